Source: an optimization exercise on an open RTL-to-GDS flow (aim: small area, a short achievable clock period and few clock cycles). Production flows keep margins and buffers that such runs may drop.
Where RTL was checked, it was by simulation tests only, not by an equivalence proof against the original.
The runs stand in the order in which they began. Some may have run side by side, so a run need not build on the results above it, and the first need not be the original design.
Some runs may be left out. An edit can pass the tests and still lose a function that they never use.
For runs 5 to 7, 11 to 13 and 16 to 21, only the layout was checked, not whether the RTL still works.
Power figures rest on the tool's default switching activity, not on a simulated workload.

[design/flow/config.mk]
export PLATFORM = sky130hd
export DESIGN_NAME = MIPS
export DESIGN_NICKNAME = MIPS
export VERILOG_FILES = /design/flow/design.v
export SDC_FILE = /design/flow/constraint.sdc
export NUM_CORES = 4
export LEC_CHECK = 0
export CAP_MARGIN = 20
export CORE_MARGIN = 2
export CORE_UTILIZATION = 40
export PLACE_DENSITY = 0.6
export SLEW_MARGIN = 20
[design/flow/constraint.sdc]
create_clock -name core_clock -period 8.0 [get_ports {clk}]
set_input_delay 1.6000 -clock core_clock [delete_from_list [all_inputs] [get_ports {clk}]]
set_output_delay 1.6000 -clock core_clock [all_outputs]
set_load 0.01 [all_outputs]
[design/flow/design.v]
module PCALU ( in1 , in2  , out );
	input 	[7:0] in1 , in2 ;
	output 	[7:0]	out;
	assign out = in1 + in2 ;
endmodule
module PC (enable, inPC , adr_PC , reset ,clk );
  input 		enable;
  input 		[7:0] inPC;
  output	reg[7:0] adr_PC;
  input 		reset ,clk ;
always @(posedge clk)
begin
	if (reset==1)
    adr_PC <= 8'd0;
	else
	begin 
	if(!enable)	
		adr_PC <= inPC;
	end
 end 
 endmodule
module IF_stage
(  input 					clk,
	input						rst,
	input						instr_fetch_enable,
	input			[5:0]		imm_branch_offset,
	input						branch_enable,
	output 		[7:0]		pc,
	output 		[15:0]	instr,
	input			[15:0]	instr_int
);
wire [7:0] pc_plus; 
wire [7:0] pc_add , imm_branch_offset_extend;
assign imm_branch_offset_extend = { imm_branch_offset[5], imm_branch_offset[5], imm_branch_offset };
assign pc_add = ( branch_enable ) ? imm_branch_offset_extend : 8'd1;
PCALU pcalu (pc , pc_add , pc_plus);
PC m_pc ( instr_fetch_enable , pc_plus , pc , rst ,clk);
assign instr = ( branch_enable ) ? 16'b0 : instr_int;
endmodule
module controller 
(
input [3:0] opcode,
output	reg	write_back_en,  
output	reg	write_back_result_mux,  
output	reg	mem_write_en,	 
output	reg	branch_en,	 
output	reg	mux_imm_or_reg	, 
output 		[2:0]alu_opcode  
);
reg [3:0] alu_opcode_tmp;
always@(*)begin
	write_back_en= 0;
	write_back_result_mux = 0;
	mem_write_en =0 ;
	branch_en =0;
	mux_imm_or_reg =0;
	alu_opcode_tmp = 4'b0;
	if(opcode > 0 && opcode < 4'd9)
		begin
			alu_opcode_tmp = opcode-4'd1;
			write_back_en =1;
		end
	else if(opcode == 4'b 1001)  
		begin
			alu_opcode_tmp=4'b0;
			mux_imm_or_reg = 1;
			write_back_en = 1;
		end
	else if(opcode == 4'b1100)  
		begin
			branch_en=1;
		end
	else if(opcode == 4'b 1010)  
		begin
			alu_opcode_tmp = 4'b 0;
			mux_imm_or_reg =1;
			write_back_en =1;
			write_back_result_mux =1 ; 
		end
	else if(opcode == 4'b 1011)  
		begin
			alu_opcode_tmp = 4'b 0;
			mux_imm_or_reg =1;
			mem_write_en =1;
		end
	end
assign alu_opcode = alu_opcode_tmp[2:0];
endmodule
module ID_stage
(
input							clk,
input							rst,
input							instruction_decode_en,
input 						enable,
output	reg	[62:0]	pipeline_reg_out,
input				[15:0]	instruction_in,
output			[5:0]		branch_offset_imm,
output						branch_taken,
output			[2:0]		reg_read_addr_1,
output			[2:0]		reg_read_addr_2,
input				[15:0]	reg_read_data_1,
input				[15:0]	reg_read_data_2,
output			[2:0]		decoding_op_src1,
output			[2:0]		decoding_op_src2,
output branch_en_stall,
input				[15:0]	instruction_fetched,
output						branch_in_decode
);
reg 				[15:0]		instruction;
wire 				[3:0]			op; 
always @(posedge clk)
begin 
	if(rst)
		instruction <= 16'b0;
	else if ( ~instruction_decode_en )
		instruction <= instruction_in; 
end
assign op = (instruction_decode_en)? 4'b0 : instruction[15:12];
assign branch_en_stall = ( instruction_fetched[15:12] == 4'b1100 ) ? 1 : 0;
assign branch_in_decode = ( instruction[15:12] == 4'b1100 ) ? 1 : 0;
assign reg_read_addr_1 =  instruction[8:6]; 
assign reg_read_addr_2 = ( instruction[15:12] == 4'b1011 )  ?  instruction[11:9] : instruction[5:3];  
assign branch_offset_imm = instruction [5:0];
wire write_back_en,write_back_result_mux, mem_write_en,mux_imm_or_reg;
wire branch_en;
wire [15:0] offset , reg_read_data_2_mux;
wire [2:0]alu_opcode;
controller Ctrlr( op ,write_back_en,write_back_result_mux, mem_write_en, branch_en,mux_imm_or_reg ,alu_opcode);
assign offset = { instruction[5], instruction[5], instruction[5], instruction[5], instruction[5], instruction[5], instruction[5], instruction[5], instruction[5], instruction[5], instruction[5:0] };
assign reg_read_data_2_mux = (mux_imm_or_reg) ? offset : reg_read_data_2;
always@(posedge clk)
	begin
	if(rst) begin pipeline_reg_out <= 63'b0; end
	else if ( !enable )
		begin 	
			pipeline_reg_out[62:60] <= decoding_op_src1;				 
			pipeline_reg_out[59:57] <= decoding_op_src2;				 
			pipeline_reg_out[56:22] <= {alu_opcode, reg_read_data_1 , reg_read_data_2_mux };
			pipeline_reg_out[21:5] <= {mem_write_en , reg_read_data_2 };  
			pipeline_reg_out[4:0] <= {write_back_en , instruction[11:9], write_back_result_mux};
		end
	end
wire condition ;
assign	condition = (reg_read_data_1 == 16'b0 ) ? 1:0;
assign	branch_taken = branch_en & condition;
assign decoding_op_src1 = ( (instruction[15:12] == 4'b0) )      
									 ? 3'b0 : reg_read_addr_1;
assign decoding_op_src2 = ( (instruction[15:12] == 4'b1010) ||  
									 (instruction[15:12] == 4'b1001) ||  
									 (instruction[15:12] == 4'b1100) ||  
									 (instruction[15:12] == 4'b0) )      
									 ? 3'b0 : reg_read_addr_2;	
endmodule
module reg_file
(
	input	clk,
	input	rst,
	input				rg_wrt_enable,
	input		[2:0]	rg_wrt_dest,
	input		[15:0]rg_wrt_data,
	input		[2:0]	rg_rd_addr1,
	output	[15:0]rg_rd_data1,
	input 	[2:0]	rg_rd_addr2,
	output	[15:0]rg_rd_data2
);
  reg		[15:0]	R	[0:7];
  integer i;
  always @(posedge clk)
  begin
   if(rst)
     begin
       for (i = 0; i < 8; i = i + 1)
         R[i] <= 16'd0;
    end
  else if(rg_wrt_enable && (rg_wrt_dest != 0 ))
      R[rg_wrt_dest]<= rg_wrt_data;
  end
  wire wr_valid = rg_wrt_enable && (rg_wrt_dest != 0);
  assign rg_rd_data1	=	(wr_valid && rg_rd_addr1 == rg_wrt_dest) ? rg_wrt_data : R[rg_rd_addr1];
  assign rg_rd_data2	=	(wr_valid && rg_rd_addr2 == rg_wrt_dest) ? rg_wrt_data : R[rg_rd_addr2];
  endmodule
module alu(a , b , cmd , r);
  input signed [15:0] 	a , b ;
  input signed	[2:0] cmd ;
  output reg [15:0] r ; 
  always @(*)
  begin
  r = 16'd0;
  if			(cmd==3'b000)
    begin
    r	=	a	+	b;
    end 
  else if	(cmd==3'b001)
    begin
    r	=	a	-	b;
    end
  else if	(cmd==3'b010)
    begin
    r	=	a	&	b;
    end  
  else if	(cmd==3'b011)
    begin
    r =	a	| b;
    end  
  else if	(cmd==3'b100)
    begin
    r =	a	^ b;
    end  
  else if	(cmd==3'b101)
    begin
    r = a <<< b;    
    end
  else if	(cmd==3'b110)
    begin
    r = a >>> b; 
	 end
  else if	(cmd==3'b111)
    begin
    r = a >> b; 
    end 
  end
endmodule
module EX_stage
(
input							clk,
input							rst,
input							enable,
input			   [62:0]	pipline_reg_in,
output	reg 	[37:0]	pipline_reg_out,
output			[2:0]		ex_op_dest,
input 			[1:0]		forwarding_sel_1,
input 			[1:0]		forwarding_sel_2,
input 			[15:0]	Mem_data,
input 			[15:0]	WB_data,
output			mem_or_reg
);
reg [15:0] alu_input_1;
reg [15:0] alu_input_2;
wire [15:0] a , b ;
wire [2:0]  cmd ;
wire [15:0] r ;
wire mem_write;
wire [15:0] mem_data_ex;
wire [15:0] temp;
assign cmd	 = pipline_reg_in[56:54];
assign a 	 = pipline_reg_in[53:38];
assign b		 = pipline_reg_in[37:22];
always @(*)
begin
	case(forwarding_sel_1) 
		2'd0: alu_input_1 = a;
		2'd1:	alu_input_1 = Mem_data;
		2'd2:	alu_input_1 = WB_data;
		default: alu_input_1 = a;
	endcase
	case(forwarding_sel_2) 
		2'd0: alu_input_2 = b;
		2'd1:	alu_input_2 = Mem_data;
		2'd2:	alu_input_2 = WB_data;
		default: alu_input_2 = b;
	endcase
	if ( mem_write )
	alu_input_2 =b;
end
alu	alu_unit(alu_input_1 , alu_input_2 , cmd , r);
assign ex_op_dest = (pipline_reg_in[4]) ? pipline_reg_in[3:1] : 3'b0 ;
assign mem_or_reg = pipline_reg_in[0];
assign mem_write = pipline_reg_in[21];
assign mem_data_ex  = pipline_reg_in[20:5];
assign temp = (forwarding_sel_2 == 2'd1) ? Mem_data : ( (forwarding_sel_2 == 2'd2) ? WB_data : mem_data_ex ) ;
always@(posedge clk)
	begin
	if(rst) pipline_reg_out <= 38'b0;
	else if (!enable)
		begin
			pipline_reg_out[37:22] <= r;
			pipline_reg_out[21:5]  <= {mem_write , temp };
			pipline_reg_out[4:0]   <= pipline_reg_in[4:0];
		end
	end
endmodule
module MEM_stage
(
input				clk,
input				rst,
input				enable,
input				[37:0]	pipeline_reg_in,
output	reg	[36:0]	pipeline_reg_out,
output			[2:0]		mem_op_dest,
output			[15:0]	mem_addr,
output			[15:0]	mem_wdata,
output						mem_we,
input				[15:0]	mem_rdata
);
wire mem_write_en;
wire [15:0] data, q , addr;
assign mem_write_en = pipeline_reg_in [21];	
assign data = pipeline_reg_in [20:5];
assign addr = pipeline_reg_in [37:22];
assign mem_addr  = addr;
assign mem_wdata = data;
assign mem_we    = mem_write_en;
assign q         = mem_rdata;
always@(posedge clk)
	begin
	if(rst) begin pipeline_reg_out <= 37'b0; end
	else if (!enable)
			pipeline_reg_out <= {pipeline_reg_in[37:22], q , pipeline_reg_in[4:0]};
	else 
			pipeline_reg_out <= 37'd0;
	end
assign mem_op_dest = (pipeline_reg_in[4])  ? pipeline_reg_in[3:1] : 3'b0 ;
endmodule
module WB_stage
(
input			[36:0]		pipeline_reg_in,
output						reg_write_en,
output		[2:0]			reg_write_dest,
output		[15:0]		reg_write_data,
output		[2:0]			wb_op_dest
);
assign reg_write_data = (pipeline_reg_in[0]) ? pipeline_reg_in[20:5] : pipeline_reg_in[36:21];
assign reg_write_dest = pipeline_reg_in [3:1];
assign reg_write_en = pipeline_reg_in [4];
assign wb_op_dest = (reg_write_en) ? reg_write_dest  : 3'b0;
endmodule
module Forwarding (src1 , src2 , dest_Mem , dest_WB , reg_write_en_Mem , reg_write_en_WB, sel_a , sel_b , forwarding_en);
input 			[2:0] src1 , src2 , dest_Mem , dest_WB;							
input				reg_write_en_Mem , reg_write_en_WB;   
output	reg	[1:0] sel_a , sel_b;
input forwarding_en;
always@(*)
begin
	sel_a = 2'd0;
	sel_b = 2'd0;
	if(forwarding_en)
	begin 
		if ((src1 == dest_Mem) && (reg_write_en_Mem) && (src1 != 3'b0))
			sel_a = 2'd1;
		else if ( (src1 == dest_WB) && (reg_write_en_WB) && (src1 != 3'b0) )
			sel_a = 2'd2;
		else 
			sel_a = 2'd0;
		if ((src2 == dest_Mem) && (reg_write_en_Mem) && (src2 != 3'b0) )
			sel_b = 2'd1;
		else if ( (src2 == dest_WB) && (reg_write_en_WB) && (src2 != 3'b0) )
			sel_b = 2'd2;
		else 
			sel_b = 2'd0;
	end
end                   
endmodule
module hazard_detection_unit 
(
input [2:0]		decode_op_src1,
input [2:0]		decode_op_src2,
input [2:0]		ex_op_dest,
input [2:0]		mem_op_dest,
input [2:0]		wb_op_dest,
output	 reg	 pipline_stall_n,
input forwarding_en,
input mem_or_reg,
input branch_en,
input branch_in_decode,
input [2:0]		branch_src
);
always@(*)
begin
	if ((!forwarding_en) | branch_en)
		begin
			if( ( ( decode_op_src1 == ex_op_dest) && (ex_op_dest != 3'b0) ) || ( (decode_op_src1 == mem_op_dest) && (mem_op_dest != 3'b0) ) || ((decode_op_src1== wb_op_dest) && (wb_op_dest != 3'b0) ) ||
				( ( decode_op_src2 == ex_op_dest) && (ex_op_dest != 3'b0) ) || ( (decode_op_src2 == mem_op_dest) && (mem_op_dest != 3'b0) ) || ((decode_op_src2== wb_op_dest) && (wb_op_dest != 3'b0) ) )
					pipline_stall_n=1'b1;
			else
					pipline_stall_n=1'b0;
		end
	else if ( branch_in_decode && ( ((branch_src == ex_op_dest) && (ex_op_dest != 3'b0)) ||
											  ((branch_src == mem_op_dest) && (mem_op_dest != 3'b0)) ) )
		pipline_stall_n=1'b1;
	else  
		begin
			if (   
					( (decode_op_src1== ex_op_dest) && (ex_op_dest != 3'b0) && mem_or_reg ) ||
					( (decode_op_src2== ex_op_dest) && (ex_op_dest != 3'b0) && mem_or_reg ) )				
					pipline_stall_n=1'b1;
			else
					pipline_stall_n=1'b0;
		end
end 
endmodule
module datapath 
(
input			clk ,
input			rst ,
output 		[15:0] IF_reg,
output 	 	[62:0] ID_reg ,
output 		[37:0] EX_reg ,
output 		[36:0] MEM_reg ,
output		[7:0]		imem_addr,
input			[15:0]	imem_rdata,
output		[15:0]	dmem_addr,
output		[15:0]	dmem_wdata,
output					dmem_we,
input			[15:0]	dmem_rdata
);
wire 			[7:0]		pc;
wire			[2:0]		reg_read_addr_1;
wire			[2:0]		reg_read_addr_2;
wire			[15:0]	reg_read_data1;
wire			[15:0]	reg_read_data2;
wire						branch_taken;
wire 			[5:0]		branch_offset_imm;
wire 						reg_write_en;
wire 			[2:0]		reg_write_dest;
wire 			[15:0]	reg_write_data;
wire			[2:0]		decoding_op_src1;
wire			[2:0]		decoding_op_src2;
wire			[2:0]		ex_op_dest;
wire 			[2:0]		mem_op_dest;
wire 			[2:0]		wb_op_dest;
wire						pipline_stall_n;
wire 			[2:0]		src1 , src2;
wire			[2:0]		dest_Mem;
wire 						reg_write_en_Mem;
wire 			[1:0]		sel_a;
wire 			[1:0]		sel_b;
wire						forwarding_en; 
wire 						mem_or_reg;
wire 			[15:0]	Mem_reg_data;
wire 						branch_en;
wire 						branch_in_id;
assign forwarding_en = 1'b1;
wire		fetch_en;
assign	fetch_en =  pipline_stall_n;
IF_stage ifstage (clk, rst, fetch_en , branch_offset_imm ,branch_taken, pc, IF_reg, imem_rdata);
assign imem_addr = pc;
wire ID_stall;
assign ID_stall = pipline_stall_n; 
ID_stage idstage (clk, rst, ID_stall , 1'b0 ,ID_reg, IF_reg , branch_offset_imm ,branch_taken,  reg_read_addr_1, reg_read_addr_2 ,
						reg_read_data1  , reg_read_data2 , decoding_op_src1 , decoding_op_src2 , branch_en, imem_rdata, branch_in_id); 
reg_file REGFILE(clk,rst,reg_write_en ,reg_write_dest, reg_write_data, 
					reg_read_addr_1, reg_read_data1 , reg_read_addr_2 , reg_read_data2);
EX_stage exstage ( clk, rst, 1'b0 , ID_reg, EX_reg, ex_op_dest, sel_a, sel_b, Mem_reg_data, reg_write_data, mem_or_reg );
MEM_stage memstage(clk, rst, 1'b0 , EX_reg, MEM_reg, mem_op_dest,
 dmem_addr, dmem_wdata, dmem_we, dmem_rdata );
WB_stage wbstage(MEM_reg, reg_write_en, reg_write_dest, reg_write_data, wb_op_dest);
hazard_detection_unit HD ( decoding_op_src1, decoding_op_src2 , ex_op_dest, mem_op_dest, wb_op_dest, pipline_stall_n , forwarding_en , mem_or_reg, branch_en,
 branch_in_id, reg_read_addr_1);
assign src1 = ID_reg[62:60];
assign src2 = ID_reg[59:57];
assign reg_write_en_Mem = EX_reg[4];
assign dest_Mem = (EX_reg[0])  ?  3'd0 : EX_reg[3:1];
assign Mem_reg_data = EX_reg[37:22];
Forwarding fw (src1 , src2 , dest_Mem , reg_write_dest , reg_write_en_Mem , reg_write_en, sel_a, sel_b, forwarding_en);
endmodule
module MIPS (
	input				clk,
	input				rst,
	output	[7:0]		imem_addr,
	input		[15:0]	imem_rdata,
	output	[15:0]	dmem_addr,
	output	[15:0]	dmem_wdata,
	output				dmem_we,
	input		[15:0]	dmem_rdata
);
wire	[15:0] IF_reg ;
wire 	[62:0] ID_reg ;
wire	[37:0] EX_reg ;
wire	[36:0] MEM_reg ;
datapath dp ( clk , rst , IF_reg , ID_reg , EX_reg , MEM_reg ,
imem_addr, imem_rdata, dmem_addr, dmem_wdata, dmem_we, dmem_rdata
 );
endmodule
[design/flow/run.sh]
#!/bin/bash
# synth_recipe.tcl (not shown) runs the flow's synth.tcl, then flattens the netlist and writes it again
# the make line also repeats each setting of config.mk as NAME=value (left out here)
make -C /OpenROAD-flow-scripts/flow DESIGN_CONFIG=/design/flow/config.mk WORK_HOME=/design/flow/orfs CLKGATE_MAP_FILE= SYNTH_SCRIPT=/design/flow/synth_recipe.tcl finish
==> results of run 1 <==
cells in the final DEF, fill, tap and decap left out, types with 12 or more instances in the layout:
| cell | instances |
|---|---|
| nor2_1 | 264 |
| dfxtp_1 | 164 |
| a211oi_1 | 22 |
| o31ai_1 | 20 |
| nor2b_1 | 68 |
| mux2_2 | 62 |
| clkdlybuf4s50_1 | 73 |
| clkbuf_16 | 36 |
| edfxtp_1 | 128 |
| mux4_2 | 33 |
| a311oi_1 | 18 |
| nand2_1 | 260 |
| nand2b_1 | 19 |
| inv_1 | 56 |
| and3_1 | 25 |
| ha_1 | 59 |
| conb_1 | 16 |
| a31oi_1 | 37 |
| o21a_1 | 12 |
| nor3_1 | 38 |
| nor4_1 | 15 |
| nand3_1 | 64 |
| o21ai_0 | 75 |
| or3_1 | 14 |
| mux2i_1 | 105 |
| a21oi_1 | 101 |
| and2_1 | 22 |
| xnor2_1 | 38 |
| o211ai_1 | 24 |
| buf_4 | 50 |
stage by stage:
step	std cells	instance area [µm²]	power, µW
2_1_floorplan	2151	19000	2490
3_3_place_gp	2684	20000	2870
3_5_place_dp	2685	20000	2880
4_1_cts	2749	21200	4530
5_1_grt	2749	21200	4700
6_report	2751	21200	4540
power by group:
group | switching (µW) | total (µW) | leakage, µW | internal [µW]
logic | 677 | 1100 | 0.00448 | 419
registers | 129 | 1790 | 0.00267 | 1660
clock network | 684 | 1660 | 0.000589 | 971
final cells by class:
class / count / area, µm² / share of cell area (%)
Sequential cell: 293 / 7150 / 33.7
Tap cell: 607 / 759 / 3.58
Multi-Input combinational cell: 1599 / 10700 / 50.7
Clock buffer: 45 / 975 / 4.60
Timing Repair Buffer: 124 / 1110 / 5.24
Inverter: 62 / 235 / 1.11
Antenna cell: 2 / 5.00 / 0.0236
Clock inverter: 19 / 218 / 1.03
worst max-delay path, stage by stage (launching register included):
cell and delay, ns:
dfxtp_1 0.66, nand4b_2 0.44, mux2_2 0.51, buf_4 0.57, nand4b_1 0.16, a221oi_1 0.29, o31ai_1 0.10, o21ai_1 0.18
a22o_2 0.45, nor2b_1 0.18, inv_1 0.15, ha_1 0.22, nand3_1 0.15, nor4_4 0.32, nor2b_4 0.28, nand2_1 0.10
inv_1 0.06, ha_1 0.21, a21o_1 0.17, a21oi_1 0.21, o21bai_1 0.09, a21oi_1 0.22, o21bai_1 0.09, a21oi_1 0.18
xnor2_1 0.10, or3_1 0.31, a21oi_1 0.13
logic make-up (layout without fill, tap and decap cells):
| logic type | Yosys count | after routing |
|---|---|---|
| adders and majority gates | 62 | 62 |
| AOI/OAI and AO/OA | 441 | 441 |
| other | 1 | 18 |
| and+or+nand+nor | 827 | 827 |
| xor gates and xnor gates | 47 | 47 |
| muxes | 206 | 206 |
| DFF | 293 | 293 |
| buffers and inverters | 259 | 250 |
routing by layer:
metal  vias up  track usage, %  wire (µm)
met3       155            5.34       6360
met1      8272            38.6      30000
met4         2            9.63       2420
met5         -               0         12
met2       889            41.0      29800
li1       7576               -          -
state kept, by name, indices dropped and copies added (netlist names), named ones only:
name / cells
dp.memstage.pipeline_reg_out: 37
dp.idstage.pipeline_reg_out: 63
dp.idstage.instruction: 16
dp.exstage.pipline_reg_out: 38
dp.ifstage.m_pc.adr_PC: 8
dp.REGFILE.R: 128
worst max path at each step:
stage	to	slack (ns)	cells after the start
2_1_floorplan	dp.ifstage.m_pc.adr_PC[7]	2.55	26
3_3_place_gp	dp.ifstage.m_pc.adr_PC[7]	1.55	26
3_5_place_dp	dp.ifstage.m_pc.adr_PC[7]	1.38	26
4_1_cts	dp.ifstage.m_pc.adr_PC[7]	1.36	26
5_1_grt	dp.ifstage.m_pc.adr_PC[7]	0.78	26
6_report	dp.ifstage.m_pc.adr_PC[7]	1.40	26
==> summary.txt, run 1 <==
* Worst-path clk slew at 0.06 ns
* R2R Path End: dp.ifstage.m_pc.adr_PC[7]
* PortBufs at 74
* RSZ-0062 raised after global routing: no
* Hpwl dp at 48500 µm
* Area Overhead vs Synth at 11.7%
* Most common cell in the netlist: nor2_1
* Setup crit start: dp.idstage.instruction[15]
* Total global routing overflow at 0
* Root buf cell: clkbuf_16
* Worst hold path class: reg2reg
* CP Data Required Time at 8.49 ns
* Reg2reg start: dp.idstage.instruction[15]
* Vias at about 17000
* CP arrival at 7.09 ns
* GR Util All Layers at a little over a quarter
* CTS tree: built
* Worst Hold Endpoint: dp.exstage.pipline_reg_out[0]
* Ys Warns at 9
* Synth area leaders: edfxtp_1, dfxtp_1, mux2i_1
* Share of cells above drive strength 1 at ~11%
* Initial Util at approximately 41%
* Max Cap Viol at 0
* Pre-CTS setup slack at approximately 1.4 ns
* #FFs+latches synth at 293
* Worst rel slew slack at 25.9%
* Fmax at 151 MHz
* Yosys top cell by area: edfxtp_1
* Final setup margin at between 1 and 1.5 ns
* TNS Setup at 0 ns
* Cts bufs inserted at 35
* Synth Area in Adders at 4.21%
* Final Hold Slack at 0.494 ns
* Post-synth ARST share at 0%
* Drt wl/cell at 24.9 µm
* Reg2reg setup slack at 1.40 ns
* Reg2reg path depth at 26
* Max-slew violations at 0
* Die H at ~220 µm
* Vias in the first global route at 15700
* Hold Vio Cnt, Final at 0
* Initial antenna violation count at 4
* Later-pin clock latency in the skew report at 0.56 ns
* Drt pass-1 iters at 17
* Power per cell area at 214 nW/µm²
* Pin count of the biggest net entering global routing at 66
* Post-DRT Antenna Nets at 0
* Post-CTS Setup Inserts at 0
* Post-Syn Area at 19000 µm²
* Fin util at 45.4%
* Mapped Cells at ~2100
* Leak at 0.00774 µW
* Skew final at 0.0173 ns
* Yosys cell types at 98
* Hold Crit Start: dp.idstage.pipeline_reg_out[0]
* Critical-path maximum fanout at 60
* Cts hold-fix bufs at 0
* Syn avg cell area at 8.88 µm²
* Largest family of logic cells by synthesized area: simple AND/OR/NAND/NOR gates
* Critical Path Start Type: register
* Synth top area share at between 20% and 30%
* Peak supply drop at 0.123 mV
* Synth Area in Simple Gates at 20.1%
* Post-synth top cells: nor2_1, nand2_1, dfxtp_1
* Fin nets at between 2000 and 2500
* Final WL at 68600 µm
* Finish-stage setup viols at 0
* Xor and xnor fraction of the mapped netlist area at 2.17%
* Core footprint at 46700 µm²
* Crit path time final at about 6.6 ns
* Predominant post-synthesis flop cell: dfxtp_1
* I/O Pins at 75
* Global placer's final weighted congestion at around 0.96
* Post-synthesis mux area share at 13.5%
* Status: no timing/DRC/antenna violations
* H-tree depth at 2
* Num rows at 79
* Fillers at 4453
* Die area at 49200 µm²
* Critical path type: reg2reg
* Worst Max-Slew Pin Slew at 1.10 ns
* First-pass GRT wire length at slightly above 100000 µm
* Synth Area in Compound Gates at 16.0%
* Post-synth EDFFs at around 130
* Share of synthesized area occupied by flip-flops and latches at between 30% and 40%
* Final worst-path cycle share at 82.5%
* # clock sinks at 293
* WHS Path Cells at 1
* PostCTS Resize Cnt at 0
* Iteration-0 DRC Markers at ~2000
* Clock buffer depth at 3
* Crit. End Element: register
* Die W at 222 µm
* Drt drc at 0
* Vias per cell at 6.14
Testbench counts, summed over its fixed seeds: cycles 74,148.
==> inputs of run 2 (changes only) <==
==> design/flow/design.v (replaced) <==
module reg_file (
	input			clk,
	input			rst,
	input			we,
	input	[2:0]	wa,
	input	[15:0]	wd,
	input	[7:1]	s1,
	output	[15:0]	rd1,
	input	[7:1]	s2,
	output	[15:0]	rd2
);
reg [15:0] R [1:7];
wire [15:0] wdz = rst ? 16'd0 : wd;
genvar i;
generate for (i = 1; i < 8; i = i + 1) begin : g
	always @(posedge clk)
		if (rst || (we && wa == i)) R[i] <= wdz;
end endgenerate
assign rd1 = ({16{s1[1]}} & R[1]) | ({16{s1[2]}} & R[2]) | ({16{s1[3]}} & R[3])
           | ({16{s1[4]}} & R[4]) | ({16{s1[5]}} & R[5]) | ({16{s1[6]}} & R[6])
           | ({16{s1[7]}} & R[7]);
assign rd2 = ({16{s2[1]}} & R[1]) | ({16{s2[2]}} & R[2]) | ({16{s2[3]}} & R[3])
           | ({16{s2[4]}} & R[4]) | ({16{s2[5]}} & R[5]) | ({16{s2[6]}} & R[6])
           | ({16{s2[7]}} & R[7]);
endmodule
module alu (
	input	[15:0]	a,
	input	[15:0]	b,
	input			sub,
	input			s_add,		 
	input			s_and,
	input			s_or,
	input			s_xor,
	input			s_sll,
	input			s_sra,
	input			s_srl,
	output	[15:0]	r,
	output	[15:0]	sum
);
wire [15:0] bx = b ^ {16{sub}};
wire [15:0] g0 = a & bx;
wire [15:0] p0 = a ^ bx;
wire [15:0] g [0:4];
wire [15:0] p [0:4];
assign g[0] = {g0[15:1], g0[0] | (p0[0] & sub)};
assign p[0] = p0;
genvar l, i;
generate for (l = 0; l < 4; l = l + 1) begin : lv
	for (i = 0; i < 16; i = i + 1) begin : bt
		if ((i >> l) & 1) begin : c
			localparam integer j = ((i >> l) << l) - 1;
			assign g[l+1][i] = g[l][i] | (p[l][i] & g[l][j]);
			assign p[l+1][i] = p[l][i] & p[l][j];
		end else begin : n
			assign g[l+1][i] = g[l][i];
			assign p[l+1][i] = p[l][i];
		end
	end
end endgenerate
wire [15:0] cin = {g[4][14:0], sub};
assign sum = p0 ^ cin;
wire big = |b[15:4];
wire [15:0] ar;
generate for (i = 0; i < 16; i = i + 1) begin : rv
	assign ar[i] = a[15-i];
end endgenerate
wire fill = s_sra & a[15];
wire [15:0] sin = s_sll ? ar : a;
wire signed [16:0] sx = {fill, sin};
wire [16:0] sr = sx >>> b[3:0];
wire [15:0] sh = big ? {16{fill}} : sr[15:0];
wire [15:0] shl;
generate for (i = 0; i < 16; i = i + 1) begin : rv2
	assign shl[i] = sh[15-i];
end endgenerate
assign r = ({16{s_add}} & sum)
         | ({16{s_and}} & (a & b))
         | ({16{s_or}}  & (a | b))
         | ({16{s_xor}} & (a ^ b))
         | ({16{s_sll}} & shl)
         | ({16{s_sra | s_srl}} & sh);
endmodule
module MIPS (
	input				clk,
	input				rst,
	output	[7:0]		imem_addr,
	input		[15:0]	imem_rdata,
	output	[15:0]	dmem_addr,
	output	[15:0]	dmem_wdata,
	output				dmem_we,
	input		[15:0]	dmem_rdata
);
reg  [7:1]	s1, s2;		 
reg			f1, f2;		 
reg			e_imm;		 
reg  [5:0]	e_i6;		 
reg			e_sub, e_add, e_and, e_or, e_xor, e_sll, e_sra, e_srl;
reg			e_st, e_ld, e_wr, e_br;	 
reg  [2:0]	e_rd;
reg  [7:0]	e_tgt;		 
reg			e_stl;		 
reg  [15:0]	res;
reg  [15:0]	sd;
reg			mwe, wbe, mld;
reg  [2:0]	mrd;
reg  [7:0]	pc;
wire [7:0]	pc1 = pc + 8'd1;
assign imem_addr = pc;
wire [15:0]	ins = imem_rdata;
wire [3:0]	op  = ins[15:12];
wire [2:0]	rd  = ins[11:9];
wire [2:0]	rs1 = ins[8:6];
wire [2:0]	rs2 = ins[5:3];
wire [7:0]	tgt = pc1 + {{2{ins[5]}}, ins[5:0]};
wire d_alu  = (op >= 4'd1) && (op <= 4'd8);
wire d_addi = op == 4'd9;
wire d_ld   = op == 4'd10;
wire d_st   = op == 4'd11;
wire d_br   = op == 4'd12;
wire d_use1 = d_alu | d_addi | d_ld | d_st | d_br;
wire d_use2 = d_alu | d_st;
wire rd_nz  = rd != 3'd0;
wire d_wr   = (d_alu | d_addi | d_ld) & rd_nz;
wire br0    = d_br & (rs1 == 3'd0);
wire [2:0]	ra2 = d_st ? rd : rs2;
wire e_fw   = e_wr & !e_ld;
wire m1     = d_use1 && (rs1 == e_rd);
wire m2     = d_use2 && (ra2 == e_rd);
wire [7:0]	oh1 = d_use1 ? (8'd1 << rs1) : 8'd0;
wire [7:0]	oh2 = d_use2 ? (8'd1 << ra2) : 8'd0;
wire [15:0]	r1, r2;
wire [15:0]	wd = mld ? dmem_rdata : res;
reg_file rf (.clk(clk), .rst(rst), .we(wbe), .wa(mrd), .wd(wd),
	.s1(s1), .rd1(r1), .s2(s2), .rd2(r2));
wire [15:0]	a  = r1 | ({16{f1}} & res);
wire [15:0]	b2 = r2 | ({16{f2}} & res);
wire [15:0]	b  = e_imm ? {{10{e_i6[5]}}, e_i6} : b2;
wire [15:0]	r, sum;
alu alu_u (.a(a), .b(b), .sub(e_sub), .s_add(e_add), .s_and(e_and), .s_or(e_or),
	.s_xor(e_xor), .s_sll(e_sll), .s_sra(e_sra), .s_srl(e_srl), .r(r), .sum(sum));
wire stall = e_stl;
wire taken = e_br && (a == 16'd0) && !stall;
wire kill  = rst || taken;		 
always @(posedge clk) begin
	if (rst)
		pc <= 8'd0;
	else if (!stall)
		pc <= taken ? e_tgt : (br0 ? tgt : pc1);
end
always @(posedge clk) begin
	if (kill) begin
		s1 <= 7'd0; s2 <= 7'd0; f1 <= 1'b0; f2 <= 1'b0;
		e_sub <= 1'b0; e_add <= 1'b0; e_and <= 1'b0; e_or <= 1'b0; e_xor <= 1'b0;
		e_sll <= 1'b0; e_sra <= 1'b0; e_srl <= 1'b0;
		e_st <= 1'b0; e_ld <= 1'b0; e_wr <= 1'b0; e_br <= 1'b0; e_stl <= 1'b0;
	end else if (stall) begin
		e_stl <= 1'b0;
	end else begin
		f1 <= m1 && e_fw;
		f2 <= m2 && e_fw;
		s1 <= (m1 && e_fw) ? 7'd0 : oh1[7:1];
		s2 <= (m2 && e_fw) ? 7'd0 : oh2[7:1];
		e_stl <= ((m1 || m2) && e_wr && e_ld);
		e_sub <= op == 4'd2;
		e_add <= op == 4'd1 || op == 4'd2 || d_addi || d_ld || d_st;
		e_and <= op == 4'd3;
		e_or  <= op == 4'd4;
		e_xor <= op == 4'd5;
		e_sll <= op == 4'd6;
		e_sra <= op == 4'd7;
		e_srl <= op == 4'd8;
		e_st  <= d_st;
		e_ld  <= d_ld && rd_nz;
		e_wr  <= d_wr;
		e_br  <= d_br && !br0;
	end
	if (!stall) begin
		e_imm <= d_addi | d_ld | d_st;
		e_i6  <= ins[5:0];
		e_rd  <= rd;
		e_tgt <= tgt;
	end
end
always @(posedge clk) begin
	if (rst) begin
		mwe <= 1'b0;
		wbe <= 1'b0;
		mld <= 1'b0;
	end else begin
		mwe <= e_st && !stall;
		wbe <= e_wr && !stall;
		mld <= e_ld && !stall;
	end
	res <= r;
	sd  <= b2;
	mrd <= e_rd;
end
assign dmem_addr  = res;
assign dmem_wdata = sd;
assign dmem_we    = mwe;
endmodule
--- a/design/flow/config.mk
+++ b/design/flow/config.mk
@@ -11,2 +11,3 @@
 export PLACE_DENSITY = 0.6
+export SETUP_SLACK_MARGIN = 4
 export SLEW_MARGIN = 20
==> summary.txt, run 2 <==
* Largest regs: rf.R: 112 flops, res: 16 flops, sd: 16 flops
* Leak at 0.00504 µW
* Critical-path maximum fanout at 9
* Die area at 31100 µm²
* Predominant post-synthesis flop cell: edfxtp_1
* Setup crit start: s1[5]
* Crit path time final at 3.89 ns
* Hpwl dp at 26300 µm
* Pint at between 1500 and 2000 µW
* Antenna diodes at 0
* Skew final at 0.0177 ns
* Pin count of the biggest net entering global routing at 55
* Fin nets at 1253
* Worst Path Buf+Inv at 1
* Crit-path cells: buf_4, a22oi_1, nand4_1, ha_1, o21a_1, o31ai_2, a21oi_1, o31ai_1, a21oi_2, a211oi_1, xnor2_1, o221ai_1
* Iteration-0 DRC Markers at 1472
* CTS tree: built
* Clock buffer depth at 3
* Final worst-path cycle share at between 40% and 50%
* Global placer's final weighted congestion at 0.993
* CP Data Required Time at 8.37 ns
* Core footprint at 29500 µm²
* Initial Util at about two fifths
* Power per cell area at between 200 and 250 nW/µm²
* Total global routing overflow at 0
* Yosys top cell by area: edfxtp_1
* Post-synth EDFFs at 130
* Most common cell after layout, fill and taps aside: a22oi_1
* Drt pass-1 iters at 6
* Critical Path Start Type: register
* Psw at between 700 and 800 µW
* Worst Max-Slew Pin Slew at 1.08 ns
* Syn avg cell area at 10.7 µm²
* Power share of the sequential group at 45.8%
* Initial antenna violation count at 1
* H-tree depth at 1
* Final Instance Area at 13700 µm²
* Drt drc at 0
* TNS Setup at 0 ns
* Max Cap Viol at 0
* First-pass GRT wire length at around 58000 µm
* Critical path type: reg2reg
* Finish-stage setup viols at 0
* Yosys cell types at 79
* Max reg flops at ~110
* Drt wl/cell at 24.7 µm
* GR Util All Layers at 24.7%
* Crit. End Element: register
* #FFs+latches synth at ~210
* # clock sinks at around 210
* Reg2reg path depth at 12
* Mapped Cells at 1108
* Num rows at 63
* Die H at 176 µm
* Logic pwr share at 17.8%
* Later-pin clock latency in the skew report at roughly 0.52 ns
* Ys Warns at 4
* Fmax at roughly 260 MHz
* Final WL at 38700 µm
* Sw Ratio at roughly 29%
* Post-synth top cells: a22oi_1, edfxtp_1, nor2_1
* Delay of the slowest cell on the worst path at 0.60 ns
* Fin util at 46.5%
* Worst hold path class: reg2reg
* WP depth at 12
* Synth top area share at 32.8%
* Worst rel slew slack at 27.9%
* R2R Path End: res[15]
* Synth area leaders: edfxtp_1, dfxtp_1, a22oi_1
* Share of cells above drive strength 1 at between 10% and 20%
* Critical path's slowest cell: nand4_1
* Share of synthesized area occupied by flip-flops and latches at 45.4%
* Die W at 176 µm
* DP Area at 12900 µm²
* Hold Vio Cnt, Final at 0
* Post-DRT Antenna Nets at 0
* Vias at 9886
* Peak supply drop at 0.154 mV
* RSZ-0062 raised after global routing: yes
* Final Hold Slack at 0.455 ns
* Reg2reg start: s1[5]
* Post-synth ARST share at 0%
* CP arrival at 4.26 ns
* Area Overhead vs Synth at 15.3%
* Worst path top cell family by delay: compound AO/OA/AOI/OAI gates
* Vias per cell at 6.30
* Root buf cell: clkbuf_16
* Top reg by flops: rf.R
* Most frequent cells in the layout: a22oi_1, edfxtp_1, nor2_1
* Status: no timing/DRC/antenna violations
* Post-Syn Area at between 10000 and 15000 µm²
* Reg2reg setup slack at approximately 4.1 ns
* Max-slew violations at 0
* Cts hold-fix bufs at 0
* Worst-path clk slew at 0.07 ns
* PortBufs at 74
* Most common cell in the netlist: a22oi_1
* Worst Setup EP: res[15]
* Vias in the first global route at 9463
* Clock network power share at 36.4%
* Cts bufs inserted at 23
* I/O Pins at 75
[run 2: metal layers]
metal / GRT usage [%] / routed length, µm / up-vias
met5: 0 / 0 / -
met4: 9.44 / 1590 / 0
met3: 3.57 / 3720 / 97
met2: 38.0 / 17000 / 634
met1: 35.2 / 16400 / 4761
li1: - / - / 4394
[run 2: area by class of cell]
class | instances | area (µm²)
clock buffer | 24 | 579
clock inverter | 18 | 130
fill | 2786 | 15800
inverter | 46 | 185
multi-input combinational | 778 | 5930
sequential | 205 | 5410
tap | 390 | 488
timing repair buffer | 107 | 995
[run 2: worst min-delay path by stage]
stage | depth (start not counted) | to | slack (ns) | startpoint
after global placement | 0 | mrd[1] | 0.44 | e_rd[1]
after detailed placement | 0 | mrd[0] | 0.44 | e_rd[0]
after CTS | 0 | mrd[0] | 0.45 | e_rd[0]
final | 0 | mrd[0] | 0.46 | e_rd[0]
after global routing | 0 | mrd[0] | 0.46 | e_rd[0]
after floorplan | 0 | mrd[0] | 0.41 | e_rd[0]
[run 2: cells by family (layout without fill, tap and decap cells)]
| family | count (synthesis) | in the layout | synth area share, % |
|---|---|---|---|
| AOI/OAI and AO/OA | 336 | 337 | 20.2 |
| and+or+nand+nor | 260 | 260 | 11.2 |
| DFF | 205 | 205 | 45.4 |
| buffers and inverters | 126 | 195 | 5.16 |
| muxes | 80 | 80 | 8.40 |
| adders and majority gates | 58 | 58 | 6.42 |
| xor gates and xnor gates | 43 | 43 | 3.17 |
[run 2: metrics by stage]
step	worst slack, ns	total power [µW]	cells
5_1_grt	3.98	2860	1568
3_5_place_dp	3.03	1750	1515
6_report	4.11	2750	1568
4_1_cts	4.00	2750	1561
3_3_place_gp	3.13	1750	1515
2_1_floorplan	4.38	1570	1108
[run 2: timing repair]
| item | CTS | global route |
|---|---|---|
| pin swaps | 2 | 3 |
| endpoints found under the setup margin | 16 | 16 |
| endpoints found under the hold margin | 0 | 0 |
| setup buffers | 3 | 7 |
| resized for setup | 6 | 10 |
| gates cloned | 1 | 0 |
[run 2: worst reg2reg max path, cell delays in order (launching register included)]
cell and delay, ns:
dfxtp_1 0.48, buf_4 0.29, a22oi_1 0.20, nand4_1 0.60
ha_1 0.60, o21a_1 0.20, o31ai_2 0.09, a21oi_1 0.14
o31ai_1 0.37, a21oi_2 0.19, a211oi_1 0.30, xnor2_1 0.16
o221ai_1 0.13
[run 2: power by group through the flow]
stage	logic [µW]	clock network (µW)	registers, µW
6_report	490	1000	1260
5_1_grt	529	1060	1270
4_1_cts	476	1010	1260
3_5_place_dp	469	0	1280
3_3_place_gp	465	0	1280
2_1_floorplan	310	0	1260
Testbench counts for the RTL of run 2, summed over its fixed seeds: cycles 58,788.
==> inputs of run 3 (changes only) <==
--- a/design/flow/config.mk
+++ b/design/flow/config.mk
@@ -11,3 +11,3 @@
 export PLACE_DENSITY = 0.6
-export SETUP_SLACK_MARGIN = 4
+export SETUP_SLACK_MARGIN = 5
 export SLEW_MARGIN = 20
==> summary.txt, run 3 <==
* Iteration-0 DRC Markers at 1391
* Post-synth ARST share at 0%
* Worst Max-Slew Pin Slew at between 0.9 and 1 ns
* Critical Path Start Type: register
* I/O Pins at 75
* Max-slew violations at 0
* Drt drc at 0
* Skew final at roughly 0.017 ns
* Clock buffer depth at 3
* Fin nets at 1363
* Total power at 3060 µW
* Worst-path clk slew at 0.06 ns
* Share of synthesized area occupied by flip-flops and latches at 45.4%
* Largest regs: rf.R: 112 flops, res: 16 flops, sd: 16 flops
* Max reg flops at 112
* Root buf cell: clkbuf_16
* # clock sinks at 205
* Crit path time final at 3.44 ns
* Vias at 10600
* Post-synth top cells: a22oi_1, edfxtp_1, nor2_1
* Hold Crit Start: e_wr
* Fillers at approximately 2600
* Fin util at 52.9%
* Fmax at about 290 MHz
* Yosys cell types at 79
* Status: no timing/DRC/antenna violations
* Worst hold path class: reg2reg
* H-tree depth at 1
* Finish-stage setup viols at 0
* Cts bufs inserted at 23
* Initial Util at 40.4%
* Antenna diodes at 0
* Top reg by flops: rf.R
* Core footprint at 29500 µm²
* Initial antenna violation count at 0
* Ys Warns at 4
* Synth area leaders: edfxtp_1, dfxtp_1, a22oi_1
* GR Util All Layers at a little over a quarter
* Synth top area share at about a third
* Critical-path maximum fanout at 9
* Most frequent cells in the layout: a22oi_1, edfxtp_1, buf_4
* CTS tree: built
* Mapped Cells at 1108
* Setup crit start: s2[6]
* Vias per cell at 6.29
* Hold Vio Cnt, Final at 0
* Hpwl dp at roughly 26000 µm
* Reg2reg start: s2[6]
* Later-pin clock latency in the skew report at 0.52 ns
* PortBufs at 74
* Yosys top cell by area: edfxtp_1
* Max Cap Viol at 0
* TNS Setup at 0 ns
* Most common cell in the netlist: a22oi_1
* Num rows at 63
* CP arrival at 3.84 ns
* Pin count of the biggest net entering global routing at 55
* Drt wl/cell at 24.7 µm
* Post-Syn Area at 11900 µm²
* Post-DRT Antenna Nets at 0
* Vias in the first global route at 10000
* Die W at 176 µm
* Area Overhead vs Synth at 31.1%
* Die area at 31100 µm²
* Final setup margin at 4.56 ns
* Critical path type: reg2reg
* Share of cells above drive strength 1 at ~29%
* Power per cell area at between 150 and 200 nW/µm²
* Leak at 0.00613 µW
* Die H at around 180 µm
* Drt pass-1 iters at 6
* Global placer's final weighted congestion at ~0.91
* Total global routing overflow at 0
* CP Data Required Time at 8.40 ns
* Final worst-path cycle share at 43.1%
* Pre-CTS setup slack at 3.68 ns
* Worst rel slew slack at 39.1%
* #FFs+latches synth at approximately 210
* Peak supply drop at 0.155 mV
* RSZ-0062 raised after global routing: yes
* First-pass GRT wire length at 61600 µm
* Post-synth EDFFs at 130
* Syn avg cell area at 10.7 µm²
* Final WL at roughly 42000 µm
* Predominant post-synthesis flop cell: edfxtp_1
* Most common cell after layout, fill and taps aside: a22oi_1
* Crit. End Element: register
## run 3: cell families after synthesis
group	synth area share, %
AND/OR/NAND/NOR	11.2
buffers and inverters	5.16
AO/OA/AOI/OAI	20.2
multiplexers	8.40
XOR/XNOR	3.17
adder cells (fa/ha/maj)	6.42
flip-flops	45.4
## run 3: final cells by class
cell class	instances	area [µm²]	area share (%)
multi-input cells	778	6680	42.8
flip-flops and latches	205	5480	35.1
repair buffers	217	1940	12.4
clock buffers	26	587	3.76
well taps	390	488	3.13
clock inverters	16	235	1.51
inverters	46	198	1.27
## run 3: repair_timing
item | 4_1_cts | 5_1_grt
setup buffers | 106 | 25
cloned | 1 | 1
endpoints found under the hold margin | 0 | 0
setup endpoints to repair | 146 | 89
pin swaps | 56 | 40
hold buffers | 0 | 0
resized for setup | 185 | 83
## run 3: through the flow
| stage | hold WS (ns) | cells | area (µm²) |
|---|---|---|---|
| 2_1_floorplan | 0.409 | 1108 | 12100 |
| 3_3_place_gp | 0.462 | 1503 | 12900 |
| 3_5_place_dp | 0.448 | 1503 | 12900 |
| 4_1_cts | 0.473 | 1652 | 15100 |
| 5_1_grt | 0.497 | 1678 | 15600 |
| 6_report | 0.473 | 1678 | 15600 |
## run 3: path summary, 6_finish.rpt
kind,cells after the start,slack (ns),end
setup reg to reg,15,4.56,res[4]
hold / removal,2,0.47,e_stl
hold reg to reg,2,0.47,e_stl
setup / recovery,15,4.56,res[4]
## run 3: critical path, stage by stage (launching register included)
cell and delay, ns:
dfxtp_4 0.40, a22oi_1 0.19, nand4_1 0.24, o21ai_2 0.25, buf_12 0.15, inv_12 0.03
xnor2_4 0.11, fa_2 0.43, nor2b_4 0.17, buf_6 0.11, o21a_1 0.12, nor2_2 0.05
fa_2 0.54, o22ai_1 0.07, nand3b_1 0.20, a211o_1 0.25
## run 3: per-layer routing
| layer | share of wire, % | global-route usage (%) | wire length (µm) |
|---|---|---|---|
| met1 | 42 | 36.1 | 17400 |
| met2 | 46 | 40.8 | 19000 |
| met3 | 8.1 | 4.01 | 3370 |
| met4 | 4.1 | 10.5 | 1720 |
| met5 | 0 | 0 | 0 |
## run 3: where the power goes
| part | total (µW) | internal, µW | switching, µW |
|---|---|---|---|
| Combinational | 637 | 282 | 355 |
| Sequential | 1270 | 1200 | 66.3 |
| Clock | 1150 | 721 | 432 |
==> inputs of run 4 (changes only) <==
==> design/flow/flow/run.sh (new file) <==
#!/bin/bash
# The standard layout, with plain buffers (not delay cells) on the ports.
set -euo pipefail
bash standard.sh BUFFER_PORTS_ARGS="-buffer_cell sky130_fd_sc_hd__buf_2" finish > standard.log 2>&1
==> design/flow/standard.sh (new file) <==
#!/bin/bash
# synth_recipe.tcl (not shown) runs the flow's synth.tcl, then flattens the netlist and writes it again
# the make line also repeats each setting of config.mk as NAME=value (left out here)
make -C /OpenROAD-flow-scripts/flow DESIGN_CONFIG=/design/flow/config.mk WORK_HOME=/design/flow/orfs CLKGATE_MAP_FILE= SYNTH_SCRIPT=/design/flow/synth_recipe.tcl "${@:-finish}"
removed: design/flow/run.sh
==> summary.txt, run 4 <==
* Drt drc at 0
* Power per cell area at 200 nW/µm²
* Synth area leaders: edfxtp_1, dfxtp_1, a22oi_1
* R2R Path End: res[12]
* Hpwl dp at 26600 µm
* Die W at ~180 µm
* Predominant post-synthesis flop cell: edfxtp_1
* Largest regs: rf.R: 112 flops, res: 16 flops, sd: 16 flops
* Ys Warns at 4
* Later-pin clock latency in the skew report at ~0.52 ns
* Yosys cell types at between 70 and 80
* Fmax at around 300 MHz
* Skew final at roughly 0.015 ns
* Setup crit start: rf.R[1][1]
* Total global routing overflow at 0
* Area Overhead vs Synth at 23.5%
* Peak supply drop at 0.182 mV
* Vias in the first global route at 9781
* Reg2reg setup slack at approximately 4.6 ns
* Initial antenna violation count at 1
* CP arrival at 3.83 ns
* Most common cell in the netlist: a22oi_1
* Share of synthesized area occupied by flip-flops and latches at 45.4%
* Global placer's final weighted congestion at 0.941
* TNS Setup at 0 ns
* Fin nets at 1339
* Syn avg cell area at roughly 11 µm²
* Top reg by flops: rf.R
* Iteration-0 DRC Markers at 1342
* Global routing usage on met1 at 36.3%
* Die H at 176 µm
* Worst path top cell family by delay: compound AO/OA/AOI/OAI gates
* Fillers at about 2600
* Worst Hold Endpoint: e_stl
* Post-synth EDFFs at 130
* GR Util All Layers at approximately a quarter
* RSZ-0062 raised after global routing: yes
* CTS tree: built
* Yosys top cell by area: edfxtp_1
* Final WL at slightly above 40000 µm
* Reg2reg path depth at 16
* Max-slew violations at 0
* Final Instance Area at 14700 µm²
* Delay of the slowest cell on the worst path at 0.42 ns
* Post-synth ARST share at 0%
* Critical-path maximum fanout at 5
* WHS Path Cells at 2
* Die area at 31100 µm²
* Crit path time final at between 3 and 4 ns
* GRT Max-Usage Layer: met2
* WP depth at 16
* Max Cap Viol at 0
* Post-DRT Antenna Nets at 0
* Status: no timing/DRC/antenna violations
* Reg2reg start: rf.R[1][1]
* Initial Util at 40.4%
* CP Data Required Time at roughly 8.4 ns
* Post-Syn Area at ~12000 µm²
* Num rows at 63
* Finish-stage setup viols at 0
* Share of cells above drive strength 1 at 29.0%
* Most frequent cells in the layout: a22oi_1, edfxtp_1, buf_4
* Critical path's slowest cell: edfxtp_1
* Placed Cells at 1503
* H-tree depth at 1
* Most common cell after layout, fill and taps aside: a22oi_1
* Post-synth top cells: a22oi_1, edfxtp_1, nor2_1
* First-pass GRT wire length at 60700 µm
* Leak at between 0.005 and 0.006 µW
* GR Layer Usage met3 at 3.66%
* Vias at 10400
* Crit-path most repeated cell: o31ai_4
* Worst Max-Slew Pin Slew at 0.872 ns
* Crit. End Element: register
* Worst hold path class: reg2reg
* Antenna diodes at 0
* Root buf cell: clkbuf_16
* Drt wl/cell at between 20 and 25 µm
* Final worst-path cycle share at 42.9%
* Hold Crit Start: e_wr
* Core footprint at 29500 µm²
* Worst-path clk slew at 0.06 ns
* Layout Cells excl Fill at 1654
* Worst Path Buf+Inv at 3
* Worst rel slew slack at 41.3%
* Mapped Cells at 1108
* Critical Path Start Type: register
* PortBufs at 74
* Vias per cell at 6.28
* Critical path type: reg2reg
* Crit-path cells: a22oi_2, nand4_1, o21ai_2, buf_12, inv_12, xnor2_4, fa_2, nor2b_4, o31ai_4, a21oi_2, buf_4, o31ai_4, a21oi_4, xor2_1, a221oi_1, o21ai_1
* DP Area at 12600 µm²
* Hold Vio Cnt, Final at 0
* Pin count of the biggest net entering global routing at 55
* Cts bufs inserted at 23
* # clock sinks at 205
* Drt pass-1 iters at 8
* Clock buffer depth at 3
* #FFs+latches synth at 205
* Synth top area share at 32.8%
* Max reg flops at 112
* I/O Pins at 75
* Routing usage on met2 at 40.2%
-- run 4: worst register-to-register path: cells and delay by family, from the launching register on --
family                     cells  cell delay, ns
AOI/OAI and AO/OA              8            1.64
adders and majority gates      1            0.29
DFF                            1            0.42
xor gates and xnor gates       2            0.31
and+or+nand+nor                2            0.32
buffers and inverters          3            0.34
-- run 4: metal layers --
metal  routed length, µm  vias up
li1                    -     4559
met1               17000     5060
met2               18300      632
met3                4000      131
met4                1620        2
met5                  11        -
-- run 4: worst max path at each step --
stage | to | slack, ns
global placement | res[15] | 4.02
finish | res[12] | 4.57
global route | res[13] | 4.41
floorplan | pc[6] | 4.65
CTS | res[13] | 4.64
detailed placement | res[13] | 3.89
-- run 4: layout make-up --
cell class	instances	area (µm²)	area share, %
well taps	390	488	3.32
multi-input cells	778	6400	43.6
clock inverters	15	185	1.26
inverters	46	198	1.35
repair buffers	193	1380	9.39
flip-flops and latches	205	5450	37.1
clock buffers	27	591	4.02
-- run 4: where the power goes --
| group | leakage (µW) | switching [µW] | internal, µW |
|---|---|---|---|
| Sequential | 0.00197 | 71.4 | 1200 |
| Combinational | 0.00338 | 334 | 243 |
| Clock | 0.000378 | 434 | 660 |
-- run 4: logic make-up (layout without fill, tap and decap cells) --
family	after synthesis	after routing	share of synthesized area, %
adder cells (fa/ha/maj)	58	58	6.42
AND/OR/NAND/NOR	260	261	11.2
buffers and inverters	126	281	5.16
AO/OA/AOI/OAI	336	336	20.2
flip-flops	205	205	45.4
multiplexers	80	80	8.40
XOR/XNOR	43	43	3.17
-- run 4: stage by stage --
step                      power, µW  hold WS, ns  worst slack [ns]  util (%)
after CTS                      2910        0.463              4.64      48.9
after global routing           3040        0.486              4.41      49.8
after detailed placement       1740        0.452              3.89      42.6
after floorplan                1590        0.409              4.65         -
after global placement         1740        0.453              4.02      42.6
final                          2940        0.463              4.57      49.8
-- run 4: timing repair --
| action | 4_1_cts | 5_1_grt |
|---|---|---|
| setup buffers | 85 | 21 |
| hold buffers | 0 | 0 |
| pin swaps | 59 | 37 |
| resized for setup | 90 | 31 |
| cloned | 2 | 1 |
| endpoints found under the setup margin | 78 | 84 |
==> inputs of run 5 (changes only) <==
--- a/design/flow/design.v
+++ b/design/flow/design.v
@@ -27,3 +27,7 @@
 	input	[15:0]	a,
-	input	[15:0]	b,
+	input	[15:0]	b2,		 
+	input	[15:0]	imm,
+	input			bp,
+	input			bn,
+	input			bi,
 	input			sub,
@@ -36,6 +40,5 @@
 	input			s_srl,
-	output	[15:0]	r,
-	output	[15:0]	sum
+	output	[15:0]	r
 );
-wire [15:0] bx = b ^ {16{sub}};
+wire [15:0] bx = ({16{bp}} & b2) | ({16{bn}} & ~b2) | ({16{bi}} & imm);
 wire [15:0] g0 = a & bx;
@@ -49,6 +52,5 @@
 	for (i = 0; i < 16; i = i + 1) begin : bt
-		if ((i >> l) & 1) begin : c
-			localparam integer j = ((i >> l) << l) - 1;
-			assign g[l+1][i] = g[l][i] | (p[l][i] & g[l][j]);
-			assign p[l+1][i] = p[l][i] & p[l][j];
+		if (i >= (1 << l)) begin : c
+			assign g[l+1][i] = g[l][i] | (p[l][i] & g[l][i - (1 << l)]);
+			assign p[l+1][i] = p[l][i] & p[l][i - (1 << l)];
 		end else begin : n
@@ -60,4 +62,3 @@
 wire [15:0] cin = {g[4][14:0], sub};
-assign sum = p0 ^ cin;
-wire big = |b[15:4];
+wire big = |b2[15:4];
 wire [15:0] ar;
@@ -69,3 +70,3 @@
 wire signed [16:0] sx = {fill, sin};
-wire [16:0] sr = sx >>> b[3:0];
+wire [16:0] sr = sx >>> b2[3:0];
 wire [15:0] sh = big ? {16{fill}} : sr[15:0];
@@ -75,8 +76,10 @@
 end endgenerate
-assign r = ({16{s_add}} & sum)
-         | ({16{s_and}} & (a & b))
-         | ({16{s_or}}  & (a | b))
-         | ({16{s_xor}} & (a ^ b))
-         | ({16{s_sll}} & shl)
-         | ({16{s_sra | s_srl}} & sh);
+wire [15:0] other = ({16{s_and}} & (a & b2))
+                  | ({16{s_or}}  & (a | b2))
+                  | ({16{s_xor}} & (a ^ b2))
+                  | ({16{s_sll}} & shl)
+                  | ({16{s_sra | s_srl}} & sh);
+wire [15:0] r0 = s_add ? p0 : other;
+wire [15:0] r1 = s_add ? ~p0 : other;
+assign r = (cin & r1) | (~cin & r0);
 endmodule
@@ -95,2 +98,3 @@
 reg			e_imm;		 
+reg			e_bp;		 
 reg  [5:0]	e_i6;		 
@@ -136,6 +140,6 @@
 wire [15:0]	b2 = r2 | ({16{f2}} & res);
-wire [15:0]	b  = e_imm ? {{10{e_i6[5]}}, e_i6} : b2;
-wire [15:0]	r, sum;
-alu alu_u (.a(a), .b(b), .sub(e_sub), .s_add(e_add), .s_and(e_and), .s_or(e_or),
-	.s_xor(e_xor), .s_sll(e_sll), .s_sra(e_sra), .s_srl(e_srl), .r(r), .sum(sum));
+wire [15:0]	r;
+alu alu_u (.a(a), .b2(b2), .imm({{10{e_i6[5]}}, e_i6}), .bp(e_bp), .bn(e_sub), .bi(e_imm),
+	.sub(e_sub), .s_add(e_add), .s_and(e_and), .s_or(e_or),
+	.s_xor(e_xor), .s_sll(e_sll), .s_sra(e_sra), .s_srl(e_srl), .r(r));
 wire stall = e_stl;
@@ -152,3 +156,3 @@
 		s1 <= 7'd0; s2 <= 7'd0; f1 <= 1'b0; f2 <= 1'b0;
-		e_sub <= 1'b0; e_add <= 1'b0; e_and <= 1'b0; e_or <= 1'b0; e_xor <= 1'b0;
+		e_sub <= 1'b0; e_bp <= 1'b0; e_add <= 1'b0; e_and <= 1'b0; e_or <= 1'b0; e_xor <= 1'b0;
 		e_sll <= 1'b0; e_sra <= 1'b0; e_srl <= 1'b0;
@@ -164,2 +168,3 @@
 		e_sub <= op == 4'd2;
+		e_bp  <= op == 4'd1;
 		e_add <= op == 4'd1 || op == 4'd2 || d_addi || d_ld || d_st;
==> summary.txt, run 5 <==
* Status: no timing/DRC/antenna violations
* Fmax at a little under 300 MHz
* Share of cells above drive strength 1 at 31.7%
* Syn avg cell area at slightly above 10 µm²
* Ys Warns at 4
* Drt wl/cell at 24.6 µm
* Fin nets at 1422
* First-pass GRT wire length at between 60000 and 70000 µm
* Pin count of the biggest net entering global routing at 60
* Worst Max-Slew Pin Slew at between 0.8 and 0.9 ns
* Cts bufs inserted at 23
* H-tree depth at 1
* Post-synth top cells: a22oi_1, edfxtp_1, nor2_1
* Clock buffer depth at 3
* Drt drc at 0
* CTS tree: built
* I/O Pins at between 70 and 80
* Most frequent cells in the layout: a22oi_1, edfxtp_1, buf_4
* # clock sinks at between 200 and 250
* Mapped Cells at 1176
* Iteration-0 DRC Markers at 1407
* Initial antenna violation count at 0
* Synth area leaders: edfxtp_1, dfxtp_1, a22oi_1
* Post-Syn Area at 12000 µm²
* Predominant post-synthesis flop cell: edfxtp_1
* Top reg by flops: rf.R
* #FFs+latches synth at between 200 and 250
* Later-pin clock latency in the skew report at 0.52 ns
* Share of synthesized area occupied by flip-flops and latches at 45.2%
* Die H at 177 µm
* GR Util All Layers at 26.7%
* Final WL at 42800 µm
* Yosys cell types at 76
* Pre-CTS setup slack at around 3.4 ns
* TNS Setup at 0 ns
* Worst hold path class: reg2reg
* Hpwl dp at 26700 µm
* Vias at approximately 11000
* Core footprint at 29600 µm²
* RSZ-0062 raised after global routing: yes
* Vias in the first global route at 10400
* Layout Cells excl Fill at 1741
* Post-synth EDFFs at 130
* Skew final at between 0.02 and 0.025 ns
* Root buf cell: clkbuf_16
* Final setup margin at 4.54 ns
* Power per cell area at slightly below 200 nW/µm²
* Crit. End Element: register
* Post-synth ARST share at 0%
* CP Data Required Time at 8.38 ns
* Worst rel slew slack at 43.1%
* Cts hold-fix bufs at 0
* Drt pass-1 iters at 5
* Worst-path clk slew at 0.06 ns
* Finish-stage setup viols at 0
* Num rows at 63
* Die W at approximately 180 µm
* Crit path time final at 3.46 ns
* Most common cell in the netlist: a22oi_1
* Post-DRT Antenna Nets at 0
* Leak at 0.00589 µW
* Critical-path maximum fanout at 12
* Area Overhead vs Synth at 28.1%
* Yosys top cell by area: edfxtp_1
* Synth top area share at 32.6%
* Global placer's final weighted congestion at 0.967
* Max Cap Viol at 0
* Hold Vio Cnt, Final at 0
* Reg2reg setup slack at approximately 4.5 ns
* CP arrival at 3.85 ns
* Initial Util at approximately two fifths
* Total global routing overflow at 0
* PortBufs at 74
* Max reg flops at roughly 110
* Vias per cell at 6.32
* Critical Path Start Type: register
* Peak supply drop at 0.141 mV
* Final worst-path cycle share at 43.3%
* Largest regs: rf.R: 112 flops, res: 16 flops, sd: 16 flops
* Placed Cells at around 1600
* Max-slew violations at 0
* Die area at 31400 µm²
* Critical path type: reg2reg
[run 5: cell count changes after synthesis, moves of 7 or more]
cell / change
a211oi_1: +7
a21oi_1: +11
buf_2: -20
buf_4: -8
buf_6: +9
clkbuf_1: +23
nand2_1: +37
nand3_1: +24
nor2_1: +13
nor3_1: +7
o21ai_0: -21
xnor2_1: -15
[run 5: power by group]
group          internal [µW]  total (µW)  switching, µW
Sequential              1210        1280           69.2
Combinational            259         619            360
Clock                    672        1110            436
[run 5: critical path, cell delays in order (launching register included)]
cell	delay, ns
dfxtp_4	0.42
a22oi_1	0.20
nand4_1	0.21
buf_4	0.20
buf_6	0.10
buf_6	0.10
buf_6	0.10
buf_6	0.10
buf_6	0.10
buf_6	0.10
buf_6	0.10
buf_6	0.10
buf_6	0.10
buf_6	0.10
buf_8	0.13
buf_16	0.15
nor2_4	0.08
a22oi_2	0.08
a311oi_2	0.36
a211oi_4	0.12
a221oi_4	0.30
a21oi_1	0.07
[run 5: metrics by stage]
| stage | power (µW) | cell area, µm² | hold WS [ns] | utilization, % |
|---|---|---|---|---|
| 2_1_floorplan | 1580 | 12200 | 0.409 | - |
| 3_3_place_gp | 1730 | 12700 | 0.439 | 42.9 |
| 3_5_place_dp | 1730 | 12700 | 0.439 | 42.9 |
| 4_1_cts | 2950 | 14800 | 0.449 | 50.1 |
| 5_1_grt | 3100 | 15400 | 0.487 | 52.0 |
| 6_report | 3000 | 15400 | 0.450 | 52.0 |
[run 5: final timing paths]
| path | cells after the start | to | start |
|---|---|---|---|
| setup / recovery | 21 | res[11] | s2[3] |
| hold / removal | 2 | e_stl | e_wr |
| setup reg to reg | 21 | res[11] | s2[3] |
| hold reg to reg | 2 | e_stl | e_wr |
[run 5: kinds of logic (layout without fill, tap and decap cells)]
group	count (synthesis)	in the layout	share of synthesized area [%]
other	0	1	0
muxes	73	73	7.09
adders and majority gates	55	55	5.80
DFF	206	206	45.2
AOI/OAI and AO/OA	337	337	20.2
xor gates and xnor gates	34	34	2.48
and+or+nand+nor	342	344	14.0
buffers and inverters	129	301	5.22
[run 5: final cells by class]
class                      count  area, µm²
fill                        2627      14200
timing repair buffer         214       1660
clock inverter                14        190
inverter                      44        218
antenna                        1       2.50
clock buffer                  28        604
timing repair inverter         1       16.3
sequential                   206       5470
tap                          390        488
multi-input combinational    843       6720
[run 5: repair_timing]
item,4_1_cts,5_1_grt
gates resized for setup,123,72
gates cloned,5,1
buffers inserted,98,23
pin swaps,67,42
endpoints found under the setup margin,64,95
[run 5: routing by layer]
metal	GRT usage (%)	routed length, µm
met5	0	0
met4	12.2	2350
met3	4.17	3930
met2	43.0	19700
met1	35.4	16800
==> inputs of run 6 (changes only) <==
--- a/design/flow/design.v
+++ b/design/flow/design.v
@@ -104,3 +104,2 @@
 reg  [7:0]	e_tgt;		 
-reg			e_stl;		 
 reg  [15:0]	res;
@@ -144,5 +143,5 @@
 	.s_xor(e_xor), .s_sll(e_sll), .s_sra(e_sra), .s_srl(e_srl), .r(r));
-wire stall = e_stl;
-wire taken = e_br && (a == 16'd0) && !stall;
-wire kill  = rst || taken;		 
+wire stall = (m1 || m2) && e_ld;
+wire taken = e_br && (a == 16'd0);
+wire kill  = rst || taken || stall;	 
 always @(posedge clk) begin
@@ -150,4 +149,6 @@
 		pc <= 8'd0;
+	else if (taken)
+		pc <= e_tgt;
 	else if (!stall)
-		pc <= taken ? e_tgt : (br0 ? tgt : pc1);
+		pc <= br0 ? tgt : pc1;
 end
@@ -158,5 +159,3 @@
 		e_sll <= 1'b0; e_sra <= 1'b0; e_srl <= 1'b0;
-		e_st <= 1'b0; e_ld <= 1'b0; e_wr <= 1'b0; e_br <= 1'b0; e_stl <= 1'b0;
-	end else if (stall) begin
-		e_stl <= 1'b0;
+		e_st <= 1'b0; e_ld <= 1'b0; e_wr <= 1'b0; e_br <= 1'b0;
 	end else begin
@@ -166,3 +165,2 @@
 		s2 <= (m2 && e_fw) ? 7'd0 : oh2[7:1];
-		e_stl <= ((m1 || m2) && e_wr && e_ld);
 		e_sub <= op == 4'd2;
@@ -181,3 +179,3 @@
 	end
-	if (!stall) begin
+	begin
 		e_imm <= d_addi | d_ld | d_st;
@@ -194,5 +192,5 @@
 	end else begin
-		mwe <= e_st && !stall;
-		wbe <= e_wr && !stall;
-		mld <= e_ld && !stall;
+		mwe <= e_st;
+		wbe <= e_wr;
+		mld <= e_ld;
 	end
==> summary.txt, run 6 <==
* H-tree depth at 1
* TNS Setup at 0 ns
* Critical path type: reg2reg
* Final WL at 40500 µm
* Vias per cell at a little over 6
* Most common cell in the netlist: a22oi_1
* Max Cap Viol at 0
* Synth top area share at between 20% and 30%
* Die W at 172 µm
* Placed Cells at 1471
* Post-synth top cells: a22oi_1, edfxtp_1, dfxtp_1
* Ys Warns at 4
* Fin util at 52.2%
* Most common cell after layout, fill and taps aside: buf_4
* First-pass GRT wire length at 58800 µm
* Global placer's final weighted congestion at 0.928
* Post-DRT Antenna Nets at 0
* Post-synth EDFFs at 112
* Total global routing overflow at 0
* Initial antenna violation count at 0
* Status: no timing/DRC/antenna violations
* Worst hold path class: reg2reg
* Final worst-path cycle share at around 46%
* # clock sinks at 205
* Post-Syn Area at approximately 11000 µm²
* Mapped Cells at approximately 1100
* Drt wl/cell at 24.7 µm
* Largest regs: rf.R: 112 flops, res: 16 flops, sd: 16 flops
* Critical Path Start Type: register
* Yosys top cell by area: edfxtp_1
* CP Data Required Time at 8.37 ns
* Worst Max-Slew Pin Slew at between 0.8 and 0.9 ns
* Area Overhead vs Synth at 28.9%
* Cts bufs inserted at 23
* Reg2reg setup slack at 4.32 ns
* Die H at roughly 170 µm
* Critical-path maximum fanout at 5
* Leak at around 0.0057 µW
* Finish-stage setup viols at 0
* PortBufs at between 70 and 80
* Top reg by flops: rf.R
* Layout Cells excl Fill at 1644
* Vias in the first global route at roughly 9500
* Later-pin clock latency in the skew report at between 0.5 and 0.6 ns
* Yosys cell types at just under 80
* Crit path time final at 3.68 ns
* Peak supply drop at around 0.13 mV
* Core footprint at ~28000 µm²
* Worst rel slew slack at 40.9%
* Vias at 10200
* Drt drc at 0
* Fin nets at 1313
* Post-synth ARST share at 0%
* Crit. End Element: register
* Antenna diodes at 0
* Fmax at 272 MHz
* Synth area leaders: edfxtp_1, dfxtp_1, a22oi_1
* GR Util All Layers at 26.7%
* Clock buffer depth at 3
* Hpwl dp at around 24000 µm
* Total power at 2810 µW
* Power per cell area at roughly 190 nW/µm²
* Initial Util at around two fifths
* Worst-path clk slew at 0.06 ns
* Skew final at 0.0196 ns
* Iteration-0 DRC Markers at 1381
* Max reg flops at 112
* Root buf cell: clkbuf_16
* Num rows at between 60 and 70
* Max-slew violations at 0
* Most frequent cells in the layout: buf_4, edfxtp_1, a22oi_1
* Share of cells above drive strength 1 at 34.1%
* CP arrival at 4.05 ns
* Die area at 29500 µm²
* I/O Pins at 75
* Predominant post-synthesis flop cell: edfxtp_1
* RSZ-0062 raised after global routing: yes
* Syn avg cell area at 10.4 µm²
* #FFs+latches synth at 205
* CTS tree: built
* Share of synthesized area occupied by flip-flops and latches at a little under half
* Pin count of the biggest net entering global routing at 36
* Drt pass-1 iters at 6
* Hold Vio Cnt, Final at 0
==> run 6: worst paths after layout <==
kind	from	to	cells after the start
hold / removal	e_rd[2]	mrd[2]	0
hold reg to reg	e_rd[2]	mrd[2]	0
setup reg to reg	s2[4]	res[14]	16
setup / recovery	s2[4]	res[14]	16
==> run 6: per-layer routing <==
metal	global-route usage, %	up-vias	wire [µm]
met1	37.1	4928	16500
met4	10.4	0	1610
met2	40.1	674	17700
met5	0	-	0
met3	6.58	137	4760
li1	-	4496	-
==> run 6: timing repair <==
item                       4_1_cts  5_1_grt
hold buffers                     0        0
setup endpoints to repair       88       66
gates resized for setup        120       65
gates cloned                     5        0
pin swaps                       61       56
buffers inserted                98       29
==> run 6: layout make-up <==
type | instances | area (µm²)
sequential | 205 | 5280
clock buffer | 35 | 661
multi-input combinational | 749 | 6200
fill | 2432 | 13300
timing repair buffer | 209 | 1610
clock inverter | 6 | 33.8
inverter | 62 | 244
tap | 378 | 473
==> run 6: logic make-up after synthesis <==
logic type / synth area share [%]
AO/OA/AOI/OAI: 21.6
buffers and inverters: 5.34
flip-flops: 46.4
adder cells (fa/ha/maj): 3.66
multiplexers: 6.50
XOR/XNOR: 3.27
AND/OR/NAND/NOR: 13.2
==> run 6: per-stage QoR <==
| step | worst slack, ns | cell area, µm² | hold WS [ns] |
|---|---|---|---|
| finish | 4.32 | 14500 | 0.407 |
| global route | 4.19 | 14500 | 0.417 |
| CTS | 4.32 | 14000 | 0.409 |
| detailed placement | 3.41 | 12000 | 0.398 |
| global placement | 3.48 | 12000 | 0.403 |
| floorplan | 4.15 | 11600 | 0.374 |
==> run 6: report_power, final <==
group          leakage (µW)  switching, µW  internal, µW
registers           0.00193           67.9          1190
logic               0.00343            329           233
clock network      0.000346            422           568
==> run 6: worst max-delay path, cell delays in order (launching register included) <==
cell       delay (ns)
dfxtp_2          0.33
buf_12           0.13
a22oi_2          0.25
nand4_4          0.16
a221o_1          0.36
ha_4             0.24
a21oi_4          0.19
o211ai_2         0.16
a41oi_2          0.30
o21bai_4         0.11
a2111oi_4        0.36
a21oi_2          0.10
buf_4            0.17
o31ai_4          0.19
o21ai_2          0.12
a2111oi_4        0.31
a211oi_2         0.07
==> inputs of run 7 (changes only) <==
--- a/design/flow/design.v
+++ b/design/flow/design.v
@@ -6,6 +6,8 @@
 	input	[15:0]	wd,
-	input	[7:1]	s1,
+	input	[2:0]	ra1,
 	output	[15:0]	rd1,
-	input	[7:1]	s2,
-	output	[15:0]	rd2
+	input	[2:0]	ra2,
+	output	[15:0]	rd2,
+	input	[7:1]	s3,
+	output	[15:0]	rd3
 );
@@ -18,2 +20,4 @@
 end endgenerate
+wire [7:0] s1 = 8'd1 << ra1;
+wire [7:0] s2 = 8'd1 << ra2;
 assign rd1 = ({16{s1[1]}} & R[1]) | ({16{s1[2]}} & R[2]) | ({16{s1[3]}} & R[3])
@@ -24,2 +28,5 @@
            | ({16{s2[7]}} & R[7]);
+assign rd3 = ({16{s3[1]}} & R[1]) | ({16{s3[2]}} & R[2]) | ({16{s3[3]}} & R[3])
+           | ({16{s3[4]}} & R[4]) | ({16{s3[5]}} & R[5]) | ({16{s3[6]}} & R[6])
+           | ({16{s3[7]}} & R[7]);
 endmodule
@@ -27,7 +34,3 @@
 	input	[15:0]	a,
-	input	[15:0]	b2,		 
-	input	[15:0]	imm,
-	input			bp,
-	input			bn,
-	input			bi,
+	input	[15:0]	b,
 	input			sub,
@@ -42,3 +45,3 @@
 );
-wire [15:0] bx = ({16{bp}} & b2) | ({16{bn}} & ~b2) | ({16{bi}} & imm);
+wire [15:0] bx = b;
 wire [15:0] g0 = a & bx;
@@ -62,3 +65,4 @@
 wire [15:0] cin = {g[4][14:0], sub};
-wire big = |b2[15:4];
+wire [15:0] sum = p0 ^ cin;
+wire big = |b[15:4];
 wire [15:0] ar;
@@ -70,3 +74,3 @@
 wire signed [16:0] sx = {fill, sin};
-wire [16:0] sr = sx >>> b2[3:0];
+wire [16:0] sr = sx >>> b[3:0];
 wire [15:0] sh = big ? {16{fill}} : sr[15:0];
@@ -76,10 +80,8 @@
 end endgenerate
-wire [15:0] other = ({16{s_and}} & (a & b2))
-                  | ({16{s_or}}  & (a | b2))
-                  | ({16{s_xor}} & (a ^ b2))
-                  | ({16{s_sll}} & shl)
-                  | ({16{s_sra | s_srl}} & sh);
-wire [15:0] r0 = s_add ? p0 : other;
-wire [15:0] r1 = s_add ? ~p0 : other;
-assign r = (cin & r1) | (~cin & r0);
+assign r = ({16{s_add}} & sum)
+         | ({16{s_and}} & (a & b))
+         | ({16{s_or}}  & (a | b))
+         | ({16{s_xor}} & (a ^ b))
+         | ({16{s_sll}} & shl)
+         | ({16{s_sra | s_srl}} & sh);
 endmodule
@@ -95,7 +97,7 @@
 );
-reg  [7:1]	s1, s2;		 
-reg			f1, f2;		 
-reg			e_imm;		 
-reg			e_bp;		 
-reg  [5:0]	e_i6;		 
+reg  [15:0]	ea;			 
+reg  [15:0]	eb;			 
+reg			f1, fb;		 
+reg  [7:1]	s3;			 
+reg			f3, f3l;	 
 reg			e_sub, e_add, e_and, e_or, e_xor, e_sll, e_sra, e_srl;
@@ -122,4 +124,5 @@
 wire d_br   = op == 4'd12;
+wire d_sub  = op == 4'd2;
+wire d_imm  = d_addi | d_ld | d_st;
 wire d_use1 = d_alu | d_addi | d_ld | d_st | d_br;
-wire d_use2 = d_alu | d_st;
 wire rd_nz  = rd != 3'd0;
@@ -127,17 +130,16 @@
 wire br0    = d_br & (rs1 == 3'd0);
-wire [2:0]	ra2 = d_st ? rd : rs2;
-wire e_fw   = e_wr & !e_ld;
-wire m1     = d_use1 && (rs1 == e_rd);
-wire m2     = d_use2 && (ra2 == e_rd);
-wire [7:0]	oh1 = d_use1 ? (8'd1 << rs1) : 8'd0;
-wire [7:0]	oh2 = d_use2 ? (8'd1 << ra2) : 8'd0;
-wire [15:0]	r1, r2;
+wire [15:0]	r1, r2, r3;
 wire [15:0]	wd = mld ? dmem_rdata : res;
 reg_file rf (.clk(clk), .rst(rst), .we(wbe), .wa(mrd), .wd(wd),
-	.s1(s1), .rd1(r1), .s2(s2), .rd2(r2));
-wire [15:0]	a  = r1 | ({16{f1}} & res);
-wire [15:0]	b2 = r2 | ({16{f2}} & res);
+	.ra1(rs1), .rd1(r1), .ra2(rs2), .rd2(r2), .s3(s3), .rd3(r3));
+wire [15:0]	v1 = (wbe && mrd == rs1) ? wd : r1;
+wire [15:0]	v2 = (wbe && mrd == rs2) ? wd : r2;
+wire e_fw   = e_wr & !e_ld;
+wire m1     = d_use1 && (rs1 == e_rd) && e_wr;
+wire m2     = d_alu  && (rs2 == e_rd) && e_wr;
+wire m3     = d_st   && (rd  == e_rd) && e_wr;
+wire [15:0]	a = f1 ? res : ea;
+wire [15:0]	b = fb ? (res ^ {16{e_sub}}) : eb;
 wire [15:0]	r;
-alu alu_u (.a(a), .b2(b2), .imm({{10{e_i6[5]}}, e_i6}), .bp(e_bp), .bn(e_sub), .bi(e_imm),
-	.sub(e_sub), .s_add(e_add), .s_and(e_and), .s_or(e_or),
+alu alu_u (.a(a), .b(b), .sub(e_sub), .s_add(e_add), .s_and(e_and), .s_or(e_or),
 	.s_xor(e_xor), .s_sll(e_sll), .s_sra(e_sra), .s_srl(e_srl), .r(r));
@@ -156,4 +158,3 @@
 	if (kill) begin
-		s1 <= 7'd0; s2 <= 7'd0; f1 <= 1'b0; f2 <= 1'b0;
-		e_sub <= 1'b0; e_bp <= 1'b0; e_add <= 1'b0; e_and <= 1'b0; e_or <= 1'b0; e_xor <= 1'b0;
+		e_sub <= 1'b0; e_add <= 1'b0; e_and <= 1'b0; e_or <= 1'b0; e_xor <= 1'b0;
 		e_sll <= 1'b0; e_sra <= 1'b0; e_srl <= 1'b0;
@@ -161,9 +162,4 @@
 	end else begin
-		f1 <= m1 && e_fw;
-		f2 <= m2 && e_fw;
-		s1 <= (m1 && e_fw) ? 7'd0 : oh1[7:1];
-		s2 <= (m2 && e_fw) ? 7'd0 : oh2[7:1];
-		e_sub <= op == 4'd2;
-		e_bp  <= op == 4'd1;
-		e_add <= op == 4'd1 || op == 4'd2 || d_addi || d_ld || d_st;
+		e_sub <= d_sub;
+		e_add <= op == 4'd1 || d_sub || d_imm;
 		e_and <= op == 4'd3;
@@ -179,8 +175,11 @@
 	end
-	begin
-		e_imm <= d_addi | d_ld | d_st;
-		e_i6  <= ins[5:0];
-		e_rd  <= rd;
-		e_tgt <= tgt;
-	end
+	f1  <= m1 && e_fw;
+	fb  <= m2 && e_fw;
+	f3  <= m3 && e_fw;
+	f3l <= m3 && e_ld;
+	s3  <= (d_st && !m3) ? (8'd1 << rd) >> 1 : 7'd0;
+	ea  <= v1;
+	eb  <= d_imm ? {{10{ins[5]}}, ins[5:0]} : (v2 ^ {16{d_sub}});
+	e_rd  <= rd;
+	e_tgt <= tgt;
 end
@@ -197,3 +196,3 @@
 	res <= r;
-	sd  <= b2;
+	sd  <= r3 | ({16{f3}} & res) | ({16{f3l}} & dmem_rdata);
 	mrd <= e_rd;
==> summary.txt, run 7 <==
* Most common cell after layout, fill and taps aside: edfxtp_1
* Pin count of the biggest net entering global routing at 48
* Final worst-path cycle share at between 30% and 40%
* Final WL at 52300 µm
* Critical Path Start Type: primary input
* Post-Syn Area at ~14000 µm²
* Hpwl dp at around 33000 µm
* Post-synthesis mux area share at between 10% and 20%
* Yosys cell types at roughly 80
* Die area at 36400 µm²
* Post-synth ARST share at 0%
* Yosys top cell by area: edfxtp_1
* Area Overhead vs Synth at 23.6%
* CP Data Required Time at 8.44 ns
* Root buf cell: clkbuf_16
* Leak at 0.00667 µW
* Placed Cells at roughly 1900
* Initial antenna violation count at 1
* Crit path time final at 3.08 ns
* Later-pin clock latency in the skew report at around 0.54 ns
* Power per cell area at 209 nW/µm²
* Drt drc at 0
* Synth Area in Compound Gates at 20.3%
* # clock sinks at 224
* Crit. End Element: register
* Layout Cells excl Fill at a little under 2000
* Status: no timing/DRC/antenna violations
* Post-synth top cells: dfxtp_1, edfxtp_1, nand2_1
* GR Util All Layers at 27.5%
* TNS Setup at 0 ns
* Largest family of logic cells by synthesized area: compound AO/OA/AOI/OAI gates
* Predominant post-synthesis flop cell: edfxtp_1
* Max Cap Viol at 0
* Fmax at 325 MHz
* Mapped Cells at around 1400
* Total global routing overflow at 0
* First-pass GRT wire length at 75600 µm
* Post-DRT Antenna Nets at 0
* Core footprint at 34500 µm²
* Iteration-0 DRC Markers at 1562
* Num rows at 68
* Drt pass-1 iters at 6
* CP arrival at 3.51 ns
* Critical path type: in2reg
* Worst Max-Slew Pin Slew at roughly 1.1 ns
* Clock buffer depth at 3
* Met1 Wirelength at 20700 µm
* Worst hold path class: reg2reg
* Cts bufs inserted at 25
* Ys Warns at 4
* PortBufs at 74
* Synth Area in Simple Gates at between 10% and 20%
* Vias at between 10000 and 15000
* Fin nets at around 1600
* Worst-path clk slew at 0.06 ns
* Drt wl/cell at around 27 µm
* Most frequent cells in the layout: edfxtp_1, nand2_1, nor2_1
* Peak supply drop at 0.160 mV
* Max reg flops at 112
* I/O Pins at 75
* Top Metal Used: met5
* Top reg by flops: rf.R
* Finish-stage setup viols at 0
* RSZ-0062 raised after global routing: yes
* Share of synthesized area occupied by flip-flops and latches at 40.2%
* Antenna diodes at 0
* Xor and xnor fraction of the mapped netlist area at 3.26%
* Max-slew violations at 0
* Met2 routed WL at 24800 µm
* Syn avg cell area at 9.91 µm²
* Synth area leaders: edfxtp_1, dfxtp_1, mux2i_1
* Vias per cell at between 6 and 7
* Share of cells above drive strength 1 at approximately 27%
* Synth top area share at 24.1%
* Die H at 191 µm
* Hold Vio Cnt, Final at 0
* Global placer's final weighted congestion at 0.923
* Fillers at 3096
* Cts hold-fix bufs at 0
* Total power at 3610 µW
* CTS tree: built
* Worst rel slew slack at 28.5%
* #FFs+latches synth at 224
* H-tree depth at 1
* Initial Util at 40.4%
* Critical-path maximum fanout at 3
* Vias in the first global route at 12100
* Synth Area in Adders at 4.11%
* Skew final at approximately 0.020 ns
* Die W at 191 µm
* Wire length on met3 at 4550 µm
* Post-synth EDFFs at 112
-- run 7: per-layer routing --
metal	global-route usage, %	vias up
met5	0	-
met4	11.1	2
met3	4.44	159
met2	45.7	786
met1	35.6	6272
li1	-	5568
-- run 7: worst max-delay path: stages --
cell       delay [ns]
buf_2            0.14
ha_1             0.33
a21oi_4          0.20
o2111ai_4        0.15
nand3_1          0.11
or3b_4           0.41
xnor2_4          0.14
a21bo_2          0.22
a311oi_1         0.22
-- run 7: area by class of cell --
class	instances	area [µm²]	area share, %
sequential	224	5640	32.7
inverter	57	216	1.26
clock buffer	26	629	3.65
multi-input combinational	1022	8410	48.8
timing repair buffer	168	1570	9.13
clock inverter	19	196	1.14
tap	455	569	3.30
-- run 7: timing repair --
action / in CTS / in global routing
endpoints found under the setup margin: 95 / 48
pin swaps: 27 / 26
buffers inserted: 30 / 27
gates cloned: 9 / 5
gates resized for setup: 85 / 75
-- run 7: per-stage QoR --
stage                     worst slack [ns]  hold slack [ns]  util, %  instance area, µm²
after global routing                  4.84            0.455     50.0               17200
after detailed placement              3.51            0.439     43.1               14800
after floorplan                       4.67            0.397        -               14300
final                                 4.92            0.448     50.0               17200
after global placement                3.61            0.438     43.0               14800
after CTS                             4.93            0.443     48.0               16600
-- run 7: path summary, 6_finish.rpt --
path                                    start      end  cells after the start  slack, ns
worst max register to register          e_sub  res[12]                     14       4.93
worst min-delay path                  e_rd[0]   mrd[0]                      0       0.45
worst max-delay path            imem_rdata[1]    pc[7]                      9       4.92
worst min register to register        e_rd[0]   mrd[0]                      0       0.45
-- run 7: cells by family after synthesis --
kind of cell             after synthesis
AO/OA/AOI/OAI                        402
AND/OR/NAND/NOR                      366
flip-flops                           224
buffers and inverters                161
multiplexers                         158
XOR/XNOR                              51
adder cells (fa/ha/maj)               44
-- run 7: report_power, final --
| part | total, µW | leakage [µW] | internal [µW] | switching [µW] |
|---|---|---|---|---|
| combinational | 960 | 0.00419 | 415 | 545 |
| clock | 1170 | 0.000395 | 674 | 496 |
| sequential | 1480 | 0.00209 | 1330 | 150 |
| total | 3610 | 0.00667 | 2420 | 1190 |
==> inputs of run 8 (changes only) <==
==> design/flow/design.v (replaced) <==
module reg_file (
	input			clk,
	input			rst,
	input			we,
	input	[2:0]	wa,
	input	[15:0]	wd,
	input	[7:1]	s1,
	output	[15:0]	rd1,
	input	[7:1]	s2,
	output	[15:0]	rd2
);
reg [15:0] R [1:7];
wire [15:0] wdz = rst ? 16'd0 : wd;
genvar i;
generate for (i = 1; i < 8; i = i + 1) begin : g
	always @(posedge clk)
		if (rst || (we && wa == i)) R[i] <= wdz;
end endgenerate
assign rd1 = ({16{s1[1]}} & R[1]) | ({16{s1[2]}} & R[2]) | ({16{s1[3]}} & R[3])
           | ({16{s1[4]}} & R[4]) | ({16{s1[5]}} & R[5]) | ({16{s1[6]}} & R[6])
           | ({16{s1[7]}} & R[7]);
assign rd2 = ({16{s2[1]}} & R[1]) | ({16{s2[2]}} & R[2]) | ({16{s2[3]}} & R[3])
           | ({16{s2[4]}} & R[4]) | ({16{s2[5]}} & R[5]) | ({16{s2[6]}} & R[6])
           | ({16{s2[7]}} & R[7]);
endmodule
module alu (
	input	[15:0]	a,
	input	[15:0]	b2,		 
	input	[15:0]	imm,
	input			bp,
	input			bn,
	input			bi,
	input			sub,
	input			s_and,
	input			s_or,
	input			s_xor,
	input			s_sll,
	input			s_sra,
	input			s_srl,
	output	[15:0]	sum,		 
	output	[15:0]	other		 
);
wire [15:0] bx = ({16{bp}} & b2) | ({16{bn}} & ~b2) | ({16{bi}} & imm);
wire [15:0] g0 = a & bx;
wire [15:0] p0 = a ^ bx;
wire [15:0] g [0:4];
wire [15:0] p [0:4];
assign g[0] = {g0[15:1], g0[0] | (p0[0] & sub)};
assign p[0] = p0;
genvar l, i;
generate for (l = 0; l < 4; l = l + 1) begin : lv
	for (i = 0; i < 16; i = i + 1) begin : bt
		if (i >= (1 << l)) begin : c
			assign g[l+1][i] = g[l][i] | (p[l][i] & g[l][i - (1 << l)]);
			assign p[l+1][i] = p[l][i] & p[l][i - (1 << l)];
		end else begin : n
			assign g[l+1][i] = g[l][i];
			assign p[l+1][i] = p[l][i];
		end
	end
end endgenerate
wire [15:0] cin = {g[4][14:0], sub};
wire big = |b2[15:4];
wire [15:0] ar;
generate for (i = 0; i < 16; i = i + 1) begin : rv
	assign ar[i] = a[15-i];
end endgenerate
wire fill = s_sra & a[15];
wire [15:0] sin = s_sll ? ar : a;
wire signed [16:0] sx = {fill, sin};
wire [16:0] sr = sx >>> b2[3:0];
wire [15:0] sh = big ? {16{fill}} : sr[15:0];
wire [15:0] shl;
generate for (i = 0; i < 16; i = i + 1) begin : rv2
	assign shl[i] = sh[15-i];
end endgenerate
assign other = ({16{s_and}} & (a & b2))
                  | ({16{s_or}}  & (a | b2))
                  | ({16{s_xor}} & (a ^ b2))
                  | ({16{s_sll}} & shl)
                  | ({16{s_sra | s_srl}} & sh);
assign sum = p0 ^ cin;
endmodule
module MIPS (
	input				clk,
	input				rst,
	output	[7:0]		imem_addr,
	input		[15:0]	imem_rdata,
	output	[15:0]	dmem_addr,
	output	[15:0]	dmem_wdata,
	output				dmem_we,
	input		[15:0]	dmem_rdata
);
reg  [7:1]	s1, s2;		 
reg			f1, f2;		 
reg			e_imm;		 
reg			e_bp;		 
reg  [5:0]	e_i6;		 
reg			e_sub, e_add, e_and, e_or, e_xor, e_sll, e_sra, e_srl;
reg			e_st, e_ld, e_wr, e_br;	 
reg  [2:0]	e_rd;
reg  [7:0]	e_tgt;		 
reg  [15:0]	res_s;		 
reg  [15:0]	res_o;		 
reg			m_add;		 
wire [15:0]	res = m_add ? res_s : res_o;
reg  [15:0]	sd;
reg			mwe, wbe, mld;
reg  [2:0]	mrd;
reg  [7:0]	pc;
wire [7:0]	pc1 = pc + 8'd1;
assign imem_addr = pc;
wire [15:0]	ins = imem_rdata;
wire [3:0]	op  = ins[15:12];
wire [2:0]	rd  = ins[11:9];
wire [2:0]	rs1 = ins[8:6];
wire [2:0]	rs2 = ins[5:3];
wire [7:0]	tgt = pc1 + {{2{ins[5]}}, ins[5:0]};
wire d_alu  = (op >= 4'd1) && (op <= 4'd8);
wire d_addi = op == 4'd9;
wire d_ld   = op == 4'd10;
wire d_st   = op == 4'd11;
wire d_br   = op == 4'd12;
wire d_use1 = d_alu | d_addi | d_ld | d_st | d_br;
wire d_use2 = d_alu | d_st;
wire rd_nz  = rd != 3'd0;
wire d_wr   = (d_alu | d_addi | d_ld) & rd_nz;
wire br0    = d_br & (rs1 == 3'd0);
wire [2:0]	ra2 = d_st ? rd : rs2;
wire e_fw   = e_wr & !e_ld;
wire m1     = d_use1 && (rs1 == e_rd);
wire m2     = d_use2 && (ra2 == e_rd);
wire [7:0]	oh1 = d_use1 ? (8'd1 << rs1) : 8'd0;
wire [7:0]	oh2 = d_use2 ? (8'd1 << ra2) : 8'd0;
wire [15:0]	r1, r2;
wire [15:0]	wd = mld ? dmem_rdata : res;
reg_file rf (.clk(clk), .rst(rst), .we(wbe), .wa(mrd), .wd(wd),
	.s1(s1), .rd1(r1), .s2(s2), .rd2(r2));
wire [15:0]	a  = r1 | ({16{f1}} & res);
wire [15:0]	b2 = r2 | ({16{f2}} & res);
wire [15:0]	sum, other;
alu alu_u (.a(a), .b2(b2), .imm({{10{e_i6[5]}}, e_i6}), .bp(e_bp), .bn(e_sub), .bi(e_imm),
	.sub(e_sub), .s_and(e_and), .s_or(e_or),
	.s_xor(e_xor), .s_sll(e_sll), .s_sra(e_sra), .s_srl(e_srl), .sum(sum), .other(other));
wire stall = (m1 || m2) && e_ld;
wire taken = e_br && (a == 16'd0);
wire kill  = rst || taken || stall;	 
always @(posedge clk) begin
	if (rst)
		pc <= 8'd0;
	else if (taken)
		pc <= e_tgt;
	else if (!stall)
		pc <= br0 ? tgt : pc1;
end
always @(posedge clk) begin
	if (kill) begin
		e_st <= 1'b0; e_ld <= 1'b0; e_wr <= 1'b0; e_br <= 1'b0;
	end else begin
		e_st  <= d_st;
		e_ld  <= d_ld && rd_nz;
		e_wr  <= d_wr;
		e_br  <= d_br && !br0;
	end
	f1 <= m1 && e_fw;
	f2 <= m2 && e_fw;
	s1 <= (m1 && e_fw) ? 7'd0 : oh1[7:1];
	s2 <= (m2 && e_fw) ? 7'd0 : oh2[7:1];
	e_sub <= op == 4'd2;
	e_bp  <= op == 4'd1;
	e_add <= op == 4'd1 || op == 4'd2 || d_addi || d_ld || d_st;
	e_and <= op == 4'd3;
	e_or  <= op == 4'd4;
	e_xor <= op == 4'd5;
	e_sll <= op == 4'd6;
	e_sra <= op == 4'd7;
	e_srl <= op == 4'd8;
	begin
		e_imm <= d_addi | d_ld | d_st;
		e_i6  <= ins[5:0];
		e_rd  <= rd;
		e_tgt <= tgt;
	end
end
always @(posedge clk) begin
	if (rst) begin
		mwe <= 1'b0;
		wbe <= 1'b0;
		mld <= 1'b0;
	end else begin
		mwe <= e_st;
		wbe <= e_wr;
		mld <= e_ld;
	end
	res_s <= sum;
	res_o <= other;
	m_add <= e_add;
	sd  <= b2;
	mrd <= e_rd;
end
assign dmem_addr  = res_s;
assign dmem_wdata = sd;
assign dmem_we    = mwe;
endmodule
==> summary.txt, run 8 <==
* GR Util All Layers at between 20% and 30%
* Worst-path clk slew at 0.06 ns
* WP depth at 15
* Hold Vio Cnt, Final at 0
* Yosys cell types at 62
* Worst Setup EP: res_s[15]
* Reg2reg start: s2[3]
* CTS tree: built
* Max Cap Viol at 0
* Max-slew violations at 0
* Share of synthesized area occupied by flip-flops and latches at 48.5%
* Worst path top cell family by delay: compound AO/OA/AOI/OAI gates
* Drt drc at 0
* Area Overhead vs Synth at 30.0%
* Most common cell in the netlist: edfxtp_1
* Power per cell area at 231 nW/µm²
* Initial Util at 40.3%
* Drt pass-1 iters at 8
* PortBufs at 74
* Post-DRT Antenna Nets at 0
* Later-pin clock latency in the skew report at about 0.55 ns
* Worst Path Buf+Inv at 3
* Core footprint at around 28000 µm²
* Crit-path cells: buf_4, buf_4, a222oi_1, o2111ai_1, buf_4, nand2_1, nand3_2, ha_4, a21o_1, a21o_1, a21oi_2, o21ai_2, o21bai_4, o41ai_4, xnor2_1
* Predominant post-synthesis flop cell: edfxtp_1
* Antenna diodes at 0
* Share of cells above drive strength 1 at a little under a third
* First-pass GRT wire length at 62000 µm
* Most frequent cells in the layout: edfxtp_1, buf_4, dfxtp_1
* CP Data Required Time at 8.47 ns
* Yosys top cell by area: edfxtp_1
* Pre-CTS setup slack at about 3.6 ns
* CP arrival at 3.92 ns
* Die area at 30100 µm²
* Final worst-path cycle share at 43.2%
* Final setup margin at 4.55 ns
* RSZ-0062 raised after global routing: yes
* Most common cell after layout, fill and taps aside: edfxtp_1
* Hpwl dp at 26800 µm
* Worst rel slew slack at 31.5%
* Fmax at a little under 300 MHz
* TNS Setup at 0 ns
* Die H at 173 µm
* Crit path time final at 3.45 ns
* #FFs+latches synth at 222
* Critical Path Start Type: register
* Worst Max-Slew Pin Slew at 1.03 ns
* Mapped Cells at 1110
* Critical-path maximum fanout at 5
* Crit-path most repeated cell: buf_4
* Drt wl/cell at 25.2 µm
* WHS Path Cells at 0
* Post-synth EDFFs at around 110
* Reg2reg setup slack at 4.55 ns
* # clock sinks at 222
* Post-Syn Area at between 10000 and 15000 µm²
* H-tree depth at 1
* Vias in the first global route at approximately 10000
* Ys Warns at 4
* Leak at ~0.006 µW
* Root buf cell: clkbuf_16
* Critical path's slowest cell: a222oi_1
* Post-synth ARST share at 0%
* Post-synth top cells: edfxtp_1, dfxtp_1, nand2_1, nor2_1, a22oi_1
* Global placer's final weighted congestion at 1.01
* Top reg by flops: rf.R
* Skew final at between 0.01 and 0.015 ns
* Fillers at 2516
* Finish-stage setup viols at 0
* Die W at 173 µm
* Final WL at 42400 µm
* Total global routing overflow at 0
* Vias at 10500
* Delay of the slowest cell on the worst path at 0.57 ns
* Synth top area share at 29.3%
* Cts bufs inserted at 26
* Status: no timing/DRC/antenna violations
* Initial antenna violation count at 0
* Critical path type: reg2reg
* Iteration-0 DRC Markers at 1377
* Peak supply drop at 0.138 mV
* Pin count of the biggest net entering global routing at 38
* Syn avg cell area at 10.3 µm²
* Num rows at 62
* Max reg flops at about 110
* Fin nets at 1368
* R2R Path End: res_s[15]
* Reg2reg path depth at 15
* Worst hold path class: reg2reg
* Vias per cell at 6.27
* Clock buffer depth at 3
* Synth area leaders: edfxtp_1, dfxtp_1, ha_1
* Crit. End Element: register
* Setup crit start: s2[3]
* I/O Pins at 75
-- run 8: cell types whose count changed after synthesis, sizes merged, moves of 16 or more --
| cell | before | now |
|---|---|---|
| mux2i | 88 | 46 |
| a221oi | 38 | 4 |
| o21ai | 77 | 45 |
| clkbuf | 76 | 49 |
| o211ai | 31 | 6 |
| a22oi | 45 | 69 |
| a22o | 23 | 0 |
| mux4 | 31 | 8 |
| a21oi | 71 | 50 |
| mux2 | 39 | 18 |
| a222oi | 16 | 32 |
| xnor2 | 39 | 23 |
-- run 8: layout make-up --
type / count / area (µm²) / area share [%]
multi-input cells: 768 / 6220 / 41.6
flip-flops and latches: 222 / 5600 / 37.5
repair buffers: 204 / 1500 / 10.0
clock buffers: 37 / 742 / 4.97
well taps: 384 / 480 / 3.22
inverters: 54 / 234 / 1.57
clock inverters: 11 / 149 / 0.998
repair inverters: 1 / 8.76 / 0.0587
-- run 8: how the worst min path moves through the flow --
stage / end / from
final: m_add / e_add
after detailed placement: m_add / e_add
after CTS: m_add / e_add
after global routing: m_add / e_add
after global placement: m_add / e_add
after floorplan: m_add / e_add
-- run 8: power breakdown --
group | switching (µW) | total (µW) | internal [µW] | leakage [µW]
combinational | 474 | 806 | 331 | 0.00351
sequential | 99.5 | 1420 | 1320 | 0.00207
clock | 487 | 1230 | 743 | 0.000436
total | 1060 | 3450 | 2390 | 0.00602
-- run 8: stage by stage --
| step | hold slack [ns] | cells | total power (µW) | area, µm² | utilization, % |
|---|---|---|---|---|---|
| 2_1_floorplan | 0.310 | 1110 | 1790 | 11700 | - |
| 3_3_place_gp | 0.337 | 1525 | 2030 | 12300 | 43.2 |
| 3_5_place_dp | 0.339 | 1525 | 2030 | 12300 | 43.2 |
| 4_1_cts | 0.341 | 1636 | 3350 | 14200 | 49.8 |
| 5_1_grt | 0.344 | 1681 | 3570 | 14900 | 52.4 |
| 6_report | 0.341 | 1681 | 3450 | 14900 | 52.4 |
-- run 8: logic make-up after synthesis --
kind of cell               synth area share [%]
buffers and inverters                      4.37
muxes                                      7.35
xor gates and xnor gates                   2.44
AOI/OAI and AO/OA                          18.9
DFF                                        48.5
and+or+nand+nor                            12.1
adders and majority gates                  6.41
-- run 8: routing by layer --
layer | track usage (%) | part of all wire (%) | vias up | wire length (µm)
li1 | - | - | 4569 | -
met1 | 36.5 | 40 | 5103 | 16800
met2 | 41.6 | 44 | 701 | 18600
met3 | 4.10 | 10 | 170 | 4250
met4 | 15.1 | 6.7 | 0 | 2830
met5 | 0 | 0 | - | 0
-- run 8: what timing repair did --
item	4_1_cts	5_1_grt
resized for setup	126	96
gates cloned	2	1
hold buffers	0	0
pin swaps	47	58
endpoints found under the setup margin	82	55
buffers inserted	61	44
-- run 8: worst register-to-register path, delay by kind of cell, from the launching register on --
family / cells / cell delay (ns)
compound gates: 8 / 1.95
xor+xnor: 1 / 0.16
fa+ha+maj: 1 / 0.21
buf+inv: 3 / 0.47
flops: 1 / 0.38
simple gates: 2 / 0.19
Testbench counts for the RTL of run 8, summed over its fixed seeds: cycles 58,788.
==> inputs of run 9 (changes only) <==
--- a/design/flow/config.mk
+++ b/design/flow/config.mk
@@ -9,4 +9,4 @@
 export CORE_MARGIN = 2
-export CORE_UTILIZATION = 40
-export PLACE_DENSITY = 0.6
+export CORE_UTILIZATION = 60
+export PLACE_DENSITY = 0.75
 export SETUP_SLACK_MARGIN = 5
==> summary.txt, run 9 <==
* Status: no timing/DRC/antenna violations
* Clock buffer depth at 3
* # clock sinks at 222
* Die W at roughly 140 µm
* Area occupied by multi-input gates at around 6300 µm²
* Critical path type: reg2reg
* Die area at 20300 µm²
* CTS tree: built
* Most frequent cells in the layout: edfxtp_1, buf_4, dfxtp_1
* CP Data Required Time at 8.47 ns
* Core footprint at 18800 µm²
* Mapped Cells at 1110
* Reg2reg path depth at 13
* Power per cell area at 228 nW/µm²
* Total global routing overflow at 0
* Reg2reg setup slack at between 4 and 5 ns
* Num rows at 50
* Die H at approximately 140 µm
* Hold Crit Start: e_add
* Post-synth EDFFs at between 100 and 150
* Register Area at 5600 µm²
* Fillers at 1124
* PortBufs at between 70 and 80
* Clock network power share at 33.9%
* Syn avg cell area at between 10 and 15 µm²
* Vias in the first global route at 9902
* Post-synth top cells: edfxtp_1, dfxtp_1, nand2_1, nor2_1, a22oi_1
* Pint at 2320 µW
* Ys Warns at 4
* Share of cells above drive strength 1 at ~33%
* Final WL at 42300 µm
* Root buf cell: clkbuf_16
* Skew final at 0.0141 ns
* I/O Pins at 75
* Vias per cell at 7.08
* RSZ-0062 raised after global routing: yes
* Initial antenna violation count at 1
* Post-synth ARST share at 0%
* Most common cell in the netlist: edfxtp_1
* Max-slew violations at 0
* Antenna diodes at 0
* Worst hold path class: reg2reg
* Peak supply drop at 0.216 mV
* Top reg by flops: rf.R
* Synth area leaders: edfxtp_1, dfxtp_1, ha_1
* Cts bufs inserted at 25
* Psw at between 1000 and 1500 µW
* Critical-path maximum fanout at 9
* Max Cap Viol at 0
* Drt pass-1 iters at 9
* Worst Hold Endpoint: m_add
* Crit path time final at 3.43 ns
* Global placer's final weighted congestion at 1.01
* Power share of the sequential group at 41.9%
* Post-Syn Area at 11500 µm²
* Logic pwr share at 24.2%
* Worst-path clk slew at ~0.060 ns
* Fmax at approximately 290 MHz
* R2R Path End: res_s[15]
* Max reg flops at 112
* #FFs+latches synth at 222
* Reg2reg start: m_add
* Iteration-0 DRC Markers at between 1500 and 2000
* GR Util All Layers at 38.3%
* Crit. End Element: register
* Worst Max-Slew Pin Slew at 0.976 ns
* Sw Ratio at 31.8%
* Later-pin clock latency in the skew report at about 0.54 ns
* Initial Util at 61.2%
* Fin util at 79.4%
* Predominant post-synthesis flop cell: edfxtp_1
* Synth top area share at just under 30%
* Most common cell after layout, fill and taps aside: edfxtp_1
* Area Overhead vs Synth at 29.9%
* Drt drc at 0
* CP arrival at 3.90 ns
* Pin count of the biggest net entering global routing at 38
* Critical Path Start Type: register
* H-tree depth at 1
* Fin nets at 1369
* Worst rel slew slack at 34.9%
* Hpwl dp at approximately 25000 µm
* Yosys top cell by area: edfxtp_1
* Hold Vio Cnt, Final at 0
* WHS Path Cells at 0
* Yosys cell types at 62
* Final worst-path cycle share at 42.8%
* First-pass GRT wire length at 58200 µm
* Post-DRT Antenna Nets at 0
* Finish-stage setup viols at 0
* Share of synthesized area occupied by flip-flops and latches at 48.5%
* Drt wl/cell at 27.6 µm
* Vias at 10800
* Leak at 0.00607 µW
* TNS Setup at 0 ns
==> run 9: through the flow <==
stage                     instances  worst slack (ns)  hold WS (ns)  instance area [µm²]  power [µW]
after detailed placement       1363              3.63         0.350                12000        2010
after global placement         1363              3.66         0.357                12000        2000
after CTS                      1472              4.66         0.354                13900        3220
after global routing           1531              4.46         0.338                14900        3490
final                          1531              4.57         0.341                14900        3400
after floorplan                1110              4.49         0.310                11700        1790
==> run 9: final cells by class <==
cell class                      count  share of cell area [%]
Sequential cell                   222                    37.6
Timing Repair inverter              1                  0.0587
Timing Repair Buffer              207                    10.7
Clock buffer                       31                    4.76
Tap cell                          234                    1.96
Multi-Input combinational cell    767                    42.6
Inverter                           54                    1.59
Clock inverter                     15                   0.831
==> run 9: power by group through the flow <==
stage	sequential (µW)	clock (µW)	combinational, µW
global placement	1440	0	561
finish	1430	1150	825
CTS	1410	1150	662
global route	1430	1200	866
floorplan	1400	0	392
detailed placement	1440	0	569
==> run 9: per-layer routing <==
metal / up-vias / track usage, % / wire length (µm)
li1: 4560 / - / -
met1: 5077 / 51.2 / 15100
met2: 975 / 58.6 / 18700
met3: 225 / 8.08 / 5610
met4: 2 / 20.6 / 2940
met5: - / 0 / 13
==> run 9: timing repair <==
item,CTS,global route
endpoints found under the setup margin,47,83
hold buffers,0,0
cloned,1,0
setup buffers,62,59
pin swaps,42,64
gates resized for setup,127,121
==> run 9: how the worst max path moves through the flow <==
| stage | startpoint | to |
|---|---|---|
| final | m_add | res_s[15] |
| after global routing | m_add | res_s[15] |
| after CTS | rf.R[3][0] | res_s[12] |
| after detailed placement | imem_rdata[14] | e_ld |
| after global placement | imem_rdata[14] | e_ld |
| after floorplan | imem_rdata[14] | pc[1] |
==> run 9: critical path, cell delays in order (launching register included) <==
cell and delay [ns]:
dfxtp_4 0.43, buf_4 0.22, mux2i_1 0.46, nor2_1 0.18, nor2_2 0.41, inv_1 0.15
ha_2 0.23, a21o_1 0.15, a21o_1 0.20, a21oi_2 0.22, o21ai_2 0.12, o21bai_1 0.19
o41ai_2 0.24, xnor2_1 0.15
==> run 9: kinds of logic (layout without fill, tap and decap cells) <==
kind of cell / count (synthesis) / after routing / synth area share (%)
compound gates: 296 / 296 / 18.9
xor+xnor: 32 / 32 / 2.44
fa+ha+maj: 57 / 57 / 6.41
buf+inv: 121 / 308 / 4.37
flops: 222 / 222 / 48.5
mux: 72 / 72 / 7.35
simple gates: 310 / 310 / 12.1
==> inputs of run 10 (changes only) <==
--- a/design/flow/config.mk
+++ b/design/flow/config.mk
@@ -7,6 +7,7 @@
 export LEC_CHECK = 0
+export ABC_AREA = 1
 export CAP_MARGIN = 20
 export CORE_MARGIN = 2
-export CORE_UTILIZATION = 60
-export PLACE_DENSITY = 0.75
+export CORE_UTILIZATION = 40
+export PLACE_DENSITY = 0.6
 export SETUP_SLACK_MARGIN = 5
==> summary.txt, run 10 <==
* Largest family of logic cells by synthesized area: simple AND/OR/NAND/NOR gates
* Ys Warns at 4
* Yosys cell types at 55
* Synth Area in Compound Gates at 7.19%
* Clock buffer depth at 3
* Top reg by flops: rf.R
* First-pass GRT wire length at 60700 µm
* # clock sinks at around 220
* Synth Area in Simple Gates at 32.3%
* CP Data Required Time at 8.47 ns
* Antenna diodes at 0
* Fin nets at 1795
* Drt drc at 0
* Die area at 32700 µm²
* Global placer's final weighted congestion at 0.915
* Pin count of the biggest net entering global routing at 35
* Post-synth EDFFs at between 100 and 150
* GR Util All Layers at 23.8%
* Cts hold-fix bufs at 0
* Later-pin clock latency in the skew report at 0.55 ns
* Most frequent cells in the layout: nand2_1, nand3_1, inv_1
* Post-synth ARST share at 0%
* Leak at ~0.0071 µW
* Yosys top cell by area: edfxtp_1
* #FFs+latches synth at between 200 and 250
* Total global routing overflow at 0
* CP arrival at 3.53 ns
* Vias at around 11000
* Status: no timing/DRC/antenna violations
* Mapped Cells at 1591
* Skew final at 0.0215 ns
* Xor and xnor fraction of the mapped netlist area at under 10%
* Crit-path most repeated cell: nand2_1
* Iteration-0 DRC Markers at 1068
* Most common cell after layout, fill and taps aside: nand2_1
* PortBufs at 74
* Core footprint at 30700 µm²
* Critical path's slowest cell: fa_2
* Fmax at 326 MHz
* Final worst-path cycle share at 38.3%
* Critical-path maximum fanout at 7
* Root buf cell: clkbuf_16
* Crit-path cells: buf_4, nand2_1, and2_1, nand2_1, nand2_1, nor2_4, buf_6, o21ai_0, a21oi_2, fa_2, nand3b_1, nand2_1, inv_1, o21a_1, o21ai_2, nand2_1, nand2_1, nand2_1, nand2_1, nand3_1, nand2_1, xor2_1
* Final setup margin at 4.94 ns
* Drt pass-1 iters at 6
* Hold Vio Cnt, Final at 0
* Finish-stage setup viols at 0
* Final Hold Slack at 0.326 ns
* Initial Util at 40.7%
* H-tree depth at 1
* Fillers at 2980
* Area Overhead vs Synth at 17.9%
* Cts bufs inserted at 26
* Worst-path clk slew at 0.06 ns
* Num rows at 64
* Share of synthesized area occupied by flip-flops and latches at 44.5%
* Crit path time final at 3.07 ns
* Worst hold path class: reg2reg
* Post-synth top cells: nand2_1, nand3_1, inv_1
* Share of cells above drive strength 1 at 19.0%
* Power per cell area at 219 nW/µm²
* Critical Path Start Type: register
* Critical path type: reg2reg
* Pre-CTS setup slack at 4.15 ns
* Synth top area share at 26.9%
* Max reg flops at approximately 110
* Vias in the first global route at 10600
* Hpwl dp at 27300 µm
* Initial antenna violation count at 0
* Vias per cell at between 5 and 6
* Syn avg cell area at 7.85 µm²
* Post-Syn Area at roughly 12000 µm²
* Post-synthesis mux area share at 0%
* Synth Area in Adders at 5.89%
* Drt wl/cell at 18.7 µm
* Die H at 181 µm
* Predominant post-synthesis flop cell: edfxtp_1
* Worst Max-Slew Pin Slew at roughly 0.8 ns
* Crit. End Element: register
* Max-slew violations at 0
* RSZ-0062 raised after global routing: yes
* TNS Setup at 0 ns
* Max Cap Viol at 0
* Delay of the slowest cell on the worst path at approximately 0.42 ns
* Worst rel slew slack at 46.8%
* Post-DRT Antenna Nets at 0
* Peak supply drop at 0.163 mV
* Synth area leaders: edfxtp_1, dfxtp_1, nand2_1
* I/O Pins at 75
* Die W at around 180 µm
* Most common cell in the netlist: nand2_1
* Final WL at roughly 40000 µm
* CTS tree: built
## run 10: cell types whose count changed after synthesis, moves of 21 or more
cell,delta
a222oi_1,-32
o2111ai_1,-21
mux2i_1,-46
inv_1,+95
clkbuf_1,-28
nand2_2,+22
nand3_1,+136
a22oi_1,-69
nand2_1,+431
## run 10: kinds of logic after synthesis
group / Yosys count
adders and majority gates: 57
xor gates and xnor gates: 33
buffers and inverters: 225
and+or+nand+nor: 900
AOI/OAI and AO/OA: 154
DFF: 222
## run 10: cell type report
| class | instances | area (µm²) | area share [%] |
|---|---|---|---|
| flip-flops and latches | 222 | 5620 | 38.1 |
| well taps | 396 | 495 | 3.36 |
| clock inverters | 15 | 148 | 1.00 |
| inverters | 155 | 591 | 4.01 |
| multi-input cells | 1144 | 6140 | 41.7 |
| clock buffers | 33 | 721 | 4.89 |
| repair buffers | 155 | 1020 | 6.92 |
## run 10: timing repair
action | CTS | global route
resized for setup | 45 | 35
setup buffers | 41 | 24
endpoints found under the setup margin | 40 | 19
gates cloned | 3 | 0
pin swaps | 13 | 30
## run 10: path summary, 6_finish.rpt
kind / startpoint / endpoint / slack, ns / depth (start not counted)
max: m_add / res_s[12] / 4.94 / 22
min: e_add / m_add / 0.33 / 0
max reg2reg: m_add / res_s[12] / 4.94 / 22
min reg2reg: e_add / m_add / 0.33 / 0
## run 10: critical path: cells and delay by family, from the launching register on
family                     cells  cell delay, ns
AOI/OAI and AO/OA              4            0.63
xor gates and xnor gates       1            0.13
adders and majority gates      1            0.42
buffers and inverters          3            0.31
DFF                            1            0.38
and+or+nand+nor               13            1.10
## run 10: power by group
| part | switching, µW | internal, µW | total [µW] |
|---|---|---|---|
| Combinational | 429 | 224 | 653 |
| Sequential | 71.3 | 1310 | 1380 |
| Clock | 489 | 705 | 1190 |
## run 10: per-layer routing
layer / up-vias / GRT usage [%] / wire length [µm]
li1: 5465 / - / -
met1: 5361 / 33.1 / 17600
met2: 479 / 37.2 / 17400
met3: 92 / 4.21 / 3230
met4: 0 / 8.35 / 1480
met5: - / 0 / 0
## run 10: through the flow
step / area (µm²) / total power, µW / util [%] / std cells
after CTS: 14400 / 3200 / 46.9 / 2094
after detailed placement: 13100 / 1990 / 42.7 / 2002
after floorplan: 12500 / 1780 / - / 1591
final: 14700 / 3230 / 48.0 / 2120
after global routing: 14700 / 3370 / 48.0 / 2120
after global placement: 13100 / 1980 / 42.7 / 2002
==> inputs of run 11 (changes only) <==
==> design/flow/design.v: back to that of run 6 <==
==> summary.txt, run 11 <==
* Synth area leaders: edfxtp_1, nand2_1, dfxtp_1
* Vias per cell at 5.52
* Cts bufs inserted at 24
* Pint at 1950 µW
* Peak supply drop at 0.142 mV
* Later-pin clock latency in the skew report at 0.53 ns
* Sw Ratio at 29.6%
* Finish-stage setup viols at 0
* Die area at 32000 µm²
* Delay of the slowest cell on the worst path at 0.63 ns
* Max reg flops at between 100 and 150
* Max-slew violations at 0
* Setup crit start: rst
* RSZ-0062 raised after global routing: yes
* Global placer's final weighted congestion at 0.970
* GR Util All Layers at 26.8%
* Top reg by flops: rf.R
* Worst Setup EP: rf.R[7][12]
* Critical-path maximum fanout at 28
* Critical path type: in2reg
* CTS tree: built
* Ys Warns at 4
* R2R Path End: res[14]
* Worst rel slew slack at 34.2%
* DP Area at ~13000 µm²
* Crit path time final at 2.94 ns
* Largest regs: rf.R: 112 flops, res: 16 flops, sd: 16 flops
* Leak at 0.00664 µW
* Vias in the first global route at 11100
* CP arrival at 3.12 ns
* Power per cell area at 198 nW/µm²
* Core footprint at 30300 µm²
* Drt wl/cell at 20.0 µm
* Crit. End Element: register
* Die W at around 180 µm
* Reg2reg path depth at 14
* Fin nets at 1807
* CP Data Required Time at 8.18 ns
* Worst Max-Slew Pin Slew at between 0.9 and 1 ns
* Share of synthesized area occupied by flip-flops and latches at 42.7%
* Die H at 179 µm
* Total global routing overflow at 0
* Fmax at 340 MHz
* Post-Syn Area at 12200 µm²
* Syn avg cell area at 7.30 µm²
* Root buf cell: clkbuf_16
* First-pass GRT wire length at 64300 µm
* # clock sinks at around 210
* Iteration-0 DRC Markers at 1252
* Clock buffer depth at 3
* Initial Util at 40.3%
* Layout Cells excl Fill at 2158
* Predominant post-synthesis flop cell: edfxtp_1
* Post-synth EDFFs at 112
* Drt drc at 0
* Mapped Cells at 1676
* Hpwl dp at a little under 30000 µm
* Worst-path clk slew at 0.06 ns
* Drt pass-1 iters at 6
* Final Instance Area at 14000 µm²
* Critical path's slowest cell: clkinvlp_4
* Share of cells above drive strength 1 at 13.6%
* Initial antenna violation count at 0
* Antenna diodes at 0
* Max Cap Viol at 0
* #FFs+latches synth at ~210
* Most common cell in the netlist: nand2_1
* PortBufs at 74
* Power share of the sequential group at 45.0%
* Synth top area share at 27.5%
* Post-synth top cells: nand2_1, nand3_1, nor2_1
* H-tree depth at 1
* Num rows at 64
* Post-synth ARST share at 0%
* Status: no timing/DRC/antenna violations
* Critical Path Start Type: primary input
* I/O Pins at 75
* Final WL at 43200 µm
* Pin count of the biggest net entering global routing at 34
* Skew final at 0.0188 ns
* Post-DRT Antenna Nets at 0
* TNS Setup at 0 ns
* Yosys top cell by area: edfxtp_1
* Logic pwr share at 17.1%
* Reg2reg start: s1[1]
* Area Overhead vs Synth at 14.1%
* Psw at about 820 µW
* Vias at roughly 12000
* Reg2reg setup slack at 5.07 ns
* Placed Cells at 2094
* Hold Vio Cnt, Final at 0
* Final worst-path cycle share at 36.8%
* Most frequent cells in the layout: nand2_1, nand3_1, nor2_1
* Most common cell after layout, fill and taps aside: nand2_1
* Worst hold path class: reg2reg
* Yosys cell types at 49
* Clock network power share at around 38%
* Crit-path cells: buf_2, clkinvlp_4, o21ai_1, buf_4
[run 11: critical path, delay by kind of cell]
kind | cells | cell delay [ns]
compound gates | 1 | 0.27
buf+inv | 3 | 1.22
[run 11: logic make-up after synthesis]
kind of cell / share of synthesized area (%)
flops: 42.7
buf+inv: 7.75
fa+ha+maj: 3.03
xor+xnor: 1.43
simple gates: 38.8
compound gates: 6.32
[run 11: per-stage QoR]
| step | worst slack [ns] | utilization, % | hold slack, ns | power [µW] |
|---|---|---|---|---|
| CTS | 5.02 | 45.1 | 0.419 | 2750 |
| global route | 4.95 | 46.0 | 0.440 | 2870 |
| floorplan | 4.87 | - | 0.374 | 1550 |
| detailed placement | 4.25 | 42.2 | 0.400 | 1690 |
| global placement | 4.28 | 42.2 | 0.410 | 1690 |
| finish | 5.06 | 46.0 | 0.416 | 2770 |
[run 11: layout make-up]
cell class	instances	area (µm²)
clock buffer	31	648
fill	3058	16400
multi-input combinational	1278	6240
timing repair buffer	111	747
sequential	205	5240
clock inverter	13	101
tap	396	495
inverter	124	489
[run 11: worst min-delay path by stage]
stage                     startpoint     end  slack [ns]  cells after the start
after floorplan              e_rd[2]  mrd[2]        0.37                      0
after global placement          e_st     mwe        0.41                      2
after detailed placement        e_st     mwe        0.40                      2
after CTS                       e_st     mwe        0.42                      2
after global routing            e_st     mwe        0.44                      2
final                           e_st     mwe        0.42                      2
[run 11: power by group through the flow]
stage          Sequential (µW)  Clock [µW]  Combinational, µW
2_1_floorplan             1250           0                301
3_3_place_gp              1260           0                424
3_5_place_dp              1260           0                425
4_1_cts                   1240        1060                448
5_1_grt                   1250        1110                516
6_report                  1240        1050                475
[run 11: timing repair]
action / CTS / global route
hold buffers: 0 / 0
resized for setup: 27 / 43
endpoints found under the setup margin: 39 / 36
gates cloned: 1 / 1
pin swaps: 3 / 10
setup buffers: 5 / 13
[run 11: routing by layer]
layer	wire length (µm)	vias to the layer above	GRT usage, %	part of all wire, %
li1	-	5647	-	-
met1	18000	5519	36.2	42
met2	18800	622	41.7	44
met3	4090	132	4.50	9.5
met4	2280	0	13.1	5.3
met5	0	-	0	0
==> inputs of run 12 (changes only) <==
--- a/design/flow/design.v
+++ b/design/flow/design.v
@@ -2,3 +2,3 @@
 	input			clk,
-	input			rst,
+	input			clr,
 	input			we,
@@ -12,3 +12,3 @@
 reg [15:0] R [1:7];
-wire [15:0] wdz = rst ? 16'd0 : wd;
+wire [15:0] wdz = clr ? 16'd0 : wd;
 genvar i;
@@ -16,3 +16,3 @@
 	always @(posedge clk)
-		if (rst || (we && wa == i)) R[i] <= wdz;
+		if (clr || (we && wa == i)) R[i] <= wdz;
 end endgenerate
@@ -33,3 +33,2 @@
 	input			sub,
-	input			s_add,		 
 	input			s_and,
@@ -40,3 +39,4 @@
 	input			s_srl,
-	output	[15:0]	r
+	output	[15:0]	sum,		 
+	output	[15:0]	other		 
 );
@@ -76,3 +76,3 @@
 end endgenerate
-wire [15:0] other = ({16{s_and}} & (a & b2))
+assign other = ({16{s_and}} & (a & b2))
                   | ({16{s_or}}  & (a | b2))
@@ -81,5 +81,3 @@
                   | ({16{s_sra | s_srl}} & sh);
-wire [15:0] r0 = s_add ? p0 : other;
-wire [15:0] r1 = s_add ? ~p0 : other;
-assign r = (cin & r1) | (~cin & r0);
+assign sum = p0 ^ cin;
 endmodule
@@ -104,3 +102,6 @@
 reg  [7:0]	e_tgt;		 
-reg  [15:0]	res;
+reg  [15:0]	res_s;		 
+reg  [15:0]	res_o;		 
+reg			m_add;		 
+wire [15:0]	res = m_add ? res_s : res_o;
 reg  [15:0]	sd;
@@ -135,3 +136,5 @@
 wire [15:0]	wd = mld ? dmem_rdata : res;
-reg_file rf (.clk(clk), .rst(rst), .we(wbe), .wa(mrd), .wd(wd),
+reg			rf_clr;
+always @(posedge clk) rf_clr <= rst;
+reg_file rf (.clk(clk), .clr(rf_clr), .we(wbe), .wa(mrd), .wd(wd),
 	.s1(s1), .rd1(r1), .s2(s2), .rd2(r2));
@@ -139,6 +142,6 @@
 wire [15:0]	b2 = r2 | ({16{f2}} & res);
-wire [15:0]	r;
+wire [15:0]	sum, other;
 alu alu_u (.a(a), .b2(b2), .imm({{10{e_i6[5]}}, e_i6}), .bp(e_bp), .bn(e_sub), .bi(e_imm),
-	.sub(e_sub), .s_add(e_add), .s_and(e_and), .s_or(e_or),
-	.s_xor(e_xor), .s_sll(e_sll), .s_sra(e_sra), .s_srl(e_srl), .r(r));
+	.sub(e_sub), .s_and(e_and), .s_or(e_or),
+	.s_xor(e_xor), .s_sll(e_sll), .s_sra(e_sra), .s_srl(e_srl), .sum(sum), .other(other));
 wire stall = (m1 || m2) && e_ld;
@@ -156,20 +159,4 @@
 	if (kill) begin
-		s1 <= 7'd0; s2 <= 7'd0; f1 <= 1'b0; f2 <= 1'b0;
-		e_sub <= 1'b0; e_bp <= 1'b0; e_add <= 1'b0; e_and <= 1'b0; e_or <= 1'b0; e_xor <= 1'b0;
-		e_sll <= 1'b0; e_sra <= 1'b0; e_srl <= 1'b0;
 		e_st <= 1'b0; e_ld <= 1'b0; e_wr <= 1'b0; e_br <= 1'b0;
 	end else begin
-		f1 <= m1 && e_fw;
-		f2 <= m2 && e_fw;
-		s1 <= (m1 && e_fw) ? 7'd0 : oh1[7:1];
-		s2 <= (m2 && e_fw) ? 7'd0 : oh2[7:1];
-		e_sub <= op == 4'd2;
-		e_bp  <= op == 4'd1;
-		e_add <= op == 4'd1 || op == 4'd2 || d_addi || d_ld || d_st;
-		e_and <= op == 4'd3;
-		e_or  <= op == 4'd4;
-		e_xor <= op == 4'd5;
-		e_sll <= op == 4'd6;
-		e_sra <= op == 4'd7;
-		e_srl <= op == 4'd8;
 		e_st  <= d_st;
@@ -179,2 +166,15 @@
 	end
+	f1 <= m1 && e_fw;
+	f2 <= m2 && e_fw;
+	s1 <= (m1 && e_fw) ? 7'd0 : oh1[7:1];
+	s2 <= (m2 && e_fw) ? 7'd0 : oh2[7:1];
+	e_sub <= op == 4'd2;
+	e_bp  <= op == 4'd1;
+	e_add <= op == 4'd1 || op == 4'd2 || d_addi || d_ld || d_st;
+	e_and <= op == 4'd3;
+	e_or  <= op == 4'd4;
+	e_xor <= op == 4'd5;
+	e_sll <= op == 4'd6;
+	e_sra <= op == 4'd7;
+	e_srl <= op == 4'd8;
 	begin
@@ -196,3 +196,5 @@
 	end
-	res <= r;
+	res_s <= sum;
+	res_o <= other;
+	m_add <= e_add;
 	sd  <= b2;
@@ -200,3 +202,3 @@
 end
-assign dmem_addr  = res;
+assign dmem_addr  = res_s;
 assign dmem_wdata = sd;
==> summary.txt, run 12 <==
* Vias in the first global route at 10900
* Root buf cell: clkbuf_16
* GRT Max-Usage Layer: met2
* Synth Area in Compound Gates at 7.04%
* Post-Syn Area at 12600 µm²
* Routing usage on met2 at 37.7%
* Sw Ratio at a little under a third
* Global routing usage on met1 at around 34%
* Clock buffer depth at 3
* Share of cells above drive strength 1 at between 15 and 20%
* Max reg flops at around 110
* Fin nets at 1850
* H-tree depth at 1
* GR Util All Layers at 24.5%
* # clock sinks at between 200 and 250
* Yosys top cell by area: edfxtp_1
* Hpwl dp at slightly below 30000 µm
* Die W at around 180 µm
* GR Layer Usage met3 at 3.29%
* Skew final at a little under 0.01 ns
* Critical-path maximum fanout at 6
* Delay of the slowest cell on the worst path at about 0.36 ns
* Worst Path Buf+Inv at 4
* Critical path type: reg2reg
* Largest family of logic cells by synthesized area: simple AND/OR/NAND/NOR gates
* Post-synth EDFFs at 112
* Synth area leaders: edfxtp_1, dfxtp_1, nand2_1
* Core footprint at 31300 µm²
* Ys Warns at 4
* CP Data Required Time at between 8 and 9 ns
* Post-synth top cells: nand2_1, inv_1, nand3_1
* Final WL at 41300 µm
* Global placer's final weighted congestion at 0.929
* Worst hold path class: reg2reg
* Finish-stage setup viols at 0
* Final worst-path cycle share at 40.6%
* Cts bufs inserted at 26
* Vias per cell at roughly 5.4
* Cts hold-fix bufs at 0
* Fillers at 3002
* CP arrival at 3.66 ns
* Crit path time final at around 3.2 ns
* Antenna diodes at 0
* Worst Max-Slew Pin Slew at 0.755 ns
* Power per cell area at between 200 and 250 nW/µm²
* Peak supply drop at 0.146 mV
* Drt drc at 0
* Yosys cell types at between 40 and 50
* I/O Pins at 75
* Area Overhead vs Synth at 19.3%
* Crit. End Element: register
* Post-synth ARST share at 0%
* Syn avg cell area at 7.65 µm²
* PortBufs at 74
* Synth Area in Adders at 5.82%
* Power share of the sequential group at 42.4%
* Most frequent cells in the layout: nand2_1, nand3_1, inv_1
* Top reg by flops: rf.R
* Worst path top cell family by delay: compound AO/OA/AOI/OAI gates
* Pint at around 2300 µW
* Initial antenna violation count at 0
* Pin count of the biggest net entering global routing at 37
* Post-DRT Antenna Nets at 0
* Initial Util at 40.4%
* Most common cell in the netlist: nand2_1
* Leak at 0.00735 µW
* Critical Path Start Type: register
* Worst-path clk slew at ~0.060 ns
* Clock network power share at 36.0%
* Total global routing overflow at 0
* Share of synthesized area occupied by flip-flops and latches at 44.2%
* Hold Vio Cnt, Final at 0
* Num rows at 65
* First-pass GRT wire length at just over 60000 µm
* Max Cap Viol at 0
* #FFs+latches synth at 223
* Most common cell after layout, fill and taps aside: nand2_1
* Crit-path most repeated cell: a21oi_2
* Psw at 1020 µW
* TNS Setup at 0 ns
* Area occupied by multi-input gates at 6340 µm²
* Fin util at 48.1%
* Fmax at just over 300 MHz
* Register Area at between 5000 and 6000 µm²
* Vias at ~12000
* Mapped Cells at 1652
* CTS tree: built
* Drt pass-1 iters at 5
* Predominant post-synthesis flop cell: edfxtp_1
* Logic pwr share at 21.6%
* Max-slew violations at 0
* Die H at 182 µm
* Synth top area share at 26.6%
* Critical path's slowest cell: dfxtp_4
* Iteration-0 DRC Markers at 1079
* Crit-path cells: buf_12, clkinv_8, nand2_4, nand2_4, nor2_4, nor4_4, buf_6, inv_12, o211ai_1, ha_1, a21oi_2, nand2_2, a21o_1, a21oi_2, o21ai_2, a21oi_2, o21ai_1, xor2_1
* Die area at 33000 µm²
* Status: no timing/DRC/antenna violations
* Drt wl/cell at around 19 µm
* Later-pin clock latency in the skew report at about 0.53 ns
* Post-synthesis mux area share at 0%
* RSZ-0062 raised after global routing: yes
* Worst rel slew slack at between 40 and 50%
* Total power at 3310 µW
* Synth Area in Simple Gates at 31.8%
* Xor and xnor fraction of the mapped netlist area at 2.36%
## run 12: cell count changes in the layout (fill, tap and decap cells not counted), moves of 11 or more
cell,previous run,this run
xor2_1,12,23
nand3_1,206,162
dfxtp_1,84,101
inv_1,112,160
nand3b_1,18,4
a21oi_1,25,40
buf_4,27,58
nand2_1,649,569
nor2_1,133,94
ha_1,28,51
o2111ai_1,11,0
a21oi_2,0,11
## run 12: timing repair
item / 4_1_cts / 5_1_grt
setup buffers: 24 / 26
pin swaps: 21 / 44
setup endpoints to repair: 46 / 14
cloned: 1 / 2
resized for setup: 53 / 81
endpoints found under the hold margin: 0 / 0
## run 12: power groups by stage
stage | Clock, µW | Sequential (µW) | Combinational (µW)
3_5_place_dp | 0 | 1420 | 603
2_1_floorplan | 0 | 1400 | 399
3_3_place_gp | 0 | 1420 | 599
6_report | 1190 | 1400 | 714
5_1_grt | 1250 | 1410 | 781
4_1_cts | 1210 | 1400 | 639
## run 12: area by class of cell
type / instances / share of cell area, %
Tap cell: 402 / 3.34
Timing Repair Buffer: 147 / 7.00
Clock inverter: 11 / 0.739
Sequential cell: 223 / 37.2
Clock buffer: 35 / 5.03
Multi-Input combinational cell: 1187 / 42.1
Inverter: 174 / 4.56
## run 12: final timing paths
kind	cells after the start	startpoint	to	slack (ns)
hold / removal	0	e_add	m_add	0.33
setup reg to reg	18	m_add	res_s[9]	4.75
hold reg to reg	0	e_add	m_add	0.33
setup / recovery	18	m_add	res_s[9]	4.75
## run 12: cell families after synthesis
| logic type | Yosys count |
|---|---|
| compound gates | 154 |
| flops | 223 |
| fa+ha+maj | 57 |
| simple gates | 941 |
| xor+xnor | 34 |
| buf+inv | 243 |
## run 12: metrics by stage
stage | worst slack, ns | hold slack, ns | instances | area (µm²)
CTS | 4.86 | 0.335 | 2151 | 14500
finish | 4.75 | 0.331 | 2179 | 15100
floorplan | 4.97 | 0.310 | 1652 | 12700
global route | 4.62 | 0.337 | 2179 | 15100
detailed placement | 3.86 | 0.317 | 2080 | 13300
global placement | 4.03 | 0.318 | 2080 | 13300
## run 12: per-layer routing
metal | vias up | wire length (µm)
met5 | - | 0
met1 | 5395 | 17900
li1 | 5594 | -
met4 | 0 | 2350
met3 | 127 | 3320
met2 | 557 | 17700
==> inputs of run 13 (changes only) <==
==> design/flow/design.v: back to that of run 7 <==
==> summary.txt, run 13 <==
* Crit. End Element: register
* Pre-CTS setup slack at 4.01 ns
* Cts hold-fix bufs at 0
* Crit path time final at 2.97 ns
* Hold Vio Cnt, Final at 0
* Peak supply drop at 0.142 mV
* Vias in the first global route at ~13000
* Critical-path maximum fanout at 11
* Initial Util at 40.8%
* Post-synth ARST share at 0%
* Delay of the slowest cell on the worst path at about 0.50 ns
* Fin nets at roughly 2000
* Later-pin clock latency in the skew report at 0.57 ns
* PortBufs at 74
* RSZ-0062 raised after global routing: yes
* Power per cell area at 214 nW/µm²
* Most common cell in the netlist: nand2_1
* Drt wl/cell at roughly 22 µm
* Finish-stage setup viols at 0
* Max-slew violations at 0
* Core footprint at approximately 34000 µm²
* Antenna diodes at 0
* # clock sinks at 224
* Share of synthesized area occupied by flip-flops and latches at about two fifths
* Yosys top cell by area: edfxtp_1
* Crit-path most repeated cell: inv_1
* Power share of the sequential group at 40.9%
* Post-Syn Area at between 10000 and 15000 µm²
* Clock buffer depth at 3
* Worst hold path class: reg2reg
* Die H at 189 µm
* Die W at about 190 µm
* First-pass GRT wire length at 77200 µm
* CP Data Required Time at between 8 and 9 ns
* Sw Ratio at 32.2%
* Fmax at 337 MHz
* Max reg flops at 112
* Worst Max-Slew Pin Slew at 1.07 ns
* H-tree depth at 1
* CP arrival at 3.36 ns
* Skew final at approximately 0.038 ns
* Crit-path cells: buf_2, inv_1, nand3_2, inv_1, nand2_1, nand3_1, nor4_1, a21oi_1
* Leak at between 0.007 and 0.008 µW
* Global placer's final weighted congestion at between 0.9 and 1
* Pin count of the biggest net entering global routing at 38
* Cts bufs inserted at 26
* Post-synth top cells: nand2_1, inv_1, nand3_1
* Final WL at between 50000 and 60000 µm
* Most frequent cells in the layout: nand2_1, inv_1, nor2_1, nand3_1, edfxtp_1
* Status: no timing/DRC/antenna violations
* Yosys cell types at 61
* Predominant post-synthesis flop cell: edfxtp_1
* Top reg by flops: rf.R
* Placed Cells at 2295
* Worst Path Buf+Inv at 3
* Mapped Cells at 1836
* Die area at 35800 µm²
* Vias per cell at 5.72
* Root buf cell: clkbuf_16
* Drt drc at 0
* CTS tree: built
* Critical path type: in2reg
* Iteration-0 DRC Markers at 1464
* Critical path's slowest cell: nor4_1
* Share of cells above drive strength 1 at 14.0%
* Vias at 13600
* Post-synth EDFFs at 112
* Worst rel slew slack at just under 30%
* Final worst-path cycle share at 37.1%
* TNS Setup at 0 ns
* Syn avg cell area at 7.47 µm²
* Ys Warns at 4
* Drt pass-1 iters at 6
* GR Util All Layers at 28.2%
* Worst path top cell family by delay: simple AND/OR/NAND/NOR gates
* Initial antenna violation count at 0
* Final Hold Slack at 0.369 ns
* Num rows at 67
* Hpwl dp at 37200 µm
* #FFs+latches synth at 224
* Critical Path Start Type: primary input
* Max Cap Viol at 0
* Final setup margin at 5.03 ns
* Psw at approximately 1100 µW
* Pint at 2300 µW
* Post-DRT Antenna Nets at 0
* Layout Cells excl Fill at 2373
* Synth top area share at 24.5%
* Clock network power share at 37.8%
* I/O Pins at 75
* Area Overhead vs Synth at 15.7%
* Worst-path clk slew at approximately 0.060 ns
* Logic pwr share at 21.2%
* Total power at around 3400 µW
* Total global routing overflow at 0
* Synth area leaders: edfxtp_1, dfxtp_1, nand2_1
* Most common cell after layout, fill and taps aside: nand2_1
-- run 13: cell types whose count changed in the layout (fill, tap and decap cells not counted), sizes merged, moves of 28 or more --
cell / before / now
a21oi: 52 / 88
inv: 170 / 226
buf: 145 / 117
o22ai: 1 / 36
nand2: 590 / 531
a221oi: 6 / 38
-- run 13: cell type report --
type	instances	area, µm²
clock buffers	37	838
clock inverters	11	125
fillers	3309	17700
inverters	231	907
multi-input cells	1303	7040
flip-flops and latches	224	5630
well taps	448	561
repair buffers	119	767
-- run 13: per-stage QoR --
stage	util (%)	area (µm²)
4_1_cts	46.2	15500
3_5_place_dp	42.8	14400
6_report	47.2	15900
2_1_floorplan	-	13700
5_1_grt	47.2	15900
3_3_place_gp	42.8	14400
-- run 13: layer usage --
metal	global-route usage (%)	wire [µm]	vias to the layer above
met3	4.58	4360	148
met4	13.1	2190	0
li1	-	-	6353
met1	36.2	20900	6407
met2	46.4	24400	663
met5	0	0	-
-- run 13: kinds of logic after synthesis --
group                      count (synthesis)  share of synthesized area, %
adders and majority gates                 44                          4.18
xor gates and xnor gates                  23                          1.47
muxes                                      3                         0.219
and+or+nand+nor                          905                          28.5
DFF                                      224                          40.9
buffers and inverters                    309                          9.22
AOI/OAI and AO/OA                        328                          15.6
-- run 13: worst paths after layout --
path / startpoint / end / slack, ns / cells past startpoint
worst max register to register: fb / res[7] / 5.12 / 14
worst min register to register: e_rd[1] / mrd[1] / 0.37 / 0
worst min-delay path: e_rd[1] / mrd[1] / 0.37 / 0
worst max-delay path: imem_rdata[6] / ea[5] / 5.03 / 8
-- run 13: power by group through the flow --
| stage | Clock, µW | Sequential, µW | Combinational, µW |
|---|---|---|---|
| 2_1_floorplan | 0 | 1380 | 465 |
| 3_3_place_gp | 0 | 1410 | 671 |
| 3_5_place_dp | 0 | 1410 | 670 |
| 4_1_cts | 1300 | 1390 | 685 |
| 5_1_grt | 1350 | 1400 | 796 |
| 6_report | 1290 | 1390 | 721 |
-- run 13: timing repair --
item / 4_1_cts / 5_1_grt
gates resized for setup: 29 / 49
setup endpoints to repair: 61 / 58
endpoints found under the hold margin: 0 / 0
buffers inserted: 11 / 18
pin swaps: 3 / 4
cloned: 0 / 1
==> inputs of run 14 (changes only) <==
--- a/design/flow/design.v
+++ b/design/flow/design.v
@@ -2,3 +2,3 @@
 	input			clk,
-	input			rst,
+	input			clr,
 	input			we,
@@ -6,11 +6,9 @@
 	input	[15:0]	wd,
-	input	[2:0]	ra1,
+	input	[7:1]	s1,
 	output	[15:0]	rd1,
-	input	[2:0]	ra2,
-	output	[15:0]	rd2,
-	input	[7:1]	s3,
-	output	[15:0]	rd3
+	input	[7:1]	s2,
+	output	[15:0]	rd2
 );
 reg [15:0] R [1:7];
-wire [15:0] wdz = rst ? 16'd0 : wd;
+wire [15:0] wdz = clr ? 16'd0 : wd;
 genvar i;
@@ -18,6 +16,4 @@
 	always @(posedge clk)
-		if (rst || (we && wa == i)) R[i] <= wdz;
-end endgenerate
-wire [7:0] s1 = 8'd1 << ra1;
-wire [7:0] s2 = 8'd1 << ra2;
+		if (clr || (we && wa == i)) R[i] <= wdz;
+end endgenerate
 assign rd1 = ({16{s1[1]}} & R[1]) | ({16{s1[2]}} & R[2]) | ({16{s1[3]}} & R[3])
@@ -28,5 +24,2 @@
            | ({16{s2[7]}} & R[7]);
-assign rd3 = ({16{s3[1]}} & R[1]) | ({16{s3[2]}} & R[2]) | ({16{s3[3]}} & R[3])
-           | ({16{s3[4]}} & R[4]) | ({16{s3[5]}} & R[5]) | ({16{s3[6]}} & R[6])
-           | ({16{s3[7]}} & R[7]);
 endmodule
@@ -34,3 +27,7 @@
 	input	[15:0]	a,
-	input	[15:0]	b,
+	input	[15:0]	b2,		 
+	input	[15:0]	imm,
+	input			bp,
+	input			bn,
+	input			bi,
 	input			sub,
@@ -45,3 +42,3 @@
 );
-wire [15:0] bx = b;
+wire [15:0] bx = ({16{bp}} & b2) | ({16{bn}} & ~b2) | ({16{bi}} & imm);
 wire [15:0] g0 = a & bx;
@@ -65,4 +62,3 @@
 wire [15:0] cin = {g[4][14:0], sub};
-wire [15:0] sum = p0 ^ cin;
-wire big = |b[15:4];
+wire big = |b2[15:4];
 wire [15:0] ar;
@@ -74,3 +70,3 @@
 wire signed [16:0] sx = {fill, sin};
-wire [16:0] sr = sx >>> b[3:0];
+wire [16:0] sr = sx >>> b2[3:0];
 wire [15:0] sh = big ? {16{fill}} : sr[15:0];
@@ -80,8 +76,10 @@
 end endgenerate
-assign r = ({16{s_add}} & sum)
-         | ({16{s_and}} & (a & b))
-         | ({16{s_or}}  & (a | b))
-         | ({16{s_xor}} & (a ^ b))
-         | ({16{s_sll}} & shl)
-         | ({16{s_sra | s_srl}} & sh);
+wire [15:0] other = ({16{s_and}} & (a & b2))
+                  | ({16{s_or}}  & (a | b2))
+                  | ({16{s_xor}} & (a ^ b2))
+                  | ({16{s_sll}} & shl)
+                  | ({16{s_sra | s_srl}} & sh);
+wire [15:0] r0 = s_add ? p0 : other;
+wire [15:0] r1 = s_add ? ~p0 : other;
+assign r = (cin & r1) | (~cin & r0);
 endmodule
@@ -97,7 +95,7 @@
 );
-reg  [15:0]	ea;			 
-reg  [15:0]	eb;			 
-reg			f1, fb;		 
-reg  [7:1]	s3;			 
-reg			f3, f3l;	 
+reg  [7:1]	s1, s2;		 
+reg			f1, f2;		 
+reg			e_imm;		 
+reg			e_bp;		 
+reg  [5:0]	e_i6;		 
 reg			e_sub, e_add, e_and, e_or, e_xor, e_sll, e_sra, e_srl;
@@ -124,5 +122,4 @@
 wire d_br   = op == 4'd12;
-wire d_sub  = op == 4'd2;
-wire d_imm  = d_addi | d_ld | d_st;
 wire d_use1 = d_alu | d_addi | d_ld | d_st | d_br;
+wire d_use2 = d_alu | d_st;
 wire rd_nz  = rd != 3'd0;
@@ -130,16 +127,19 @@
 wire br0    = d_br & (rs1 == 3'd0);
-wire [15:0]	r1, r2, r3;
+wire [2:0]	ra2 = d_st ? rd : rs2;
+wire e_fw   = e_wr & !e_ld;
+wire m1     = d_use1 && (rs1 == e_rd);
+wire m2     = d_use2 && (ra2 == e_rd);
+wire [7:0]	oh1 = d_use1 ? (8'd1 << rs1) : 8'd0;
+wire [7:0]	oh2 = d_use2 ? (8'd1 << ra2) : 8'd0;
+wire [15:0]	r1, r2;
 wire [15:0]	wd = mld ? dmem_rdata : res;
-reg_file rf (.clk(clk), .rst(rst), .we(wbe), .wa(mrd), .wd(wd),
-	.ra1(rs1), .rd1(r1), .ra2(rs2), .rd2(r2), .s3(s3), .rd3(r3));
-wire [15:0]	v1 = (wbe && mrd == rs1) ? wd : r1;
-wire [15:0]	v2 = (wbe && mrd == rs2) ? wd : r2;
-wire e_fw   = e_wr & !e_ld;
-wire m1     = d_use1 && (rs1 == e_rd) && e_wr;
-wire m2     = d_alu  && (rs2 == e_rd) && e_wr;
-wire m3     = d_st   && (rd  == e_rd) && e_wr;
-wire [15:0]	a = f1 ? res : ea;
-wire [15:0]	b = fb ? (res ^ {16{e_sub}}) : eb;
+reg			rf_clr;
+always @(posedge clk) rf_clr <= rst;
+reg_file rf (.clk(clk), .clr(rf_clr), .we(wbe), .wa(mrd), .wd(wd),
+	.s1(s1), .rd1(r1), .s2(s2), .rd2(r2));
+wire [15:0]	a  = r1 | ({16{f1}} & res);
+wire [15:0]	b2 = r2 | ({16{f2}} & res);
 wire [15:0]	r;
-alu alu_u (.a(a), .b(b), .sub(e_sub), .s_add(e_add), .s_and(e_and), .s_or(e_or),
+alu alu_u (.a(a), .b2(b2), .imm({{10{e_i6[5]}}, e_i6}), .bp(e_bp), .bn(e_sub), .bi(e_imm),
+	.sub(e_sub), .s_add(e_add), .s_and(e_and), .s_or(e_or),
 	.s_xor(e_xor), .s_sll(e_sll), .s_sra(e_sra), .s_srl(e_srl), .r(r));
@@ -158,3 +158,4 @@
 	if (kill) begin
-		e_sub <= 1'b0; e_add <= 1'b0; e_and <= 1'b0; e_or <= 1'b0; e_xor <= 1'b0;
+		s1 <= 7'd0; s2 <= 7'd0; f1 <= 1'b0; f2 <= 1'b0;
+		e_sub <= 1'b0; e_bp <= 1'b0; e_add <= 1'b0; e_and <= 1'b0; e_or <= 1'b0; e_xor <= 1'b0;
 		e_sll <= 1'b0; e_sra <= 1'b0; e_srl <= 1'b0;
@@ -162,4 +163,9 @@
 	end else begin
-		e_sub <= d_sub;
-		e_add <= op == 4'd1 || d_sub || d_imm;
+		f1 <= m1 && e_fw;
+		f2 <= m2 && e_fw;
+		s1 <= (m1 && e_fw) ? 7'd0 : oh1[7:1];
+		s2 <= (m2 && e_fw) ? 7'd0 : oh2[7:1];
+		e_sub <= op == 4'd2;
+		e_bp  <= op == 4'd1;
+		e_add <= op == 4'd1 || op == 4'd2 || d_addi || d_ld || d_st;
 		e_and <= op == 4'd3;
@@ -175,11 +181,8 @@
 	end
-	f1  <= m1 && e_fw;
-	fb  <= m2 && e_fw;
-	f3  <= m3 && e_fw;
-	f3l <= m3 && e_ld;
-	s3  <= (d_st && !m3) ? (8'd1 << rd) >> 1 : 7'd0;
-	ea  <= v1;
-	eb  <= d_imm ? {{10{ins[5]}}, ins[5:0]} : (v2 ^ {16{d_sub}});
-	e_rd  <= rd;
-	e_tgt <= tgt;
+	begin
+		e_imm <= d_addi | d_ld | d_st;
+		e_i6  <= ins[5:0];
+		e_rd  <= rd;
+		e_tgt <= tgt;
+	end
 end
@@ -196,3 +199,3 @@
 	res <= r;
-	sd  <= r3 | ({16{f3}} & res) | ({16{f3l}} & dmem_rdata);
+	sd  <= b2;
 	mrd <= e_rd;
==> design/flow/flow/run.sh (replaced) <==
#!/bin/bash
# The standard layout, with plain buffers (not delay cells) on the ports and
# timing repair aimed at a larger setup margin.
set -euo pipefail
bash standard.sh BUFFER_PORTS_ARGS="-buffer_cell sky130_fd_sc_hd__buf_2" SETUP_SLACK_MARGIN=5.5 finish > standard.log 2>&1
==> summary.txt, run 14 <==
* Later-pin clock latency in the skew report at 0.54 ns
* Antenna diodes at 0
* Drt drc at 0
* Hold Crit Start: e_rd[2]
* Post-Syn Area at around 12000 µm²
* Max reg flops at 112
* Pin count of the biggest net entering global routing at 34
* # clock sinks at 206
* Reg2reg path depth at 22
* Total global routing overflow at 0
* Initial antenna violation count at 1
* Fin nets at 1877
* Critical path's slowest cell: o21ai_4
* Final Hold Slack at 0.408 ns
* Critical-path maximum fanout at 8
* Synth top area share at roughly 27%
* Largest regs: rf.R: 112 flops, res: 16 flops, sd: 16 flops
* WHS Path Cells at 0
* Vias in the first global route at about 11000
* Syn avg cell area at 7.42 µm²
* GR Util All Layers at 26.0%
* Vias at 12100
* R2R Path End: res[12]
* Power per cell area at 186 nW/µm²
* Top reg by flops: rf.R
* Most common cell in the netlist: nand2_1
* Most frequent cells in the layout: nand2_1, nand3_1, edfxtp_1
* Pre-CTS setup slack at 4.38 ns
* Clock network power share at 37.6%
* #FFs+latches synth at 206
* I/O Pins at 75
* Yosys cell types at 49
* Initial Util at 40.6%
* Post-DRT Antenna Nets at 0
* Max-slew violations at 0
* Worst Path Buf+Inv at 2
* Yosys top cell by area: edfxtp_1
* Pint at 2090 µW
* Crit. End Element: register
* Worst-path clk slew at 0.06 ns
* Predominant post-synthesis flop cell: edfxtp_1
* Register Area at around 5400 µm²
* Critical path type: in2reg
* H-tree depth at 1
* Leak at between 0.007 and 0.008 µW
* Post-synth EDFFs at approximately 110
* CTS tree: built
* Skew final at between 0.015 and 0.02 ns
* Post-synth ARST share at 0%
* Worst Max-Slew Pin Slew at 0.813 ns
* Final worst-path cycle share at 35.1%
* PortBufs at 74
* Share of synthesized area occupied by flip-flops and latches at 42.3%
* Final Instance Area at 15900 µm²
* Mapped Cells at 1672
* First-pass GRT wire length at around 66000 µm
* Status: no timing/DRC/antenna violations
* Worst hold path class: reg2reg
* Delay of the slowest cell on the worst path at approximately 0.18 ns
* Ys Warns at 4
* Fillers at 2914
* Hold Vio Cnt, Final at 0
* Critical Path Start Type: primary input
* Core footprint at 30600 µm²
* Num rows at 64
* DP Area at 13100 µm²
* Final WL at between 40000 and 50000 µm
* Cts bufs inserted at 24
* Reg2reg start: s2[3]
* Most common cell after layout, fill and taps aside: nand2_1
* Area Overhead vs Synth at 27.9%
* Area occupied by multi-input gates at 7020 µm²
* CP Data Required Time at 8.45 ns
* Crit-path cells: buf_8, nor2_4, nand2_8, o21ai_4, xor2_1, nor2_1, nand2_1, a21oi_4, nor2_4, nand2_4, inv_4, nand3b_1, nor3_1
* Finish-stage setup viols at 0
* CP arrival at 3.26 ns
* Clock buffer depth at 3
* Final setup margin at 5.19 ns
* Power share of the sequential group at 42.2%
* Peak supply drop at 0.137 mV
* Share of cells above drive strength 1 at between 20% and 30%
* RSZ-0062 raised after global routing: yes
* TNS Setup at 0 ns
* Vias per cell at between 5 and 6
* Die H at 180 µm
* Die area at 32400 µm²
* Psw at 863 µW
* Crit path time final at around 2.8 ns
* Worst rel slew slack at 45.7%
* Hpwl dp at 29000 µm
* Global placer's final weighted congestion at 0.976
* Post-synth top cells: nand2_1, nand3_1, nor2_1
* Drt wl/cell at a little under 20 µm
* Root buf cell: clkbuf_16
* Max Cap Viol at 0
* Worst path top cell family by delay: simple AND/OR/NAND/NOR gates
* Fmax at 356 MHz
* Logic pwr share at 20.3%
* Drt pass-1 iters at 8
* Iteration-0 DRC Markers at 1181
* Sw Ratio at between 20 and 30%
* Reg2reg setup slack at about 5.3 ns
* Die W at 180 µm
* Synth area leaders: edfxtp_1, nand2_1, dfxtp_1
* Crit-path most repeated cell: nor2_4
* Worst Hold Endpoint: mrd[2]
* Total power at ~3000 µW
==> run 14: what timing repair did <==
action | in CTS | in global routing
gates cloned | 2 | 2
hold buffers | 0 | 0
gates resized for setup | 194 | 129
setup endpoints to repair | 94 | 94
setup buffers | 51 | 39
pin swaps | 30 | 55
==> run 14: worst max-delay path by stage <==
stage | to | cells after the start | start | slack [ns]
4_1_cts | s1[1] | 15 | imem_rdata[15] | 5.26
3_5_place_dp | s1[2] | 15 | imem_rdata[15] | 4.38
2_1_floorplan | pc[6] | 12 | imem_rdata[0] | 4.93
3_3_place_gp | s1[2] | 15 | imem_rdata[15] | 4.43
6_report | s1[3] | 13 | imem_rdata[14] | 5.19
5_1_grt | s1[1] | 15 | imem_rdata[13] | 5.07
==> run 14: cell type report <==
type	instances	area share [%]
timing repair inverter	1	0.0473
sequential	206	33.8
inverter	127	3.26
multi-input combinational	1271	44.2
timing repair buffer	183	10.4
clock buffer	39	4.90
tap	396	3.12
clock inverter	5	0.260
==> run 14: cells by family after synthesis <==
group           synth area share, %
fa+ha+maj                      2.98
compound gates                 6.72
flops                          42.3
simple gates                   38.7
buf+inv                        7.97
xor+xnor                       1.34
==> run 14: through the flow <==
stage	std cells	util, %
finish	2228	51.9
global route	2228	51.9
CTS	2187	49.2
detailed placement	2090	42.8
global placement	2090	42.8
floorplan	1672	-
==> run 14: per-layer routing <==
layer / part of all wire (%) / track usage (%)
met1: 42 / 34.3
met2: 46 / 42.6
met4: 4.2 / 11.2
met5: 0.023 / 0
met3: 7.8 / 3.56
==> run 14: worst reg2reg max path, cell delays in order, from the launching register on <==
cell,delay [ns]
dfxtp_2,0.33
buf_12,0.15
nand2_1,0.09
nand2_2,0.06
nor2_4,0.14
nand2_4,0.09
o211ai_1,0.24
ha_1,0.28
nand2_1,0.08
inv_2,0.06
nor2_4,0.09
inv_2,0.05
nand3_4,0.12
nand2_4,0.09
buf_12,0.14
nand2_4,0.06
nand2_4,0.07
nand3_2,0.08
nand3_1,0.07
nand2_1,0.09
nand3_2,0.10
nand2_1,0.10
inv_1,0.04
==> run 14: power groups by stage <==
| stage | sequential, µW | combinational (µW) | clock, µW |
|---|---|---|---|
| after floorplan | 1260 | 317 | 0 |
| after global placement | 1270 | 440 | 0 |
| after detailed placement | 1270 | 443 | 0 |
| after CTS | 1240 | 529 | 1120 |
| after global routing | 1250 | 648 | 1170 |
| final | 1250 | 600 | 1110 |
Testbench counts for the RTL of run 14, summed over its fixed seeds: cycles 58,788.
==> inputs of run 15 (changes only) <==
==> design/flow/flow/run.sh (replaced) <==
#!/bin/bash
# The standard layout, with plain buffers (not delay cells) on the ports.
set -euo pipefail
bash standard.sh BUFFER_PORTS_ARGS="-buffer_cell sky130_fd_sc_hd__buf_2" finish > standard.log 2>&1
==> summary.txt, run 15 <==
* Status: no timing/DRC/antenna violations
* Synth Area in Simple Gates at 38.7%
* I/O Pins at 75
* Crit path time final at 2.95 ns
* Die H at 180 µm
* Worst rel slew slack at 41.1%
* Vias in the first global route at roughly 11000
* Peak supply drop at approximately 0.16 mV
* Area occupied by multi-input gates at 6310 µm²
* Critical Path Start Type: register
* Delay of the slowest cell on the worst path at roughly 0.60 ns
* Max Cap Viol at 0
* Worst-path clk slew at 0.06 ns
* Fillers at 3143
* Pin count of the biggest net entering global routing at 34
* Max-slew violations at 0
* Cts hold-fix bufs at 0
* Worst Max-Slew Pin Slew at 0.883 ns
* Crit. End Element: output port
* Psw at just over 800 µW
* Post-synth ARST share at 0%
* Clock buffer depth at 3
* Share of cells above drive strength 1 at ~15%
* First-pass GRT wire length at between 60000 and 70000 µm
* RSZ-0062 raised after global routing: yes
* Hold Vio Cnt, Final at 0
* CP arrival at 1.35 ns
* Synth Area in Adders at 2.98%
* Total global routing overflow at 0
* Worst Path Buf+Inv at 1
* Most frequent cells in the layout: nand2_1, nand3_1, nor2_1
* Finish-stage setup viols at 0
* PortBufs at 74
* Leak at ~0.0066 µW
* Initial antenna violation count at 1
* Max reg flops at 112
* Critical path's slowest cell: dfxtp_1
* GR Util All Layers at 24.7%
* Root buf cell: clkbuf_16
* Post-Syn Area at 12400 µm²
* Reg2reg setup slack at 5.08 ns
* Power share of the sequential group at roughly 44%
* Skew final at between 0.02 and 0.03 ns
* Yosys cell types at 49
* Core footprint at 30600 µm²
* Fin util at 45.6%
* Final worst-path cycle share at 36.9%
* Sw Ratio at 29.1%
* Antenna diodes at 0
* Die W at 180 µm
* Drt drc at 0
* Initial Util at 40.6%
* Crit-path cells: buf_2
* Most common cell in the netlist: nand2_1
* Final WL at 41100 µm
* Drt wl/cell at 19.2 µm
* Register Area at 5290 µm²
* Drt pass-1 iters at 5
* Clock network power share at roughly two fifths
* Syn avg cell area at 7.42 µm²
* Fin nets at 1787
* Predominant post-synthesis flop cell: edfxtp_1
* Mapped Cells at between 1500 and 2000
* DP Area at approximately 13000 µm²
* #FFs+latches synth at 206
* CP Data Required Time at 6.40 ns
* Iteration-0 DRC Markers at 1279
* Synth Area in Compound Gates at under 10%
* Post-synth EDFFs at ~110
* TNS Setup at 0 ns
* Yosys top cell by area: edfxtp_1
* Share of synthesized area occupied by flip-flops and latches at a little over two fifths
* Fmax at 338 MHz
* Critical path type: reg2out
* Critical-path maximum fanout at 4
* Pint at 2020 µW
* CTS tree: built
* Global placer's final weighted congestion at 0.980
* Synth area leaders: edfxtp_1, nand2_1, dfxtp_1
* Later-pin clock latency in the skew report at between 0.5 and 0.6 ns
* Num rows at 64
* Largest family of logic cells by synthesized area: simple AND/OR/NAND/NOR gates
* # clock sinks at 206
* Most common cell after layout, fill and taps aside: nand2_1
* Post-DRT Antenna Nets at 0
* Worst hold path class: reg2reg
* Logic pwr share at 15.5%
* Ys Warns at 4
* Xor and xnor fraction of the mapped netlist area at 1.34%
* Vias at between 10000 and 15000
* Hpwl dp at 29300 µm
* Final Instance Area at 13900 µm²
* Vias per cell at approximately 5.4
* Area Overhead vs Synth at 12.3%
* H-tree depth at 1
* Largest regs: rf.R: 112 flops, res: 16 flops, sd: 16 flops
* Die area at 32400 µm²
* Post-synthesis mux area share at 0%
* Cts bufs inserted at 25
* Power per cell area at around 200 nW/µm²
* Synth top area share at between 20 and 30%
* Worst path top cell family by delay: flip-flops
* Top reg by flops: rf.R
* Post-synth top cells: nand2_1, nand3_1, nor2_1
## run 15: changes by cell type in the layout (fill, tap and decap cells not counted), moves of 18 or more
| cell | previous run | this run |
|---|---|---|
| buf_4 | 88 | 19 |
| nand2_1 | 579 | 625 |
| buf_6 | 39 | 0 |
| buf_2 | 38 | 74 |
| dfxtp_1 | 51 | 78 |
| nand2_2 | 52 | 29 |
| nand2_4 | 30 | 8 |
| nor2_1 | 94 | 116 |
| nand3_1 | 189 | 207 |
## run 15: metrics by stage
step | instances | power [µW] | hold slack (ns) | setup slack, ns
6_report | 2139 | 2850 | 0.406 | 5.05
5_1_grt | 2139 | 2970 | 0.405 | 4.94
4_1_cts | 2129 | 2860 | 0.406 | 4.97
3_5_place_dp | 2083 | 1710 | 0.393 | 4.41
3_3_place_gp | 2083 | 1700 | 0.391 | 4.45
2_1_floorplan | 1672 | 1570 | 0.374 | 4.92
## run 15: final timing paths
kind         startpoint            to  cells past startpoint
max              res[5]  dmem_addr[5]                      1
min             e_rd[2]        mrd[2]                      0
max reg2reg          f1       res[14]                     15
min reg2reg     e_rd[2]        mrd[2]                      0
## run 15: power groups by stage
stage,clock [µW],combinational [µW],sequential [µW]
after floorplan,0,310,1260
after global placement,0,421,1280
after detailed placement,0,426,1280
after CTS,1170,428,1260
after global routing,1210,492,1270
final,1150,442,1260
## run 15: cell type report
cell class	count	share of cell area, %
inverter	127	3.46
sequential	206	38.0
clock inverter	11	1.10
tap	396	3.55
timing repair buffer	94	3.82
clock buffer	35	4.83
multi-input combinational	1270	45.3
## run 15: cell families (layout without fill, tap and decap cells)
family / Yosys count / in the layout
XOR/XNOR: 19 / 19
AO/OA/AOI/OAI: 129 / 129
flip-flops: 206 / 206
AND/OR/NAND/NOR: 1092 / 1093
adder cells (fa/ha/maj): 29 / 29
buffers and inverters: 197 / 267
## run 15: routing by layer
layer | share of wire [%] | track usage, %
met5 | 0 | 0
met4 | 5.5 | 12.7
met3 | 8.2 | 3.13
met2 | 44 | 38.8
met1 | 43 | 33.6
## run 15: timing repair
action	in CTS	in global routing
setup endpoints to repair	52	40
gates resized for setup	22	26
pin swaps	0	2
gates cloned	0	1
buffers inserted	0	9
==> inputs of run 16 (changes only) <==
--- a/design/flow/design.v
+++ b/design/flow/design.v
@@ -103,3 +103,2 @@
 reg  [2:0]	e_rd;
-reg  [7:0]	e_tgt;		 
 reg  [15:0]	res;
@@ -146,2 +145,3 @@
 wire stall = (m1 || m2) && e_ld;
+wire [7:0]	e_tgt = pc + {{2{e_i6[5]}}, e_i6};
 wire taken = e_br && (a == 16'd0);
@@ -152,3 +152,3 @@
 	else if (taken)
-		pc <= e_tgt;
+		pc <= e_tgt;	 
 	else if (!stall)
@@ -158,20 +158,4 @@
 	if (kill) begin
-		s1 <= 7'd0; s2 <= 7'd0; f1 <= 1'b0; f2 <= 1'b0;
-		e_sub <= 1'b0; e_bp <= 1'b0; e_add <= 1'b0; e_and <= 1'b0; e_or <= 1'b0; e_xor <= 1'b0;
-		e_sll <= 1'b0; e_sra <= 1'b0; e_srl <= 1'b0;
 		e_st <= 1'b0; e_ld <= 1'b0; e_wr <= 1'b0; e_br <= 1'b0;
 	end else begin
-		f1 <= m1 && e_fw;
-		f2 <= m2 && e_fw;
-		s1 <= (m1 && e_fw) ? 7'd0 : oh1[7:1];
-		s2 <= (m2 && e_fw) ? 7'd0 : oh2[7:1];
-		e_sub <= op == 4'd2;
-		e_bp  <= op == 4'd1;
-		e_add <= op == 4'd1 || op == 4'd2 || d_addi || d_ld || d_st;
-		e_and <= op == 4'd3;
-		e_or  <= op == 4'd4;
-		e_xor <= op == 4'd5;
-		e_sll <= op == 4'd6;
-		e_sra <= op == 4'd7;
-		e_srl <= op == 4'd8;
 		e_st  <= d_st;
@@ -181,2 +165,15 @@
 	end
+	f1 <= m1 && e_fw;
+	f2 <= m2 && e_fw;
+	s1 <= (m1 && e_fw) ? 7'd0 : oh1[7:1];
+	s2 <= (m2 && e_fw) ? 7'd0 : oh2[7:1];
+	e_sub <= op == 4'd2;
+	e_bp  <= op == 4'd1;
+	e_add <= op == 4'd1 || op == 4'd2 || d_addi || d_ld || d_st;
+	e_and <= op == 4'd3;
+	e_or  <= op == 4'd4;
+	e_xor <= op == 4'd5;
+	e_sll <= op == 4'd6;
+	e_sra <= op == 4'd7;
+	e_srl <= op == 4'd8;
 	begin
@@ -185,3 +182,2 @@
 		e_rd  <= rd;
-		e_tgt <= tgt;
 	end
==> summary.txt, run 16 <==
* Status: no timing/DRC/antenna violations
* Yosys cell types at 53
* Hold Crit Start: e_rd[2]
* Peak supply drop at between 0.1 and 0.15 mV
* Post-synth top cells: nand2_1, nand3_1, nor2_1
* Fin util at 46.8%
* Vias in the first global route at ~10000
* Share of synthesized area occupied by flip-flops and latches at between 40% and 50%
* Area Overhead vs Synth at 14.3%
* Iteration-0 DRC Markers at roughly 1200
* Total global routing overflow at 0
* Synth Area in Adders at 6.59%
* Reg2reg setup slack at around 5 ns
* Synth Area in Compound Gates at roughly a tenth
* Reg2reg start: s2[5]
* Final worst-path cycle share at between 30 and 40%
* Initial antenna violation count at 0
* Die H at 179 µm
* Critical path's slowest cell: fa_2
* Top reg by flops: rf.R
* Delay of the slowest cell on the worst path at 0.39 ns
* Critical path type: in2reg
* Most frequent cells in the layout: nand2_1, nand3_1, nor2_1
* Yosys top cell by area: edfxtp_1
* Reg2reg path depth at 19
* Vias per cell at roughly 5.5
* Hpwl dp at between 20000 and 30000 µm
* Ys Warns at 4
* CP Data Required Time at 8.35 ns
* Synth area leaders: edfxtp_1, nand2_1, dfxtp_1
* Root buf cell: clkbuf_16
* Cts hold-fix bufs at 0
* Crit-path most repeated cell: nand2_1
* Synth top area share at 27.6%
* Post-synth EDFFs at 112
* Worst hold path class: reg2reg
* #FFs+latches synth at 198
* Hold Vio Cnt, Final at 0
* TNS Setup at 0 ns
* Crit-path cells: buf_2, ha_4, fa_2, a21oi_1, o21a_1, or2_4, nand2_1, a21oi_2, or2_2, nand3_1, o2111ai_2, nand2_1
* Synth Area in Simple Gates at 33.0%
* Drt wl/cell at 20.2 µm
* Crit path time final at 2.88 ns
* Final Hold Slack at between 0.4 and 0.5 ns
* I/O Pins at 75
* PortBufs at 74
* Most common cell after layout, fill and taps aside: nand2_1
* Fmax at 347 MHz
* Mapped Cells at 1563
* H-tree depth at 4
* Leak at 0.00636 µW
* Fin nets at roughly 1800
* Largest regs: rf.R: 112 flops, res: 16 flops, sd: 16 flops
* Num rows at 63
* WHS Path Cells at 0
* Later-pin clock latency in the skew report at about 0.47 ns
* Post-synthesis mux area share at 0%
* Largest family of logic cells by synthesized area: simple AND/OR/NAND/NOR gates
* Power per cell area at 196 nW/µm²
* Initial Util at 40.9%
* Max reg flops at 112
* Critical Path Start Type: primary input
* Antenna diodes at 0
* Drt pass-1 iters at 6
* Share of cells above drive strength 1 at a little under a fifth
* Worst-path clk slew at about 0.08 ns
* First-pass GRT wire length at 61700 µm
* Clock buffer depth at 2
* GR Util All Layers at 26.3%
* # clock sinks at a little under 200
* RSZ-0062 raised after global routing: yes
* Die area at 31900 µm²
* Fillers at 2917
* Post-Syn Area at roughly 12000 µm²
* Most common cell in the netlist: nand2_1
* Worst Hold Endpoint: mrd[2]
* Max-slew violations at 0
* Post-DRT Antenna Nets at 0
* Pin count of the biggest net entering global routing at 30
* Max Cap Viol at 0
* Finish-stage setup viols at 0
* Core footprint at 29800 µm²
* Crit. End Element: register
* Vias at 11300
* Critical-path maximum fanout at 2
* Cts bufs inserted at 17
* Global placer's final weighted congestion at 0.957
* Worst rel slew slack at 51.1%
* Die W at about 180 µm
* CTS tree: built
* Post-synth ARST share at 0%
* R2R Path End: res[13]
* Syn avg cell area at 7.80 µm²
* Final WL at 41400 µm
* Total power at between 2000 and 3000 µW
* Skew final at between 0.02 and 0.03 ns
* CP arrival at 3.24 ns
* Worst Max-Slew Pin Slew at around 0.73 ns
* Drt drc at 0
* Xor and xnor fraction of the mapped netlist area at under 10%
* Predominant post-synthesis flop cell: edfxtp_1
[run 16: worst max-delay path by stage]
| stage | from | endpoint | cells past startpoint |
|---|---|---|---|
| 4_1_cts | s2[2] | res[14] | 17 |
| 6_report | imem_rdata[0] | pc[6] | 12 |
| 2_1_floorplan | imem_rdata[0] | pc[6] | 11 |
| 5_1_grt | s2[5] | res[14] | 20 |
| 3_3_place_gp | s2[1] | res[13] | 18 |
| 3_5_place_dp | s2[1] | res[13] | 18 |
[run 16: area by class of cell]
class	instances	area [µm²]	area share, %
Multi-Input combinational cell	1193	6410	46.0
Tap cell	390	488	3.50
Inverter	106	423	3.03
Sequential cell	198	5120	36.8
Clock buffer	18	450	3.23
Clock inverter	14	130	0.934
Timing Repair Buffer	137	910	6.53
[run 16: logic make-up after synthesis]
group / count (synthesis)
fa+ha+maj: 63
xor+xnor: 22
buf+inv: 173
flops: 198
compound gates: 184
simple gates: 923
[run 16: timing repair]
item | in CTS | in global routing
gates cloned | 1 | 1
buffers inserted | 8 | 42
resized for setup | 30 | 46
endpoints found under the setup margin | 17 | 27
pin swaps | 5 | 33
[run 16: stage by stage]
step                      cell area (µm²)  setup WS [ns]  std cells
after CTS                           13400           5.01       2013
after detailed placement            12700           4.30       1972
after floorplan                     12300           4.92       1563
after global routing                13900           4.92       2056
after global placement              12700           4.39       1971
final                               13900           5.12       2056
[run 16: per-layer routing]
metal	vias to the layer above	share of wire, %	routed length, µm	track usage (%)
li1	5407	-	-	-
met1	5301	44	18000	35.3
met2	539	43	17900	40.3
met3	92	9.2	3820	6.71
met4	0	3.9	1630	10.6
met5	-	0	0	0
[run 16: power breakdown]
group	internal, µW	switching (µW)	leakage [µW]
logic	208	395	0.00420
registers	1170	92.9	0.00187
clock network	433	438	0.000292
[run 16: worst max-delay path, delay by kind of cell]
kind                     cells  cell delay, ns
buffers and inverters        1            0.12
AND/OR/NAND/NOR              5            0.44
AO/OA/AOI/OAI                4            0.52
adder cells (fa/ha/maj)      2            0.56
==> inputs of run 17 (changes only) <==
--- a/design/flow/config.mk
+++ b/design/flow/config.mk
@@ -14 +14,2 @@
 export SLEW_MARGIN = 20
+export TNS_END_PERCENT = 5
==> summary.txt, run 17 <==
* Status: no timing/DRC/antenna violations
* H-tree depth at 4
* Syn avg cell area at 7.80 µm²
* Hpwl dp at 29500 µm
* Synth area leaders: edfxtp_1, nand2_1, dfxtp_1
* Share of synthesized area occupied by flip-flops and latches at 41.7%
* Post-synth top cells: nand2_1, nand3_1, nor2_1
* Worst Max-Slew Pin Slew at ~0.77 ns
* Pint at ~1800 µW
* Drt wl/cell at 20.3 µm
* Setup crit start: e_sll
* Total global routing overflow at 0
* Reg2reg path depth at 10
* Power share of the sequential group at 45.7%
* Initial antenna violation count at 0
* Max-slew violations at 0
* Synth Area in Simple Gates at 33.0%
* Reg2reg start: e_sll
* Drt drc at 0
* Post-synthesis mux area share at 0%
* Area occupied by multi-input gates at 6390 µm²
* Largest family of logic cells by synthesized area: simple AND/OR/NAND/NOR gates
* Die area at roughly 32000 µm²
* PortBufs at 74
* Worst rel slew slack at 48.5%
* Final worst-path cycle share at 37.7%
* Yosys cell types at 53
* Post-synth ARST share at 0%
* RSZ-0062 raised after global routing: yes
* Later-pin clock latency in the skew report at between 0.4 and 0.5 ns
* Fmax at around 330 MHz
* Power per cell area at 199 nW/µm²
* Critical Path Start Type: register
* Num rows at 63
* TNS Setup at 0 ns
* Clock network power share at about a third
* Antenna diodes at 0
* Root buf cell: clkbuf_16
* Sw Ratio at between 30% and 40%
* Ys Warns at 4
* Iteration-0 DRC Markers at 1348
* Max reg flops at 112
* Placed Cells at 1976
* Finish-stage setup viols at 0
* # clock sinks at 198
* CP arrival at 3.32 ns
* Fillers at 2971
* Worst-path clk slew at 0.08 ns
* Final WL at between 40000 and 50000 µm
* Most common cell after layout, fill and taps aside: nand2_1
* Max Cap Viol at 0
* Reg2reg setup slack at 4.98 ns
* Layout Cells excl Fill at between 2000 and 2500
* Vias per cell at 5.56
* Post-synth EDFFs at 112
* First-pass GRT wire length at 60600 µm
* Xor and xnor fraction of the mapped netlist area at approximately 1.6%
* Synth Area in Adders at about 6.6%
* Predominant post-synthesis flop cell: edfxtp_1
* Register Area at 5120 µm²
* Fin nets at 1748
* Mapped Cells at 1563
* Top reg by flops: rf.R
* Clock buffer depth at 2
* CP Data Required Time at 8.31 ns
* Yosys top cell by area: edfxtp_1
* GR Util All Layers at 25.9%
* Peak supply drop at about 0.15 mV
* Die H at 179 µm
* CTS tree: built
* Vias at around 11000
* Worst hold path class: reg2reg
* Cts bufs inserted at 17
* Critical path type: reg2reg
* Core footprint at 29800 µm²
* Psw at approximately 940 µW
* #FFs+latches synth at a little under 200
* Synth Area in Compound Gates at 9.54%
* I/O Pins at 75
* Crit path time final at 3.02 ns
* Area Overhead vs Synth at 13.6%
* Share of cells above drive strength 1 at between 10% and 20%
* Post-DRT Antenna Nets at 0
* Crit. End Element: register
* R2R Path End: res[1]
* Die W at 179 µm
* Worst Setup EP: res[1]
* Most common cell in the netlist: nand2_1
* Skew final at ~0.017 ns
* Largest regs: rf.R: 112 flops, res: 16 flops, sd: 16 flops
* Initial Util at between 40% and 50%
* Most frequent cells in the layout: nand2_1, nor2_1, nand3_1
* Critical-path maximum fanout at 29
* Global placer's final weighted congestion at 0.967
* Hold Vio Cnt, Final at 0
* Drt pass-1 iters at 7
* Leak at 0.00634 µW
* Logic pwr share at between 20% and 30%
* Post-Syn Area at 12200 µm²
* Vias in the first global route at a little over 10000
* Synth top area share at between 20% and 30%
* Cts hold-fix bufs at 0
* Pin count of the biggest net entering global routing at 30
[run 17: cell counts after synthesis]
Identical to the previous run, type by type.
[run 17: layout make-up]
cell class	instances	area share [%]
Clock buffer	18	3.25
Clock inverter	14	1.09
Inverter	106	2.94
Multi-Input combinational cell	1195	46.2
Sequential cell	198	37.0
Tap cell	390	3.52
Timing Repair Buffer	133	6.05
[run 17: repair_timing]
item,CTS,global route
setup buffers,2,40
setup endpoints to repair,21,35
pin swaps,1,25
gates cloned,0,4
resized for setup,10,60
[run 17: metal layers]
metal | routed length, µm | global-route usage (%) | part of all wire (%) | vias to the layer above
li1 | - | - | - | 5391
met1 | 17900 | 35.5 | 43 | 5307
met2 | 18300 | 39.6 | 44 | 626
met3 | 3710 | 4.77 | 8.9 | 98
met4 | 1810 | 11.7 | 4.4 | 0
met5 | 0 | 0 | 0 | -
[run 17: how the worst min path moves through the flow]
stage / from / to / cells after the start
final: e_rd[0] / mrd[0] / 0
after global routing: e_rd[0] / mrd[0] / 0
after CTS: e_rd[0] / mrd[0] / 0
after detailed placement: e_rd[0] / mrd[0] / 0
after global placement: e_rd[2] / mrd[2] / 0
after floorplan: e_rd[0] / mrd[0] / 0
[run 17: critical path: stages, from the launching register on]
cell     delay (ns)
dfxtp_2        0.74
inv_1          0.55
nand3_1        0.41
nand3_1        0.17
nand3_1        0.15
nand2_1        0.06
nand2_1        0.06
nand2_1        0.07
o21ai_1        0.20
nand2_1        0.07
a31oi_1        0.39
[run 17: cell families (layout without fill, tap and decap cells)]
kind of cell / Yosys count / after routing
flip-flops: 198 / 198
adder cells (fa/ha/maj): 63 / 63
AO/OA/AOI/OAI: 184 / 184
XOR/XNOR: 22 / 22
buffers and inverters: 173 / 271
AND/OR/NAND/NOR: 923 / 926
[run 17: power groups by stage]
stage	clock (µW)	sequential, µW	combinational, µW
3_5_place_dp	0	1280	546
5_1_grt	937	1260	665
3_3_place_gp	0	1280	541
4_1_cts	897	1260	552
6_report	891	1260	606
2_1_floorplan	0	1240	385
[run 17: per-stage QoR]
stage | cell area (µm²) | power [µW] | hold WS (ns) | setup WS (ns) | utilization (%)
after floorplan | 12200 | 1630 | 0.374 | 4.92 | -
after global placement | 12700 | 1820 | 0.398 | 4.26 | 42.6
after detailed placement | 12700 | 1830 | 0.395 | 4.20 | 42.6
after CTS | 13300 | 2710 | 0.406 | 4.66 | 44.7
after global routing | 13800 | 2870 | 0.414 | 4.84 | 46.5
final | 13800 | 2760 | 0.405 | 4.98 | 46.5
==> inputs of run 18 (changes only) <==
--- a/design/flow/config.mk
+++ b/design/flow/config.mk
@@ -12,4 +12,3 @@
 export PLACE_DENSITY = 0.6
-export SETUP_SLACK_MARGIN = 5
+export SETUP_SLACK_MARGIN = 4.5
 export SLEW_MARGIN = 20
-export TNS_END_PERCENT = 5
==> summary.txt, run 18 <==
* Largest regs: rf.R: 112 flops, res: 16 flops, sd: 16 flops
* Final WL at 41300 µm
* Clock buffer depth at 2
* RSZ-0062 raised after global routing: no
* Peak supply drop at 0.151 mV
* Crit. End Element: register
* CTS tree: built
* CP arrival at around 3.6 ns
* Finish-stage setup viols at 0
* Worst-path clk slew at 0.08 ns
* TNS Setup at 0 ns
* Die W at between 150 and 200 µm
* Reg2reg path depth at 19
* Die H at 179 µm
* Most common cell in the netlist: nand2_1
* GR Util All Layers at a little over a quarter
* Mapped Cells at approximately 1600
* Skew final at 0.0162 ns
* Post-synth ARST share at 0%
* Post-DRT Antenna Nets at 0
* Root buf cell: clkbuf_16
* Critical-path maximum fanout at 16
* Core footprint at about 30000 µm²
* Area Overhead vs Synth at 10.0%
* Vias per cell at approximately 5.6
* Num rows at 63
* Synth top area share at between 20 and 30%
* Fillers at 2989
* Share of synthesized area occupied by flip-flops and latches at 41.7%
* Iteration-0 DRC Markers at 1143
* Sw Ratio at about a third
* Pint at 1790 µW
* Global placer's final weighted congestion at around 0.96
* Critical Path Start Type: register
* Pin count of the biggest net entering global routing at 30
* Drt pass-1 iters at 6
* Vias at 11300
* DP Area at between 10000 and 15000 µm²
* Final Instance Area at around 13000 µm²
* Critical path type: reg2reg
* Syn avg cell area at ~8 µm²
* Drt wl/cell at ~20 µm
* Yosys top cell by area: edfxtp_1
* Predominant post-synthesis flop cell: edfxtp_1
* Post-Syn Area at 12200 µm²
* # clock sinks at 198
* Max-slew violations at 0
* Later-pin clock latency in the skew report at 0.46 ns
* Logic pwr share at a little over a fifth
* H-tree depth at 4
* First-pass GRT wire length at 61600 µm
* Leak at roughly 0.006 µW
* Yosys cell types at 53
* Post-synth top cells: nand2_1, nand3_1, nor2_1
* Power per cell area at 202 nW/µm²
* Total global routing overflow at 0
* Cts bufs inserted at 17
* Most frequent cells in the layout: nand2_1, nor2_1, nand3_1
* Fmax at 307 MHz
* Worst rel slew slack at around a third
* Crit path time final at 3.25 ns
* Drt drc at 0
* CP Data Required Time at 8.34 ns
* Vias in the first global route at 10400
* Worst hold path class: reg2reg
* Initial Util at 40.9%
* Final worst-path cycle share at 40.7%
* Synth area leaders: edfxtp_1, nand2_1, dfxtp_1
* Status: no timing/DRC/antenna violations
* #FFs+latches synth at 198
* Share of cells above drive strength 1 at 14.8%
* Ys Warns at 4
* Hpwl dp at 29700 µm
* PortBufs at 74
* Max Cap Viol at 0
* Most common cell after layout, fill and taps aside: nand2_1
* Clock network power share at approximately 32%
* Initial antenna violation count at 2
* Worst Max-Slew Pin Slew at 0.979 ns
* Register Area at 5100 µm²
* Cts hold-fix bufs at 0
* Psw at 920 µW
* WHS Path Cells at 0
* Die area at 31900 µm²
* Antenna diodes at 0
* Fin nets at about 1700
* Max reg flops at between 100 and 150
* Hold Vio Cnt, Final at 0
* Area occupied by multi-input gates at 6230 µm²
* I/O Pins at 75
* Post-synth EDFFs at roughly 110
* Top reg by flops: rf.R
* Power share of the sequential group at 46.6%
[run 18: cell count changes in the layout (fill, tap and decap cells not counted), sizes merged]
cell	previous run	this run
clkinvlp	1	2
inv	110	114
nand2	572	571
nand3	134	133
buf	132	104
clkinv	9	4
nand4	34	33
[run 18: final timing paths]
| check | from | end | slack (ns) |
|---|---|---|---|
| max | s2[6] | res[14] | 4.75 |
| min | e_rd[0] | mrd[0] | 0.41 |
| max reg2reg | s2[6] | res[14] | 4.75 |
| min reg2reg | e_rd[0] | mrd[0] | 0.41 |
[run 18: area by class of cell]
cell class,count,area share [%]
Multi-Input combinational cell,1192,46.5
Sequential cell,198,38.0
Timing Repair Buffer,104,4.51
Tap cell,390,3.64
Clock buffer,19,3.39
Inverter,106,3.01
Clock inverter,13,0.933
Timing Repair inverter,1,0.0373
[run 18: routing by layer]
metal / routed length [µm] / vias to the layer above / global-route usage (%)
li1: - / 5321 / -
met2: 17900 / 581 / 40.1
met1: 18000 / 5280 / 36.9
met4: 1710 / 0 / 11.6
met3: 3780 / 97 / 4.62
met5: 0 / - / 0
[run 18: worst max-delay path, stage by stage, from the launching register on]
cell	delay, ns
dfxtp_1	0.31
buf_4	0.21
a22o_1	0.23
nor3_4	0.21
buf_6	0.17
clkinvlp_4	0.19
nand2_1	0.11
o211ai_1	0.11
ha_1	0.34
inv_1	0.06
nor3_1	0.19
nand2_1	0.07
nand2_1	0.12
a21boi_1	0.10
o21ai_1	0.17
inv_1	0.10
nor2_1	0.12
o21ai_0	0.09
a21oi_1	0.15
nor2_1	0.06
[run 18: cell families after synthesis]
logic type | share of synthesized area (%)
and+or+nand+nor | 33.0
adders and majority gates | 6.59
DFF | 41.7
AOI/OAI and AO/OA | 9.54
buffers and inverters | 7.62
xor gates and xnor gates | 1.58
[run 18: metrics by stage]
step | std cells | utilization, % | worst slack (ns) | hold WS (ns) | power (µW)
after detailed placement | 1975 | 42.6 | 4.17 | 0.395 | 1830
after global placement | 1974 | 42.5 | 4.31 | 0.394 | 1820
after CTS | 2008 | 44.6 | 4.55 | 0.407 | 2700
after global routing | 2023 | 45.0 | 4.51 | 0.412 | 2820
after floorplan | 1563 | - | 4.81 | 0.374 | 1620
final | 2023 | 45.0 | 4.75 | 0.410 | 2710
[run 18: power groups by stage]
stage	combinational, µW	sequential (µW)	clock [µW]
after floorplan	382	1240	0
after global placement	536	1280	0
after detailed placement	544	1280	0
after CTS	548	1260	887
after global routing	626	1270	925
final	574	1260	876
[run 18: repair_timing]
| item | 4_1_cts | 5_1_grt |
|---|---|---|
| gates resized for setup | 7 | 10 |
| endpoints found under the setup margin | 7 | 5 |
| setup buffers | 1 | 13 |
| pin swaps | 1 | 3 |
| gates cloned | 0 | 2 |
==> inputs of run 19 (changes only) <==
--- a/design/flow/config.mk
+++ b/design/flow/config.mk
@@ -11,4 +11,6 @@
 export CORE_UTILIZATION = 40
+export CTS_CLUSTER_DIAMETER = 100
+export CTS_CLUSTER_SIZE = 30
 export PLACE_DENSITY = 0.6
-export SETUP_SLACK_MARGIN = 4.5
+export SETUP_SLACK_MARGIN = 5
 export SLEW_MARGIN = 20
==> summary.txt, run 19 <==
* Core footprint at 29800 µm²
* Vias in the first global route at 10400
* Cts bufs inserted at 17
* CP Data Required Time at approximately 8.4 ns
* Yosys cell types at 53
* Pint at 1810 µW
* Top reg by flops: rf.R
* Setup crit start: imem_rdata[0]
* Fin util at 46.8%
* Later-pin clock latency in the skew report at 0.47 ns
* Fin nets at 1750
* Pin count of the biggest net entering global routing at 30
* Vias at 11300
* Fmax at around 350 MHz
* Fillers at 2917
* Initial antenna violation count at 0
* CP arrival at 3.24 ns
* Drt drc at 0
* GR Util All Layers at 26.3%
* Die H at approximately 180 µm
* Hpwl dp at 29400 µm
* Hold Vio Cnt, Final at 0
* Most common cell in the netlist: nand2_1
* Mapped Cells at around 1600
* Psw at 926 µW
* Most common cell after layout, fill and taps aside: nand2_1
* RSZ-0062 raised after global routing: yes
* Max Cap Viol at 0
* Clock network power share at a little under a third
* Area Overhead vs Synth at 14.3%
* Leak at 0.00636 µW
* PortBufs at 74
* Syn avg cell area at 7.80 µm²
* Iteration-0 DRC Markers at roughly 1200
* Share of synthesized area occupied by flip-flops and latches at 41.7%
* Finish-stage setup viols at 0
* Global placer's final weighted congestion at 0.957
* H-tree depth at 4
* Crit path time final at a little under 3 ns
* Yosys top cell by area: edfxtp_1
* Sw Ratio at between 30 and 40%
* Critical-path maximum fanout at 2
* Reg2reg path depth at 19
* Post-DRT Antenna Nets at 0
* Cts hold-fix bufs at 0
* # clock sinks at 198
* I/O Pins at 75
* Reg2reg start: s2[5]
* Post-synth EDFFs at 112
* Worst rel slew slack at roughly 51%
* Peak supply drop at 0.103 mV
* Status: no timing/DRC/antenna violations
* Worst hold path class: reg2reg
* R2R Path End: res[13]
* Root buf cell: clkbuf_16
* Final worst-path cycle share at a little over a third
* Worst Setup EP: pc[6]
* Initial Util at about 40%
* Synth top area share at between 20 and 30%
* Vias per cell at 5.52
* Logic pwr share at 22.0%
* Antenna diodes at 0
* Post-synth ARST share at 0%
* Crit-path cells: buf_2, ha_4, fa_2, a21oi_1, o21a_1, or2_4, nand2_1, a21oi_2, or2_2, nand3_1, o2111ai_2, nand2_1
* Skew final at around 0.025 ns
* TNS Setup at 0 ns
* Power share of the sequential group at 46.1%
* Drt wl/cell at 20.2 µm
* Worst-path clk slew at 0.08 ns
* Max-slew violations at 0
* Most frequent cells in the layout: nand2_1, nand3_1, nor2_1
* Clock buffer depth at 2
* Critical Path Start Type: primary input
* Largest regs: rf.R: 112 flops, res: 16 flops, sd: 16 flops
* Post-synth top cells: nand2_1, nand3_1, nor2_1
* Worst Max-Slew Pin Slew at ~0.73 ns
* #FFs+latches synth at about 200
* CTS tree: built
* Critical path's slowest cell: fa_2
* Die area at 31900 µm²
* Final WL at 41400 µm
* Share of cells above drive strength 1 at 19.0%
* Delay of the slowest cell on the worst path at just under 0.4 ns
* Crit-path most repeated cell: nand2_1
* Ys Warns at 4
* Post-Syn Area at 12200 µm²
* Num rows at 63
* Power per cell area at 196 nW/µm²
* Crit. End Element: register
* Critical path type: in2reg
* Predominant post-synthesis flop cell: edfxtp_1
* Reg2reg setup slack at 5.12 ns
* Total global routing overflow at 0
* Drt pass-1 iters at 6
* Synth area leaders: edfxtp_1, nand2_1, dfxtp_1
* Max reg flops at 112
* First-pass GRT wire length at 61700 µm
* Die W at between 150 and 200 µm
==> run 19: cell counts after synthesis <==
No cell type changed its count.
==> run 19: final cells by class <==
| class | count | area, µm² | share of cell area (%) |
|---|---|---|---|
| multi-input combinational | 1193 | 6410 | 46.0 |
| sequential | 198 | 5120 | 36.8 |
| timing repair buffer | 137 | 910 | 6.53 |
| clock buffer | 18 | 450 | 3.23 |
| inverter | 106 | 423 | 3.03 |
| clock inverter | 14 | 130 | 0.934 |
| tap | 390 | 488 | 3.50 |
==> run 19: stage by stage <==
| step | cell area, µm² | setup WS (ns) | hold slack [ns] | instances | total power [µW] |
|---|---|---|---|---|---|
| floorplan | 12300 | 4.92 | 0.374 | 1563 | 1630 |
| global placement | 12700 | 4.39 | 0.395 | 1971 | 1820 |
| detailed placement | 12700 | 4.30 | 0.391 | 1972 | 1830 |
| CTS | 13400 | 5.01 | 0.402 | 2013 | 2700 |
| global route | 13900 | 4.92 | 0.411 | 2056 | 2860 |
| finish | 13900 | 5.12 | 0.400 | 2056 | 2740 |
==> run 19: metal layers <==
metal | up-vias | global-route usage [%] | part of all wire [%]
met5 | - | 0 | 0
met4 | 0 | 10.6 | 3.9
met3 | 92 | 6.71 | 9.2
met2 | 539 | 40.3 | 43
met1 | 5301 | 35.3 | 44
li1 | 5407 | - | -
==> run 19: cells by family after synthesis <==
family,count (synthesis),synth area share [%]
DFF,198,41.7
buffers and inverters,173,7.62
adders and majority gates,63,6.59
AOI/OAI and AO/OA,184,9.54
xor gates and xnor gates,22,1.58
and+or+nand+nor,923,33.0
==> run 19: critical path: cells and delay by family <==
family	cells	cell delay (ns)
and+or+nand+nor	5	0.44
AOI/OAI and AO/OA	4	0.52
adders and majority gates	2	0.56
buffers and inverters	1	0.12
==> run 19: repair_timing <==
| item | 4_1_cts | 5_1_grt |
|---|---|---|
| pin swaps | 5 | 33 |
| setup endpoints to repair | 17 | 27 |
| buffers inserted | 8 | 42 |
| cloned | 1 | 1 |
| resized for setup | 30 | 46 |
==> run 19: worst min path at each step <==
stage,from,to,slack (ns),cells after the start
detailed placement,e_rd[2],mrd[2],0.39,0
floorplan,e_rd[0],mrd[0],0.37,0
finish,e_rd[2],mrd[2],0.40,0
global placement,e_rd[2],mrd[2],0.40,0
CTS,e_rd[2],mrd[2],0.40,0
global route,e_rd[2],mrd[2],0.41,0
==> run 19: power groups by stage <==
stage	combinational, µW	sequential, µW	clock, µW
floorplan	387	1240	0
global placement	536	1290	0
detailed placement	542	1290	0
CTS	555	1260	884
global route	663	1270	924
finish	603	1260	871
==> inputs of run 20 (changes only) <==
--- a/design/flow/config.mk
+++ b/design/flow/config.mk
@@ -11,4 +11,3 @@
 export CORE_UTILIZATION = 40
-export CTS_CLUSTER_DIAMETER = 100
-export CTS_CLUSTER_SIZE = 30
+export CTS_BUF_LIST = sky130_fd_sc_hd__clkbuf_8 sky130_fd_sc_hd__clkbuf_16
 export PLACE_DENSITY = 0.6
==> summary.txt, run 20 <==
* Status: no timing/DRC/antenna violations
* Setup crit start: imem_rdata[0]
* Max-slew violations at 0
* Yosys top cell by area: edfxtp_1
* Iteration-0 DRC Markers at 1151
* Crit. End Element: register
* Fmax at 347 MHz
* Clock buffer depth at 2
* H-tree depth at 4
* Finish-stage setup viols at 0
* Peak supply drop at about 0.10 mV
* Power per cell area at 196 nW/µm²
* Top reg by flops: rf.R
* CTS tree: built
* RSZ-0062 raised after global routing: yes
* CP arrival at 3.24 ns
* CP Data Required Time at 8.35 ns
* Most frequent cells in the layout: nand2_1, nand3_1, nor2_1
* Vias per cell at 5.52
* Syn avg cell area at 7.80 µm²
* Worst-path clk slew at 0.08 ns
* Post-DRT Antenna Nets at 0
* Critical path type: in2reg
* Worst rel slew slack at ~51%
* Post-synth ARST share at 0%
* Vias at between 10000 and 15000
* Post-synth EDFFs at 112
* Hold Vio Cnt, Final at 0
* Yosys cell types at 53
* Core footprint at 29800 µm²
* Drt drc at 0
* Hold Crit Start: e_rd[2]
* Share of cells above drive strength 1 at 19.0%
* Crit path time final at slightly below 3 ns
* Die H at 179 µm
* Antenna diodes at 0
* Drt pass-1 iters at 6
* Num rows at 63
* GR Util All Layers at 26.3%
* Fin nets at ~1800
* Most common cell after layout, fill and taps aside: nand2_1
* Share of synthesized area occupied by flip-flops and latches at a little over two fifths
* Worst Setup EP: pc[6]
* Most common cell in the netlist: nand2_1
* Die W at between 150 and 200 µm
* Fillers at between 2000 and 3000
* Vias in the first global route at about 10000
* Ys Warns at 4
* Final Hold Slack at 0.400 ns
* Post-Syn Area at between 10000 and 15000 µm²
* Total global routing overflow at 0
* # clock sinks at approximately 200
* Synth top area share at around 28%
* Final WL at just over 40000 µm
* Predominant post-synthesis flop cell: edfxtp_1
* Skew final at 0.0252 ns
* #FFs+latches synth at 198
* Cts bufs inserted at 17
* Global placer's final weighted congestion at 0.957
* Initial antenna violation count at 0
* Largest regs: rf.R: 112 flops, res: 16 flops, sd: 16 flops
* Leak at 0.00636 µW
* Reg2reg start: s2[5]
* Area Overhead vs Synth at 14.3%
* PortBufs at 74
* Synth area leaders: edfxtp_1, nand2_1, dfxtp_1
* Later-pin clock latency in the skew report at between 0.4 and 0.5 ns
* Critical-path maximum fanout at 2
* TNS Setup at 0 ns
* First-pass GRT wire length at 61700 µm
* I/O Pins at 75
* Final worst-path cycle share at 36.1%
* Root buf cell: clkbuf_16
* R2R Path End: res[13]
* Reg2reg setup slack at 5.12 ns
* Drt wl/cell at roughly 20 µm
* Initial Util at 40.9%
* Max reg flops at 112
* Mapped Cells at between 1500 and 2000
* Worst hold path class: reg2reg
* Hpwl dp at ~29000 µm
* Pin count of the biggest net entering global routing at 30
* Post-synth top cells: nand2_1, nand3_1, nor2_1
* Die area at 31900 µm²
* Max Cap Viol at 0
* Critical Path Start Type: primary input
* Worst Max-Slew Pin Slew at between 0.7 and 0.8 ns
* Reg2reg path depth at 19
run 20: cell families after synthesis:
group	after synthesis	share of synthesized area [%]
adder cells (fa/ha/maj)	63	6.59
XOR/XNOR	22	1.58
buffers and inverters	173	7.62
flip-flops	198	41.7
AND/OR/NAND/NOR	923	33.0
AO/OA/AOI/OAI	184	9.54
run 20: cell type report:
| type | count | area [µm²] | area share, % |
|---|---|---|---|
| timing repair buffer | 137 | 910 | 6.53 |
| clock inverter | 14 | 130 | 0.934 |
| tap | 390 | 488 | 3.50 |
| sequential | 198 | 5120 | 36.8 |
| multi-input combinational | 1193 | 6410 | 46.0 |
| inverter | 106 | 423 | 3.03 |
| clock buffer | 18 | 450 | 3.23 |
run 20: worst max-delay path: stages:
cell and delay [ns]:
buf_2 0.12, ha_4 0.17, fa_2 0.39, a21oi_1 0.14
o21a_1 0.14, or2_4 0.12, nand2_1 0.06, a21oi_2 0.13
or2_2 0.12, nand3_1 0.07, o2111ai_2 0.11, nand2_1 0.07
run 20: timing repair:
item / 4_1_cts / 5_1_grt
hold endpoints to repair: 0 / 0
pin swaps: 5 / 33
setup buffers: 8 / 42
endpoints found under the setup margin: 17 / 27
gates cloned: 1 / 1
hold buffers: 0 / 0
gates resized for setup: 30 / 46
run 20: metal layers:
metal	GRT usage [%]	share of wire, %	wire, µm
met5	0	0	0
met4	10.6	3.9	1630
met3	6.71	9.2	3820
met2	40.3	43	17900
met1	35.3	44	18000
run 20: worst min path at each step:
stage	cells after the start	endpoint
CTS	0	mrd[2]
detailed placement	0	mrd[2]
global placement	0	mrd[2]
floorplan	0	mrd[0]
global route	0	mrd[2]
finish	0	mrd[2]
run 20: where the power goes:
part | switching [µW] | internal [µW] | leakage (µW)
clock network | 438 | 433 | 0.000292
registers | 92.9 | 1170 | 0.00187
logic | 395 | 208 | 0.00420
total | 926 | 1810 | 0.00636
run 20: through the flow:
| stage | util, % | worst slack [ns] | instances | instance area, µm² | total power (µW) |
|---|---|---|---|---|---|
| after detailed placement | 42.7 | 4.30 | 1972 | 12700 | 1830 |
| after global placement | 42.7 | 4.39 | 1971 | 12700 | 1820 |
| after floorplan | - | 4.92 | 1563 | 12300 | 1630 |
| after global routing | 46.8 | 4.92 | 2056 | 13900 | 2860 |
| after CTS | 45.1 | 5.01 | 2013 | 13400 | 2700 |
| final | 46.8 | 5.12 | 2056 | 13900 | 2740 |
==> inputs of run 21 (changes only) <==
--- a/design/flow/design.v
+++ b/design/flow/design.v
@@ -81,5 +81,3 @@
                   | ({16{s_sra | s_srl}} & sh);
-wire [15:0] r0 = s_add ? p0 : other;
-wire [15:0] r1 = s_add ? ~p0 : other;
-assign r = (cin & r1) | (~cin & r0);
+assign r = s_add ? (p0 ^ cin) : other;
 endmodule
--- a/design/flow/config.mk
+++ b/design/flow/config.mk
@@ -11,3 +11,2 @@
 export CORE_UTILIZATION = 40
-export CTS_BUF_LIST = sky130_fd_sc_hd__clkbuf_8 sky130_fd_sc_hd__clkbuf_16
 export PLACE_DENSITY = 0.6
==> summary.txt, run 21 <==
* Status: no timing/DRC/antenna violations
* Share of synthesized area occupied by flip-flops and latches at 41.9%
* Reg2reg start: s2[5]
* Post-Syn Area at between 10000 and 15000 µm²
* Drt drc at 0
* Root buf cell: clkbuf_16
* Num rows at between 60 and 70
* RSZ-0062 raised after global routing: yes
* Worst hold path class: reg2reg
* Layout Cells excl Fill at 2054
* Fillers at approximately 2900
* Mapped Cells at approximately 1600
* Worst Max-Slew Pin Slew at 0.889 ns
* Crit. End Element: register
* WHS Path Cells at 0
* Fin nets at 1750
* Top reg by flops: rf.R
* Power share of the sequential group at 45.6%
* Hpwl dp at between 20000 and 30000 µm
* Logic pwr share at 22.9%
* Most common cell after layout, fill and taps aside: nand2_1
* TNS Setup at 0 ns
* Yosys cell types at 51
* Drt wl/cell at 19.6 µm
* Die H at 178 µm
* Vias in the first global route at 10700
* Most frequent cells in the layout: nand2_1, nand3_1, edfxtp_1
* Core footprint at 29700 µm²
* Reg2reg setup slack at 5.02 ns
* Most common cell in the netlist: nand2_1
* Syn avg cell area at 7.72 µm²
* Skew final at 0.0134 ns
* Vias at between 10000 and 15000
* Critical Path Start Type: register
* Worst Hold Endpoint: mrd[2]
* I/O Pins at 75
* Critical-path maximum fanout at 8
* Post-DRT Antenna Nets at 0
* CP arrival at roughly 3.3 ns
* Post-synth top cells: nand2_1, nand3_1, edfxtp_1
* Share of cells above drive strength 1 at 16.6%
* Final worst-path cycle share at between 30% and 40%
* Synth top area share at 27.7%
* Yosys top cell by area: edfxtp_1
* Die area at 31700 µm²
* Hold Vio Cnt, Final at 0
* Cts bufs inserted at 17
* Pin count of the biggest net entering global routing at 33
* Sw Ratio at 34.1%
* Worst rel slew slack at 40.7%
* Crit path time final at 2.98 ns
* First-pass GRT wire length at 61300 µm
* Reg2reg path depth at 22
* Area Overhead vs Synth at 14.7%
* Max-slew violations at 0
* R2R Path End: res[14]
* Finish-stage setup viols at 0
* Max reg flops at 112
* Max Cap Viol at 0
* Peak supply drop at 0.129 mV
* Total global routing overflow at 0
* Initial antenna violation count at 1
* Clock buffer depth at 2
* Hold Crit Start: e_rd[2]
* # clock sinks at 198
* CTS tree: built
* H-tree depth at 4
* #FFs+latches synth at around 200
* Clock network power share at 31.4%
* GR Util All Layers at 26.0%
* PortBufs at 74
* Post-synth ARST share at 0%
* Power per cell area at 200 nW/µm²
* Drt pass-1 iters at 6
* Final WL at 40300 µm
* Initial Util at between 40% and 50%
* Fmax at roughly 340 MHz
* Critical path type: reg2reg
* Psw at 949 µW
* Antenna diodes at 0
* Worst-path clk slew at 0.08 ns
* Global placer's final weighted congestion at 0.932
* Later-pin clock latency in the skew report at 0.45 ns
* Pint at around 1800 µW
* Cts hold-fix bufs at 0
* Largest regs: rf.R: 112 flops, res: 16 flops, sd: 16 flops
* Die W at approximately 180 µm
* Predominant post-synthesis flop cell: edfxtp_1
* CP Data Required Time at 8.35 ns
* Synth area leaders: edfxtp_1, nand2_1, dfxtp_1
* Leak at between 0.006 and 0.007 µW
* Vias per cell at 5.49
* Post-synth EDFFs at 112
* Placed Cells at 1981
* Iteration-0 DRC Markers at 1056
* Ys Warns at 4
run 21: stage by stage:
stage               utilization (%)  power, µW  hold slack (ns)  area, µm²  setup WS, ns
floorplan                         -       1660            0.374      12200          4.98
global placement               42.5       1860            0.392      12600          4.30
detailed placement             42.6       1860            0.402      12700          4.30
CTS                            45.3       2750            0.413      13500          5.00
global route                   46.8       2910            0.419      13900          4.85
finish                         46.8       2780            0.411      13900          5.02
run 21: layout make-up:
class / count / area, µm² / area share [%]
multi-input cells: 1188 / 6390 / 45.9
clock buffers: 18 / 450 / 3.24
flip-flops and latches: 198 / 5120 / 36.8
repair buffers: 130 / 883 / 6.35
inverters: 116 / 442 / 3.17
well taps: 390 / 488 / 3.51
clock inverters: 14 / 148 / 1.06
run 21: cell families after synthesis:
group,Yosys count,share of synthesized area (%)
AND/OR/NAND/NOR,924,32.4
flip-flops,198,41.9
buffers and inverters,186,7.79
AO/OA/AOI/OAI,173,9.13
adder cells (fa/ha/maj),65,6.95
XOR/XNOR,25,1.80
run 21: repair_timing:
| item | in CTS | in global routing |
|---|---|---|
| gates resized for setup | 32 | 57 |
| buffers inserted | 11 | 28 |
| endpoints found under the setup margin | 15 | 29 |
| pin swaps | 9 | 29 |
| cloned | 1 | 1 |
run 21: critical path, stage by stage, from the launching register on:
cell,delay (ns)
dfxtp_2,0.33
buf_12,0.14
nand2_4,0.07
nand2_2,0.05
nor2_2,0.11
nand3_2,0.09
buf_8,0.14
o211ai_1,0.23
fa_2,0.27
inv_2,0.05
fa_2,0.39
inv_2,0.08
a31oi_4,0.09
inv_2,0.10
nand4_1,0.10
nand3_2,0.11
nand2_1,0.06
inv_1,0.06
nor2_1,0.04
o21bai_1,0.16
a21oi_1,0.09
o21ai_1,0.08
nand2_1,0.05
run 21: how the worst max path moves through the flow:
stage / slack, ns / end / startpoint / cells after the start
floorplan: 4.98 / res[9] / s2[7] / 22
detailed placement: 4.30 / res[9] / s2[6] / 19
CTS: 5.00 / res[9] / f2 / 20
global placement: 4.30 / res[9] / s2[6] / 19
finish: 5.02 / res[14] / s2[5] / 22
global route: 4.85 / res[14] / s2[5] / 22
run 21: power by group through the flow:
| stage | registers, µW | logic, µW | clock network (µW) |
|---|---|---|---|
| after CTS | 1270 | 598 | 887 |
| after detailed placement | 1290 | 575 | 0 |
| after global routing | 1280 | 706 | 927 |
| final | 1270 | 638 | 874 |
| after global placement | 1290 | 570 | 0 |
| after floorplan | 1250 | 410 | 0 |
run 21: routing by layer:
layer | global-route usage [%] | up-vias | share of wire, %
met5 | 0 | - | 0
met4 | 15.1 | 0 | 5.8
met3 | 4.60 | 108 | 8.9
met2 | 39.4 | 591 | 43
met1 | 34.8 | 5179 | 42
li1 | - | 5404 | -
==> inputs of run 22 (changes only) <==
--- a/design/flow/design.v
+++ b/design/flow/design.v
@@ -52,5 +52,5 @@
 	for (i = 0; i < 16; i = i + 1) begin : bt
-		if (i >= (1 << l)) begin : c
-			assign g[l+1][i] = g[l][i] | (p[l][i] & g[l][i - (1 << l)]);
-			assign p[l+1][i] = p[l][i] & p[l][i - (1 << l)];
+		if ((i >> l) & 1) begin : c
+			assign g[l+1][i] = g[l][i] | (p[l][i] & g[l][((i >> l) << l) - 1]);
+			assign p[l+1][i] = p[l][i] & p[l][((i >> l) << l) - 1];
 		end else begin : n
@@ -81,3 +81,5 @@
                   | ({16{s_sra | s_srl}} & sh);
-assign r = s_add ? (p0 ^ cin) : other;
+wire [15:0] r0 = s_add ? p0 : other;
+wire [15:0] r1 = s_add ? ~p0 : other;
+assign r = (cin & r1) | (~cin & r0);
 endmodule
==> summary.txt, run 22 <==
* Vias in the first global route at ~10000
* Clock network power share at between 30% and 40%
* H-tree depth at 4
* Die area at 32000 µm²
* CP Data Required Time at between 8 and 9 ns
* Status: no timing/DRC/antenna violations
* Placed Cells at approximately 2000
* Hpwl dp at ~28000 µm
* Post-Syn Area at 12200 µm²
* Most common cell in the netlist: nand2_1
* Worst Max-Slew Pin Slew at 1.05 ns
* Yosys cell types at 58
* Worst rel slew slack at 29.6%
* Most frequent cells in the layout: nand2_1, nand3_1, edfxtp_1
* Max Cap Viol at 0
* Pre-CTS setup slack at ~4.2 ns
* CP arrival at 3.30 ns
* Initial antenna violation count at 1
* Skew final at 0.0225 ns
* Wire length on met3 at 3100 µm
* Yosys top cell by area: edfxtp_1
* Final setup margin at 5.05 ns
* Post-DRT Antenna Nets at 0
* Critical path type: in2reg
* Reg2reg start: s2[7]
* Predominant post-synthesis flop cell: edfxtp_1
* Root buf cell: clkbuf_16
* Reg2reg path depth at 22
* TNS Setup at 0 ns
* Leak at ~0.0064 µW
* Synth top area share at 27.5%
* Fmax at approximately 340 MHz
* Vias per cell at around 5.4
* Ys Warns at 4
* Num rows at 64
* Most common cell after layout, fill and taps aside: nand2_1
* Mapped Cells at 1564
* Power per cell area at around 200 nW/µm²
* Logic pwr share at between 20 and 25%
* Max reg flops at 112
* Critical-path maximum fanout at 2
* Pin count of the biggest net entering global routing at 34
* Drt pass-1 iters at 5
* Core footprint at 30300 µm²
* CTS tree: built
* Psw at 940 µW
* WHS Path Cells at 0
* Area Overhead vs Synth at 12.3%
* Share of synthesized area occupied by flip-flops and latches at between 40 and 50%
* Worst-path clk slew at about 0.08 ns
* Total global routing overflow at 0
* Vias at 11100
* Later-pin clock latency in the skew report at 0.46 ns
* I/O Pins at 75
* Iteration-0 DRC Markers at about 1100
* Post-synth EDFFs at ~110
* Power share of the sequential group at 46.2%
* Crit path time final at between 2 and 3 ns
* Met2 routed WL at 18100 µm
* Hold Vio Cnt, Final at 0
* Post-synth top cells: nand2_1, nand3_1, edfxtp_1
* Sw Ratio at between 30 and 40%
* Post-synth ARST share at 0%
* Top reg by flops: rf.R
* Total power at 2740 µW
* RSZ-0062 raised after global routing: yes
* Clock buffer depth at 2
* Drt wl/cell at about 19 µm
* First-pass GRT wire length at 59600 µm
* Peak supply drop at 0.134 mV
* Met1 Wirelength at approximately 17000 µm
* Top Metal Used: met4
* Initial Util at about two fifths
* GR Util All Layers at 25.3%
* Finish-stage setup viols at 0
* Share of cells above drive strength 1 at 16.2%
* Final WL at 39700 µm
* Die W at 179 µm
* #FFs+latches synth at about 200
* Hold Crit Start: e_rd[0]
* Global placer's final weighted congestion at 0.895
* Setup crit start: imem_rdata[0]
* PortBufs at 74
* Drt drc at 0
* Critical Path Start Type: primary input
* Pint at 1800 µW
* Cts bufs inserted at 17
* Fin nets at 1729
* Die H at 179 µm
* Worst hold path class: reg2reg
* Final Hold Slack at just under 0.4 ns
* Layout Cells excl Fill at 2041
* Largest regs: rf.R: 112 flops, res: 16 flops, sd: 16 flops
* Max-slew violations at 0
* Cts hold-fix bufs at 0
* Final worst-path cycle share at 36.9%
* Syn avg cell area at 7.83 µm²
* Synth area leaders: edfxtp_1, nand2_1, dfxtp_1
* Crit. End Element: register
* # clock sinks at 198
run 22: changes by cell type in the layout (fill, tap and decap cells not counted), sizes merged, moves of 3 or more:
| cell | before | now |
|---|---|---|
| xnor2 | 11 | 14 |
| nand2 | 558 | 577 |
| inv | 124 | 120 |
| o21ai | 64 | 57 |
| buf | 129 | 116 |
| clkinv | 5 | 8 |
| a211oi | 18 | 7 |
| o211ai | 23 | 20 |
| nor2 | 120 | 115 |
| nand3 | 193 | 197 |
| a221oi | 5 | 14 |
| a21oi | 39 | 25 |
run 22: stage by stage:
stage | utilization, % | cell area (µm²)
after floorplan | - | 12300
after global routing | 45.3 | 13700
after detailed placement | 41.8 | 12700
after CTS | 44.1 | 13400
after global placement | 41.8 | 12700
final | 45.3 | 13700
run 22: final cells by class:
cell class	count	area [µm²]
antenna	1	2.50
clock buffer	18	429
clock inverter	14	143
fill	3010	16600
inverter	116	445
multi-input combinational	1180	6370
sequential	198	5120
tap	396	495
timing repair buffer	117	739
timing repair inverter	1	5.00
run 22: final timing paths:
kind                                end  slack (ns)
worst max-delay path              pc[6]        5.05
worst max register to register  res[15]        5.06
worst min-delay path             mrd[0]        0.40
worst min register to register   mrd[0]        0.40
run 22: kinds of logic after synthesis:
family,after synthesis,synth area share (%)
AO/OA/AOI/OAI,141,7.54
buffers and inverters,188,8.28
XOR/XNOR,30,2.15
adder cells (fa/ha/maj),64,6.66
AND/OR/NAND/NOR,943,33.8
flip-flops,198,41.5
run 22: power groups by stage:
stage / combinational [µW] / sequential [µW] / clock [µW]
2_1_floorplan: 426 / 1250 / 0
3_3_place_gp: 571 / 1290 / 0
3_5_place_dp: 579 / 1290 / 0
4_1_cts: 590 / 1260 / 863
5_1_grt: 692 / 1270 / 907
6_report: 621 / 1260 / 852
run 22: worst max-delay path, cell delays in order:
cell     delay [ns]
buf_2          0.12
ha_4           0.17
fa_2           0.38
a21oi_2        0.16
o21ai_2        0.08
nand2_2        0.08
nand2_2        0.06
a21oi_2        0.14
nor2_1         0.05
o21ai_1        0.14
nand3_1        0.11
a21oi_1        0.17
nor2_1         0.05
run 22: routing by layer:
layer | up-vias | GRT usage [%]
met5 | - | 0
met3 | 73 | 3.73
li1 | 5330 | -
met1 | 5141 | 33.7
met4 | 0 | 11.6
met2 | 511 | 40.7
run 22: what timing repair did:
action	CTS	global route
cloned	1	3
setup endpoints to repair	20	26
gates resized for setup	29	43
pin swaps	4	25
buffers inserted	4	23
Testbench counts for the RTL of run 22, summed over its fixed seeds: cycles 58,788.

==> separate check: timing with driven ports <==
The flow's constraints put no driver on any port. The routed layouts listed below were extracted and timed again, unchanged, in two steps. Step 1 assumes that a clkbuf_16 drives the clock port and a buf_2 every other input. Step 2 adds t to the input delays and takes it off the output delays; t is the mean of the earliest and latest rising clock arrival at the registers after step 1. Input paths then give back, and output paths get back, about the clock's delay inside the block. Slacks: no drivers / after step 1 / after step 2; pairs: no drivers / after step 1.
run | t, ns | slack for setup (ns) | worst hold slack (ns) | slew at the worst register clock pin (ns) | pins driven straight from the clock port
run 1 | 0.609 | 1.396 / 1.396 / 1.396 | 0.494 / 0.494 / 0.494 | 0.07 / 0.07 | 1
run 2 | 0.564 | 4.112 / 4.112 / 3.604 | 0.455 / 0.455 / 0.455 | 0.07 / 0.07 | 1
run 3 | 0.565 | 4.556 / 4.556 / 4.478 | 0.473 / 0.473 / 0.473 | 0.07 / 0.07 | 1
run 4 | 0.566 | 4.568 / 4.568 / 4.487 | 0.463 / 0.463 / 0.463 | 0.06 / 0.06 | 1
run 5 | 0.562 | 4.536 / 4.536 / 4.368 | 0.450 / 0.450 / 0.450 | 0.07 / 0.07 | 1
run 6 | 0.553 | 4.317 / 4.317 / 4.317 | 0.407 / 0.407 / 0.407 | 0.06 / 0.06 | 1
run 7 | 0.579 | 4.924 / 4.897 / 4.361 | 0.448 / 0.448 / 0.448 | 0.07 / 0.07 | 1
run 8 | 0.589 | 4.547 / 4.547 / 4.243 | 0.341 / 0.341 / 0.341 | 0.06 / 0.06 | 1
run 9 | 0.584 | 4.575 / 4.575 / 4.232 | 0.341 / 0.341 / 0.341 | 0.07 / 0.07 | 1
run 10 | 0.588 | 4.935 / 4.935 / 4.572 | 0.326 / 0.326 / 0.326 | 0.06 / 0.06 | 1
run 11 | 0.581 | 5.059 / 5.071 / 4.514 | 0.416 / 0.416 / 0.416 | 0.06 / 0.06 | 1
run 12 | 0.577 | 4.750 / 4.750 / 4.613 | 0.331 / 0.331 / 0.331 | 0.07 / 0.07 | 1
run 13 | 0.603 | 5.034 / 4.992 / 4.463 | 0.369 / 0.369 / 0.369 | 0.07 / 0.07 | 1
run 14 | 0.582 | 5.193 / 5.188 / 4.606 | 0.408 / 0.408 / 0.408 | 0.07 / 0.07 | 1
run 15 | 0.597 | 5.046 / 4.993 / 4.585 | 0.406 / 0.406 / 0.406 | 0.06 / 0.06 | 1
run 16 | 0.502 | 5.115 / 5.116 / 4.642 | 0.400 / 0.400 / 0.400 | 0.10 / 0.10 | 1
run 17 | 0.498 | 4.984 / 4.984 / 4.567 | 0.405 / 0.405 / 0.405 | 0.09 / 0.09 | 1
run 18 | 0.503 | 4.747 / 4.747 / 4.433 | 0.410 / 0.410 / 0.410 | 0.09 / 0.09 | 1
run 19 | 0.502 | 5.115 / 5.116 / 4.642 | 0.400 / 0.400 / 0.400 | 0.10 / 0.10 | 1
run 20 | 0.502 | 5.115 / 5.116 / 4.642 | 0.400 / 0.400 / 0.400 | 0.10 / 0.10 | 1
run 21 | 0.494 | 5.018 / 5.018 / 4.699 | 0.411 / 0.411 / 0.411 | 0.08 / 0.08 | 1
run 22 | 0.496 | 5.049 / 5.051 / 4.585 | 0.398 / 0.398 / 0.398 | 0.09 / 0.09 | 1
After both steps setup and hold are still met in every run listed. For run 14, which loses most, drivers alone change the setup slack by -0.005 ns; drivers and shift together by -0.587 ns.
